Source: an optimization exercise on an open RTL-to-GDS flow (aim: small area). Production flows keep margins and buffers that such runs may drop. RTL that was checked went through simulation tests only; none was proved equivalent to the original. The runs stand in the order in which they began. Some may have run side by side, so a run need not build on the results above it, and the first need not be the original design. Not every run is shown, and edits may drop behaviour that the tests do not exercise. Only the layout flow was run in run 1; the RTL was not checked for function there.

--- config.mk ---
export PLATFORM = sky130hd
export DESIGN_NAME = MultiCycleCPU
export DESIGN_NICKNAME = MultiCycleCPU
export VERILOG_FILES = /design/flow/design.v
export SDC_FILE = /design/flow/constraint.sdc
export NUM_CORES = 4
export LEC_CHECK = 0
export CAP_MARGIN = 20
export CORE_MARGIN = 2
export CORE_UTILIZATION = 40
export SLEW_MARGIN = 20
--- constraint.sdc ---
create_clock -name core_clock -period 10.0 [get_ports {clk}]
set_input_delay 2.0000 -clock core_clock [delete_from_list [all_inputs] [get_ports {clk}]]
set_output_delay 2.0000 -clock core_clock [all_outputs]
set_load 0.01 [all_outputs]
--- design.v ---
module SimpleRegisterFile(
	idx_write, data_write,
	idx_read_1, data_read_1,
	idx_read_2, data_read_2,
	clk, reset,
	debug_out
);
input wire [4:0] idx_write;
input wire [31:0] data_write;
input wire [4:0] idx_read_1;
output wire [31:0] data_read_1;
input wire [4:0] idx_read_2;
output wire [31:0] data_read_2;
input wire clk;
input wire reset;
output wire [31:0] debug_out;
wire [31:0] regs[0:31];
assign regs[0] = 32'h0;
assign debug_out = regs[10];
assign data_read_1 = regs[idx_read_1];
assign data_read_2 = regs[idx_read_2];
genvar i;
generate
	for (i = 1; i < 32; i = i + 1) begin : g_reg
		reg [31:0] r;
		assign regs[i] = r;
		always @ (posedge clk or posedge reset) begin
			if (reset) begin
				r <= 0;
			end else begin
				if (idx_write == i) r <= data_write;
			end
		end
	end
endgenerate
endmodule
module MultiCycleCPU(
	input  wire        clk,
	input  wire        reset,
	output reg         base_ram_ce_n,
	output reg         base_ram_oe_n,
	output reg         base_ram_we_n,
	output reg  [3:0]  base_ram_be_n,
	output reg  [19:0] base_ram_addr,
	output reg  [31:0] base_ram_data_o,
	output reg         base_ram_data_oe,
	input  wire [31:0] base_ram_data_i,
	output reg         uart_rdn,
	output reg         uart_wrn,
	input  wire        uart_dataready,
	input  wire        uart_tbre,
	input  wire        uart_tsre,
	output reg         ext_ram_ce_n,
	output reg         ext_ram_oe_n,
	output reg         ext_ram_we_n,
	output reg  [3:0]  ext_ram_be_n,
	output reg  [19:0] ext_ram_addr,
	output reg  [31:0] ext_ram_data_o,
	output reg         ext_ram_data_oe,
	input  wire [31:0] ext_ram_data_i,
	output reg  [31:0] pc_out,
	output wire [31:0] addr_out
);
localparam [2:0] S_RESET = 3'd0, S_IF = 3'd1, S_ID = 3'd2, S_EXE = 3'd3, S_ERROR = 3'd4;
localparam [4:0]
	U_READ_RS1       = 5'd0,
	U_READ_RS1_RS2   = 5'd1,
	U_READ_PC_AS_RS1 = 5'd2,
	U_READ_NPC_AS_RD = 5'd3,
	U_ALU_ADD        = 5'd4,
	U_ALU_AND        = 5'd5,
	U_ALU_OR         = 5'd6,
	U_ALU_XOR        = 5'd7,
	U_ALU_EQ         = 5'd8,
	U_ALU_NE         = 5'd9,
	U_ALU_ADD_IMM    = 5'd10,
	U_ALU_AND_IMM    = 5'd11,
	U_ALU_OR_IMM     = 5'd12,
	U_ALU_SLL_IMM    = 5'd13,
	U_ALU_SRL_IMM    = 5'd14,
	U_LOAD_WORD      = 5'd15,
	U_LOAD_BYTE      = 5'd16,
	U_STORE_WORD     = 5'd17,
	U_STORE_BYTE     = 5'd18,
	U_WRITE_RD       = 5'd19,
	U_BRANCH_COND    = 5'd20,
	U_BRANCH_ALWAYS  = 5'd21,
	U_BRANCH_JALR    = 5'd22,
	U_READ_UART      = 5'd23,
	U_WRITE_UART     = 5'd24,
	U_NOP            = 5'd25,
	U_ERROR          = 5'd26;
localparam [1:0] SR_IDLE = 2'd0, SR_READ_REQUESTED = 2'd1, SR_WRITE_PREPARED = 2'd2, SR_WRITE_STARTED = 2'd3;
localparam SR_BASE_RAM = 1'b0, SR_EXT_RAM = 1'b1;
localparam [2:0] SRAM_DELAY_CYCLES = 3'd4;
localparam [3:0] UART_DELAY_CYCLES = 4'd10;
localparam [31:0] UART_ADDR_PREFIX = 32'h10000000;
localparam [31:0] UART_DATA_ADDR = 32'h10000000;
localparam [31:0] UART_STATUS_ADDR = 32'h10000005;
reg [2:0]  cpu_state;
reg [4:0]  uops0, uops1, uops2, uops3;
reg [31:0] pc;
reg [1:0]  sram_state;
reg [2:0]  cycles_remaining;
reg [3:0]  uart_cycles;
reg        is_reading, is_writing, has_tbre, has_tsre;
reg [4:0]  rs1, rs2;
reg [31:0] insn;
reg [31:0] orig_pc;
reg [4:0]  rd;
reg [31:0] imm;
reg [31:0] rs1_value;
reg [31:0] rs2_value;
reg [31:0] rd_value;
reg        sram_access;
reg [1:0]  sram_byte_index;
wire [4:0]  regs_idx_write = uops0 == U_WRITE_RD ? rd : 5'd0;
wire [31:0] regs_data_write = rd_value;
wire [31:0] regs_data_read_1;
wire [31:0] regs_data_read_2;
SimpleRegisterFile regs (
	.idx_write(regs_idx_write),
	.data_write(regs_data_write),
	.idx_read_1(rs1),
	.data_read_1(regs_data_read_1),
	.idx_read_2(rs2),
	.data_read_2(regs_data_read_2),
	.clk(clk),
	.reset(reset),
	.debug_out()
);
assign addr_out = { 16'h0, 3'h0, rs1, 3'h0, rs2 };
function is_uart_addr(input [31:0] addr);
	is_uart_addr = addr[31:3] == UART_ADDR_PREFIX[31:3];
endfunction
function is_base_ram_addr(input [31:0] addr);
	is_base_ram_addr = addr[31:24] == 8'h80 && addr[23:22] == 2'b00;
endfunction
function is_ext_ram_addr(input [31:0] addr);
	is_ext_ram_addr = addr[31:24] == 8'h80 && addr[23:22] == 2'b01;
endfunction
function [31:0] byte_signed(input [31:0] data, input [1:0] byte_index);
	case (byte_index)
		2'd0: byte_signed = { {24 {data[7]}}, data[7:0] };
		2'd1: byte_signed = { {24 {data[15]}}, data[15:8] };
		2'd2: byte_signed = { {24 {data[23]}}, data[23:16] };
		default: byte_signed = { {24 {data[31]}}, data[31:24] };
	endcase
endfunction
wire [6:0] funct7 = insn[31:25];
wire [2:0] funct3 = insn[14:12];
wire [6:0] opcode = insn[6:0];
wire [4:0] insn_rs1 = insn[19:15];
wire [4:0] insn_rs2 = insn[24:20];
wire [4:0] insn_rd = insn[11:7];
wire [4:0] insn_shamt32 = insn[24:20];
wire [11:0] imm_I = insn[31:20];
wire [11:0] imm_S = { insn[31:25], insn[11:7] };
wire [11:0] imm_B = { insn[31], insn[7], insn[30:25], insn[11:8] };
wire [19:0] imm_U = insn[31:12];
wire [19:0] imm_J = { insn[31], insn[19:12], insn[20], insn[30:21] };
wire [31:0] imm_I_sext = { {20 {imm_I[11]}}, imm_I };
wire [31:0] imm_S_sext = { {20 {imm_S[11]}}, imm_S };
wire [31:0] imm_B_sext = { {19 {imm_B[11]}}, imm_B, 1'b0 };
wire [31:0] imm_U_sext = { imm_U, 12'h0 };
wire [31:0] imm_J_sext = { {11 {imm_J[19]}}, imm_J, 1'b0 };
wire [31:0] mem_addr = rd_value;
wire [31:0] mem_data_to_write = rs2_value;
reg [2:0]  n_cpu_state;
reg [4:0]  n_uops0, n_uops1, n_uops2, n_uops3;
reg [31:0] n_pc;
reg [1:0]  n_sram_state;
reg [2:0]  n_cycles_remaining;
reg [3:0]  n_uart_cycles;
reg        n_is_reading, n_is_writing, n_has_tbre, n_has_tsre;
reg [4:0]  n_rs1, n_rs2;
reg [31:0] n_insn, n_orig_pc, n_imm, n_rs1_value, n_rs2_value, n_rd_value;
reg [4:0]  n_rd;
reg        n_sram_access;
reg [1:0]  n_sram_byte_index;
reg [31:0] n_pc_out;
reg        n_b_ce_n, n_b_oe_n, n_b_we_n, n_b_oe, n_u_rdn, n_u_wrn;
reg [3:0]  n_b_be_n;
reg [19:0] n_b_addr;
reg [31:0] n_b_data;
reg        n_e_ce_n, n_e_oe_n, n_e_we_n, n_e_oe;
reg [3:0]  n_e_be_n;
reg [19:0] n_e_addr;
reg [31:0] n_e_data;
always @(*) begin
	n_cpu_state = cpu_state;
	n_uops0 = uops0; n_uops1 = uops1; n_uops2 = uops2; n_uops3 = uops3;
	n_pc = pc;
	n_sram_state = sram_state;
	n_cycles_remaining = cycles_remaining;
	n_uart_cycles = uart_cycles;
	n_is_reading = is_reading; n_is_writing = is_writing;
	n_has_tbre = has_tbre; n_has_tsre = has_tsre;
	n_rs1 = rs1; n_rs2 = rs2; n_rd = rd;
	n_insn = insn; n_orig_pc = orig_pc; n_imm = imm;
	n_rs1_value = rs1_value; n_rs2_value = rs2_value; n_rd_value = rd_value;
	n_sram_access = sram_access; n_sram_byte_index = sram_byte_index;
	n_pc_out = pc_out;
	n_b_ce_n = base_ram_ce_n; n_b_oe_n = base_ram_oe_n; n_b_we_n = base_ram_we_n;
	n_b_be_n = base_ram_be_n; n_b_addr = base_ram_addr; n_b_data = base_ram_data_o;
	n_b_oe = base_ram_data_oe; n_u_rdn = uart_rdn; n_u_wrn = uart_wrn;
	n_e_ce_n = ext_ram_ce_n; n_e_oe_n = ext_ram_oe_n; n_e_we_n = ext_ram_we_n;
	n_e_be_n = ext_ram_be_n; n_e_addr = ext_ram_addr; n_e_data = ext_ram_data_o;
	n_e_oe = ext_ram_data_oe;
	case (cpu_state)
	S_IF: begin
		if (sram_state == SR_IDLE) begin
			n_pc_out = pc;
			if (is_base_ram_addr(pc) && pc[1:0] == 2'b00) begin
				n_b_addr = pc[21:2]; n_b_be_n = 4'b0000; n_b_ce_n = 1'b0; n_b_oe_n = 1'b0; n_b_oe = 1'b0;
				n_sram_state = SR_READ_REQUESTED;
				n_sram_access = SR_BASE_RAM;
				n_cycles_remaining = SRAM_DELAY_CYCLES;
			end else if (is_ext_ram_addr(pc) && pc[1:0] == 2'b00) begin
				n_e_addr = pc[21:2]; n_e_be_n = 4'b0000; n_e_ce_n = 1'b0; n_e_oe_n = 1'b0; n_e_oe = 1'b0;
				n_sram_state = SR_READ_REQUESTED;
				n_sram_access = SR_EXT_RAM;
				n_cycles_remaining = SRAM_DELAY_CYCLES;
			end else begin
				n_cpu_state = S_ERROR;
			end
		end else if (sram_state == SR_READ_REQUESTED) begin
			if (cycles_remaining == 3'd1) begin
				if (sram_access == SR_BASE_RAM) begin
					n_insn = base_ram_data_i; n_b_ce_n = 1'b1; n_b_oe_n = 1'b1;
				end else begin
					n_insn = ext_ram_data_i; n_e_ce_n = 1'b1; n_e_oe_n = 1'b1;
				end
				n_orig_pc = pc;
				n_pc = pc + 32'd4;
				n_sram_state = SR_IDLE;
				n_cpu_state = S_ID;
			end else begin
				n_cycles_remaining = cycles_remaining - 3'd1;
			end
		end else begin
			n_cpu_state = S_ERROR;
		end
	end
	S_ID: begin
		n_rs1 = insn_rs1;
		n_rs2 = insn_rs2;
		n_rd = insn_rd;
		n_cpu_state = S_EXE;
		n_uops0 = U_ERROR;
		if (opcode == 7'b0110011 && funct3 == 3'b000 && funct7 == 0) begin
			n_uops0 = U_READ_RS1_RS2; n_uops1 = U_ALU_ADD; n_uops2 = U_WRITE_RD; n_uops3 = U_NOP;
		end
		if (opcode == 7'b0010011 && funct3 == 3'b000) begin
			n_imm = imm_I_sext;
			n_uops0 = U_READ_RS1; n_uops1 = U_ALU_ADD_IMM; n_uops2 = U_WRITE_RD; n_uops3 = U_NOP;
		end
		if (opcode == 7'b0110011 && funct3 == 3'b111 && funct7 == 0) begin
			n_uops0 = U_READ_RS1_RS2; n_uops1 = U_ALU_AND; n_uops2 = U_WRITE_RD; n_uops3 = U_NOP;
		end
		if (opcode == 7'b0010011 && funct3 == 3'b111) begin
			n_imm = imm_I_sext;
			n_uops0 = U_READ_RS1; n_uops1 = U_ALU_AND_IMM; n_uops2 = U_WRITE_RD; n_uops3 = U_NOP;
		end
		if (opcode == 7'b0010111) begin
			n_imm = imm_U_sext;
			n_uops0 = U_READ_PC_AS_RS1; n_uops1 = U_ALU_ADD_IMM; n_uops2 = U_WRITE_RD; n_uops3 = U_NOP;
		end
		if (opcode == 7'b1100011 && funct3 == 3'b000) begin
			n_imm = imm_B_sext;
			n_uops0 = U_READ_RS1_RS2; n_uops1 = U_ALU_EQ; n_uops2 = U_BRANCH_COND; n_uops3 = U_NOP;
		end
		if (opcode == 7'b1100011 && funct3 == 3'b001) begin
			n_imm = imm_B_sext;
			n_uops0 = U_READ_RS1_RS2; n_uops1 = U_ALU_NE; n_uops2 = U_BRANCH_COND; n_uops3 = U_NOP;
		end
		if (opcode == 7'b1101111) begin
			n_imm = imm_J_sext;
			if (insn_rd == 0) begin
				n_uops0 = U_BRANCH_ALWAYS; n_uops1 = U_NOP; n_uops2 = U_NOP; n_uops3 = U_NOP;
			end else begin
				n_uops0 = U_READ_NPC_AS_RD; n_uops1 = U_WRITE_RD; n_uops2 = U_BRANCH_ALWAYS; n_uops3 = U_NOP;
			end
		end
		if (opcode == 7'b1100111 && funct3 == 3'b000) begin
			n_imm = imm_I_sext;
			if (insn_rd == 0) begin
				n_uops0 = U_READ_RS1; n_uops1 = U_BRANCH_JALR; n_uops2 = U_NOP; n_uops3 = U_NOP;
			end else begin
				n_uops0 = U_READ_RS1; n_uops1 = U_BRANCH_JALR; n_uops2 = U_READ_NPC_AS_RD; n_uops3 = U_WRITE_RD;
			end
		end
		if (opcode == 7'b0000011 && funct3 == 3'b000) begin
			n_imm = imm_I_sext;
			n_uops0 = U_READ_RS1; n_uops1 = U_ALU_ADD_IMM; n_uops2 = U_LOAD_BYTE; n_uops3 = U_WRITE_RD;
		end
		if (opcode == 7'b0110111) begin
			n_rd_value = imm_U_sext;
			n_uops0 = U_WRITE_RD; n_uops1 = U_NOP; n_uops2 = U_NOP; n_uops3 = U_NOP;
		end
		if (opcode == 7'b0000011 && funct3 == 3'b010) begin
			n_imm = imm_I_sext;
			n_uops0 = U_READ_RS1; n_uops1 = U_ALU_ADD_IMM; n_uops2 = U_LOAD_WORD; n_uops3 = U_WRITE_RD;
		end
		if (opcode == 7'b0110011 && funct3 == 3'b110 && funct7 == 0) begin
			n_uops0 = U_READ_RS1_RS2; n_uops1 = U_ALU_OR; n_uops2 = U_WRITE_RD; n_uops3 = U_NOP;
		end
		if (opcode == 7'b0010011 && funct3 == 3'b110) begin
			n_imm = imm_I_sext;
			n_uops0 = U_READ_RS1; n_uops1 = U_ALU_OR_IMM; n_uops2 = U_WRITE_RD; n_uops3 = U_NOP;
		end
		if (opcode == 7'b0100011 && funct3 == 3'b000) begin
			n_imm = imm_S_sext;
			n_uops0 = U_READ_RS1_RS2; n_uops1 = U_ALU_ADD_IMM; n_uops2 = U_STORE_BYTE; n_uops3 = U_NOP;
		end
		if (opcode == 7'b0010011 && funct3 == 3'b001 && funct7 == 0) begin
			n_imm = {27'h0, insn_shamt32};
			n_uops0 = U_READ_RS1; n_uops1 = U_ALU_SLL_IMM; n_uops2 = U_WRITE_RD; n_uops3 = U_NOP;
		end
		if (opcode == 7'b0010011 && funct3 == 3'b101 && funct7 == 0) begin
			n_imm = {27'h0, insn_shamt32};
			n_uops0 = U_READ_RS1; n_uops1 = U_ALU_SRL_IMM; n_uops2 = U_WRITE_RD; n_uops3 = U_NOP;
		end
		if (opcode == 7'b0100011 && funct3 == 3'b010) begin
			n_imm = imm_S_sext;
			n_uops0 = U_READ_RS1_RS2; n_uops1 = U_ALU_ADD_IMM; n_uops2 = U_STORE_WORD; n_uops3 = U_NOP;
		end
		if (opcode == 7'b0110011 && funct3 == 3'b100 && funct7 == 0) begin
			n_uops0 = U_READ_RS1_RS2; n_uops1 = U_ALU_XOR; n_uops2 = U_WRITE_RD; n_uops3 = U_NOP;
		end
	end
	S_EXE: begin
		n_uops0 = uops1; n_uops1 = uops2; n_uops2 = uops3; n_uops3 = U_NOP;
		case (uops0)
		U_READ_RS1: n_rs1_value = regs_data_read_1;
		U_READ_RS1_RS2: begin
			n_rs1_value = regs_data_read_1;
			n_rs2_value = regs_data_read_2;
		end
		U_READ_PC_AS_RS1: n_rs1_value = orig_pc;
		U_READ_NPC_AS_RD: n_rd_value = orig_pc + 32'd4;
		U_ALU_ADD: n_rd_value = rs1_value + rs2_value;
		U_ALU_AND: n_rd_value = rs1_value & rs2_value;
		U_ALU_OR:  n_rd_value = rs1_value | rs2_value;
		U_ALU_XOR: n_rd_value = rs1_value ^ rs2_value;
		U_ALU_EQ:  n_rd_value = {31'h0, rs1_value == rs2_value};
		U_ALU_NE:  n_rd_value = {31'h0, rs1_value != rs2_value};
		U_ALU_ADD_IMM: n_rd_value = rs1_value + imm;
		U_ALU_AND_IMM: n_rd_value = rs1_value & imm;
		U_ALU_OR_IMM:  n_rd_value = rs1_value | imm;
		U_ALU_SLL_IMM: n_rd_value = rs1_value << imm[4:0];
		U_ALU_SRL_IMM: n_rd_value = rs1_value >> imm[4:0];
		U_LOAD_WORD: begin
			if (sram_state == SR_IDLE) begin
				if (is_base_ram_addr(mem_addr) && mem_addr[1:0] == 2'b00) begin
					n_b_addr = mem_addr[21:2]; n_b_be_n = 4'b0000; n_b_ce_n = 1'b0; n_b_oe_n = 1'b0; n_b_oe = 1'b0;
					n_sram_state = SR_READ_REQUESTED;
					n_sram_access = SR_BASE_RAM;
					n_cycles_remaining = SRAM_DELAY_CYCLES;
					n_uops0 = uops0; n_uops1 = uops1; n_uops2 = uops2; n_uops3 = uops3;
				end else if (is_ext_ram_addr(mem_addr) && mem_addr[1:0] == 2'b00) begin
					n_e_addr = mem_addr[21:2]; n_e_be_n = 4'b0000; n_e_ce_n = 1'b0; n_e_oe_n = 1'b0; n_e_oe = 1'b0;
					n_sram_state = SR_READ_REQUESTED;
					n_sram_access = SR_EXT_RAM;
					n_cycles_remaining = SRAM_DELAY_CYCLES;
					n_uops0 = uops0; n_uops1 = uops1; n_uops2 = uops2; n_uops3 = uops3;
				end else begin
					n_cpu_state = S_ERROR;
				end
			end else if (sram_state == SR_READ_REQUESTED) begin
				if (cycles_remaining == 3'd1) begin
					if (sram_access == SR_BASE_RAM) begin
						n_rd_value = base_ram_data_i; n_b_ce_n = 1'b1; n_b_oe_n = 1'b1;
					end else begin
						n_rd_value = ext_ram_data_i; n_e_ce_n = 1'b1; n_e_oe_n = 1'b1;
					end
					n_sram_state = SR_IDLE;
				end else begin
					n_cycles_remaining = cycles_remaining - 3'd1;
					n_uops0 = uops0; n_uops1 = uops1; n_uops2 = uops2; n_uops3 = uops3;
				end
			end else begin
				n_cpu_state = S_ERROR;
			end
		end
		U_LOAD_BYTE: begin
			if (sram_state == SR_IDLE) begin
				if (is_base_ram_addr(mem_addr)) begin
					n_b_addr = mem_addr[21:2]; n_b_be_n = 4'b0000; n_b_ce_n = 1'b0; n_b_oe_n = 1'b0; n_b_oe = 1'b0;
					n_sram_state = SR_READ_REQUESTED;
					n_sram_access = SR_BASE_RAM;
					n_sram_byte_index = mem_addr[1:0];
					n_cycles_remaining = SRAM_DELAY_CYCLES;
					n_uops0 = uops0; n_uops1 = uops1; n_uops2 = uops2; n_uops3 = uops3;
				end else if (is_ext_ram_addr(mem_addr)) begin
					n_e_addr = mem_addr[21:2]; n_e_be_n = 4'b0000; n_e_ce_n = 1'b0; n_e_oe_n = 1'b0; n_e_oe = 1'b0;
					n_sram_state = SR_READ_REQUESTED;
					n_sram_access = SR_EXT_RAM;
					n_sram_byte_index = mem_addr[1:0];
					n_cycles_remaining = SRAM_DELAY_CYCLES;
					n_uops0 = uops0; n_uops1 = uops1; n_uops2 = uops2; n_uops3 = uops3;
				end else if (mem_addr == UART_DATA_ADDR) begin
					n_uops0 = U_READ_UART; n_uops1 = uops1; n_uops2 = uops2; n_uops3 = uops3;
				end else if (mem_addr == UART_STATUS_ADDR) begin
					n_rd_value = {26'h0, 1'b1, 4'h0, uart_dataready};   
				end else if (is_uart_addr(mem_addr)) begin
					n_rd_value = 32'h0;   
				end else begin
					n_cpu_state = S_ERROR;
				end
			end else if (sram_state == SR_READ_REQUESTED) begin
				if (cycles_remaining == 3'd1) begin
					if (sram_access == SR_BASE_RAM) begin
						n_rd_value = byte_signed(base_ram_data_i, sram_byte_index); n_b_ce_n = 1'b1; n_b_oe_n = 1'b1;
					end else begin
						n_rd_value = byte_signed(ext_ram_data_i, sram_byte_index); n_e_ce_n = 1'b1; n_e_oe_n = 1'b1;
					end
					n_sram_state = SR_IDLE;
				end else begin
					n_cycles_remaining = cycles_remaining - 3'd1;
					n_uops0 = uops0; n_uops1 = uops1; n_uops2 = uops2; n_uops3 = uops3;
				end
			end else begin
				n_cpu_state = S_ERROR;
			end
		end
		U_STORE_WORD, U_STORE_BYTE: begin
			if (sram_state == SR_IDLE) begin
				if (uops0 == U_STORE_WORD) begin
					if (is_base_ram_addr(mem_addr) && mem_addr[1:0] == 2'b00) begin
						n_b_addr = mem_addr[21:2]; n_b_be_n = 4'b0000; n_b_data = mem_data_to_write; n_b_oe = 1'b1;
						n_sram_state = SR_WRITE_PREPARED;
						n_sram_access = SR_BASE_RAM;
						n_uops0 = uops0; n_uops1 = uops1; n_uops2 = uops2; n_uops3 = uops3;
					end else if (is_ext_ram_addr(mem_addr) && mem_addr[1:0] == 2'b00) begin
						n_e_addr = mem_addr[21:2]; n_e_be_n = 4'b0000; n_e_data = mem_data_to_write; n_e_oe = 1'b1;
						n_sram_state = SR_WRITE_PREPARED;
						n_sram_access = SR_EXT_RAM;
						n_uops0 = uops0; n_uops1 = uops1; n_uops2 = uops2; n_uops3 = uops3;
					end else begin
						n_cpu_state = S_ERROR;
					end
				end else begin
					if (is_base_ram_addr(mem_addr)) begin
						n_b_addr = mem_addr[21:2];
						n_b_be_n = ~(4'b0001 << mem_addr[1:0]);
						n_b_data = {24'h0, mem_data_to_write[7:0]} << {mem_addr[1:0], 3'b000};
						n_b_oe = 1'b1;
						n_sram_state = SR_WRITE_PREPARED;
						n_sram_access = SR_BASE_RAM;
						n_uops0 = uops0; n_uops1 = uops1; n_uops2 = uops2; n_uops3 = uops3;
					end else if (is_ext_ram_addr(mem_addr)) begin
						n_e_addr = mem_addr[21:2];
						n_e_be_n = ~(4'b0001 << mem_addr[1:0]);
						n_e_data = {24'h0, mem_data_to_write[7:0]} << {mem_addr[1:0], 3'b000};
						n_e_oe = 1'b1;
						n_sram_state = SR_WRITE_PREPARED;
						n_sram_access = SR_EXT_RAM;
						n_uops0 = uops0; n_uops1 = uops1; n_uops2 = uops2; n_uops3 = uops3;
					end else if (mem_addr == UART_DATA_ADDR) begin
						n_uops0 = U_WRITE_UART; n_uops1 = uops1; n_uops2 = uops2; n_uops3 = uops3;
					end else if (is_uart_addr(mem_addr)) begin
					end else begin
						n_cpu_state = S_ERROR;
					end
				end
			end else if (sram_state == SR_WRITE_PREPARED) begin
				if (sram_access == SR_BASE_RAM) begin
					n_b_ce_n = 1'b0; n_b_we_n = 1'b0;
				end else begin
					n_e_ce_n = 1'b0; n_e_we_n = 1'b0;
				end
				n_sram_state = SR_WRITE_STARTED;
				n_cycles_remaining = SRAM_DELAY_CYCLES;
				n_uops0 = uops0; n_uops1 = uops1; n_uops2 = uops2; n_uops3 = uops3;
			end else if (sram_state == SR_WRITE_STARTED) begin
				if (cycles_remaining == 3'd1) begin
					if (sram_access == SR_BASE_RAM) begin
						n_b_ce_n = 1'b1; n_b_we_n = 1'b1;
					end else begin
						n_e_ce_n = 1'b1; n_e_we_n = 1'b1;
					end
					n_sram_state = SR_IDLE;
				end else begin
					n_cycles_remaining = cycles_remaining - 3'd1;
					n_uops0 = uops0; n_uops1 = uops1; n_uops2 = uops2; n_uops3 = uops3;
				end
			end else begin
				n_cpu_state = S_ERROR;
			end
		end
		U_WRITE_RD: begin
		end
		U_BRANCH_COND: if (rd_value[0]) n_pc = orig_pc + imm;
		U_BRANCH_ALWAYS: n_pc = orig_pc + imm;
		U_BRANCH_JALR: begin
			n_pc = rs1_value + imm;
			n_pc[0] = 1'b0;
		end
		U_READ_UART: begin
			if (uart_cycles == UART_DELAY_CYCLES) begin
				n_uart_cycles = 4'd1;
				if (is_reading) begin
					n_u_rdn = 1'b1;
					n_rd_value = { {24 {base_ram_data_i[7]}}, base_ram_data_i[7:0] };
					n_is_reading = 1'b0;
				end else begin
					if (!is_reading && uart_dataready) begin
						n_is_reading = 1'b1;
						n_u_rdn = 1'b0;
						n_b_oe = 1'b0;
					end
					n_uops0 = uops0; n_uops1 = uops1; n_uops2 = uops2; n_uops3 = uops3;
				end
			end else begin
				n_uart_cycles = uart_cycles + 4'd1;
				n_uops0 = uops0; n_uops1 = uops1; n_uops2 = uops2; n_uops3 = uops3;
			end
		end
		U_WRITE_UART: begin
			if (uart_cycles == UART_DELAY_CYCLES) begin
				n_uart_cycles = 4'd1;
				if (is_writing && has_tsre) begin
					n_is_writing = 1'b0;
					n_has_tbre = 1'b0;
					n_has_tsre = 1'b0;
				end else begin
					if (!is_writing) begin
						n_is_writing = 1'b1;
						n_u_wrn = 1'b0;
						n_b_data[7:0] = mem_data_to_write[7:0];
						n_b_oe = 1'b1;
					end else if (is_writing && !uart_wrn) begin
						n_u_wrn = 1'b1;
					end else if (is_writing && uart_wrn && !has_tbre && uart_tbre) begin
						n_has_tbre = 1'b1;
					end else if (is_writing && uart_wrn && has_tbre && !has_tsre && uart_tsre) begin
						n_has_tsre = 1'b1;
					end
					n_uops0 = uops0; n_uops1 = uops1; n_uops2 = uops2; n_uops3 = uops3;
				end
			end else begin
				n_uart_cycles = uart_cycles + 4'd1;
				n_uops0 = uops0; n_uops1 = uops1; n_uops2 = uops2; n_uops3 = uops3;
			end
		end
		U_NOP: n_cpu_state = S_IF;
		default: n_cpu_state = S_ERROR;
		endcase
	end
	S_RESET: begin
		n_pc_out = 32'h0;
		n_u_rdn = 1'b1; n_u_wrn = 1'b1;
		n_is_reading = 1'b0; n_is_writing = 1'b0; n_has_tbre = 1'b0; n_has_tsre = 1'b0;
		n_b_ce_n = 1'b1; n_b_oe_n = 1'b1; n_b_we_n = 1'b1; n_b_be_n = 4'b0000;
		n_e_ce_n = 1'b1; n_e_oe_n = 1'b1; n_e_we_n = 1'b1; n_e_be_n = 4'b0000;
		n_sram_state = SR_IDLE;
		n_cycles_remaining = 3'd1;
		n_uart_cycles = 4'd1;
		n_uops0 = U_NOP; n_uops1 = U_NOP; n_uops2 = U_NOP; n_uops3 = U_NOP;
		n_pc = 32'h80000000;
		n_cpu_state = S_IF;
	end
	default: n_cpu_state = S_ERROR;
	endcase
end
always @(posedge clk or posedge reset) begin
	if (reset) begin
		cpu_state <= S_IF;
		uops0 <= U_NOP; uops1 <= U_NOP; uops2 <= U_NOP; uops3 <= U_NOP;
		pc <= 32'h80000000;
		sram_state <= SR_IDLE;
		cycles_remaining <= 3'd1;
		uart_cycles <= 4'd1;
		is_reading <= 1'b0; is_writing <= 1'b0; has_tbre <= 1'b0; has_tsre <= 1'b0;
		rs1 <= 5'd0; rs2 <= 5'd0;
		pc_out <= 32'h0;
		base_ram_ce_n <= 1'b1; base_ram_oe_n <= 1'b1; base_ram_we_n <= 1'b1;
		base_ram_be_n <= 4'b0000; base_ram_data_oe <= 1'b0;
		uart_rdn <= 1'b1; uart_wrn <= 1'b1;
		ext_ram_ce_n <= 1'b1; ext_ram_oe_n <= 1'b1; ext_ram_we_n <= 1'b1;
		ext_ram_be_n <= 4'b0000; ext_ram_data_oe <= 1'b0;
	end else begin
		cpu_state <= n_cpu_state;
		uops0 <= n_uops0; uops1 <= n_uops1; uops2 <= n_uops2; uops3 <= n_uops3;
		pc <= n_pc;
		sram_state <= n_sram_state;
		cycles_remaining <= n_cycles_remaining;
		uart_cycles <= n_uart_cycles;
		is_reading <= n_is_reading; is_writing <= n_is_writing;
		has_tbre <= n_has_tbre; has_tsre <= n_has_tsre;
		rs1 <= n_rs1; rs2 <= n_rs2;
		pc_out <= n_pc_out;
		base_ram_ce_n <= n_b_ce_n; base_ram_oe_n <= n_b_oe_n; base_ram_we_n <= n_b_we_n;
		base_ram_be_n <= n_b_be_n; base_ram_data_oe <= n_b_oe;
		uart_rdn <= n_u_rdn; uart_wrn <= n_u_wrn;
		ext_ram_ce_n <= n_e_ce_n; ext_ram_oe_n <= n_e_oe_n; ext_ram_we_n <= n_e_we_n;
		ext_ram_be_n <= n_e_be_n; ext_ram_data_oe <= n_e_oe;
	end
end
always @(posedge clk) begin
	if (!reset) begin
		insn <= n_insn;
		orig_pc <= n_orig_pc;
		rd <= n_rd;
		imm <= n_imm;
		rs1_value <= n_rs1_value;
		rs2_value <= n_rs2_value;
		rd_value <= n_rd_value;
		sram_access <= n_sram_access;
		sram_byte_index <= n_sram_byte_index;
		base_ram_addr <= n_b_addr;
		base_ram_data_o <= n_b_data;
		ext_ram_addr <= n_e_addr;
		ext_ram_data_o <= n_e_data;
	end
end
endmodule
--- run.sh ---
#!/bin/bash
# synth_recipe.tcl (not shown) runs the flow's synth.tcl, then flattens the netlist and writes it again
# the make line also repeats each setting of config.mk as NAME=value (left out here)
make -C /OpenROAD-flow-scripts/flow DESIGN_CONFIG=/design/flow/config.mk WORK_HOME=/design/flow/orfs CLKGATE_MAP_FILE= SYNTH_SCRIPT=/design/flow/synth_recipe.tcl finish
==> results.txt, run 1 <==
CP Class=input pin to asynchronous set/reset pin; Relative slew margins=14.97%; WL met1=147200 um; TritonRoute pass-1 iters=8; status=complete, no violations; most frequent CP cell=buf_12; first-pass GRT wire length=569300 um; TritonCTS clock tree=built; area leader, netlist=dfrtp_1; area share of the largest cell type after synthesis=34.27%; slew at the pin with the worst max-slew slack=1.266 ns; Max FO, Critical Path=159; post-route ant nets=0; Post-Syn Area=0.08003 mm^2; met2 wire length=174500 um; final core occ=45.90%; RSZ-0062 raised after global routing=no; hold buffers post-CTS=0; critical path's largest stage delay=0.68 ns; Post-synth EDFFs=304; synthesis-stage register bit count=1424; latest clock arrival within the worst-skew pair=0.87 ns; Tcrit/Tclk final=47.04%; share of cells above drive strength 1=24.34%; fmax=212.6 MHz; H-tree depth=4; top sig layer=met5; drt via density=7.334; met3 wire len=58240 um; Worst-path clk slew=0.06 ns; wire length per cell=41.07 um; GRT overflow=0; Nets=7535; root buf cell=clkbuf_16; Netlist cell types=107; Min Hold Slack=0.4665 ns; critical path's slowest cell=buf_4; worst path cell trace=clkdlybuf4s50_1 > clkinvlp_4 > buf_12 > buf_4 > buf_12; Tmin final=4.704 ns; via count=74630; Final GP Congestion=1.070; Cells after Synth=7369; IO Pins=255; # port buffers=232; final setup vio count=0; top post-synthesis cells by area=dfrtp_1 (34%), mux2_2 (15%), edfxtp_1 (11%), a22oi_1 (4.8%), a221oi_1 (2.8%); family with the most delay on the worst path=buffers and inverters; Die ar.=0.2037 mm^2; count leader, synth=dfrtp_1; Post-synth ARST share=78.65%; largest net degree at the start of global routing=174; Critical Path RT=10.86 ns; CP Launch Type=input pin; Area Growth Syn to Fin=14.28%; detailed placement HPWL=257700 um; Tot GR Track Use=39.64%; Commonest cells post-synth=dfrtp_1 (1096), mux2_2 (1042), a22oi_1 (516); CP bufs+invs=5; clk_skew=0.07631 ns; Die Span X=451.3 um; Setup Buffers After CTS=0; Worst EP arrival=5.56 ns; sequential cell area fraction in the yosys report=46.46%; initial antenna violation count=29; Hold Crit Class=flip-flop to flip-flop; Max Root-Sink Buffers=3; Resize count post-CTS=0; vias in the first global route=70210; Post-Syn Area per Cell=10.86 um^2; critical path capture point type=asynchronous set/reset pin; max-cap viol count=0; ys flop type=dfrtp_1; DRT iter0 DRCs=14070; Ys Warns=2; Die Y=451.3 um; total CTS buffers=158; Row Count=164; Starting Density=40.17%; Final Max Slew Viols=0; Num Clock Sinks=1424; WL final=417900 um; Core Area=0.1992 mm^2; Final Hold Vio Count=0; Post-route DRC=0
==> flip-flops by register name, summed over array words and instances, names as in the netlist, 20 cells and up <==
signal / cells
base_ram_addr: 20
base_ram_data_o: 32
ext_ram_addr: 20
ext_ram_data_o: 32
imm: 32
insn: 32
orig_pc: 32
pc: 32
pc_out: 32
rd_value: 32
regs.g.r: 992
rs1_value: 32
rs2_value: 32
==> area by class of cell <==
type / instances / area [um^2]
Tap cell: 2656 / 3323
Antenna cell: 25 / 62.56
Fill cell: 18340 / 107800
Inverter: 44 / 168.9
Multi-Input combinational cell: 5246 / 40780
Timing Repair Buffer: 489 / 4404
Clock inverter: 67 / 963.4
Clock buffer: 225 / 4569
Sequential cell: 1424 / 37190
==> cell families (layout without fill, tap and decap cells) <==
| logic type | count (synthesis) | after routing | synth area share, % |
|---|---|---|---|
| muxes | 1175 | 1175 | 17.15 |
| DFF | 1424 | 1424 | 46.46 |
| xor gates and xnor gates | 100 | 100 | 1.094 |
| other | 1 | 47 | 0.004686 |
| AOI/OAI and AO/OA | 2138 | 2138 | 19.58 |
| and+or+nand+nor | 1708 | 1708 | 10.35 |
| buffers and inverters | 720 | 825 | 3.713 |
| adders and majority gates | 103 | 103 | 1.638 |
==> stage by stage <==
step	std cells	area (um^2)	setup WS, ns	TNS (ns)
after detailed placement	9853	85700	4.254	0
after CTS	10150	91240	5.121	0
after floorplan	7390	80110	-11.93	-9728.57
after global routing	10150	91400	4.985	0
after global placement	9852	85670	4.276	0
final	10180	91460	5.296	0
==> worst register-to-register path, delay by kind of cell (launching register included) <==
kind	cells	cell delay, ns
and+or+nand+nor	4	2.76
DFF	1	0.84
buffers and inverters	1	0.56
muxes	1	0.44
==> metal layers <==
metal  track usage, %  vias to the layer above
met1            48.30                    37260
met4            28.39                       24
met5            1.376                        -
li1                 -                    28610
met3            14.89                     2032
met2            57.35                     6704
==> placed cells by master, fill, tap and decap left out, types with 30 or more instances in the layout <==
master | synthesis | routed
dfrtp_1 | 1096 | 1096
nor2b_1 | 41 | 41
clkbuf_8 | 0 | 30
clkbuf_16 | 0 | 161
a22o_1 | 250 | 250
nor2_4 | 0 | 79
a221oi_1 | 258 | 258
nor3_1 | 108 | 96
a21o_1 | 50 | 50
o21ai_0 | 300 | 299
nor2_1 | 378 | 294
edfxtp_1 | 304 | 304
nand3_1 | 243 | 243
xnor2_1 | 59 | 59
a221o_1 | 32 | 32
xor2_1 | 41 | 41
nand4_1 | 134 | 134
mux2_2 | 1042 | 1042
clkbuf_1 | 474 | 34
a22oi_1 | 516 | 516
o22ai_1 | 36 | 36
o211ai_1 | 35 | 35
ha_1 | 100 | 100
inv_1 | 43 | 42
mux2i_1 | 80 | 80
a31oi_1 | 86 | 86
and3_1 | 39 | 39
clkdlybuf4s50_1 | 0 | 232
or3_1 | 41 | 40
buf_4 | 49 | 243
a21oi_1 | 238 | 238
a222oi_1 | 75 | 75
nand2b_1 | 39 | 39
nand2_1 | 513 | 501
mux4_2 | 53 | 53
==> path summary, 6_finish.rpt <==
kind | cells after the start | end | slack, ns | start
min in group asynchronous | 2 | uops0[2] | 1.91 | reset
hold / removal | 2 | ext_ram_we_n | 0.47 | ext_ram_we_n
setup reg to reg | 6 | regs.g_reg[23].r[22] | 5.30 | uops0[4]
setup / recovery | 5 | regs.g_reg[27].r[30] | 5.30 | reset
max in group core_clock | 6 | regs.g_reg[23].r[22] | 5.30 | uops0[4]
hold reg to reg | 2 | ext_ram_we_n | 0.47 | ext_ram_we_n
Power of run 1 is not shown: the default activity estimate is doubtful for this run.
==> run 2, diff against run 1 <==
==> design.v (replaced) <==
module SimpleRegisterFile(
	input  wire        clk,
	input  wire        reset,
	input  wire [4:0]  idx_read_next,
	output wire [31:0] data_read,
	input  wire [4:0]  idx_write,
	input  wire [31:0] data_write,
	input  wire        write_pending,
	output wire        write_done
);
reg  [4:0]  t;
reg  [31:0] w [0:30];
reg  [30:0] v;
function [4:0] ring_pos(input [4:0] r, input [4:0] tt);
	reg [5:0] u;
	begin
		u = {1'b0, r} + {1'b0, tt};
		ring_pos = (u >= 6'd31) ? u - 6'd31 : u[4:0];
	end
endfunction
wire [4:0] wpos = ring_pos(idx_write, t);
wire [4:0] t_next = (t == 5'd30) ? 5'd0 : t + 5'd1;
reg  [4:0] rpos;
wire [30:0] ins;
wire [30:0] sel;
genvar p;
generate
	for (p = 0; p < 31; p = p + 1) begin : g_pos
		if (p % 8 == 0) begin : g_ins
			assign ins[p] = write_pending && wpos == ((p + 30) % 31);
		end else begin : g_noins
			assign ins[p] = 1'b0;
		end
		assign sel[p] = v[p] && rpos == p;
		always @(posedge clk) begin
			w[p] <= ins[p] ? data_write : w[(p + 30) % 31];
		end
	end
endgenerate
assign write_done = |ins;
integer i;
reg [31:0] rd;
always @(*) begin
	rd = 32'h0;
	for (i = 0; i < 31; i = i + 1)
		rd = rd | ({32{sel[i]}} & w[i]);
end
assign data_read = rd;
always @(posedge clk or posedge reset) begin
	if (reset) begin
		t <= 5'd0;
		v <= 31'h0;
		rpos <= 5'd31;
	end else begin
		t <= t_next;
		rpos <= (idx_read_next == 5'd0) ? 5'd31 : ring_pos(idx_read_next, t_next);
		v <= {v[29:0], v[30]} | ins;
	end
end
endmodule
module MultiCycleCPU(
	input  wire        clk,
	input  wire        reset,
	output wire        base_ram_ce_n,
	output wire        base_ram_oe_n,
	output wire        base_ram_we_n,
	output reg  [3:0]  base_ram_be_n,
	output wire [19:0] base_ram_addr,
	output wire [31:0] base_ram_data_o,
	output reg         base_ram_data_oe,
	input  wire [31:0] base_ram_data_i,
	output reg         uart_rdn,
	output wire        uart_wrn,
	input  wire        uart_dataready,
	input  wire        uart_tbre,
	input  wire        uart_tsre,
	output wire        ext_ram_ce_n,
	output wire        ext_ram_oe_n,
	output wire        ext_ram_we_n,
	output reg  [3:0]  ext_ram_be_n,
	output wire [19:0] ext_ram_addr,
	output reg  [31:0] ext_ram_data_o,
	output reg         ext_ram_data_oe,
	input  wire [31:0] ext_ram_data_i,
	output reg  [31:0] pc_out,
	output wire [31:0] addr_out
);
localparam [1:0] S_IF = 2'd0, S_ID = 2'd1, S_EX = 2'd2, S_ERR = 2'd3;
localparam [1:0] M_IDLE = 2'd0, M_RD = 2'd1, M_WPREP = 2'd2, M_WSTART = 2'd3;
localparam [2:0] W_IDLE = 3'd0, W_LOW = 3'd1, W_TBRE = 3'd2, W_TSRE = 3'd3, W_DONE = 3'd4;
reg [1:0]  st;
reg [1:0]  ms;
reg [3:0]  cnt;
reg        urd, uwr;
reg [2:0]  ws;
reg [4:0]  rs1, rs2;
reg        wbv;
reg [2:0]  step;
reg        acc;             
reg [31:0] insn;
reg [31:0] opa;             
reg [31:0] wb;              
reg [4:0]  wbi;             
reg        cond;            
reg [7:0]  b_lo;            
assign addr_out = {16'h0, 3'h0, rs1, 3'h0, rs2};
wire [6:0] opcode = insn[6:0];
wire [2:0] f3 = insn[14:12];
wire       f7z = insn[31:25] == 7'h0;
wire [4:0] rd = insn[11:7];
wire       rd_nz = rd != 5'd0;
wire c_op    = opcode == 7'b0110011 && f7z && (f3 == 3'b000 || f3 == 3'b111 || f3 == 3'b110 || f3 == 3'b100);
wire c_opimm = opcode == 7'b0010011 && (f3 == 3'b000 || f3 == 3'b111 || f3 == 3'b110 || (f7z && (f3 == 3'b001 || f3 == 3'b101)));
wire c_auipc = opcode == 7'b0010111;
wire c_lui   = opcode == 7'b0110111;
wire c_jal   = opcode == 7'b1101111;
wire c_jalr  = opcode == 7'b1100111 && f3 == 3'b000;
wire c_br    = opcode == 7'b1100011 && f3[2:1] == 2'b00;
wire c_ld    = opcode == 7'b0000011 && (f3 == 3'b000 || f3 == 3'b010);
wire c_st    = opcode == 7'b0100011 && (f3 == 3'b000 || f3 == 3'b010);
wire c_ill   = !(c_op || c_opimm || c_auipc || c_lui || c_jal || c_jalr || c_br || c_ld || c_st);
wire is_word = f3[1];       
wire [31:0] imm_I = {{20{insn[31]}}, insn[31:20]};
wire [31:0] imm_S = {{20{insn[31]}}, insn[31:25], insn[11:7]};
wire [31:0] imm_B = {{20{insn[31]}}, insn[7], insn[30:25], insn[11:8], 1'b0};
wire [31:0] imm_U = {insn[31:12], 12'h0};
wire [31:0] imm_J = {{12{insn[31]}}, insn[19:12], insn[20], insn[30:21], 1'b0};
wire [31:0] imm = c_st ? imm_S : c_br ? imm_B : (c_lui || c_auipc) ? imm_U : c_jal ? imm_J : imm_I;
reg [2:0] last_step;
always @(*) begin
	if (c_jal) last_step = rd_nz ? 3'd3 : 3'd1;
	else if (c_jalr) last_step = rd_nz ? 3'd4 : 3'd2;
	else if (c_lui) last_step = 3'd1;
	else if (c_ld) last_step = 3'd4;
	else last_step = 3'd3;
end
wire [31:0] rdata;
wire        wb_done;
SimpleRegisterFile regs (
	.clk(clk),
	.reset(reset),
	.idx_read_next(st == S_ID ? insn[24:20] : insn[19:15]),
	.data_read(rdata),
	.idx_write(wbi),
	.data_write(wb),
	.write_pending(wbv),
	.write_done(wb_done)
);
wire first = !pc_out[31];   
wire use_pc = st == S_IF || (st == S_ID && c_jal) || c_auipc || (c_jalr && step == 3'd2);
wire use_rd = !use_pc && st != S_ID;    
wire [31:0] alu_a = ({32{use_pc}} & pc_out) | ({32{use_rd}} & rdata);
reg  [31:0] alu_b;
always @(*) begin
	if (st == S_IF) alu_b = first ? 32'h80000000 : ((c_jal || (c_br && cond)) ? imm : 32'd4);
	else if ((st == S_ID && c_jal) || (c_jalr && step == 3'd2)) alu_b = 32'd4;
	else if (c_op || c_br) alu_b = opa;
	else alu_b = imm;
end
wire [31:0] sum = alu_a + alu_b;
wire [31:0] x = alu_a ^ alu_b;
wire        eq = x == 32'h0;
function [31:0] rev32(input [31:0] a);
	integer k;
	for (k = 0; k < 32; k = k + 1) rev32[k] = a[31 - k];
endfunction
wire [31:0] shr = (f3[2] ? alu_a : rev32(alu_a)) >> alu_b[4:0];
reg [31:0] alu;
always @(*) begin
	case ((c_op || c_opimm) ? f3 : 3'b000)
		3'b111: alu = alu_a & alu_b;
		3'b110: alu = alu_a | alu_b;
		3'b100: alu = x;
		3'b001: alu = rev32(shr);
		3'b101: alu = shr;
		default: alu = sum;
	endcase
end
wire [31:0] npc = (!first && c_jalr) ? opa : sum;
wire [31:0] ma = wb;
wire ma_base = ma[31:22] == 10'b1000_0000_00;
wire ma_ext  = ma[31:22] == 10'b1000_0000_01;
wire ma_ok   = ma[1:0] == 2'b00 || !is_word;
wire ma_uart = ma[31:3] == 29'h02000000 && !is_word;
wire ma_udat = ma_uart && ma[2:0] == 3'd0;
wire ma_ustat = ma_uart && ma[2:0] == 3'd5;
wire pc_base = npc[31:22] == 10'b1000_0000_00 && npc[1:0] == 2'b00;
wire pc_ext  = npc[31:22] == 10'b1000_0000_01 && npc[1:0] == 2'b00;
assign base_ram_ce_n = !((ms == M_RD || ms == M_WSTART) && !acc);
assign base_ram_oe_n = !(ms == M_RD && !acc);
assign base_ram_we_n = !(ms == M_WSTART && !acc);
assign ext_ram_ce_n  = !((ms == M_RD || ms == M_WSTART) && acc);
assign ext_ram_oe_n  = !(ms == M_RD && acc);
assign ext_ram_we_n  = !(ms == M_WSTART && acc);
wire [19:0] bus_addr = st == S_IF ? pc_out[21:2] : ma[21:2];
assign base_ram_addr = bus_addr;
assign ext_ram_addr = bus_addr;
wire [31:0] st_data = is_word ? opa : ({24'h0, opa[7:0]} << {ma[1:0], 3'b000});
assign base_ram_data_o = {st_data[31:8], b_lo};
assign uart_wrn = ws != W_LOW;
wire [31:0] rdbus = acc ? ext_ram_data_i : base_ram_data_i;
reg  [7:0]  rbyte;
always @(*) begin
	case (ma[1:0])
		2'd0: rbyte = rdbus[7:0];
		2'd1: rbyte = rdbus[15:8];
		2'd2: rbyte = rdbus[23:16];
		default: rbyte = rdbus[31:24];
	endcase
end
wire [31:0] ldata = is_word ? rdbus : {{24{rbyte[7]}}, rbyte};
wire fire = (urd || uwr) ? cnt == 4'd9 : cnt == 4'd3;
wire counting = ms == M_RD || ms == M_WSTART || urd || uwr;
wire mem_step = (c_ld || c_st) && step == 3'd2;
reg [1:0]  n_st, n_ms;
reg [2:0]  n_step, n_ws;
reg        n_urd, n_uwr, n_acc, n_cond, n_wbv, n_rdn, n_b_oe, n_e_oe;
reg [31:0] n_insn, n_opa, n_wb, n_pc_out, n_e_data;
reg [4:0]  n_rs1, n_rs2;
reg [7:0]  n_b_lo;
reg [3:0]  n_b_be_n, n_e_be_n;
reg        load_wb, set_wbv;
always @(*) begin
	n_st = st; n_ms = ms; n_step = step; n_ws = ws;
	n_urd = urd; n_uwr = uwr; n_acc = acc; n_cond = cond;
	n_rdn = uart_rdn; n_b_oe = base_ram_data_oe; n_e_oe = ext_ram_data_oe;
	n_insn = insn; n_opa = opa; n_wb = wb; n_pc_out = pc_out; n_e_data = ext_ram_data_o;
	n_rs1 = rs1; n_rs2 = rs2; n_b_lo = b_lo;
	n_b_be_n = base_ram_be_n; n_e_be_n = ext_ram_be_n;
	load_wb = 1'b0;
	set_wbv = 1'b0;
	case (st)
	S_IF: begin
		if (ms == M_IDLE) begin
			n_pc_out = npc;
			if (pc_base) begin
				n_b_be_n = 4'b0000; n_b_oe = 1'b0; n_ms = M_RD; n_acc = 1'b0;
			end else if (pc_ext) begin
				n_e_be_n = 4'b0000; n_e_oe = 1'b0; n_ms = M_RD; n_acc = 1'b1;
			end else begin
				n_st = S_ERR;
			end
		end else if (fire) begin
			n_insn = rdbus;
			n_ms = M_IDLE;
			n_st = S_ID;
		end
	end
	S_ID: begin
		n_rs1 = insn[19:15];
		n_rs2 = insn[24:20];
		n_step = 3'd0;
		n_st = S_EX;
		n_wb = sum;
		load_wb = c_lui || c_jal;
		set_wbv = load_wb;
	end
	S_EX: begin
		if (c_ill) begin
			n_st = S_ERR;
		end else if (mem_step) begin
			n_wb = ldata;
			if (urd) begin
				if (fire) begin
					if (!uart_rdn) begin
						n_rdn = 1'b1;
						load_wb = 1'b1; set_wbv = 1'b1;
						n_urd = 1'b0;
						n_step = step + 3'd1;
					end else if (uart_dataready) begin
						n_rdn = 1'b0;
						n_b_oe = 1'b0;
					end
				end
			end else if (uwr) begin
				if (fire) begin
					case (ws)
					W_IDLE: begin
						n_ws = W_LOW; n_b_lo = opa[7:0]; n_b_oe = 1'b1;
					end
					W_LOW: n_ws = W_TBRE;
					W_TBRE: if (uart_tbre) n_ws = W_TSRE;
					W_TSRE: if (uart_tsre) n_ws = W_DONE;
					default: begin
						n_ws = W_IDLE; n_uwr = 1'b0; n_step = step + 3'd1;
					end
					endcase
				end
			end else if (ms == M_IDLE) begin
				if (ma_base && ma_ok) begin
					n_acc = 1'b0;
					if (c_ld) begin
						n_b_be_n = 4'b0000; n_b_oe = 1'b0; n_ms = M_RD;
					end else begin
						n_b_be_n = is_word ? 4'b0000 : ~(4'b0001 << ma[1:0]);
						n_b_lo = st_data[7:0];
						n_b_oe = 1'b1; n_ms = M_WPREP;
					end
				end else if (ma_ext && ma_ok) begin
					n_acc = 1'b1;
					if (c_ld) begin
						n_e_be_n = 4'b0000; n_e_oe = 1'b0; n_ms = M_RD;
					end else begin
						n_e_be_n = is_word ? 4'b0000 : ~(4'b0001 << ma[1:0]);
						n_e_data = st_data;
						n_e_oe = 1'b1; n_ms = M_WPREP;
					end
				end else if (ma_udat) begin
					n_acc = 1'b0;
					n_urd = c_ld;
					n_uwr = c_st;
				end else if (ma_uart) begin
					n_wb = {26'h0, ma_ustat, 4'h0, ma_ustat && uart_dataready};
					load_wb = c_ld; set_wbv = c_ld;
					n_step = step + 3'd1;
				end else begin
					n_st = S_ERR;
				end
			end else if (ms == M_RD) begin
				if (fire) begin
					load_wb = 1'b1; set_wbv = 1'b1;
					n_ms = M_IDLE;
					n_step = step + 3'd1;
				end
			end else if (ms == M_WPREP) begin
				n_ms = M_WSTART;
			end else begin
				if (fire) begin
					n_ms = M_IDLE;
					n_step = step + 3'd1;
				end
			end
		end else if (step == last_step) begin
			n_st = S_IF;
		end else begin
			n_step = step + 3'd1;
			if (step == 3'd0) n_opa = rdata;
			if (step == 3'd1) begin
				n_wb = alu;
				load_wb = c_op || c_opimm || c_auipc || c_ld || c_st;
				set_wbv = c_op || c_opimm || c_auipc;
				if (c_br) n_cond = eq ^ f3[0];
				if (c_jalr) n_opa = {sum[31:1], 1'b0};
			end
			if (step == 3'd2) begin
				n_wb = sum;
				load_wb = c_jalr;
				set_wbv = c_jalr;
			end
		end
	end
	default: ;
	endcase
	n_wbv = (set_wbv && rd_nz) || (wbv && !wb_done);
end
always @(posedge clk or posedge reset) begin
	if (reset) begin
		st <= S_IF;
		ms <= M_IDLE;
		cnt <= 4'd0;
		urd <= 1'b0; uwr <= 1'b0;
		ws <= W_IDLE;
		rs1 <= 5'd0; rs2 <= 5'd0;
		wbv <= 1'b0;
		pc_out <= 32'h0;
		uart_rdn <= 1'b1;
		base_ram_data_oe <= 1'b0; ext_ram_data_oe <= 1'b0;
		base_ram_be_n <= 4'b0000; ext_ram_be_n <= 4'b0000;
	end else begin
		st <= n_st;
		ms <= n_ms;
		cnt <= (counting && !fire) ? cnt + 4'd1 : 4'd0;
		urd <= n_urd; uwr <= n_uwr;
		ws <= n_ws;
		rs1 <= n_rs1; rs2 <= n_rs2;
		wbv <= n_wbv;
		pc_out <= n_pc_out;
		uart_rdn <= n_rdn;
		base_ram_data_oe <= n_b_oe; ext_ram_data_oe <= n_e_oe;
		base_ram_be_n <= n_b_be_n; ext_ram_be_n <= n_e_be_n;
	end
end
always @(posedge clk) begin
	step <= n_step;
	acc <= n_acc;
	insn <= n_insn;
	opa <= n_opa;
	if (load_wb) begin
		wb <= n_wb;
		wbi <= rd;
	end
	cond <= n_cond;
	b_lo <= n_b_lo;
	ext_ram_data_o <= n_e_data;
end
endmodule
==> results.txt, run 2 <==
status=complete, no violations; Setup Buffers After CTS=0 (unchanged); clk_skew=0.05748 ns (-0.01883 ns); via count=45680 (-39%); final setup vio count=0 (unchanged); Relative slew margins=16.52% (+1.6 points); critical path's largest stage delay=0.80 ns (+0.12 ns); Tmin final=8.090 ns (+3.387 ns); fmax=123.6 MHz (-42%); slew at the pin with the worst max-slew slack=1.252 ns (-0.01355 ns); Cells after Synth=5020 (-32%); Critical Path RT=10.66 ns (-0.20 ns); hold depth=0 (-2); RSZ-0062 raised after global routing=no; Ys Warns=3 (+1); # port buffers=232 (unchanged); Num Clock Sinks=1246 (-13%); share of cells above drive strength 1=13.80% (-11 points); ys flop type=dfxtp_1; Post-synth EDFFs=146 (-52%); Tot GR Track Use=37.34% (-2.3 points); critical path's slowest cell=or3_1; wire length per cell=36.19 um (-12%); CP Launch Type=flip-flop; Tcrit/Tclk final=80.90% (+34 points); IO Pins=255 (unchanged); hold buffers post-CTS=0 (unchanged); most frequent cells in the layout=dfxtp_1 (992), nand2_1 (568), nor3_1 (285); top post-synthesis cells by area=dfxtp_1 (39%), edfxtp_1 (8.6%), dfrtp_1 (5.0%), mux2_2 (4.9%), nand2_1 (4.2%); synthesis-stage register bit count=1246 (-13%); TritonCTS clock tree=built; Worst EP arrival=8.75 ns (+3.19 ns); Die Span X=360.0 um (-20%); Die Y=360.0 um (-20%); root buf cell=clkbuf_16; Post-Syn Area=0.05070 mm^2 (-37%); worst path cell trace=or3_1 > buf_4 > nor3_1 > a2111oi_0 > nand4_1 > nor3_1 > o21ai_1 > ha_1 > a21o_1 > a21oi_1 > o21ai_0 > a21o_1 > a41o_1 > a21oi_1 > nor3_1 > a211oi_1 > nand3_1 > a211oi_2 > buf_4 > a31oi_1 > mux2_2; Min-Delay Startpoint=regs.w[16][22]; post-route ant nets=0 (unchanged); drt via density=6.598 (-10%); DRT iter0 DRCs=7900 (-44%); Post-synth ARST share=8.668% (-70 points); Worst-path clk slew=0.07 ns (about the same); area leader, netlist=dfxtp_1; latest clock arrival within the worst-skew pair=0.80 ns (-0.07 ns); Post-Syn Area per Cell=10.10 um^2 (-7.0%); Resize count post-CTS=0 (unchanged); Nets=5311 (-30%); worst r2r src=regs.rpos[2]; initial antenna violation count=25 (-14%); max FFs per register=992 (unchanged); Final Max Slew Viols=0 (unchanged); WL final=250500 um (-40%); Hold Crit Class=flip-flop to flip-flop; commonest non-fill, non-tap cell in the layout=dfxtp_1; detailed placement HPWL=177500 um (-31%); CP Class=flip-flop to flip-flop; Final GP Congestion=1.052 (-1.7%); vias in the first global route=42370 (-40%); sequential cell area fraction in the yosys report=53.16% (+6.7 points); Max FO, Critical Path=23 (-86%); area share of the largest cell type after synthesis=39.17% (+4.9 points); critical path capture point type=flip-flop; register bank with the most flops=regs.w; first-pass GRT wire length=341700 um (-40%); Core Area=0.1257 mm^2 (-37%); total CTS buffers=132 (-16%); Netlist cell types=99 (-7.5%); Row Count=130 (-21%); critical path startpoint=regs.rpos[2]; Max Root-Sink Buffers=3 (unchanged); count leader, synth=dfxtp_1; most frequent CP cell=nor3_1; Die ar.=0.1296 mm^2 (-36%); Post-route DRC=0 (unchanged); max-cap viol count=0 (unchanged); r2r worst-path depth=21 (+15); GRT overflow=0 (unchanged); H-tree depth=4 (unchanged); Starting Density=40.32% (+0.16 points); TritonRoute pass-1 iters=8 (unchanged); Commonest cells post-synth=dfxtp_1 (992), nand2_1 (571), nor3_1 (290); Area Growth Syn to Fin=16.58%; setup TNS=0 ns (unchanged); Final Hold Vio Count=0 (unchanged); largest net degree at the start of global routing=56 (-68%)
run 2: cell count changes after synthesis, sizes merged, moves of 179 or more:
cell,before,now
a22o,250,42
a221oi,261,35
clkbuf,474,243
nor2,379,193
a22oi,516,218
dfrtp,1096,102
mux2,1042,222
nor3,111,290
dfxtp,0,992
run 2: through the flow:
stage | setup slack (ns) | hold slack, ns | util (%) | cells | instance area, um^2
final | 1.910 | 0.3083 | 47.01 | 6923 | 59110
after global routing | 1.741 | 0.3190 | 46.99 | 6912 | 59080
after floorplan | 3.457 | 0.3231 | - | 5041 | 50780
after CTS | 1.975 | 0.3164 | 46.98 | 6912 | 59070
after detailed placement | 1.999 | 0.3280 | 43.34 | 6668 | 54490
after global placement | 1.941 | 0.3269 | 43.34 | 6668 | 54490
run 2: layout make-up:
class                           instances  area [um^2]
Antenna cell                           11        27.53
Multi-Input combinational cell       3246        21440
Sequential cell                      1246        26950
Timing Repair Buffer                  395         3546
Fill cell                           11650        66630
Tap cell                             1650         2064
Clock inverter                         61        760.7
Clock buffer                          183         3812
Inverter                              131        496.7
run 2: path summary, 6_finish.rpt:
path / to / slack [ns]
max: st[0] / 1.91
min: regs.w[17][22] / 0.31
max reg2reg: st[0] / 1.91
min reg2reg: regs.w[17][22] / 0.31
max in group asynchronous: pc_out[13] / 7.37
min in group asynchronous: pc_out[28] / 1.53
run 2: critical path: cells and delay by family (launching register included):
kind | cells | cell delay [ns]
AOI/OAI and AO/OA | 11 | 3.67
muxes | 1 | 0.35
DFF | 1 | 0.76
adders and majority gates | 1 | 0.43
buffers and inverters | 2 | 0.73
and+or+nand+nor | 6 | 1.99
run 2: cell families after synthesis:
logic type	Yosys count	synth area share, %
flops	1246	53.16
other cells	1	0.007396
xor+xnor	46	0.7946
buf+inv	549	5.010
simple gates	1599	15.29
fa+ha+maj	90	2.265
mux	315	7.433
compound gates	1174	16.04
run 2: metal layers:
layer  part of all wire, %  global-route usage, %  vias to the layer above  wire length (um)
met5                 0.074                      0                        -               185
met4                   6.1                  19.93                       24             15210
met3                    14                  12.78                      747             35500
met2                    39                  50.28                     3824             97790
met1                    41                  52.03                    22470            101800
li1                      -                      -                    18610                 -
Power of run 2 is not shown: the default activity estimate is doubtful for this run.
==> run 3, diff against run 2 <==
==> flow/run.sh (new file) <==
#!/bin/bash
# Standard synthesis, then the standard ORFS layout with a few knobs changed:
# smaller port buffers, clock tree without dummy loads, power/area recovery
# after global routing. Each step's output goes to its own log file here.
set -euo pipefail
bash standard.sh synth > synth.log 2>&1
bash standard.sh \
  "BUFFER_PORTS_ARGS=-buffer_cell sky130_fd_sc_hd__buf_1" \
  "CTS_ARGS=-sink_clustering_enable -repair_clock_nets -dont_use_dummy_load" \
  "RECOVER_POWER=100" \
  finish > layout.log 2>&1
==> standard.sh (new file) <==
#!/bin/bash
# synth_recipe.tcl (not shown) runs the flow's synth.tcl, then flattens the netlist and writes it again
# the make line also repeats each setting of config.mk as NAME=value (left out here)
make -C /OpenROAD-flow-scripts/flow DESIGN_CONFIG=/design/flow/config.mk WORK_HOME=/design/flow/orfs CLKGATE_MAP_FILE= SYNTH_SCRIPT=/design/flow/synth_recipe.tcl "${@:-finish}"
--- a/config.mk
+++ b/config.mk
@@ -9,3 +9,3 @@
 export CORE_MARGIN = 2
-export CORE_UTILIZATION = 40
+export CORE_UTILIZATION = 55
 export SLEW_MARGIN = 20
removed: run.sh
==> results.txt, run 3 <==
status=failed layout checks; layout check failures=max-capacitance violations, max-slew violations; Ys Warns=3 (unchanged); Relative slew margins=-169.6% (-190 points); Worst-path clk slew=0.06 ns (about the same); Post-synth EDFFs=146 (unchanged); initial antenna violation count=16 (-36%); Post-Syn Area=0.05070 mm^2 (unchanged); area leader, netlist=dfxtp_1; TritonCTS clock tree=built; sequential cell area fraction in the yosys report=53.16% (unchanged); TritonRoute pass-1 iters=10 (+2); worst r2r src=st[1]; WL final=232600 um (-7.2%); IO Pins=255 (unchanged); largest net degree at the start of global routing=62 (+11%); Netlist cell types=99 (unchanged); Setup Buffers After CTS=0 (unchanged); Nets=5277 (-0.64%); most frequent cells in the layout=dfxtp_1 (992), nand2_1 (569), nor3_1 (287); slew at the pin with the worst max-slew slack=4.044 ns (+2.791 ns); Die Y=307.6 um (-15%); setup TNS=0 ns (unchanged); worst path cell trace=inv_1 > ha_1 > clkbuf_1 > o2111ai_1 > a21boi_1 > nor2_1 > a22o_1 > ha_1 > a2111oi_0 > a211oi_1 > o211ai_1 > a21oi_1 > nor2_1 > xor2_1 > a21oi_1 > a221oi_1 > o21ai_0; first-pass GRT wire length=319800 um (-6.4%); Setup crit end=wb[26]; Commonest cells post-synth=dfxtp_1 (992), nand2_1 (571), nor3_1 (290); clk_skew=0.09855 ns (+0.04107 ns); top post-synthesis cells by area=dfxtp_1 (39%), edfxtp_1 (8.6%), dfrtp_1 (5.0%), mux2_2 (4.9%), nand2_1 (4.2%); hold buffers post-CTS=0 (unchanged); Max Root-Sink Buffers=3 (unchanged); Critical Path RT=10.34 ns (-0.32 ns); Resize count post-CTS=0 (unchanged); max-cap viol count=27 (+27); final setup vio count=0 (unchanged); Post-Syn Area per Cell=10.10 um^2 (unchanged); H-tree depth=3 (-1); DRT iter0 DRCs=7366 (-6.8%); register-to-register setup slack=0.76 ns (-1.15 ns); Tot GR Track Use=47.86% (+11 points); post-route ant nets=0 (unchanged); Starting Density=55.40% (+15 points); latest clock arrival within the worst-skew pair=0.75 ns (-0.05 ns); Area Growth Syn to Fin=8.931%; total CTS buffers=119 (-9.8%); max FFs per register=992 (unchanged); critical path startpoint=st[1]; ys flop type=dfxtp_1; critical path capture point type=flip-flop; Max FO, Critical Path=37 (+61%); Post-route DRC=0 (unchanged); Final Hold Vio Count=0 (unchanged); CP Launch Type=flip-flop; share of cells above drive strength 1=10.38% (-3.4 points); Post-DP Area=0.05235 mm^2 (-3.9%); Cells after Synth=5020 (unchanged); vias in the first global route=41900 (-1.1%); reg2reg end=wb[26]; Final Max Slew Viols=723 (+723); count leader, synth=dfxtp_1; Num Clock Sinks=1246 (unchanged); Die ar.=0.09463 mm^2 (-27%); Final GP Congestion=1.120 (+6.5%); wire length per cell=36.83 um (+1.8%); Worst EP arrival=9.58 ns (+0.83 ns); detailed placement HPWL=161500 um (-9.0%); Hold Crit Class=flip-flop to flip-flop; Tcrit/Tclk final=92.39% (+11 points); GRT overflow=0 (unchanged); drt via density=7.167 (+8.6%); Tmin final=9.239 ns (+1.148 ns); synthesis-stage register bit count=1246 (unchanged); Post-synth ARST share=8.668% (unchanged); fmax=108.2 MHz (-12%); Core Area=0.09152 mm^2 (-27%); design area=0.05523 mm^2 (-6.6%); critical path's largest stage delay=2.02 ns (+1.22 ns); register bank with the most flops=regs.w; family with the most delay on the worst path=compound AO/OA/AOI/OAI gates; Crit. path cell count=17 (-19%); Row Count=111 (-15%); CP Class=flip-flop to flip-flop; commonest non-fill, non-tap cell in the layout=dfxtp_1; RSZ-0062 raised after global routing=no; root buf cell=clkbuf_16; critical path's slowest cell=clkbuf_1; hold depth=0 (unchanged); r2r worst-path depth=17 (-19%); CP bufs+invs=2 (unchanged); via count=45250 (-0.93%); area share of the largest cell type after synthesis=39.17% (unchanged); Die Span X=307.6 um (-15%); # port buffers=232 (unchanged)
==> run 3: cell types whose count changed in the layout (fill, tap and decap cells not counted), moves of 7 or more <==
cell             before  now
and2_1               23   16
buf_1                 0  232
mux2_1                0   38
mux2_2              222  184
clkbuf_8             19    0
inv_6                 9    0
clkinv_2             26    0
bufinv_16            11    0
and2_0                1    9
buf_4               163  109
clkbuf_16           138  119
clkdlybuf4s50_1     232    0
==> run 3: area by class of cell <==
| class | count | area (um^2) |
|---|---|---|
| Antenna cell | 12 | 30.03 |
| Multi-Input combinational cell | 3246 | 21430 |
| Sequential cell | 1246 | 26950 |
| Fill cell | 7762 | 36290 |
| Timing Repair Buffer | 374 | 1862 |
| Tap cell | 1186 | 1484 |
| Clock buffer | 119 | 2978 |
| Inverter | 131 | 493.0 |
==> run 3: how the worst min path moves through the flow <==
stage,startpoint,to,slack [ns]
after global placement,regs.w[1][29],regs.w[2][29],0.32
after detailed placement,regs.w[29][31],regs.w[30][31],0.33
after CTS,regs.w[4][0],regs.w[5][0],0.29
after floorplan,regs.w[11][10],regs.w[12][10],0.32
after global routing,regs.w[16][6],regs.w[17][6],0.29
final,regs.w[6][8],regs.w[7][8],0.29
==> run 3: cell families (layout without fill, tap and decap cells) <==
| kind of cell | after synthesis | after routing | synth area share (%) |
|---|---|---|---|
| AND/OR/NAND/NOR | 1599 | 1599 | 15.29 |
| flip-flops | 1246 | 1246 | 53.16 |
| AO/OA/AOI/OAI | 1174 | 1174 | 16.04 |
| buffers and inverters | 549 | 624 | 5.010 |
| multiplexers | 315 | 315 | 7.433 |
| adder cells (fa/ha/maj) | 90 | 90 | 2.265 |
| XOR/XNOR | 46 | 46 | 0.7946 |
| other | 1 | 34 | 0.007396 |
==> run 3: metal layers <==
layer  wire length, um  part of all wire [%]  track usage (%)
met5                68                 0.029                0
met1             81240                    35            57.99
met4             21420                   9.2            35.24
met3             30770                    13            14.12
met2             99060                    43            72.32
==> run 3: per-stage QoR <==
stage                     hold slack [ns]  instances  utilization, %  setup WS [ns]
final                              0.2857       6314           60.34         0.7612
after global routing               0.2942       6303           60.31         0.6687
after floorplan                    0.3231       5041               -          3.457
after detailed placement           0.3305       6182           57.19          1.814
after CTS                          0.2923       6301           60.45          1.737
after global placement             0.3247       6182           57.18          1.620
Power of run 3 is not shown: the default activity estimate is doubtful for this run.
==> run 4, diff against run 3 <==
==> run.sh (new file) <==
#!/bin/bash
# synth_recipe.tcl (not shown) runs the flow's synth.tcl, then flattens the netlist and writes it again
# the make line also repeats each setting of config.mk as NAME=value (left out here)
make -C /OpenROAD-flow-scripts/flow DESIGN_CONFIG=/design/flow/config.mk WORK_HOME=/design/flow/orfs CLKGATE_MAP_FILE= SYNTH_SCRIPT=/design/flow/synth_recipe.tcl finish
--- a/config.mk
+++ b/config.mk
@@ -10,2 +10,4 @@
 export CORE_UTILIZATION = 55
+export CTS_BUF_LIST = sky130_fd_sc_hd__clkbuf_8
+export CTS_CLUSTER_SIZE = 30
 export SLEW_MARGIN = 20
removed: flow/run.sh
removed: standard.sh
==> results.txt, run 4 <==
Post-synth ARST share=8.668% (unchanged); Final Hold Vio Count=0 (unchanged); Nets=5355 (+1.5%); Starting Density=55.40% (unchanged); commonest non-fill, non-tap cell in the layout=dfxtp_1; Die Span X=307.6 um (unchanged); family with the most delay on the worst path=simple AND/OR/NAND/NOR gates; CP Class=flip-flop to flip-flop; total CTS buffers=189 (+59%); Commonest cells post-synth=dfxtp_1 (992), nand2_1 (571), nor3_1 (290); largest net degree at the start of global routing=56 (-9.7%); status=complete, no violations; max FFs per register=992 (unchanged); RSZ-0062 raised after global routing=no; TritonRoute pass-1 iters=7 (-3); initial antenna violation count=19 (+3); Ys Warns=3 (unchanged); ys flop type=dfxtp_1; fmax=115.4 MHz (+6.6%); share of cells above drive strength 1=14.71% (+4.3 points); critical path capture point type=flip-flop; area share of the largest cell type after synthesis=39.17% (unchanged); Die ar.=0.09463 mm^2 (unchanged); detailed placement HPWL=160600 um (-0.59%); # port buffers=232 (unchanged); root buf cell=clkbuf_8; Die Y=307.6 um (unchanged); Worst EP arrival=9.42 ns (-0.16 ns); critical path's slowest cell=nand2b_2; Relative slew margins=18.19% (+190 points); setup TNS=0 ns (unchanged); hold buffers post-CTS=0 (unchanged); Hold Crit Class=flip-flop to flip-flop; Core Area=0.09152 mm^2 (unchanged); Tcrit/Tclk final=86.63% (-5.8 points); GRT overflow=0 (unchanged); worst path cell trace=nand2b_2 > buf_4 > nor3_1 > a2111oi_0 > nand3_1 > or4_1 > a22o_1 > ha_1 > nand2_1 > o21ai_0 > a211oi_1 > nor3_1 > or4b_2 > o211a_1 > or4b_2 > nand2_1 > nor2_1 > a211oi_1 > a21o_1 > nand3_1; slew at the pin with the worst max-slew slack=1.214 ns (-2.829 ns); Row Count=111 (unchanged); max-cap viol count=0 (-100%); wire length per cell=35.93 um (-2.4%); register bank with the most flops=regs.w; Num Clock Sinks=1246 (unchanged); design area=0.05798 mm^2 (+5.0%); Cells after Synth=5020 (unchanged); Resize count post-CTS=0 (unchanged); DRT iter0 DRCs=7451 (+1.2%); Area Growth Syn to Fin=14.35%; CP Launch Type=flip-flop; final setup vio count=0 (unchanged); most frequent cells in the layout=dfxtp_1 (992), nand2_1 (568), nor3_1 (287); latest clock arrival within the worst-skew pair=0.92 ns (+0.17 ns); synthesis-stage register bit count=1246 (unchanged); count leader, synth=dfxtp_1; Tot GR Track Use=48.71% (+0.86 points); Post-Syn Area=0.05070 mm^2 (unchanged); drt via density=6.974 (-2.7%); Netlist cell types=99 (unchanged); H-tree depth=4 (+1); vias in the first global route=43240 (+3.2%); Post-synth EDFFs=146 (unchanged); Min Hold Slack=0.3222 ns (+0.03654 ns); Worst-path clk slew=0.07 ns (about the same); Final GP Congestion=1.102 (-1.7%); Post-Syn Area per Cell=10.10 um^2 (unchanged); post-route ant nets=0 (unchanged); IO Pins=255 (unchanged); Max FO, Critical Path=36 (-2.7%); clk_skew=0.04716 ns (-0.05139 ns); Max Root-Sink Buffers=3 (unchanged); Setup Buffers After CTS=0 (unchanged); WL final=235400 um (+1.2%); Critical Path RT=10.76 ns (+0.42 ns); Post-DP Area=0.05381 mm^2 (+2.8%); sequential cell area fraction in the yosys report=53.16% (unchanged); CP bufs+invs=1 (-1); critical path's largest stage delay=1.01 ns (-1.01 ns); TritonCTS clock tree=built; Final Max Slew Viols=0 (-100%); via count=45690 (+0.97%); Tmin final=8.663 ns (-0.5757 ns); area leader, netlist=dfxtp_1; first-pass GRT wire length=325500 um (+1.8%); Post-route DRC=0 (unchanged); top post-synthesis cells by area=dfxtp_1 (39%), edfxtp_1 (8.6%), dfrtp_1 (5.0%), mux2_2 (4.9%), nand2_1 (4.2%)
run 4: final timing paths:
kind | startpoint | to | slack, ns | depth (start not counted)
max in group asynchronous | reset | regs.v[6] | 6.88 | 3
worst max-delay path | regs.rpos[3] | ext_ram_be_n[3] | 1.34 | 20
worst max register to register | regs.rpos[3] | ext_ram_be_n[3] | 1.34 | 20
worst min-delay path | regs.w[22][21] | regs.w[23][21] | 0.32 | 0
min in group asynchronous | reset | cnt[3] | 1.63 | 2
worst min register to register | regs.w[22][21] | regs.w[23][21] | 0.32 | 0
run 4: kinds of logic after synthesis:
family / Yosys count / synth area share [%]
muxes: 315 / 7.433
and+or+nand+nor: 1599 / 15.29
other: 1 / 0.007396
adders and majority gates: 90 / 2.265
DFF: 1246 / 53.16
buffers and inverters: 549 / 5.010
AOI/OAI and AO/OA: 1174 / 16.04
xor gates and xnor gates: 46 / 0.7946
run 4: per-stage QoR:
step,util [%],cells,setup WS (ns)
6_report,63.35,6552,1.337
5_1_grt,63.33,6544,1.086
3_5_place_dp,58.79,6190,1.729
2_1_floorplan,-,5041,3.457
4_1_cts,63.30,6541,1.682
3_3_place_gp,58.79,6190,1.751
run 4: cell type report:
| class | instances | area, um^2 |
|---|---|---|
| fill | 7601 | 33550 |
| sequential | 1246 | 26950 |
| multi-input combinational | 3246 | 21420 |
| timing repair buffer | 382 | 3473 |
| clock buffer | 244 | 3358 |
| tap | 1186 | 1484 |
| clock inverter | 107 | 768.2 |
| inverter | 131 | 494.2 |
| antenna | 10 | 25.02 |
run 4: per-layer routing:
metal	track usage, %	vias up	routed length, um
met5	0	-	75
met4	38.48	10	22780
met3	16.79	1202	32640
met2	71.91	4004	98980
met1	57.90	21770	80960
li1	-	18710	-
Power of run 4 is not shown: the default activity estimate is doubtful for this run.
==> run 5, diff against run 4 <==
==> flow/run.sh (new file) <==
#!/bin/bash
# Standard synthesis, then the standard ORFS layout with a few knobs changed:
# smaller port buffers and a clock tree of larger clkbuf_16 clusters without
# dummy loads. Each step's output goes to its own log file here.
set -euo pipefail
bash standard.sh synth > synth.log 2>&1
bash standard.sh \
  "BUFFER_PORTS_ARGS=-buffer_cell sky130_fd_sc_hd__buf_1" \
  "CTS_ARGS=-sink_clustering_enable -repair_clock_nets -dont_use_dummy_load -sink_clustering_size 30 -sink_clustering_max_diameter 100" \
  finish > layout.log 2>&1
==> standard.sh (new file) <==
#!/bin/bash
# synth_recipe.tcl (not shown) runs the flow's synth.tcl, then flattens the netlist and writes it again
# the make line also repeats each setting of config.mk as NAME=value (left out here)
make -C /OpenROAD-flow-scripts/flow DESIGN_CONFIG=/design/flow/config.mk WORK_HOME=/design/flow/orfs CLKGATE_MAP_FILE= SYNTH_SCRIPT=/design/flow/synth_recipe.tcl "${@:-finish}"
--- a/config.mk
+++ b/config.mk
@@ -10,4 +10,2 @@
 export CORE_UTILIZATION = 55
-export CTS_BUF_LIST = sky130_fd_sc_hd__clkbuf_8
-export CTS_CLUSTER_SIZE = 30
 export SLEW_MARGIN = 20
removed: run.sh
==> results.txt, run 5 <==
critical path's largest stage delay=1.06 ns (+0.05 ns); Critical Path RT=10.52 ns (-0.24 ns); Final Hold Vio Count=0 (unchanged); Tmin final=8.434 ns (-0.2288 ns); Netlist cell types=99 (unchanged); share of cells above drive strength 1=10.72% (-4.0 points); # port buffers=232 (unchanged); most frequent CP cell=a22o_1; sequential cell area fraction in the yosys report=53.16% (unchanged); RSZ-0062 raised after global routing=no; max FFs per register=992 (unchanged); clk_skew=0.1044 ns (+0.05720 ns); register bank with the most flops=regs.w; TritonRoute pass-1 iters=7 (unchanged); Commonest cells post-synth=dfxtp_1 (992), nand2_1 (571), nor3_1 (290); GR peak layer=met2; critical path's slowest cell=and2_1; most frequent cells in the layout=dfxtp_1 (992), nand2_1 (569), nor3_1 (286); Synth Area in Compound Gates=16.04% (unchanged); Synth Area in Adders=2.265% (unchanged); met2 usage=71.49% (-0.42 points); Worst-path clk slew=0.12 ns (+0.05 ns); CP Class=flip-flop to flip-flop; Max FO, Critical Path=43 (+19%); Die Y=307.6 um (unchanged); root buf cell=clkbuf_16; total CTS buffers=51 (-73%); Ys Warns=3 (unchanged); Tot GR Track Use=47.44% (-1.3 points); Post-Synth Simple-Gate Area=15.29% (unchanged); Final Max Slew Viols=0 (unchanged); drt via density=7.127 (+2.2%); count leader, synth=dfxtp_1; via count=44510 (-2.6%); Resize count post-CTS=0 (unchanged); Cells after Synth=5020 (unchanged); Nets=5208 (-2.7%); wire length per cell=37.07 um (+3.2%); largest net degree at the start of global routing=62 (+11%); Hold Crit Class=flip-flop to flip-flop; top post-synthesis cells by area=dfxtp_1 (39%), edfxtp_1 (8.6%), dfrtp_1 (5.0%), mux2_2 (4.9%), nand2_1 (4.2%); Setup Buffers After CTS=0 (unchanged); Min Hold Slack=0.2575 ns (-0.06474 ns); Relative slew margins=14.31% (-3.9 points); Post-Syn Area per Cell=10.10 um^2 (unchanged); synthesis-stage register bit count=1246 (unchanged); largest family of logic cells by synthesized area=compound AO/OA/AOI/OAI gates; TritonCTS clock tree=built; Min-Delay Startpoint=regs.w[14][11]; detailed placement HPWL=161500 um (+0.60%); Core Area=0.09152 mm^2 (unchanged); max-cap viol count=0 (unchanged); latest clock arrival within the worst-skew pair=0.74 ns (-0.18 ns); post-place setup slack=1.814 ns (+0.08534 ns); critical path capture point type=flip-flop; setup TNS=0 ns (unchanged); H-tree depth=2 (-2); CP Launch Type=flip-flop; Post-Syn Area=0.05070 mm^2 (unchanged); Starting Density=55.40% (unchanged); Final GP Congestion=1.120 (+1.7%); post-route ant nets=0 (unchanged); Post-synth ARST share=8.668% (unchanged); r2r worst-path depth=21 (+5.0%); WL final=231500 um (-1.7%); ys flop type=dfxtp_1; final core occ=58.63% (-4.7 points); IO Pins=255 (unchanged); Post-synth EDFFs=146 (unchanged); final setup vio count=0 (unchanged); Num Clock Sinks=1246 (unchanged); vias in the first global route=41120 (-4.9%); status=complete, no violations; DRT iter0 DRCs=7652 (+2.7%); Hold EP=regs.w[15][11]; XOR/XNOR share of the synthesized area=0.7946% (unchanged); Max Root-Sink Buffers=3 (unchanged); slew at the pin with the worst max-slew slack=1.272 ns (+0.05751 ns); Worst EP arrival=8.96 ns (-0.46 ns); GRT overflow=0 (unchanged); hold depth=0 (unchanged); first-pass GRT wire length=317000 um (-2.6%); Die Span X=307.6 um (unchanged); Area Growth Syn to Fin=5.841%; fmax=118.6 MHz (+2.7%); area leader, netlist=dfxtp_1; met3 Usage GRT=12.92% (-3.9 points); met1 Usage GRT=58.23% (+0.33 points); Tcrit/Tclk final=84.34% (-2.3 points); proportion of synthesized area in mux cells=7.433% (unchanged); Row Count=111 (unchanged); worst r2r src=regs.rpos[2]; hold buffers post-CTS=0 (unchanged); Post-route DRC=0 (unchanged); worst path cell trace=and3b_4 > and2_1 > a22o_1 > a221oi_1 > nand4_1 > a22o_1 > ha_1 > inv_1 > fa_1 > nor2b_1 > o21a_1 > o21ai_0 > a211oi_1 > o211ai_1 > a21oi_1 > mux2_2 > o22ai_1 > nand3_1 > a211oi_4 > a22oi_1 > mux2i_1; area share of the largest cell type after synthesis=39.17% (unchanged); initial antenna violation count=15 (-4); Die ar.=0.09463 mm^2 (unchanged); Setup WS post-layout=1.566 ns (+0.2288 ns); commonest non-fill, non-tap cell in the layout=dfxtp_1; register-to-register setup slack=1.57 ns (+0.23 ns); reg2reg end=base_ram_be_n[1]
-- run 5: worst max path at each step --
stage	startpoint	end
global route	regs.rpos[4]	base_ram_be_n[2]
detailed placement	regs.rpos[3]	ext_ram_be_n[1]
floorplan	insn[2]	ext_ram_be_n[0]
finish	regs.rpos[2]	base_ram_be_n[1]
CTS	regs.rpos[3]	base_ram_be_n[1]
global placement	regs.rpos[3]	base_ram_be_n[3]
-- run 5: cell type report --
class | count | area, um^2
Sequential cell | 1246 | 26950
Antenna cell | 12 | 30.03
Inverter | 131 | 494.2
Fill cell | 7878 | 37860
Tap cell | 1186 | 1484
Timing Repair Buffer | 373 | 1967
Clock buffer | 51 | 1276
Multi-Input combinational cell | 3246 | 21460
-- run 5: cells by family (layout without fill, tap and decap cells) --
family	count (synthesis)	after routing
simple gates	1599	1599
flops	1246	1246
compound gates	1174	1174
buf+inv	549	555
mux	315	315
fa+ha+maj	90	90
xor+xnor	46	46
other cells	1	34
-- run 5: critical path, delay by kind of cell, from the launching register on --
family	cells	cell delay, ns
fa+ha+maj	2	0.71
buf+inv	1	0.08
flops	1	0.75
mux	2	0.58
simple gates	5	2.47
compound gates	11	3.64
-- run 5: routing by layer --
metal / share of wire [%] / vias up
li1: - / 18260
met1: 35 / 21460
met2: 42 / 3767
met3: 13 / 1024
met4: 9.2 / 4
met5: 0.012 / -
-- run 5: through the flow --
stage          area (um^2)  instances
3_3_place_gp         52330       6182
6_report             53660       6245
4_1_cts              53620       6233
2_1_floorplan        50780       5041
5_1_grt              53640       6234
3_5_place_dp         52350       6182
Power of run 5 is not shown: the default activity estimate is doubtful for this run.
==> run 6, diff against run 5 <==
--- a/design.v
+++ b/design.v
@@ -122,2 +122,7 @@
 wire is_word = f3[1];       
+wire c_shift = c_opimm && f3[1:0] == 2'b01;    
+function [31:0] rev32(input [31:0] v);
+	integer k;
+	for (k = 0; k < 32; k = k + 1) rev32[k] = v[31 - k];
+endfunction
 wire [31:0] imm_I = {{20{insn[31]}}, insn[31:20]};
@@ -141,3 +146,3 @@
 	.reset(reset),
-	.idx_read_next(st == S_ID ? insn[24:20] : insn[19:15]),
+	.idx_read_next((st == S_ID && !c_shift) ? insn[24:20] : insn[19:15]),
 	.data_read(rdata),
@@ -159,21 +164,13 @@
 end
-wire [31:0] sum = alu_a + alu_b;
-wire [31:0] x = alu_a ^ alu_b;
-wire        eq = x == 32'h0;
-function [31:0] rev32(input [31:0] a);
-	integer k;
-	for (k = 0; k < 32; k = k + 1) rev32[k] = a[31 - k];
-endfunction
-wire [31:0] shr = (f3[2] ? alu_a : rev32(alu_a)) >> alu_b[4:0];
-reg [31:0] alu;
-always @(*) begin
-	case ((c_op || c_opimm) ? f3 : 3'b000)
-		3'b111: alu = alu_a & alu_b;
-		3'b110: alu = alu_a | alu_b;
-		3'b100: alu = x;
-		3'b001: alu = rev32(shr);
-		3'b101: alu = shr;
-		default: alu = sum;
-	endcase
-end
+wire [31:0] sum, alu;
+wire        eq;
+CpuAlu alu_u (
+	.a(alu_a),
+	.b(alu_b),
+	.sh_in(opa),
+	.f3((c_op || c_opimm) ? f3 : 3'b000),
+	.sum(sum),
+	.alu(alu),
+	.eq(eq)
+);
 wire [31:0] npc = (!first && c_jalr) ? opa : sum;
@@ -234,3 +231,3 @@
 		if (ms == M_IDLE) begin
-			n_pc_out = npc;
+			n_pc_out = {npc[31:1], 1'b0};    
 			if (pc_base) begin
@@ -336,3 +333,3 @@
 			n_step = step + 3'd1;
-			if (step == 3'd0) n_opa = rdata;
+			if (step == 3'd0) n_opa = (c_shift && !f3[2]) ? rev32(rdata) : rdata;
 			if (step == 3'd1) begin
@@ -387,6 +384,4 @@
 	opa <= n_opa;
-	if (load_wb) begin
-		wb <= n_wb;
-		wbi <= rd;
-	end
+	if (load_wb) wb <= n_wb;
+	wbi <= rd;
 	cond <= n_cond;
@@ -396 +391,42 @@
 endmodule
+module CpuAlu(
+	input  wire [31:0] a,
+	input  wire [31:0] b,
+	input  wire [31:0] sh_in,
+	input  wire [2:0]  f3,
+	output wire [31:0] sum,
+	output wire [31:0] alu,
+	output wire        eq
+);
+wire [31:0] p = a ^ b;
+wire [31:0] g = a & b;
+wire [32:0] c;
+assign c[0] = 1'b0;
+genvar k;
+generate
+	for (k = 0; k < 8; k = k + 1) begin : grp
+		wire [3:0] gp = p[4*k+3:4*k];
+		wire [3:0] gg = g[4*k+3:4*k];
+		wire ci = c[4*k];
+		assign c[4*k+1] = gg[0] | (gp[0] & ci);
+		assign c[4*k+2] = gg[1] | (gp[1] & gg[0]) | (gp[1] & gp[0] & ci);
+		assign c[4*k+3] = gg[2] | (gp[2] & gg[1]) | (gp[2] & gp[1] & gg[0]) | (gp[2] & gp[1] & gp[0] & ci);
+		assign c[4*k+4] = gg[3] | (gp[3] & gg[2]) | (gp[3] & gp[2] & gg[1]) | (gp[3] & gp[2] & gp[1] & gg[0]) | (&gp & ci);
+	end
+endgenerate
+assign sum = p ^ c[31:0];
+assign eq = ~|p;
+function [31:0] rev32(input [31:0] v);
+	integer i;
+	for (i = 0; i < 32; i = i + 1) rev32[i] = v[31 - i];
+endfunction
+wire [31:0] shr = sh_in >> b[4:0];
+wire s_add = f3 == 3'b000;
+wire s_xor = f3 == 3'b100;
+wire s_or  = f3 == 3'b110;
+wire s_and = f3 == 3'b111;
+wire s_sll = f3 == 3'b001;
+wire s_srl = f3 == 3'b101;
+assign alu = ({32{s_add}} & sum) | ({32{s_xor | s_or}} & p) | ({32{s_or | s_and}} & g)
+	| ({32{s_srl}} & shr) | ({32{s_sll}} & rev32(shr));
+endmodule
==> flow/run.sh (replaced) <==
#!/bin/bash
# Standard synthesis, then the standard ORFS layout with two knobs changed:
# port buffers of the smallest buffer cell, and a clock tree of clkbuf_16
# clusters of up to 24 flip-flops without dummy loads. Each step's output
# goes to its own log file here.
set -euo pipefail
bash standard.sh synth > synth.log 2>&1
bash standard.sh \
  "BUFFER_PORTS_ARGS=-buffer_cell sky130_fd_sc_hd__buf_1" \
  "CTS_ARGS=-sink_clustering_enable -repair_clock_nets -dont_use_dummy_load -sink_clustering_size 24 -sink_clustering_max_diameter 70" \
  finish > layout.log 2>&1
--- a/config.mk
+++ b/config.mk
@@ -11 +11,2 @@
 export SLEW_MARGIN = 20
+export SYNTH_HIERARCHICAL = 1
==> results.txt, run 6 <==
area share of the largest cell type after synthesis=42.99% (+3.8 points); GRT overflow=0 (unchanged); GR peak layer=met2; top post-synthesis cells by area=dfxtp_1 (43%), edfxtp_1 (9.1%), a22oi_1 (6.3%), dfrtp_1 (5.4%), o21ai_0 (2.5%); IO Pins=255 (unchanged); final setup vio count=0 (unchanged); slew at the pin with the worst max-slew slack=1.061 ns (-0.2104 ns); Max FO, Critical Path=36 (-16%); Relative slew margins=28.92% (+15 points); r2r worst-path depth=23 (+9.5%); DRT iter0 DRCs=4724 (-38%); Post-synth EDFFs=141 (-3.4%); root buf cell=clkbuf_16; Resize count post-CTS=0 (unchanged); XOR/XNOR share of the synthesized area=0.6764% (-0.12 points); Post-DP Area=0.04771 mm^2 (-8.8%); hold depth=0 (unchanged); setup TNS=0 ns (unchanged); Row Count=106 (-4.5%); met1 Usage GRT=49.28% (-8.9 points); WL final=167400 um (-28%); Hold EP=regs.w[17][13]; via count=34940 (-21%); CP Class=flip-flop to flip-flop; met3 Usage GRT=6.048% (-6.9 points); Post-synth ARST share=8.594% (-0.073 points); TritonRoute pass-1 iters=8 (+1); max FFs per register=992 (unchanged); Tot GR Track Use=37.89% (-9.6 points); Die ar.=0.08676 mm^2 (-8.3%); share of cells above drive strength 1=10.18% (-0.54 points); Synth Area in Compound Gates=16.76% (+0.72 points); worst path cell trace=nor3b_1 > nand2_1 > o31ai_1 > and2_1 > nand2_1 > o21ai_4 > buf_4 > ha_1 > a21oi_1 > nor4bb_1 > o22ai_2 > o31ai_1 > a221o_2 > nor2_1 > fa_1 > xnor2_1 > nor4_1 > nand4_1 > mux2_2 > nor2_1 > a21boi_0 > a211oi_2 > mux2_2; most frequent cells in the layout=dfxtp_1 (997), a22oi_1 (389), nand2_1 (293); register-to-register setup slack=1.50 ns (-0.07 ns); Commonest cells post-synth=dfxtp_1 (997), a22oi_1 (389), nand2_1 (293); worst r2r src=insn[3]; Final Hold Vio Count=0 (unchanged); Synth Area in Adders=1.913% (-0.35 points); Die Span X=294.6 um (-4.2%); H-tree depth=3 (+1); design area=0.04939 mm^2 (-8.0%); commonest non-fill, non-tap cell in the layout=dfxtp_1; clk_skew=0.09909 ns (-0.005267 ns); # port buffers=231 (-0.43%); Hold Crit Class=flip-flop to flip-flop; Post-route DRC=0 (unchanged); total CTS buffers=67 (+31%); area leader, netlist=dfxtp_1; critical path's slowest cell=and2_1; post-route ant nets=0 (unchanged); count leader, synth=dfxtp_1; register bank with the most flops=regs.w; Final Max Slew Viols=0 (unchanged); RSZ-0062 raised after global routing=no; drt via density=6.685 (-6.2%); Netlist cell types=105 (+6.1%); wire length per cell=32.02 um (-14%); detailed placement HPWL=113500 um (-30%); Post-Synth Simple-Gate Area=9.712% (-5.6 points); Final GP Congestion=1.052 (-6.1%); vias in the first global route=33650 (-18%); max-cap viol count=0 (unchanged); met2 usage=60.61% (-11 points); latest clock arrival within the worst-skew pair=0.67 ns (-0.07 ns); fmax=117.6 MHz (-0.82%); Max Root-Sink Buffers=3 (unchanged); Die Y=294.6 um (-4.2%); Num Clock Sinks=1245 (-0.080%); initial antenna violation count=8 (-7); Post-Syn Area=0.04643 mm^2 (-8.4%); Tcrit/Tclk final=85.04% (+0.70 points); Setup Buffers After CTS=0 (unchanged); Tmin final=8.504 ns (+0.07008 ns); TritonCTS clock tree=built; Post-Syn Area per Cell=11.35 um^2 (+12%); critical path capture point type=flip-flop; Area Growth Syn to Fin=6.373%; Ys Warns=10 (+7); Worst EP arrival=9.01 ns (+0.05 ns); synthesis-stage register bit count=1245 (-0.080%); sequential cell area fraction in the yosys report=57.89% (+4.7 points); hold buffers post-CTS=0 (unchanged); CP Launch Type=flip-flop; status=complete, no violations; largest net degree at the start of global routing=67 (+8.1%); proportion of synthesized area in mux cells=8.771% (+1.3 points); fill count=7020 (-11%); critical path's largest stage delay=0.81 ns (-0.25 ns); Nets=4283 (-18%); reg2reg end=base_ram_be_n[1]; Antenna Cells=0 (-12); Starting Density=55.57% (+0.17 points); first-pass GRT wire length=237700 um (-25%); Worst-path clk slew=0.10 ns (-0.02 ns); Cells after Synth=4092 (-18%); largest family of logic cells by synthesized area=compound AO/OA/AOI/OAI gates; Core Area=0.08356 mm^2 (-8.7%); ys flop type=dfxtp_1; Critical Path RT=10.50 ns (-0.02 ns); Min-Delay Startpoint=regs.w[16][13]
run 6: cell types whose count changed after synthesis, moves of 91 or more:
cell	before	now
nor3_1	290	41
and3_1	135	44
a2111oi_0	114	6
nand2_1	571	293
mux2_2	222	94
a22oi_1	217	389
run 6: Yosys stat by module (local to each module, per instance):
module / cells inside / copies in the design / area [um^2]
SimpleRegisterFile: 2113 / 1 / 29250
CpuAlu: 570 / 1 / 4018
MultiCycleCPU: 1409 / 1 / 13170
run 6: per-stage QoR:
stage	setup slack [ns]	utilization (%)	hold WS, ns	instances
2_1_floorplan	3.652	-	0.3298	4114
3_3_place_gp	1.900	57.11	0.3325	5160
3_5_place_dp	1.719	57.11	0.3355	5160
4_1_cts	1.676	59.11	0.3167	5227
5_1_grt	1.052	59.11	0.3190	5227
6_report	1.496	59.11	0.3120	5227
run 6: per-layer routing:
layer | routed length (um) | vias to the layer above | part of all wire (%)
met5 | 11 | - | 0.0066
met4 | 10410 | 2 | 6.2
met3 | 14730 | 497 | 8.8
met2 | 76050 | 2072 | 45
met1 | 66170 | 17240 | 40
li1 | - | 15130 | -
run 6: critical path, delay by kind of cell, from the launching register on:
| family | cells | cell delay (ns) |
|---|---|---|
| compound gates | 8 | 2.70 |
| xor+xnor | 1 | 0.21 |
| mux | 2 | 0.76 |
| flops | 1 | 0.50 |
| fa+ha+maj | 2 | 0.72 |
| buf+inv | 1 | 0.50 |
| simple gates | 9 | 2.95 |
run 6: final cells by class:
type	instances	area (um^2)	share of cell area [%]
flip-flops and latches	1245	26880	54.42
multi-input cells	2463	17770	35.98
clock buffers	67	1677	3.395
repair buffers	316	1505	3.047
well taps	1080	1351	2.736
inverters	56	210.2	0.4256
run 6: cell families after synthesis:
kind of cell / after synthesis
other cells: 1
xor+xnor: 35
compound gates: 1116
simple gates: 886
mux: 338
flops: 1245
fa+ha+maj: 65
buf+inv: 406
run 6: worst max path at each step:
stage	startpoint	to	slack, ns	depth (start not counted)
after floorplan	regs.rpos[1]	base_ram_be_n[0]	3.65	26
after global placement	insn[12]	base_ram_be_n[2]	1.90	22
after detailed placement	insn[28]	base_ram_be_n[2]	1.72	23
after CTS	insn[3]	base_ram_be_n[1]	1.68	23
after global routing	insn[3]	base_ram_be_n[0]	1.05	22
final	insn[3]	base_ram_be_n[1]	1.50	23
Power of run 6 is not shown: the default activity estimate is doubtful for this run.
==> run 7, diff against run 6 <==
--- a/config.mk
+++ b/config.mk
@@ -9,3 +9,3 @@
 export CORE_MARGIN = 2
-export CORE_UTILIZATION = 55
+export CORE_UTILIZATION = 65
 export SLEW_MARGIN = 20
==> results.txt, run 7 <==
area of the multi-input gates=0.01778 mm^2 (about the same); Tot GR Track Use=42.94% (+5.1 points); status=complete, no violations; Setup crit end=base_ram_be_n[1]; Post-synth ARST share=8.594% (unchanged); drt via density=7.057 (+5.6%); wire length per cell=31.82 um (-0.63%); RSZ-0062 raised after global routing=no; register bank with the most flops=regs.w; largest net degree at the start of global routing=67 (unchanged); Max FO, Critical Path=39 (+8.3%); Crit. path cell count=22 (-4.3%); max FFs per register=992 (unchanged); CP Launch Type=flip-flop; slew at the pin with the worst max-slew slack=1.089 ns (+0.02722 ns); Tcrit/Tclk final=84.05% (-1.0 points); sequential cell area fraction in the yosys report=57.89% (unchanged); Final Hold Vio Count=0 (unchanged); worst r2r src=insn[12]; count leader, synth=dfxtp_1; # port buffers=231 (unchanged); critical path startpoint=insn[12]; Antenna Cells=0 (unchanged); CP bufs+invs=1 (unchanged); IO Pins=255 (unchanged); Cells after Synth=4092 (unchanged); Post-synth EDFFs=141 (unchanged); root buf cell=clkbuf_16; Relative slew margins=26.75% (-2.2 points); final setup vio count=0 (unchanged); Row Count=97 (-8.5%); critical path's largest stage delay=0.66 ns (-0.15 ns); first-pass GRT wire length=233300 um (-1.8%); family with the most delay on the worst path=simple AND/OR/NAND/NOR gates; fmax=119.0 MHz (+1.2%); fill count=5271 (-25%); Critical Path RT=10.48 ns (-0.02 ns); DRT iter0 DRCs=5403 (+14%); worst path cell trace=or4_1 > nor3_2 > a221oi_1 > o21ai_4 > buf_4 > o21ai_0 > ha_1 > nand2_1 > nor4bb_1 > o22ai_2 > o31ai_1 > a221o_2 > nor2_1 > fa_1 > xnor2_1 > nor4_1 > nand4_1 > mux2_2 > nor2_1 > a21boi_0 > a211oi_2 > mux2_2; synthesis-stage register bit count=1245 (unchanged); Max Root-Sink Buffers=3 (unchanged); Worst-path clk slew=0.10 ns (about the same); max-cap viol count=0 (unchanged); Nets=4269 (-0.33%); hold buffers post-CTS=0 (unchanged); Post-Syn Area per Cell=11.35 um^2 (unchanged); top post-synthesis cells by area=dfxtp_1 (43%), edfxtp_1 (9.1%), a22oi_1 (6.3%), dfrtp_1 (5.4%), o21ai_0 (2.5%); Die ar.=0.07359 mm^2 (-15%); TritonCTS clock tree=built; Final GP Congestion=1.094 (+4.0%); latest clock arrival within the worst-skew pair=0.65 ns (-0.02 ns); critical path's slowest cell=edfxtp_1; detailed placement HPWL=108000 um (-4.8%); share of cells above drive strength 1=9.872% (-0.30 points); commonest non-fill, non-tap cell in the layout=dfxtp_1; Ys Warns=10 (unchanged); Area Growth Syn to Fin=5.820%; register area=0.02688 mm^2 (unchanged); Num Clock Sinks=1245 (unchanged); Core Area=0.07039 mm^2 (-16%); Final Max Slew Viols=0 (unchanged); Netlist cell types=105 (unchanged); area leader, netlist=dfxtp_1; GRT overflow=0 (unchanged); clk_skew=0.09370 ns (-0.005389 ns); Starting Density=65.96% (+10 points); Post-Syn Area=0.04643 mm^2 (unchanged); most frequent cells in the layout=dfxtp_1 (997), a22oi_1 (389), nand2_1 (293); total CTS buffers=67 (unchanged); WL final=161400 um (-3.6%); vias in the first global route=34710 (+3.2%); H-tree depth=3 (unchanged); area share of the largest cell type after synthesis=42.99% (unchanged); r2r worst-path depth=22 (-4.3%); CP Class=flip-flop to flip-flop; Worst EP arrival=8.89 ns (-0.12 ns); ys flop type=dfxtp_1; Resize count post-CTS=0 (unchanged); Hold Crit Class=flip-flop to flip-flop; critical path capture point type=flip-flop; register-to-register setup slack=1.60 ns (+0.10 ns); TritonRoute pass-1 iters=7 (-1); Commonest cells post-synth=dfxtp_1 (997), a22oi_1 (389), nand2_1 (293); Tmin final=8.405 ns (-0.09954 ns); initial antenna violation count=1 (-7); post-route ant nets=0 (unchanged); setup TNS=0 ns (unchanged); Setup Buffers After CTS=0 (unchanged); Post-route DRC=0 (unchanged); Die Span X=271.3 um (-7.9%); reg2reg end=base_ram_be_n[1]; Die Y=271.3 um (-7.9%); via count=35800 (+2.5%)
-- run 7: cell counts after synthesis --
No cell type changed its count.
-- run 7: how the worst min path moves through the flow --
stage                   start              to  slack [ns]  cells past startpoint
3_5_place_dp    regs.w[12][0]   regs.w[13][0]        0.34                      0
4_1_cts          regs.w[3][0]    regs.w[4][0]        0.30                      0
2_1_floorplan    regs.w[9][1]   regs.w[10][1]        0.33                      0
6_report         regs.w[3][0]    regs.w[4][0]        0.30                      0
3_3_place_gp   regs.w[18][25]  regs.w[19][25]        0.33                      0
5_1_grt        regs.w[18][24]  regs.w[19][24]        0.31                      0
-- run 7: final cells by class --
| class | count | area share (%) |
|---|---|---|
| tap | 940 | 2.394 |
| inverter | 56 | 0.4278 |
| clock buffer | 67 | 3.412 |
| timing repair buffer | 302 | 2.875 |
| multi-input combinational | 2463 | 36.19 |
| sequential | 1245 | 54.70 |
-- run 7: modules after synthesis (local to each module, per instance) --
module / flip-flops and latches / cell area [um^2]
CpuAlu: 0 / 4018
SimpleRegisterFile: 1033 / 29250
MultiCycleCPU: 212 / 13170
-- run 7: metal layers --
layer	routed length, um	global-route usage, %	up-vias
met1	59900	54.71	17320
met4	11830	25.98	0
met3	18040	9.659	675
li1	-	-	15090
met2	71640	67.11	2716
met5	0	0	-
-- run 7: cells by family (layout without fill, tap and decap cells) --
family	after synthesis	in the layout	share of synthesized area, %
buffers and inverters	406	425	4.271
AND/OR/NAND/NOR	886	886	9.712
XOR/XNOR	35	35	0.6764
adder cells (fa/ha/maj)	65	65	1.913
multiplexers	338	338	8.771
flip-flops	1245	1245	57.89
AO/OA/AOI/OAI	1116	1116	16.76
other	1	23	0.008076
-- run 7: per-stage QoR --
stage          hold WS (ns)  utilization [%]  std cells  area [um^2]  worst slack, ns
2_1_floorplan        0.3298                -       4114        46510            3.652
3_3_place_gp         0.3325            67.41       5006        47450            1.958
3_5_place_dp         0.3356            67.41       5006        47450            1.889
4_1_cts              0.3040            69.80       5073        49130            1.842
5_1_grt              0.3060            69.80       5073        49130            1.187
6_report             0.3003            69.80       5073        49130            1.595
Power of run 7 is not shown: the default activity estimate is doubtful for this run.
==> run 8, diff against run 7 <==
==> flow/run.sh (replaced) <==
#!/bin/bash
# Standard synthesis, then the standard ORFS layout with two knobs changed:
# port buffers of the smallest buffer cell, and a clock tree of clkbuf_16
# clusters of up to 28 flip-flops without dummy loads. Each step's output
# goes to its own log file here.
set -euo pipefail
bash standard.sh synth > synth.log 2>&1
bash standard.sh \
  "BUFFER_PORTS_ARGS=-buffer_cell sky130_fd_sc_hd__buf_1" \
  "CTS_ARGS=-sink_clustering_enable -repair_clock_nets -dont_use_dummy_load -sink_clustering_size 28 -sink_clustering_max_diameter 80" \
  finish > layout.log 2>&1
--- a/config.mk
+++ b/config.mk
@@ -9,3 +9,3 @@
 export CORE_MARGIN = 2
-export CORE_UTILIZATION = 65
+export CORE_UTILIZATION = 75
 export SLEW_MARGIN = 20
==> results.txt, run 8 <==
Final Max Slew Viols=0 (unchanged); max FFs per register=992 (unchanged); critical path's slowest cell=or4_1; Max FO, Critical Path=21 (-46%); root buf cell=clkbuf_16; status=complete, no violations; worst r2r src=regs.rpos[3]; Area Growth Syn to Fin=4.635%; ys flop type=dfxtp_1; drt via density=7.688 (+8.9%); wire length per cell=34.67 um (+9.0%); register area=0.02688 mm^2 (unchanged); hold buffers post-CTS=0 (unchanged); WL final=170300 um (+5.5%); Tcrit/Tclk final=85.76% (+1.7 points); TritonCTS clock tree=built; Row Count=91 (-6.2%); Die Y=252.8 um (-6.8%); total CTS buffers=53 (-21%); Tot GR Track Use=51.90% (+9.0 points); synthesis-stage register bit count=1245 (unchanged); latest clock arrival within the worst-skew pair=0.70 ns (+0.05 ns); Post-Synth Simple-Gate Area=9.712% (unchanged); # port buffers=231 (unchanged); fill count=3459 (-34%); share of cells above drive strength 1=9.517% (-0.35 points); initial antenna violation count=6 (+5); max-cap viol count=0 (unchanged); Starting Density=75.52% (+9.6 points); Critical Path RT=10.54 ns (+0.06 ns); Die ar.=0.06392 mm^2 (-13%); Min-Delay Startpoint=regs.w[29][4]; Core Area=0.06148 mm^2 (-13%); Num Clock Sinks=1245 (unchanged); proportion of synthesized area in mux cells=8.771% (unchanged); Post-synth EDFFs=141 (unchanged); RSZ-0062 raised after global routing=no; count leader, synth=dfxtp_1; CP Launch Type=flip-flop; Final Hold Vio Count=0 (unchanged); area leader, netlist=dfxtp_1; GRT overflow=0 (unchanged); Cells after Synth=4092 (unchanged); largest net degree at the start of global routing=67 (unchanged); Netlist cell types=105 (unchanged); Die Span X=252.8 um (-6.8%); area of the multi-input gates=0.01777 mm^2 (about the same); critical path capture point type=flip-flop; Commonest cells post-synth=dfxtp_1 (997), a22oi_1 (389), nand2_1 (293); TritonRoute pass-1 iters=11 (+4); most frequent cells in the layout=dfxtp_1 (997), a22oi_1 (389), nand2_1 (293); Final GP Congestion=1.071 (-2.1%); clk_skew=0.1087 ns (+0.01495 ns); Resize count post-CTS=0 (unchanged); Tmin final=8.576 ns (+0.1714 ns); critical path's largest stage delay=0.75 ns (+0.09 ns); Post-Syn Area per Cell=11.35 um^2 (unchanged); first-pass GRT wire length=242000 um (+3.7%); fmax=116.6 MHz (-2.0%); setup TNS=0 ns (unchanged); XOR/XNOR share of the synthesized area=0.6764% (unchanged); Worst EP arrival=9.11 ns (+0.22 ns); Post-Syn Area=0.04643 mm^2 (unchanged); slew at the pin with the worst max-slew slack=1.228 ns (+0.1389 ns); Ys Warns=10 (unchanged); Post-synth ARST share=8.594% (unchanged); Setup Buffers After CTS=0 (unchanged); via count=37760 (+5.5%); Synth Area in Compound Gates=16.76% (unchanged); Synth Area in Adders=1.913% (unchanged); detailed placement HPWL=110400 um (+2.2%); CP Class=flip-flop to flip-flop; post-route ant nets=0 (unchanged); critical path startpoint=regs.rpos[3]; H-tree depth=2 (-1); Max Root-Sink Buffers=3 (unchanged); IO Pins=255 (unchanged); vias in the first global route=36990 (+6.6%); final setup vio count=0 (unchanged); area share of the largest cell type after synthesis=42.99% (unchanged); sequential cell area fraction in the yosys report=57.89% (unchanged); Post-route DRC=0 (unchanged); Relative slew margins=17.86% (-8.9 points); largest family of logic cells by synthesized area=compound AO/OA/AOI/OAI gates; DRT iter0 DRCs=6533 (+21%); Hold Crit Class=flip-flop to flip-flop; Worst-path clk slew=0.10 ns (about the same); register bank with the most flops=regs.w; top post-synthesis cells by area=dfxtp_1 (43%), edfxtp_1 (9.1%), a22oi_1 (6.3%), dfrtp_1 (5.4%), o21ai_0 (2.5%); Nets=4255 (-0.33%); commonest non-fill, non-tap cell in the layout=dfxtp_1
[run 8: stage by stage]
step / utilization [%] / hold WS (ns) / setup slack (ns) / instances / instance area (um^2)
final: 79.02 / 0.2943 / 1.424 / 4912 / 48580
after global routing: 79.01 / 0.3064 / 1.388 / 4909 / 48580
after CTS: 79.00 / 0.3035 / 1.794 / 4909 / 48570
after detailed placement: 76.84 / 0.3363 / 1.854 / 4856 / 47250
after global placement: 76.84 / 0.3324 / 2.057 / 4856 / 47250
after floorplan: - / 0.3298 / 3.652 / 4114 / 46510
[run 8: logic make-up (layout without fill, tap and decap cells)]
group	count (synthesis)	in the layout
flops	1245	1245
compound gates	1116	1116
simple gates	886	886
buf+inv	406	411
mux	338	338
fa+ha+maj	65	65
xor+xnor	35	35
other cells	1	26
[run 8: cell type report]
| type | count | share of cell area [%] |
|---|---|---|
| diodes | 3 | 0.01545 |
| clock buffers | 53 | 2.730 |
| inverters | 56 | 0.4327 |
| multi-input cells | 2463 | 36.58 |
| flip-flops and latches | 1245 | 55.32 |
| well taps | 790 | 2.035 |
| repair buffers | 302 | 2.882 |
[run 8: critical path: cells and delay by family, from the launching register on]
| kind | cells | cell delay [ns] |
|---|---|---|
| AND/OR/NAND/NOR | 10 | 2.78 |
| flip-flops | 1 | 0.62 |
| AO/OA/AOI/OAI | 9 | 2.78 |
| multiplexers | 2 | 0.78 |
| adder cells (fa/ha/maj) | 2 | 0.89 |
| XOR/XNOR | 1 | 0.21 |
| buffers and inverters | 1 | 0.38 |
[run 8: metal layers]
metal	wire [um]	part of all wire, %	up-vias	global-route usage, %
met5	43	0.025	-	0
met4	17550	10	6	43.36
met3	24600	14	1188	16.83
met2	72480	43	3683	77.60
met1	55640	33	17780	61.03
li1	-	-	15100	-
[run 8: path summary, 6_finish.rpt]
| check | to | slack, ns | cells after the start |
|---|---|---|---|
| worst max-delay path | base_ram_be_n[0] | 1.42 | 25 |
| worst min-delay path | regs.w[30][4] | 0.29 | 0 |
| worst max register to register | base_ram_be_n[0] | 1.42 | 25 |
| worst min register to register | regs.w[30][4] | 0.29 | 0 |
| max in group asynchronous | pc_out[4] | 7.63 | 3 |
| min in group asynchronous | regs.t[3] | 1.47 | 3 |
[run 8: per-module statistics from Yosys (local to each module, per instance)]
| module | times used | cells |
|---|---|---|
| CpuAlu | 1 | 570 |
| SimpleRegisterFile | 1 | 2113 |
| MultiCycleCPU | 1 | 1409 |
Power of run 8 is not shown: the default activity estimate is doubtful for this run.
==> run 9, diff against run 8 <==
==> flow/run.sh (replaced) <==
#!/bin/bash
# Standard synthesis, then the standard ORFS layout with two knobs changed:
# port buffers of the smallest buffer cell, and a clock tree of clkbuf_16
# clusters of up to 24 flip-flops without dummy loads. Each step's output
# goes to its own log file here.
set -euo pipefail
bash standard.sh synth > synth.log 2>&1
bash standard.sh \
  "BUFFER_PORTS_ARGS=-buffer_cell sky130_fd_sc_hd__buf_1" \
  "CTS_ARGS=-sink_clustering_enable -repair_clock_nets -dont_use_dummy_load -sink_clustering_size 24 -sink_clustering_max_diameter 70" \
  finish > layout.log 2>&1
--- a/config.mk
+++ b/config.mk
@@ -9,3 +9,4 @@
 export CORE_MARGIN = 2
-export CORE_UTILIZATION = 75
+export CORE_UTILIZATION = 65
+export GPL_TIMING_DRIVEN = 0
 export SLEW_MARGIN = 20
==> results.txt, run 9 <==
status=failed layout checks; layout check failures=negative setup slack; ys flop type=dfxtp_1; Starting Density=65.96% (-9.6 points); clk_skew=0.1291 ns (+0.02044 ns); IO Pins=255 (unchanged); GRT overflow=0 (unchanged); Post-Syn Area=0.04643 mm^2 (unchanged); Final Max Slew Viols=0 (unchanged); Die Span X=271.3 um (+7.3%); TritonCTS clock tree=built; first-pass GRT wire length=271900 um (+12%); CP Launch Type=flip-flop; Tcrit/Tclk final=100.1% (+14 points); Setup Buffers After CTS=0 (unchanged); final setup vio count=1 (+1); max FFs per register=992 (unchanged); Nets=4563 (+7.2%); WL final=197000 um (+16%); most frequent cells in the layout=dfxtp_1 (997), a22oi_1 (389), nand2_1 (293); Relative slew margins=6.517% (-11 points); Row Count=97 (+6.6%); post-route ant nets=0 (unchanged); CP Class=flip-flop to flip-flop; met1 Usage GRT=61.96% (+0.93 points); Critical Path RT=10.51 ns (-0.03 ns); # port buffers=231 (unchanged); critical path capture point type=flip-flop; drt via density=7.302 (-5.0%); synthesis-stage register bit count=1245 (unchanged); area of the multi-input gates=0.01769 mm^2 (-0.49%); setup TNS=-0.005523 ns (-0.005523 ns); TritonRoute pass-1 iters=9 (-2); initial antenna violation count=19 (+13); total CTS buffers=67 (+26%); share of cells above drive strength 1=10.53% (+1.0 points); Die ar.=0.07359 mm^2 (+15%); Commonest cells post-synth=dfxtp_1 (997), a22oi_1 (389), nand2_1 (293); post-place setup slack=0.5447 ns (-1.309 ns); H-tree depth=3 (+1); slew at the pin with the worst max-slew slack=1.402 ns (+0.1747 ns); sequential cell area fraction in the yosys report=57.89% (unchanged); GR peak layer=met2; met2 usage=76.46% (-1.1 points); detailed placement HPWL=140200 um (+27%); Cells after Synth=4092 (unchanged); critical path's largest stage delay=1.08 ns (+0.33 ns); area share of the largest cell type after synthesis=42.99% (unchanged); RSZ-0062 raised after global routing=no; critical path startpoint=regs.rpos[2]; latest clock arrival within the worst-skew pair=0.68 ns (-0.02 ns); critical path's slowest cell=buf_1; max-cap viol count=0 (unchanged); fill count=4898 (+42%); Die Y=271.3 um (+7.3%); Max FO, Critical Path=10 (-52%); Setup WS post-layout=-0.005523 ns (-1.429 ns); commonest non-fill, non-tap cell in the layout=dfxtp_1; Hold Crit Class=flip-flop to flip-flop; register area=0.02688 mm^2 (unchanged); DRT iter0 DRCs=7202 (+10%); Layout Cells excl Fill=5383 (+9.6%); vias in the first global route=37670 (+1.8%); area leader, netlist=dfxtp_1; r2r worst-path depth=27 (+8.0%); Min-Delay Startpoint=regs.w[6][11]; Worst-path clk slew=0.09 ns (about the same); Post-Syn Area per Cell=11.35 um^2 (unchanged); Post-synth ARST share=8.594% (unchanged); met3 Usage GRT=17.05% (+0.22 points); dpl cells=5300 (+9.1%); count leader, synth=dfxtp_1; hold depth=0 (unchanged); largest net degree at the start of global routing=43 (-36%); fmax=99.94 MHz (-14%); Area Growth Syn to Fin=8.863%; worst r2r src=regs.rpos[2]; via count=39310 (+4.1%); CP bufs+invs=4 (+3); wire length per cell=36.60 um (+5.6%); Tot GR Track Use=52.08% (+0.18 points); top post-synthesis cells by area=dfxtp_1 (43%), edfxtp_1 (9.1%), a22oi_1 (6.3%), dfrtp_1 (5.4%), o21ai_0 (2.5%); Worst EP arrival=10.51 ns (+1.40 ns); Num Clock Sinks=1245 (unchanged); Tmin final=10.01 ns (+1.429 ns); Post-route DRC=0 (unchanged); Netlist cell types=105 (unchanged); Post-synth EDFFs=141 (unchanged); Final GP Congestion=1.130 (+5.4%); Ys Warns=10 (unchanged); register bank with the most flops=regs.w; Core Area=0.07039 mm^2 (+14%); family with the most delay on the worst path=simple AND/OR/NAND/NOR gates; Final Hold Vio Count=0 (unchanged); Max Root-Sink Buffers=3 (unchanged); root buf cell=clkbuf_16; Crit. path cell count=27 (+8.0%)
==> run 9: cell counts after synthesis <==
Identical to the previous run, type by type.
==> run 9: per-stage QoR <==
step / hold WS [ns] / util (%) / area, um^2
2_1_floorplan: 0.3298 / - / 46510
3_3_place_gp: 0.3324 / 68.98 / 48560
3_5_place_dp: 0.3355 / 69.35 / 48820
4_1_cts: 0.3025 / 71.73 / 50490
5_1_grt: 0.3016 / 71.75 / 50510
6_report: 0.3097 / 71.81 / 50550
==> run 9: repair_timing <==
item | 4_1_cts | 5_1_grt
hold buffers | 0 | 0
endpoints found under the setup margin | 0 | 8
gates resized for setup | 0 | 4
==> run 9: cell type report <==
class | instances | share of cell area, %
Inverter | 56 | 0.4208
Multi-Input combinational cell | 2463 | 34.99
Buffer | 350 | 3.616
Antenna cell | 16 | 0.07921
Timing Repair Buffer | 246 | 2.074
Clock buffer | 67 | 3.317
Tap cell | 940 | 2.327
Sequential cell | 1245 | 53.17
==> run 9: logic make-up (layout without fill, tap and decap cells) <==
kind of cell,count (synthesis),in the layout,share of synthesized area (%)
compound gates,1116,1116,16.76
other cells,1,39,0.008076
xor+xnor,35,35,0.6764
fa+ha+maj,65,65,1.913
buf+inv,406,719,4.271
simple gates,886,886,9.712
mux,338,338,8.771
flops,1245,1245,57.89
==> run 9: path summary, 6_finish.rpt <==
| path | endpoint | slack (ns) |
|---|---|---|
| worst max-delay path | base_ram_be_n[0] | -0.006 |
| worst min-delay path | regs.w[7][11] | 0.31 |
| worst max register to register | base_ram_be_n[0] | -0.006 |
| worst min register to register | regs.w[7][11] | 0.31 |
| max in group asynchronous | pc_out[27] | 7.92 |
| min in group asynchronous | regs.t[4] | 1.28 |
==> run 9: per-module statistics from Yosys, one instance, submodules excluded <==
module,cell area [um^2],times used,flops+latches,cells inside
SimpleRegisterFile,29250,1,1033,2113
CpuAlu,4018,1,0,570
MultiCycleCPU,13170,1,212,1409
==> run 9: routing by layer <==
metal | up-vias | part of all wire, %
met5 | - | 0.057
met1 | 18800 | 33
met4 | 18 | 11
met2 | 3666 | 42
li1 | 15740 | -
met3 | 1077 | 14
Power of run 9 is not shown: the default activity estimate is doubtful for this run.
==> run 10, diff against run 9 <==
==> flow/run.sh (replaced) <==
#!/bin/bash
# Standard synthesis, then the standard ORFS layout with two knobs changed:
# port buffers of the smallest buffer cell, and a clock tree whose leaf
# clusters of up to 18 flip-flops are driven by clkbuf_8 (clkbuf_16 above
# them), without dummy loads. Each step's output goes to its own log file.
set -euo pipefail
bash standard.sh synth > synth.log 2>&1
bash standard.sh \
  "BUFFER_PORTS_ARGS=-buffer_cell sky130_fd_sc_hd__buf_1" \
  "CTS_ARGS=-sink_clustering_enable -repair_clock_nets -dont_use_dummy_load -buf_list sky130_fd_sc_hd__clkbuf_16 -root_buf sky130_fd_sc_hd__clkbuf_16 -sink_clustering_buffer sky130_fd_sc_hd__clkbuf_8 -sink_clustering_size 18 -sink_clustering_max_diameter 60" \
  finish > layout.log 2>&1
--- a/config.mk
+++ b/config.mk
@@ -9,4 +9,3 @@
 export CORE_MARGIN = 2
-export CORE_UTILIZATION = 65
-export GPL_TIMING_DRIVEN = 0
+export CORE_UTILIZATION = 75
 export SLEW_MARGIN = 20
==> results.txt, run 10 <==
ys flop type=dfxtp_1; Core Area=0.06148 mm^2 (-13%); TritonRoute pass-1 iters=10 (+1); Post-Syn Area per Cell=11.35 um^2 (unchanged); synthesis-stage register bit count=1245 (unchanged); dpl cells=4856 (-8.4%); area share of the largest cell type after synthesis=42.99% (unchanged); Resize count post-CTS=0 (unchanged); Num Clock Sinks=1245 (unchanged); Commonest cells post-synth=dfxtp_1 (997), a22oi_1 (389), nand2_1 (293); latest clock arrival within the worst-skew pair=0.64 ns (-0.04 ns); first-pass GRT wire length=240000 um (-12%); largest net degree at the start of global routing=67 (+56%); critical path's slowest cell=or4_1; hold depth=0 (unchanged); root buf cell=clkbuf_16; status=complete, no violations; r2r worst-path depth=25 (-7.4%); fill count=3491 (-29%); Netlist cell types=105 (unchanged); initial antenna violation count=3 (-16); via count=37630 (-4.3%); critical path's largest stage delay=0.73 ns (-0.35 ns); Tcrit/Tclk final=86.24% (-14 points); Final GP Congestion=1.071 (-5.2%); Tot GR Track Use=51.45% (-0.63 points); clk_skew=0.1004 ns (-0.02873 ns); most frequent cells in the layout=dfxtp_1 (997), a22oi_1 (389), nand2_1 (293); hold buffers post-CTS=0 (unchanged); critical path capture point type=flip-flop; Die Span X=252.8 um (-6.8%); Max Root-Sink Buffers=3 (unchanged); detailed placement HPWL=110400 um (-21%); Row Count=91 (-6.2%); WL final=167300 um (-15%); CP Launch Type=flip-flop; share of cells above drive strength 1=10.19% (-0.33 points); RSZ-0062 raised after global routing=no; max-cap viol count=0 (unchanged); count leader, synth=dfxtp_1; vias in the first global route=37310 (-0.96%); Setup Buffers After CTS=0 (unchanged); IO Pins=255 (unchanged); Die Y=252.8 um (-6.8%); # port buffers=231 (unchanged); TritonCTS clock tree=built; Post-Syn Area=0.04643 mm^2 (unchanged); Area Growth Syn to Fin=4.468%; Hold Crit Class=flip-flop to flip-flop; Worst EP arrival=9.10 ns (-1.41 ns); Final Max Slew Viols=0 (unchanged); commonest non-fill, non-tap cell in the layout=dfxtp_1; Die ar.=0.06392 mm^2 (-13%); drt via density=7.616 (+4.3%); Critical Path RT=10.47 ns (-0.04 ns); Worst-path clk slew=0.11 ns (+0.02 ns); Layout Cells excl Fill=4941 (-8.2%); Cells after Synth=4092 (unchanged); top post-synthesis cells by area=dfxtp_1 (43%), edfxtp_1 (9.1%), a22oi_1 (6.3%), dfrtp_1 (5.4%), o21ai_0 (2.5%); max FFs per register=992 (unchanged); Post-synth EDFFs=141 (unchanged); setup TNS=0 ns (+0.005523 ns); Ys Warns=10 (unchanged); sequential cell area fraction in the yosys report=57.89% (unchanged); CP Class=flip-flop to flip-flop; area leader, netlist=dfxtp_1; wire length per cell=33.86 um (-7.5%); slew at the pin with the worst max-slew slack=1.243 ns (-0.1592 ns); fmax=116.0 MHz (+16%); register bank with the most flops=regs.w; GRT overflow=0 (unchanged); Max FO, Critical Path=21 (+11); DRT iter0 DRCs=6451 (-10%); Post-route DRC=0 (unchanged); final setup vio count=0 (-1); post-route ant nets=0 (unchanged); Post-synth ARST share=8.594% (unchanged); total CTS buffers=83 (+24%); Nets=4286 (-6.1%); H-tree depth=3 (unchanged); Starting Density=75.52% (+9.6 points); Tmin final=8.624 ns (-1.381 ns); Final Hold Vio Count=0 (unchanged); Relative slew margins=16.83% (+10 points)
run 10: logic make-up after synthesis:
family                   count (synthesis)  synth area share, %
XOR/XNOR                                35               0.6764
adder cells (fa/ha/maj)                 65                1.913
AND/OR/NAND/NOR                        886                9.712
flip-flops                            1245                57.89
other                                    1             0.008076
AO/OA/AOI/OAI                         1116                16.76
buffers and inverters                  406                4.271
multiplexers                           338                8.771
run 10: Yosys stat by module (local to each module, per instance):
module | cells inside | times used | flip-flops and latches
CpuAlu | 570 | 1 | 0
SimpleRegisterFile | 2113 | 1 | 1033
MultiCycleCPU | 1409 | 1 | 212
run 10: final cells by class:
cell class              instances  area (um^2)  share of cell area, %
multi-input cells            2463        17770                  36.63
flip-flops and latches       1245        26880                  55.41
well taps                     790        988.4                  2.038
clock buffers                  83         1244                  2.564
inverters                      56        210.2                 0.4333
diodes                          1        2.502               0.005159
repair buffers                303         1415                  2.917
run 10: path summary, 6_finish.rpt:
path / slack [ns] / start / to
max: 1.38 / regs.rpos[1] / base_ram_be_n[1]
max reg2reg: 1.38 / regs.rpos[1] / base_ram_be_n[1]
min reg2reg: 0.31 / regs.w[9][6] / regs.w[10][6]
min in group asynchronous: 1.49 / reset / regs.t[1]
max in group asynchronous: 7.58 / reset / pc_out[3]
min: 0.31 / regs.w[9][6] / regs.w[10][6]
run 10: layer usage:
metal	up-vias	GRT usage [%]	part of all wire, %
met5	-	0	0.0078
met4	2	43.31	10
met3	1164	16.38	14
met2	3584	76.51	43
met1	17750	60.93	33
li1	15140	-	-
run 10: worst max-delay path: cells and delay by family, from the launching register on:
| kind | cells | cell delay, ns |
|---|---|---|
| AO/OA/AOI/OAI | 9 | 2.79 |
| AND/OR/NAND/NOR | 10 | 2.75 |
| adder cells (fa/ha/maj) | 2 | 0.91 |
| multiplexers | 2 | 0.77 |
| flip-flops | 1 | 0.63 |
| buffers and inverters | 1 | 0.37 |
| XOR/XNOR | 1 | 0.21 |
run 10: through the flow:
stage	cell area, um^2	hold WS, ns	utilization, %	worst slack [ns]
after global routing	48500	0.3031	78.89	1.324
after global placement	47250	0.3324	76.84	2.057
after CTS	48490	0.3051	78.86	1.738
final	48510	0.3089	78.89	1.376
after detailed placement	47250	0.3363	76.84	1.854
after floorplan	46510	0.3298	-	3.652
Power of run 10 is not shown: the default activity estimate is doubtful for this run.
==> run 11, diff against run 10 <==
--- a/design.v
+++ b/design.v
@@ -40,10 +40,19 @@
 assign write_done = |ins;
-integer i;
-reg [31:0] rd;
-always @(*) begin
-	rd = 32'h0;
-	for (i = 0; i < 31; i = i + 1)
-		rd = rd | ({32{sel[i]}} & w[i]);
-end
-assign data_read = rd;
+wire [31:0] rn [0:10];
+generate
+	for (p = 0; p < 10; p = p + 1) begin : g_rd
+		RfAoi222 u (
+			.s0(sel[3*p]),     .d0(w[3*p]),
+			.s1(sel[3*p + 1]), .d1(w[3*p + 1]),
+			.s2(sel[3*p + 2]), .d2(w[3*p + 2]),
+			.y(rn[p])
+		);
+	end
+endgenerate
+wire [31:0] ro0, ro1, ro2;
+RfNand2 u_rd30 (.s(sel[30]), .d(w[30]), .y(rn[10]));
+RfNand4 u_rc0 (.a(rn[0]), .b(rn[1]), .c(rn[2]), .d(rn[3]), .y(ro0));
+RfNand4 u_rc1 (.a(rn[4]), .b(rn[5]), .c(rn[6]), .d(rn[7]), .y(ro1));
+RfNand3 u_rc2 (.a(rn[8]), .b(rn[9]), .c(rn[10]), .y(ro2));
+assign data_read = ro0 | ro1 | ro2;
 always @(posedge clk or posedge reset) begin
@@ -60,2 +69,16 @@
 endmodule
+module RfAoi222(input wire s0, input wire [31:0] d0, input wire s1, input wire [31:0] d1,
+	input wire s2, input wire [31:0] d2, output wire [31:0] y);
+assign y = ~(({32{s0}} & d0) | ({32{s1}} & d1) | ({32{s2}} & d2));
+endmodule
+module RfNand2(input wire s, input wire [31:0] d, output wire [31:0] y);
+assign y = ~({32{s}} & d);
+endmodule
+module RfNand3(input wire [31:0] a, input wire [31:0] b, input wire [31:0] c, output wire [31:0] y);
+assign y = ~(a & b & c);
+endmodule
+module RfNand4(input wire [31:0] a, input wire [31:0] b, input wire [31:0] c, input wire [31:0] d,
+	output wire [31:0] y);
+assign y = ~(a & b & c & d);
+endmodule
 module MultiCycleCPU(
@@ -250,3 +273,3 @@
 		n_st = S_EX;
-		n_wb = sum;
+		n_wb = alu;           
 		load_wb = c_lui || c_jal;
@@ -342,3 +365,3 @@
 			if (step == 3'd2) begin
-				n_wb = sum;
+				n_wb = alu;       
 				load_wb = c_jalr;
@@ -429,4 +452,14 @@
 wire s_srl = f3 == 3'b101;
-assign alu = ({32{s_add}} & sum) | ({32{s_xor | s_or}} & p) | ({32{s_or | s_and}} & g)
-	| ({32{s_srl}} & shr) | ({32{s_sll}} & rev32(shr));
+wire [31:0] m0, m1;
+AluAoi222 u_m0 (.s0(s_add), .d0(sum), .s1(s_xor | s_or), .d1(p), .s2(s_or | s_and), .d2(g), .y(m0));
+AluAoi22 u_m1 (.s0(s_srl), .d0(shr), .s1(s_sll), .d1(rev32(shr)), .y(m1));
+assign alu = ~(m0 & m1);
+endmodule
+module AluAoi222(input wire s0, input wire [31:0] d0, input wire s1, input wire [31:0] d1,
+	input wire s2, input wire [31:0] d2, output wire [31:0] y);
+assign y = ~(({32{s0}} & d0) | ({32{s1}} & d1) | ({32{s2}} & d2));
+endmodule
+module AluAoi22(input wire s0, input wire [31:0] d0, input wire s1, input wire [31:0] d1,
+	output wire [31:0] y);
+assign y = ~(({32{s0}} & d0) | ({32{s1}} & d1));
 endmodule
==> flow/run.sh (replaced) <==
#!/bin/bash
# Standard synthesis, then the standard ORFS layout with two knobs changed:
# port buffers of the smallest buffer cell, and a clock tree of clkbuf_16
# clusters of up to 28 flip-flops without dummy loads. Each step's output
# goes to its own log file here.
set -euo pipefail
bash standard.sh synth > synth.log 2>&1
bash standard.sh \
  "BUFFER_PORTS_ARGS=-buffer_cell sky130_fd_sc_hd__buf_1" \
  "CTS_ARGS=-sink_clustering_enable -repair_clock_nets -dont_use_dummy_load -sink_clustering_size 28 -sink_clustering_max_diameter 80" \
  finish > layout.log 2>&1
--- a/config.mk
+++ b/config.mk
@@ -9,3 +9,3 @@
 export CORE_MARGIN = 2
-export CORE_UTILIZATION = 75
+export CORE_UTILIZATION = 65
 export SLEW_MARGIN = 20
==> results.txt, run 11 <==
status=complete, no violations; fill count=5169 (+48%); Num Clock Sinks=1245 (unchanged); ys flop type=dfxtp_1; met2 wire length=69230 um (-2.7%); Worst-path clk slew=0.10 ns (about the same); max FFs per register=992 (unchanged); Critical Path RT=10.52 ns (+0.05 ns); commonest non-fill, non-tap cell in the layout=dfxtp_1; Post-synth EDFFs=141 (unchanged); register bank with the most flops=regs.w; Relative slew margins=25.65% (+8.8 points); Commonest cells post-synth=dfxtp_1 (997), nand2_1 (385), a222oi_1 (352); wire length per cell=30.99 um (-8.5%); DRT iter0 DRCs=5959 (-7.6%); register area=0.02688 mm^2 (unchanged); Area Growth Syn to Fin=4.755%; Ys Warns=11 (+1); WL met1=55210 um (+1.3%); via count=34070 (-9.5%); worst r2r src=insn[5]; register-to-register setup slack=2.32 ns (+0.95 ns); Post-Syn Area=0.04552 mm^2 (-2.0%); detailed placement HPWL=103300 um (-6.4%); drt via density=7.034 (-7.6%); Min Hold Slack=0.3007 ns (-0.008223 ns); area of the multi-input gates=0.01663 mm^2 (-6.4%); first-pass GRT wire length=216300 um (-9.9%); CP Launch Type=flip-flop; max-cap viol count=0 (unchanged); Final Max Slew Viols=0 (unchanged); Tcrit/Tclk final=76.76% (-9.5 points); reg2reg end=base_ram_be_n[1]; synthesis-stage register bit count=1245 (unchanged); H-tree depth=2 (-1); Final GP Congestion=1.062 (-0.86%); initial antenna violation count=6 (+3); sequential cell area fraction in the yosys report=59.04% (+1.2 points); root buf cell=clkbuf_16; r2r worst-path depth=25 (unchanged); setup TNS=0 ns (unchanged); critical path's slowest cell=edfxtp_1; Nets=4040 (-5.7%); Cells after Synth=3823 (-6.6%); share of cells above drive strength 1=11.79% (+1.6 points); Hold EP=regs.w[3][1]; Core Area=0.06966 mm^2 (+13%); RSZ-0062 raised after global routing=no; largest net degree at the start of global routing=87 (+30%); Worst EP arrival=8.19 ns (-0.91 ns); Post-DP Area=0.04630 mm^2 (-2.0%); vias in the first global route=33250 (-11%); # port buffers=231 (unchanged); critical path capture point type=flip-flop; latest clock arrival within the worst-skew pair=0.69 ns (+0.05 ns); GRT overflow=0 (unchanged); critical path's largest stage delay=0.71 ns (-0.02 ns); slew at the pin with the worst max-slew slack=1.115 ns (-0.1278 ns); hold buffers post-CTS=0 (unchanged); post-route ant nets=0 (unchanged); Post-synth ARST share=8.594% (unchanged); Die Y=268.6 um (+6.3%); Max Root-Sink Buffers=3 (unchanged); top post-synthesis cells by area=dfxtp_1 (44%), edfxtp_1 (9.3%), a222oi_1 (7.7%), dfrtp_1 (5.6%), mux2_2 (4.4%); top sig layer=met5; Setup Buffers After CTS=0 (unchanged); design area=0.04769 mm^2 (-1.7%); Min-Delay Startpoint=regs.w[2][1]; Starting Density=65.35% (-10 points); Tmin final=7.676 ns (-0.9485 ns); Resize count post-CTS=0 (unchanged); CP Class=flip-flop to flip-flop; most frequent cells in the layout=dfxtp_1 (997), nand2_1 (383), a222oi_1 (352); count leader, synth=dfxtp_1; final setup vio count=0 (unchanged); Die Span X=268.6 um (+6.3%); total CTS buffers=55 (-34%); TritonCTS clock tree=built; Post-Syn Area per Cell=11.91 um^2 (+4.9%); Hold Crit Class=flip-flop to flip-flop; IO Pins=255 (unchanged); met3 wire len=16970 um (-30%); Row Count=97 (+6.6%); Die ar.=0.07217 mm^2 (+13%); clk_skew=0.09164 ns (-0.008724 ns); fmax=130.3 MHz (+12%); final core occ=68.45% (-10 points); area leader, netlist=dfxtp_1; Max FO, Critical Path=40 (+90%); WL final=150100 um (-10%); TritonRoute pass-1 iters=13 (+3); Final Hold Vio Count=0 (unchanged); Post-route DRC=0 (unchanged); Tot GR Track Use=40.63% (-11 points); area share of the largest cell type after synthesis=43.84% (+0.86 points); Netlist cell types=104 (-0.95%); hold depth=0 (unchanged)
[run 11: cells by family (layout without fill, tap and decap cells)]
kind of cell | Yosys count | after routing | synth area share, %
flops | 1245 | 1245 | 59.04
compound gates | 903 | 903 | 15.05
simple gates | 889 | 889 | 9.708
buf+inv | 349 | 407 | 4.928
mux | 334 | 334 | 8.545
fa+ha+maj | 66 | 66 | 1.979
xor+xnor | 36 | 36 | 0.7394
other cells | 1 | 24 | 0.008238
[run 11: cell type report]
type | instances | share of cell area, %
sequential | 1245 | 56.36
multi-input combinational | 2251 | 34.87
timing repair buffer | 312 | 3.093
clock buffer | 55 | 2.886
tap | 940 | 2.466
inverter | 40 | 0.3175
antenna | 1 | 0.005248
[run 11: layer usage]
layer | vias up | track usage [%]
li1 | 14500 | -
met1 | 16640 | 51.23
met2 | 2469 | 65.25
met3 | 469 | 9.178
met4 | 4 | 22.03
met5 | - | 0
[run 11: modules after synthesis, one instance, submodules excluded]
| module | flops+latches | copies in the design | area, um^2 |
|---|---|---|---|
| MultiCycleCPU | 212 | 1 | 13060 |
| RfNand2 | 0 | 1 | 153.9 |
| AluAoi222 | 0 | 1 | 402.9 |
| RfNand4 | 0 | 2 | 200.2 |
| RfAoi222 | 0 | 10 | 402.9 |
| RfNand3 | 0 | 1 | 160.2 |
| SimpleRegisterFile | 1033 | 1 | 23990 |
| AluAoi22 | 0 | 1 | 289.0 |
| CpuAlu | 0 | 1 | 3037 |
[run 11: worst max-delay path: cells and delay by family, from the launching register on]
kind | cells | cell delay [ns]
flops | 1 | 0.71
mux | 2 | 0.77
simple gates | 10 | 2.69
fa+ha+maj | 2 | 0.76
buf+inv | 1 | 0.44
compound gates | 9 | 1.97
xor+xnor | 1 | 0.20
[run 11: worst max path at each step]
stage / from / endpoint / cells past startpoint
global route: insn[5] / base_ram_be_n[0] / 25
global placement: insn[5] / base_ram_be_n[0] / 25
floorplan: regs.rpos[3] / base_ram_be_n[0] / 24
detailed placement: insn[5] / base_ram_be_n[3] / 25
CTS: insn[5] / base_ram_be_n[1] / 25
finish: insn[5] / base_ram_be_n[1] / 25
[run 11: through the flow]
| step | cells | setup WS [ns] |
|---|---|---|
| CTS | 4843 | 2.456 |
| finish | 4844 | 2.324 |
| floorplan | 3845 | 4.024 |
| global placement | 4788 | 2.530 |
| detailed placement | 4788 | 2.506 |
| global route | 4843 | 1.986 |
Power of run 11 is not shown: the default activity estimate is doubtful for this run.
==> run 12, diff against run 11 <==
--- a/design.v
+++ b/design.v
@@ -40,19 +40,10 @@
 assign write_done = |ins;
-wire [31:0] rn [0:10];
-generate
-	for (p = 0; p < 10; p = p + 1) begin : g_rd
-		RfAoi222 u (
-			.s0(sel[3*p]),     .d0(w[3*p]),
-			.s1(sel[3*p + 1]), .d1(w[3*p + 1]),
-			.s2(sel[3*p + 2]), .d2(w[3*p + 2]),
-			.y(rn[p])
-		);
-	end
-endgenerate
-wire [31:0] ro0, ro1, ro2;
-RfNand2 u_rd30 (.s(sel[30]), .d(w[30]), .y(rn[10]));
-RfNand4 u_rc0 (.a(rn[0]), .b(rn[1]), .c(rn[2]), .d(rn[3]), .y(ro0));
-RfNand4 u_rc1 (.a(rn[4]), .b(rn[5]), .c(rn[6]), .d(rn[7]), .y(ro1));
-RfNand3 u_rc2 (.a(rn[8]), .b(rn[9]), .c(rn[10]), .y(ro2));
-assign data_read = ro0 | ro1 | ro2;
+integer i;
+reg [31:0] rd;
+always @(*) begin
+	rd = 32'h0;
+	for (i = 0; i < 31; i = i + 1)
+		rd = rd | ({32{sel[i]}} & w[i]);
+end
+assign data_read = rd;
 always @(posedge clk or posedge reset) begin
@@ -69,16 +60,2 @@
 endmodule
-module RfAoi222(input wire s0, input wire [31:0] d0, input wire s1, input wire [31:0] d1,
-	input wire s2, input wire [31:0] d2, output wire [31:0] y);
-assign y = ~(({32{s0}} & d0) | ({32{s1}} & d1) | ({32{s2}} & d2));
-endmodule
-module RfNand2(input wire s, input wire [31:0] d, output wire [31:0] y);
-assign y = ~({32{s}} & d);
-endmodule
-module RfNand3(input wire [31:0] a, input wire [31:0] b, input wire [31:0] c, output wire [31:0] y);
-assign y = ~(a & b & c);
-endmodule
-module RfNand4(input wire [31:0] a, input wire [31:0] b, input wire [31:0] c, input wire [31:0] d,
-	output wire [31:0] y);
-assign y = ~(a & b & c & d);
-endmodule
 module MultiCycleCPU(
--- a/config.mk
+++ b/config.mk
@@ -9,3 +9,3 @@
 export CORE_MARGIN = 2
-export CORE_UTILIZATION = 65
+export CORE_UTILIZATION = 75
 export SLEW_MARGIN = 20
==> results.txt, run 12 <==
commonest non-fill, non-tap cell in the layout=dfxtp_1; H-tree depth=2 (unchanged); largest net degree at the start of global routing=67 (-23%); post-route ant nets=0 (unchanged); Die ar.=0.06391 mm^2 (-11%); final setup vio count=0 (unchanged); hold buffers post-CTS=0 (unchanged); Setup Buffers After CTS=0 (unchanged); Nets=4158 (+2.9%); critical path capture point type=flip-flop; max-cap viol count=0 (unchanged); total CTS buffers=52 (-5.5%); root buf cell=clkbuf_16; setup TNS=0 ns (unchanged); max FFs per register=992 (unchanged); Tmin final=7.814 ns (+0.1385 ns); TritonRoute pass-1 iters=14 (+1); Post-synth ARST share=8.594% (unchanged); register area=0.02688 mm^2 (unchanged); Cells after Synth=3989 (+4.3%); critical path's largest stage delay=0.77 ns (+0.06 ns); CP Launch Type=flip-flop; IO Pins=255 (unchanged); Commonest cells post-synth=dfxtp_1 (997), a22oi_1 (370), nand2_1 (260); fmax=128.0 MHz (-1.8%); Netlist cell types=112 (+7.7%); drt via density=7.367 (+4.7%); Die Span X=252.8 um (-5.9%); area leader, netlist=dfxtp_1; clk_skew=0.08435 ns (-0.007290 ns); Post-route DRC=0 (unchanged); Die Y=252.8 um (-5.9%); critical path's slowest cell=and3_2; first-pass GRT wire length=221100 um (+2.2%); Area Growth Syn to Fin=4.242%; latest clock arrival within the worst-skew pair=0.67 ns (-0.02 ns); register bank with the most flops=regs.w; initial antenna violation count=6 (unchanged); RSZ-0062 raised after global routing=no; top post-synthesis cells by area=dfxtp_1 (43%), edfxtp_1 (9.1%), a22oi_1 (6.0%), dfrtp_1 (5.4%), mux2_2 (2.6%); vias in the first global route=35110 (+5.6%); Post-Syn Area=0.04643 mm^2 (+2.0%); GRT overflow=0 (unchanged); Setup WS post-layout=2.186 ns (-0.1385 ns); WL met1=52390 um (-5.1%); wire length per cell=31.84 um (+2.7%); Relative slew margins=28.03% (+2.4 points); Worst-path clk slew=0.10 ns (about the same); top sig layer=met5; Tcrit/Tclk final=78.14% (+1.4 points); Core Area=0.06148 mm^2 (-12%); area of the multi-input gates=0.01773 mm^2 (+6.7%); Worst EP arrival=8.30 ns (+0.11 ns); area share of the largest cell type after synthesis=42.99% (-0.86 points); sequential cell area fraction in the yosys report=57.89% (-1.2 points); TritonCTS clock tree=built; ys flop type=dfxtp_1; count leader, synth=dfxtp_1; CP Class=flip-flop to flip-flop; Post-synth EDFFs=141 (unchanged); slew at the pin with the worst max-slew slack=1.070 ns (-0.04553 ns); synthesis-stage register bit count=1245 (unchanged); Starting Density=75.52% (+10 points); Ys Warns=10 (-1); Post-Syn Area per Cell=11.64 um^2 (-2.2%); status=complete, no violations; Max FO, Critical Path=17 (-57%); CP bufs+invs=2 (+1); met2 wire length=67910 um (-1.9%); detailed placement HPWL=101200 um (-2.0%); Num Clock Sinks=1245 (unchanged); met3 wire len=19880 um (+17%); Resize count post-CTS=0 (unchanged); Critical Path RT=10.48 ns (-0.04 ns); # port buffers=231 (unchanged); Tot GR Track Use=46.84% (+6.2 points); fill count=3813 (-26%); Final Hold Vio Count=0 (unchanged); Final GP Congestion=1.109 (+4.4%); family with the most delay on the worst path=simple AND/OR/NAND/NOR gates; Max Root-Sink Buffers=3 (unchanged); DRT iter0 DRCs=5824 (-2.3%); Hold Crit Class=flip-flop to flip-flop; most frequent cells in the layout=dfxtp_1 (997), a22oi_1 (370), nand2_1 (258); Row Count=91 (-6.2%); Final Max Slew Viols=0 (unchanged); via count=35470 (+4.1%); post-place setup slack=2.311 ns (-0.1943 ns); share of cells above drive strength 1=10.77% (-1.0 points); WL final=153300 um (+2.1%)
-- run 12: logic make-up after synthesis --
logic type,synth area share (%)
AOI/OAI and AO/OA,16.59
xor gates and xnor gates,0.6575
other,0.008077
adders and majority gates,1.913
and+or+nand+nor,9.758
muxes,8.780
DFF,57.89
buffers and inverters,4.403
-- run 12: path summary, 6_finish.rpt --
path / startpoint / endpoint / slack [ns] / depth (start not counted)
worst max register to register: regs.rpos[2] / ext_ram_be_n[1] / 2.19 / 27
worst max-delay path: regs.rpos[2] / ext_ram_be_n[1] / 2.19 / 27
worst min-delay path: regs.w[21][0] / regs.w[22][0] / 0.31 / 0
min in group asynchronous: reset / regs.v[4] / 1.48 / 3
worst min register to register: regs.w[21][0] / regs.w[22][0] / 0.31 / 0
max in group asynchronous: reset / pc_out[27] / 7.63 / 3
-- run 12: final cells by class --
class                   count  share of cell area (%)
flip-flops and latches   1245                   55.53
multi-input cells        2396                   36.64
repair buffers            294                   2.810
clock buffers              52                   2.689
well taps                 790                   2.042
inverters                  35                  0.2714
diodes                      3                 0.01551
-- run 12: stage by stage --
stage | cell area, um^2 | hold WS, ns | utilization [%] | instances
floorplan | 46510 | 0.3298 | - | 4011
global placement | 47050 | 0.3324 | 76.53 | 4759
detailed placement | 47080 | 0.3356 | 76.57 | 4760
CTS | 48380 | 0.3142 | 78.69 | 4812
global route | 48390 | 0.3078 | 78.71 | 4812
finish | 48400 | 0.3121 | 78.72 | 4815
-- run 12: modules after synthesis, one instance, submodules excluded --
| module | flops+latches | times used | cells inside | area [um^2] |
|---|---|---|---|---|
| CpuAlu | 0 | 1 | 420 | 3037 |
| SimpleRegisterFile | 1033 | 1 | 2113 | 29250 |
| AluAoi22 | 0 | 1 | 38 | 289.0 |
| MultiCycleCPU | 212 | 1 | 1377 | 13460 |
| AluAoi222 | 0 | 1 | 41 | 402.9 |
-- run 12: per-layer routing --
layer  GRT usage [%]  vias up
li1                -    14770
met1           57.11    17020
met2           72.43     2872
met3           12.31      797
met4           33.73        8
met5               0        -
Power of run 12 is not shown: the default activity estimate is doubtful for this run.
==> run 13, diff against run 12 <==
--- a/design.v
+++ b/design.v
@@ -40,10 +40,19 @@
 assign write_done = |ins;
-integer i;
-reg [31:0] rd;
-always @(*) begin
-	rd = 32'h0;
-	for (i = 0; i < 31; i = i + 1)
-		rd = rd | ({32{sel[i]}} & w[i]);
-end
-assign data_read = rd;
+wire [31:0] rn [0:10];
+generate
+	for (p = 0; p < 10; p = p + 1) begin : g_rd
+		RfAoi222 u (
+			.s0(sel[3*p]),     .d0(w[3*p]),
+			.s1(sel[3*p + 1]), .d1(w[3*p + 1]),
+			.s2(sel[3*p + 2]), .d2(w[3*p + 2]),
+			.y(rn[p])
+		);
+	end
+endgenerate
+wire [31:0] ro0, ro1, ro2;
+RfNand2 u_rd30 (.s(sel[30]), .d(w[30]), .y(rn[10]));
+RfNand4 u_rc0 (.a(rn[0]), .b(rn[1]), .c(rn[2]), .d(rn[3]), .y(ro0));
+RfNand4 u_rc1 (.a(rn[4]), .b(rn[5]), .c(rn[6]), .d(rn[7]), .y(ro1));
+RfNand3 u_rc2 (.a(rn[8]), .b(rn[9]), .c(rn[10]), .y(ro2));
+assign data_read = ro0 | ro1 | ro2;
 always @(posedge clk or posedge reset) begin
@@ -60,2 +69,16 @@
 endmodule
+module RfAoi222(input wire s0, input wire [31:0] d0, input wire s1, input wire [31:0] d1,
+	input wire s2, input wire [31:0] d2, output wire [31:0] y);
+assign y = ~(({32{s0}} & d0) | ({32{s1}} & d1) | ({32{s2}} & d2));
+endmodule
+module RfNand2(input wire s, input wire [31:0] d, output wire [31:0] y);
+assign y = ~({32{s}} & d);
+endmodule
+module RfNand3(input wire [31:0] a, input wire [31:0] b, input wire [31:0] c, output wire [31:0] y);
+assign y = ~(a & b & c);
+endmodule
+module RfNand4(input wire [31:0] a, input wire [31:0] b, input wire [31:0] c, input wire [31:0] d,
+	output wire [31:0] y);
+assign y = ~(a & b & c & d);
+endmodule
 module MultiCycleCPU(
==> flow/run.sh (replaced) <==
#!/bin/bash
# Standard synthesis, then the standard ORFS layout with two knobs changed:
# port buffers of the smallest buffer cell, and a clock tree of clkbuf_16
# clusters of up to 30 flip-flops without dummy loads. Each step's output
# goes to its own log file here.
set -euo pipefail
bash standard.sh synth > synth.log 2>&1
bash standard.sh \
  "BUFFER_PORTS_ARGS=-buffer_cell sky130_fd_sc_hd__buf_1" \
  "CTS_ARGS=-sink_clustering_enable -repair_clock_nets -dont_use_dummy_load -sink_clustering_size 30 -sink_clustering_max_diameter 80" \
  finish > layout.log 2>&1
--- a/config.mk
+++ b/config.mk
@@ -9,3 +9,3 @@
 export CORE_MARGIN = 2
-export CORE_UTILIZATION = 75
+export CORE_UTILIZATION = 65
 export SLEW_MARGIN = 20
==> results.txt, run 13 <==
status=complete, no violations; max FFs per register=992 (unchanged); Post-DP Area=0.04630 mm^2 (-1.7%); Netlist cell types=104 (-7.1%); hold depth=0 (unchanged); RSZ-0062 raised after global routing=no; slew at the pin with the worst max-slew slack=1.110 ns (+0.03992 ns); sequential cell area fraction in the yosys report=59.04% (+1.2 points); Critical Path RT=10.52 ns (+0.04 ns); count leader, synth=dfxtp_1; design area=0.04764 mm^2 (-1.6%); first-pass GRT wire length=216900 um (-1.9%); WL final=150800 um (-1.6%); Nets=4038 (-2.9%); Final GP Congestion=1.062 (-4.2%); Min Hold Slack=0.2828 ns (-0.02929 ns); top post-synthesis cells by area=dfxtp_1 (44%), edfxtp_1 (9.3%), a222oi_1 (7.7%), dfrtp_1 (5.6%), mux2_2 (4.4%); wire length per cell=31.13 um (-2.2%); Max Root-Sink Buffers=3 (unchanged); Worst EP arrival=8.18 ns (-0.12 ns); Final Max Slew Viols=0 (unchanged); TritonRoute pass-1 iters=13 (-1); Post-route DRC=0 (unchanged); max-cap viol count=0 (unchanged); Final Hold Vio Count=0 (unchanged); Die Y=268.6 um (+6.3%); GRT overflow=0 (unchanged); Die ar.=0.07217 mm^2 (+13%); worst r2r src=insn[5]; synthesis-stage register bit count=1245 (unchanged); latest clock arrival within the worst-skew pair=0.69 ns (+0.02 ns); initial antenna violation count=5 (-1); share of cells above drive strength 1=11.74% (+0.97 points); H-tree depth=2 (unchanged); CP Launch Type=flip-flop; ys flop type=dfxtp_1; DRT iter0 DRCs=6326 (+8.6%); drt via density=7.064 (-4.1%); root buf cell=clkbuf_16; # port buffers=231 (unchanged); Row Count=97 (+6.6%); area leader, netlist=dfxtp_1; Hold EP=regs.w[30][2]; Starting Density=65.35% (-10 points); Resize count post-CTS=0 (unchanged); Post-synth ARST share=8.594% (unchanged); detailed placement HPWL=103300 um (+2.1%); commonest non-fill, non-tap cell in the layout=dfxtp_1; total CTS buffers=53 (+1.9%); Ys Warns=11 (+1); Num Clock Sinks=1245 (unchanged); Commonest cells post-synth=dfxtp_1 (997), nand2_1 (385), a222oi_1 (352); final setup vio count=0 (unchanged); Post-Syn Area=0.04552 mm^2 (-2.0%); Min-Delay Startpoint=regs.w[29][2]; largest net degree at the start of global routing=87 (+30%); area share of the largest cell type after synthesis=43.84% (+0.86 points); register bank with the most flops=regs.w; Tcrit/Tclk final=76.67% (-1.5 points); IO Pins=255 (unchanged); r2r worst-path depth=25 (-7.4%); Worst-path clk slew=0.11 ns (about the same); clk_skew=0.1039 ns (+0.01953 ns); Relative slew margins=26.02% (-2.0 points); reg2reg end=base_ram_be_n[1]; Tot GR Track Use=40.68% (-6.2 points); most frequent cells in the layout=dfxtp_1 (997), nand2_1 (383), a222oi_1 (352); Setup Buffers After CTS=0 (unchanged); post-route ant nets=0 (unchanged); fill count=5196 (+36%); critical path capture point type=flip-flop; Max FO, Critical Path=40 (+23); Setup WS post-layout=2.333 ns (+0.1470 ns); hold buffers post-CTS=0 (unchanged); Post-synth EDFFs=141 (unchanged); Post-Syn Area per Cell=11.91 um^2 (+2.3%); Tmin final=7.667 ns (-0.1470 ns); post-place setup slack=2.506 ns (+0.1943 ns); register-to-register setup slack=2.33 ns (+0.15 ns); Core Area=0.06966 mm^2 (+13%); vias in the first global route=33180 (-5.5%); Cells after Synth=3823 (-4.2%); Area Growth Syn to Fin=4.661%; setup TNS=0 ns (unchanged); via count=34230 (-3.5%); TritonCTS clock tree=built; fmax=130.4 MHz (+1.9%); Die Span X=268.6 um (+6.3%); Hold Crit Class=flip-flop to flip-flop; CP Class=flip-flop to flip-flop
-- run 13: critical path: stages (launching register included) --
cell      delay (ns)
edfxtp_1        0.70
and3_1          0.39
and3_1          0.30
a221oi_2        0.47
and2_1          0.61
nand2_1         0.19
o21ai_4         0.08
buf_4           0.44
ha_1            0.38
a211oi_2        0.24
o21bai_2        0.15
a31oi_4         0.25
o211ai_1        0.13
nand3_1         0.16
o21ai_1         0.12
and2_1          0.21
o21ai_0         0.18
nand2b_1        0.10
fa_1            0.38
xor2_1          0.19
nor4_1          0.35
nand4_1         0.21
mux2_4          0.40
nand2b_4        0.18
a211oi_4        0.35
mux2_1          0.36
-- run 13: per-stage QoR --
step / utilization [%] / std cells
floorplan: - / 3845
CTS: 68.37 / 4841
global route: 68.38 / 4841
global placement: 66.46 / 4788
finish: 68.39 / 4845
detailed placement: 66.46 / 4788
-- run 13: cell families (layout without fill, tap and decap cells) --
group	after synthesis	after routing	share of synthesized area (%)
xor gates and xnor gates	36	36	0.7394
adders and majority gates	66	66	1.979
AOI/OAI and AO/OA	903	903	15.05
and+or+nand+nor	889	889	9.708
DFF	1245	1245	59.04
buffers and inverters	349	405	4.928
other	1	27	0.008238
muxes	334	334	8.545
-- run 13: cell type report --
type / instances / area (um^2) / share of cell area [%]
Multi-Input combinational cell: 2251 / 16630 / 34.90
Sequential cell: 1245 / 26880 / 56.41
Timing Repair Buffer: 312 / 1475 / 3.096
Clock buffer: 53 / 1326 / 2.784
Inverter: 40 / 151.4 / 0.3178
Antenna cell: 4 / 10.01 / 0.02101
Tap cell: 940 / 1176 / 2.469
-- run 13: worst max-delay path by stage --
stage                       from          endpoint
floorplan           regs.rpos[3]  base_ram_be_n[0]
global placement         insn[5]  base_ram_be_n[0]
detailed placement       insn[5]  base_ram_be_n[3]
CTS                      insn[5]  base_ram_be_n[1]
global route             insn[5]  base_ram_be_n[0]
finish                   insn[5]  base_ram_be_n[1]
-- run 13: per-module statistics from Yosys (local to each module, per instance), a selection --
module / flip-flops and latches / cell area, um^2 / times used
RfNand4: 0 / 200.2 / 2
RfNand3: 0 / 160.2 / 1
SimpleRegisterFile: 1033 / 23990 / 1
CpuAlu: 0 / 3037 / 1
AluAoi222: 0 / 402.9 / 1
MultiCycleCPU: 212 / 13060 / 1
RfAoi222: 0 / 402.9 / 10
AluAoi22: 0 / 289.0 / 1
-- run 13: layer usage --
layer | GRT usage, % | share of wire, % | vias up
li1 | - | - | 14470
met1 | 52.15 | 37 | 16750
met2 | 65.54 | 46 | 2533
met3 | 7.635 | 11 | 466
met4 | 22.03 | 5.9 | 2
met5 | 0 | 0.011 | -
Power of run 13 is not shown: the default activity estimate is doubtful for this run.

## static timing again, ports no longer ideal
The flow's constraints put no driver on any port. The routed layouts listed below were extracted and timed again, unchanged, in two steps. Step 1 (the two cells are an assumption about what drives the block):
set clk [get_ports {clk}]
set_driving_cell -lib_cell sky130_fd_sc_hd__clkbuf_16 $clk
set_driving_cell -lib_cell sky130_fd_sc_hd__buf_2 [delete_from_list [all_inputs] $clk]
Step 2, shift: input delay + t, output delay - t, t = (earliest + latest rising clock arrival at the registers) / 2. This alone moves slack from input paths to output paths. Slacks: ideal ports / drivers / drivers and shift; pairs: ideal ports / drivers.
| run | t (ns) | setup slack, ns | latest minus earliest clock arrival (ns) | worst data-port slew with drivers (ns) |
|---|---|---|---|---|
| run 1 | 0.921 | 5.296 / 5.302 / 4.409 | 0.079 / 0.079 | 0.07 |
| run 2 | 0.848 | 1.910 / 1.910 / 1.910 | 0.058 / 0.058 | 0.06 |
| run 3 | 0.779 | 0.761 / 0.761 / 0.761 | 0.099 / 0.099 | 0.06 |
| run 4 | 0.972 | 1.337 / 1.337 / 1.337 | 0.047 / 0.047 | 0.04 |
| run 5 | 0.766 | 1.566 / 1.566 / 1.566 | 0.106 / 0.105 | 0.07 |
| run 6 | 0.696 | 1.496 / 1.496 / 1.496 | 0.099 / 0.099 | 0.04 |
| run 7 | 0.676 | 1.595 / 1.595 / 1.595 | 0.093 / 0.094 | 0.04 |
| run 8 | 0.715 | 1.424 / 1.424 / 1.424 | 0.109 / 0.109 | 0.05 |
| run 9 | 0.696 | -0.006 / -0.006 / -0.006 | 0.129 / 0.129 | 0.04 |
| run 10 | 0.658 | 1.376 / 1.376 / 1.376 | 0.100 / 0.101 | 0.05 |
| run 11 | 0.714 | 2.324 / 2.324 / 2.324 | 0.097 / 0.096 | 0.06 |
| run 12 | 0.698 | 2.186 / 2.186 / 2.186 | 0.085 / 0.085 | 0.05 |
| run 13 | 0.702 | 2.333 / 2.333 / 2.333 | 0.109 / 0.109 | 0.06 |
For run 1, which loses most, drivers alone change the setup slack by +0.006 ns; drivers and shift together by -0.887 ns. The worst setup slack also covers recovery checks on asynchronous resets.
